Source: an optimization exercise on an open RTL-to-GDS flow (aim: small area and a short achievable clock period). Production flows keep margins and buffers that such runs may drop. At most, simulation tests tie the RTL to the original design; equivalence was not proved. The runs stand in the order in which they began. Some may have run side by side, so a run need not build on the results above it, and the first need not be the original design. Some runs may be left out. An edit can pass the tests and still lose a function that they never use. Function not checked in runs 2 and 3: the RTL went through the layout flow alone. Power figures rest on the tool's default switching activity, not on a simulated workload.

`flow/run.sh`:
```
#!/bin/bash
# synth_recipe.tcl (not shown) runs the flow's synth.tcl, then flattens the netlist and writes it again
# the make line also repeats each setting of config.mk as NAME=value (left out here)
make -C /OpenROAD-flow-scripts/flow DESIGN_CONFIG=/design/flow/config.mk WORK_HOME=/design/flow/orfs CLKGATE_MAP_FILE= SYNTH_SCRIPT=/design/flow/synth_recipe.tcl finish
```
`flow/design.v`:
```
module dsp_multiplier (
	dataa,
	datab,
	result);
	input	[7:0]  dataa;
	input	[7:0]  datab;
	output	[15:0]  result;
	assign result = $signed(dataa) * $signed(datab);
endmodule
module pe(
    input clk,
    input active,
    input signed [7:0] datain,
    input signed [7:0] win,
    input signed [15:0] sumin,
    input wwrite,
    output reg signed [15:0] maccout,
    output reg signed [7:0] dataout,
    output reg signed [7:0] wout,
    output reg wwriteout,
    output reg activeout
);
    reg signed [15:0] maccout_c;
    reg signed [7:0] dataout_c, wout_c;
    reg signed [7:0] weight, weight_c;
    reg wwriteout_c, activeout_c;
    wire [15:0] mult_result;
    dsp_multiplier mult (
        .dataa (datain),
        .datab (weight),
        .result(mult_result)
    );
    always @(*) begin
        activeout_c = active;
        if (active == 1'b1) begin
            dataout_c = datain;
            maccout_c = sumin + (mult_result);
        end  
        else begin
            dataout_c = dataout;
            maccout_c = maccout;
        end  
    end  
    always @(*) begin
        wwriteout_c = wwrite;
        if ((wwrite == 1'b1) || (wwriteout == 1'b1)) begin
            weight_c    = win;
            wout_c      = weight;
        end  
        else begin
            weight_c = weight;
            wout_c = 8'hAA;
        end  
    end  
    always @(posedge clk) begin
        maccout   <= maccout_c;
        dataout   <= dataout_c;
        weight    <= weight_c;
        wout      <= wout_c;
        wwriteout <= wwriteout_c;
        activeout <= activeout_c;
    end  
endmodule  
module sysArrRow(
    clk,
    active,
    datain,
    win,
    sumin,
    wwrite,
    maccout,
    wout,
    wwriteout,
    activeout,
    dataout
);
    parameter row_width = 2;
    localparam weight_width = 8 * row_width;  
    localparam sum_width = 16 * row_width;  
    input clk;
    input active;
    input signed [7:0] datain;  
    input [weight_width-1:0] win;  
    input [sum_width-1:0] sumin;  
    input [row_width-1:0] wwrite;  
    output wire [sum_width-1:0] maccout;
    output wire [weight_width-1:0] wout;
    output wire [row_width-1:0] wwriteout;
    output wire [row_width-1:0] activeout;
    output signed [7:0] dataout;
    wire [row_width-1:0] activeout_inter;
    wire [(weight_width-8)-1:0] dataout_inter;
    assign activeout = activeout_inter;
    genvar i;
    generate
        for (i = 0; i < row_width; i = i + 1) begin : genblk1
            if (i == 0) begin
                pe first_pe_inst(
                    .clk(clk),
                    .active(active),
                    .datain(datain),
                    .win(win[7:0]),
                    .sumin(sumin[15:0]),
                    .wwrite(wwrite[0]),
                    .maccout(maccout[15:0]),
                    .dataout(dataout_inter[7:0]),
                    .wout(wout[7:0]),
                    .wwriteout(wwriteout[0]),
                    .activeout(activeout_inter[i])
                );
            end  
            else if (i == row_width - 1) begin
                pe last_pe_inst(
                    .clk(clk),
                    .active(activeout_inter[i-1]),
                    .datain(dataout_inter[(i*8)-1:(i-1)*8]),
                    .win(win[((i+1)*8)-1:(i*8)]),
                    .sumin(sumin[((i+1)*16)-1:(i*16)]),
                    .wwrite(wwrite[row_width-1]),
                    .maccout(maccout[((i+1)*16)-1:(i*16)]),
                    .dataout(dataout),
                    .wout(wout[((i+1)*8)-1:(i*8)]),
                    .wwriteout(wwriteout[row_width-1]),
                    .activeout(activeout_inter[i])
                );
            end  
            else begin
                pe pe_inst(
                    .clk(clk),
                    .active(activeout_inter[i-1]),
                    .datain(dataout_inter[(i*8)-1:(i-1)*8]),
                    .win(win[((i+1)*8)-1:(i*8)]),
                    .sumin(sumin[((i+1)*16)-1:(i*16)]),
                    .wwrite(wwrite[i]),
                    .maccout(maccout[((i+1)*16)-1:(i*16)]),
                    .dataout(dataout_inter[((i+1)*8)-1:(i*8)]),
                    .wout(wout[((i+1)*8)-1:(i*8)]),
                    .wwriteout(wwriteout[i]),
                    .activeout(activeout_inter[i])
                );
            end  
        end  
    endgenerate
endmodule  
module sysArr(
    clk,
    active,
    datain,
    win,
    sumin,
    wwrite,
    maccout,
    wout,
    wwriteout,
    activeout,
    dataout
);
    parameter width_height = 2;
    localparam weight_width = 8 * width_height;  
    localparam sum_width = 16 * width_height;  
    localparam data_width = 8 * width_height;  
    input clk;
    input active;
    input [data_width-1:0] datain;  
    input [weight_width-1:0] win;  
    input [sum_width-1:0] sumin;  
    input [width_height-1:0] wwrite;  
    output wire [sum_width-1:0] maccout;  
    output wire [weight_width-1:0] wout;  
    output wire [width_height-1:0] wwriteout;  
    output wire [width_height-1:0] activeout;  
    output [data_width-1:0] dataout;  
    wire [((width_height-1)*width_height*16)-1:0] maccout_inter;
    wire [((width_height-1)*width_height*8)-1:0] wout_inter;
    wire [((width_height-1)*width_height)-1:0] wwriteout_inter;
    wire [((width_height-1)*width_height)-1:0] activeout_inter;
    genvar i;
    generate
        for (i = 0; i < width_height; i = i + 1) begin : genblk1
            if (i == 0) begin
                sysArrRow first_sysArrRow_inst(
                    .clk      (clk),
                    .active   (active),
                    .datain   (datain[((i+1)*8)-1:(i*8)]),
                    .win      (win),
                    .sumin    ({sum_width{1'b0}}),  
                    .wwrite   (wwrite),
                    .maccout  (maccout_inter[((i+1)*width_height*16)-1:(i*width_height*16)]),
                    .wout     (wout_inter[((i+1)*width_height*8)-1:(i*width_height*8)]),
                    .wwriteout(wwriteout_inter[((i+1)*width_height)-1:(i*width_height)]),
                    .activeout(activeout_inter[((i+1)*width_height)-1:(i*width_height)]),
                    .dataout  (dataout[((i+1)*8)-1:(i*8)])
                );
                defparam first_sysArrRow_inst.row_width = width_height;
            end  
            else if (i == width_height-1) begin
                sysArrRow last_sysArrRow_inst(
                    .clk      (clk),
                    .active   (activeout_inter[((i-1)*width_height)]),
                    .datain   (datain[((i+1)*8)-1:(i*8)]),
                    .win      (wout_inter[(i*width_height*8)-1:((i-1)*width_height*8)]),
                    .sumin    (maccout_inter[(i*width_height*16)-1:((i-1)*width_height*16)]),
                    .wwrite   (wwriteout_inter[(i*width_height)-1:((i-1)*width_height)]),
                    .maccout  (maccout),
                    .wout     (wout),
                    .wwriteout(wwriteout),
                    .activeout(activeout),
                    .dataout  (dataout[((i+1)*8)-1:(i*8)])
                );
                defparam last_sysArrRow_inst.row_width = width_height;
            end  
            else begin
                sysArrRow sysArrRow_inst(
                    .clk      (clk),
                    .active   (activeout_inter[((i-1)*width_height)]),
                    .datain   (datain[((i+1)*8)-1:(i*8)]),
                    .win      (wout_inter[(i*width_height*8)-1:((i-1)*width_height*8)]),
                    .sumin    (maccout_inter[(i*width_height*16)-1:((i-1)*width_height*16)]),
                    .wwrite   (wwriteout_inter[(i*width_height)-1:((i-1)*width_height)]),
                    .maccout  (maccout_inter[((i+1)*width_height*16)-1:(i*width_height*16)]),
                    .wout     (wout_inter[((i+1)*width_height*8)-1:(i*width_height*8)]),
                    .wwriteout(wwriteout_inter[((i+1)*width_height)-1:(i*width_height)]),
                    .activeout(activeout_inter[((i+1)*width_height)-1:(i*width_height)]),
                    .dataout  (dataout[((i+1)*8)-1:(i*8)])
                );
                defparam sysArrRow_inst.row_width = width_height;
            end  
        end  
    endgenerate
endmodule  
module mmu_top(
    clk,
    active,
    datain,
    win,
    wwrite,
    maccout,
    wout,
    wwriteout,
    activeout,
    dataout
);
    parameter WIDTH_HEIGHT = 8;
    input clk;
    input active;
    input [8*WIDTH_HEIGHT-1:0] datain;
    input [8*WIDTH_HEIGHT-1:0] win;
    input [WIDTH_HEIGHT-1:0] wwrite;
    output wire [16*WIDTH_HEIGHT-1:0] maccout;
    output wire [8*WIDTH_HEIGHT-1:0] wout;
    output wire [WIDTH_HEIGHT-1:0] wwriteout;
    output wire [WIDTH_HEIGHT-1:0] activeout;
    output wire [8*WIDTH_HEIGHT-1:0] dataout;
    sysArr sysArr(
        .clk      (clk),
        .active   (active),
        .datain   (datain),
        .win      (win),
        .sumin    ({16*WIDTH_HEIGHT{1'b0}}),
        .wwrite   (wwrite),
        .maccout  (maccout),
        .wout     (wout),
        .wwriteout(wwriteout),
        .activeout(activeout),
        .dataout  (dataout)
    );
    defparam sysArr.width_height = WIDTH_HEIGHT;
endmodule  
```
`flow/constraint.sdc`:
```
create_clock -name core_clock -period 5.5 [get_ports {clk}]
set_input_delay 1.1000 -clock core_clock [delete_from_list [all_inputs] [get_ports {clk}]]
set_output_delay 1.1000 -clock core_clock [all_outputs]
set_load 0.01 [all_outputs]
```
`flow/config.mk`:
```
export PLATFORM = sky130hd
export DESIGN_NAME = mmu_top
export DESIGN_NICKNAME = mmu_top
export VERILOG_FILES = /design/flow/design.v
export SDC_FILE = /design/flow/constraint.sdc
export NUM_CORES = 4
export LEC_CHECK = 0
export CAP_MARGIN = 20
export CORE_MARGIN = 2
export CORE_UTILIZATION = 45
export SLEW_MARGIN = 20
```
==> results of run 1 <==
[kinds of logic (layout without fill, tap and decap cells)]
| group | count (synthesis) | count (layout) | share of synthesized area (%) |
|---|---|---|---|
| compound gates | 1236 | 1236 | 3.19 |
| xor+xnor | 1246 | 1246 | 4.27 |
| fa+ha+maj | 6720 | 6720 | 45.9 |
| buf+inv | 4748 | 6063 | 7.01 |
| flops | 2639 | 2639 | 28.7 |
| mux | 4 | 4 | 0.0167 |
| other cells | 0 | 3 | 0 |
| simple gates | 5425 | 5425 | 10.9 |
[routing by layer]
layer	track usage, %	vias to the layer above
met2	30.7	1819
met3	2.39	600
met1	25.9	75500
li1	-	70200
met5	0	-
met4	3.39	16
[through the flow]
step | instance area (um2) | cells
floorplan | 255000 | 22000
global placement | 272000 | 30200
detailed placement | 272000 | 30200
CTS | 283000 | 30800
global route | 283000 | 30800
finish | 283000 | 30800
[how the worst min path moves through the flow]
stage,from,end,slack (ns)
2_1_floorplan,flip-flop,flip-flop,0.35
3_3_place_gp,flip-flop,flip-flop,0.36
3_5_place_dp,flip-flop,flip-flop,0.36
4_1_cts,flip-flop,flip-flop,0.36
5_1_grt,flip-flop,flip-flop,0.37
6_report,flip-flop,flip-flop,0.37
[synth_stat cells, types with 4 or more instances]
cell       number  area (um2)
fa_1         4416       88400
a21oi_1       296        1480
o31a_1         19         166
buf_4          16         120
o22a_1          4        35.0
nand2b_1      144         901
o211ai_1       18         135
xor2_1        207        1810
nor2b_1       338        2110
a31oi_1        50         313
and2_1       2133       13300
nor3_1         65         325
clkinv_1       56         210
a211o_1        10        87.6
a31o_2          9        78.8
a2bb2oi_1      16         140
nand3b_1        4        30.0
o41ai_1        29         254
o21bai_1       72         541
xnor2_1      1039        9100
and3_1          4        25.0
o21a_1        162        1220
edfxtp_1     2048       61500
a21o_1        142        1070
dfxtp_1       591       11800
a211oi_1       92         691
nor2_1        771        2890
clkbuf_1      139         522
or2_2         217        1360
nor4_1          6        37.5
nand2_1      1677        6290
o31ai_1        48         360
o22ai_1        24         150
or4_1          37         278
a311oi_1        8        70.1
nand3_1        14        70.1
nand4_1         6        37.5
inv_1        4535       17000
ha_1         2304       28800
o21ai_0       205        1030
[final cells by class]
class | count | area (um2) | share of cell area, %
flip-flops and latches | 2639 | 73400 | 25.9
clock inverters | 182 | 2070 | 0.733
well taps | 7506 | 9390 | 3.32
multi-input cells | 14600 | 164000 | 58.0
diodes | 3 | 7.51 | 0.00265
inverters | 4591 | 17200 | 6.09
repair buffers | 885 | 7750 | 2.74
clock buffers | 405 | 8900 | 3.15
[repair_timing]
| item | CTS | global route |
|---|---|---|
| resized for setup | 0 | 3 |
| setup endpoints to repair | 0 | 4 |
| setup buffers | 0 | 3 |
| endpoints found under the hold margin | 0 | 0 |
[critical path, cell delays in order, from the launching register on]
cell	delay, ns
edfxtp_1	0.60
and2_1	0.51
fa_1	0.53
fa_1	0.52
fa_1	0.57
fa_1	0.41
ha_1	0.28
ha_1	0.21
or4_1	0.54
a2bb2oi_1	0.17
a31oi_1	0.27
o21ai_0	0.19
xnor2_1	0.15
==> flow_summary.json, run 1 <==
{
  "clockBufferDepth": 4,
  "numCtsBuffers": 318,
  "cts_sinks": 2639,
  "maxCapViolCount": 0,
  "synth.cell_area_um2": 255000,
  "drc": 0,
  "synth_cell_types": 68,
  "timing.slew.headroom_pct": 33.1,
  "clkTransAtPathRegs_ns": 0.06,
  "drive_above_1_share_pct": 5.41,
  "cts_max_level": 5,
  "synthCells": 22000,
  "fin_skew_ns": 0.0630,
  "grt-ovfl-total": 0,
  "wl_met2_mm": 236,
  "insertion_delay_ns": 0.99,
  "fin_crit_ns": 5.21,
  "core_um2": 565000,
  "period_share_pct": 94.7,
  "synth_edf_count": 2048,
  "via_per_inst": 4.81,
  "critPathKind": "flip-flop to flip-flop",
  "dp_slack_ns": -0.589,
  "r2r_slack_ns": 0.29,
  "vias": 148000,
  "synthToLayoutAreaGrowth_pct": 10.8,
  "grt_max_degree": 115,
  "ys_seq_area_share_pct": 28.7,
  "hold_depth": 0,
  "cts_tree": "done",
  "die_y_um": 757,
  "fmax_mhz": 192,
  "path_max_fanout": 9,
  "fp.dieW_um": 757,
  "critPathRequiredTime_ns": 6.21,
  "nets": 29900,
  "fin_util_pct": 50.1,
  "layout_common_cells": "inv_1 (4535), fa_1 (4416), ha_1 (2304)",
  "initial_core_util_pct": 45.2,
  "yosysWarnings": 1,
  "worstPathArrival_ns": 5.92,
  "slew_violations": 0,
  "grt_pass1_wl_mm": 861,
  "grt_util_all_layers_pct": 18.4,
  "rsz0062_at_grt": "no",
  "status": "finished clean",
  "grt_pass1_vias": 165000,
  "reg2regPathDepth": 12,
  "syn_avg_cell_area_um2": 11.6,
  "cp-start-kind": "flip-flop",
  "io_buffers": 409,
  "wl_per_cell_um": 16.3,
  "detail-route-antenna-nets": 0,
  "antenna_found_initial": 16,
  "async_flop_share_pct": 0,
  "die-area_um2": 573000,
  "wirelength_mm": 504,
  "dp_hpwl_mm": 416,
  "setup_viol": 0,
  "min_path_type": "flip-flop to flip-flop",
  "fillers": 50600,
  "ys_ff_latch": 2639,
  "end_kind": "flip-flop",
  "ioPinCount": 410,
  "wl_met1_mm": 239,
  "holdWs_ns": 0.367,
  "layout_commonest_cell": "inv_1",
  "cts_hold_buf": 0,
  "cts_root_buffer": "clkbuf_16",
  "drt_iter0_drc": 6319,
  "rows": 276,
  "setup-tns-final_ns": 0,
  "setup_slack_ns": 0.292,
  "firstDrtPassIters": 5,
  "worst_slew_pin_slew_ns": 1.00,
  "dr.max_layer_used": "met5",
  "met3_length_mm": 18.8,
  "place_congestion": 0.834,
  "ys.flop_type": "edfxtp_1",
  "hold_viol_final": 0
}
Power of run 1 is not shown: default switching activity piles up to over one toggle a cycle in this logic, so the estimate is an artifact.
## Run 2: large edit since run 1, in outline
flow/design.v: 268 -> 17409 lines; modules unchanged: 0
  mmu_top: edited, 38 -> 17366 lines, shown in part
  prefix_add16: new, 39 lines
  fa: new, 4 lines
  removed: dsp_multiplier, pe, sysArrRow, sysArr
==> module mmu_top, changes in run 2, first 57 of 17381 lines <==
@@ -10,29 +10,17357 @@
     activeout,
     dataout
 );
-    parameter WIDTH_HEIGHT = 8;
     input clk;
     input active;
-    input [8*WIDTH_HEIGHT-1:0] datain;
-    input [8*WIDTH_HEIGHT-1:0] win;
-    input [WIDTH_HEIGHT-1:0] wwrite;
-    output wire [16*WIDTH_HEIGHT-1:0] maccout;
-    output wire [8*WIDTH_HEIGHT-1:0] wout;
-    output wire [WIDTH_HEIGHT-1:0] wwriteout;
-    output wire [WIDTH_HEIGHT-1:0] activeout;
-    output wire [8*WIDTH_HEIGHT-1:0] dataout;
-    sysArr sysArr(
-        .clk      (clk),
-        .active   (active),
-        .datain   (datain),
-        .win      (win),
-        .sumin    ({16*WIDTH_HEIGHT{1'b0}}),
-        .wwrite   (wwrite),
-        .maccout  (maccout),
-        .wout     (wout),
-        .wwriteout(wwriteout),
-        .activeout(activeout),
-        .dataout  (dataout)
-    );
-    defparam sysArr.width_height = WIDTH_HEIGHT;
+    input [63:0] datain;
+    input [63:0] win;
+    input [7:0] wwrite;
+    output wire [127:0] maccout;
+    output wire [63:0] wout;
+    output wire [7:0] wwriteout;
+    output wire [7:0] activeout;
+    output wire [63:0] dataout;
+  reg [15:1] act_q;
+  wire [15:0] act = {act_q, active};
+  always @(posedge clk) act_q <= act[14:0];
+  assign activeout = act_q[15:8];
+  reg [7:0] r0c0_d, r0c0_w, r0c0_wo;
+  reg r0c0_ww;
+  wire [7:0] r0c0_di = datain[7:0];
+  wire [7:0] r0c0_wi = win[7:0];
+  wire r0c0_wwi = wwrite[0];
+  wire r0c0_e = r0c0_wwi | r0c0_ww;
+  wire r0c0_a = act[0];
+  wire [7:0] r0c0_dn = r0c0_a ? r0c0_di : r0c0_d;
+  wire [7:0] r0c0_wn = r0c0_e ? r0c0_wi : r0c0_w;
+  always @(posedge clk) begin
+    r0c0_ww <= r0c0_wwi;
+    r0c0_d <= r0c0_dn;
+    r0c0_w <= r0c0_wn;
+    r0c0_wo <= r0c0_w;
+  end
+  wire r0c0_pp0_0 = ~(r0c0_di[0] & r0c0_w[0]);
==> module prefix_add16 as of run 2 <==
module prefix_add16(input [15:0] x, input [15:0] y, output [15:0] s);
  wire [15:0] g0 = x & y;
  wire [15:0] p0 = x ^ y;
  wire [15:0] g1, p1, g2, p2, g3, p3, g4, p4;
  genvar i;
  generate
    for (i = 0; i < 16; i = i + 1) begin : lv
      if (i % 2 == 1) begin : a1
        assign g1[i] = g0[i] | (p0[i] & g0[i - 1]);
        assign p1[i] = p0[i] & p0[i - 1];
      end else begin : b1
        assign g1[i] = g0[i];
        assign p1[i] = p0[i];
      end
      if (i % 4 >= 2) begin : a2
        assign g2[i] = g1[i] | (p1[i] & g1[i - (i % 4) + 1]);
        assign p2[i] = p1[i] & p1[i - (i % 4) + 1];
      end else begin : b2
        assign g2[i] = g1[i];
        assign p2[i] = p1[i];
      end
      if (i % 8 >= 4) begin : a3
        assign g3[i] = g2[i] | (p2[i] & g2[i - (i % 8) + 3]);
        assign p3[i] = p2[i] & p2[i - (i % 8) + 3];
      end else begin : b3
        assign g3[i] = g2[i];
        assign p3[i] = p2[i];
      end
      if (i % 16 >= 8) begin : a4
        assign g4[i] = g3[i] | (p3[i] & g3[7]);
        assign p4[i] = p3[i] & p3[7];
      end else begin : b4
        assign g4[i] = g3[i];
        assign p4[i] = p3[i];
      end
    end
  endgenerate
  assign s = p0 ^ {g4[14:0], 1'b0};
endmodule
==> module fa as of run 2 <==
module fa(input a, input b, input ci, output s, output co);
  assign s = a ^ b ^ ci;
  assign co = (a & b) | (a & ci) | (b & ci);
endmodule
--- a/flow/config.mk
+++ b/flow/config.mk
@@ -8,4 +8,6 @@
 export CAP_MARGIN = 20
 export CORE_MARGIN = 2
 export CORE_UTILIZATION = 45
+export SETUP_SLACK_MARGIN = 2.0
 export SLEW_MARGIN = 20
+export SYNTH_HIERARCHICAL = 1
==> flow_summary.json, run 2 <==
{
  "vias": 102000,
  "layout_common_cells": "fa_1 (3694), nand2_1 (3392), edfxtp_1 (2182)",
  "dp_hpwl_mm": 315,
  "path_buf_inv": 2,
  "synth_common_cells": "fa_1 (3786), nand2_1 (3403), edfxtp_1 (2182)",
  "grt_pass1_wl_mm": 664,
  "dp_slack_ns": 0.678,
  "cts_hold_buf": 0,
  "rows": 244,
  "cp-start-kind": "flip-flop",
  "setup_viol": 0,
  "rsz0062_at_grt": "yes",
  "path_max_fanout": 2,
  "setup_slack_ns": 1.10,
  "worst_slew_pin_slew_ns": 1.00,
  "io_buffers": 409,
  "cts_root_buffer": "clkbuf_16",
  "setup-tns-final_ns": 0,
  "drt_iter0_drc": 6386,
  "die_y_um": 670,
  "pwr-share-seq_pct": 33.7,
  "cp_slowest_cell": "fa_2",
  "netlist.top_cell.by_area": "fa_1",
  "cts_sinks": 3388,
  "status": "finished clean",
  "wl_per_cell_um": 19.8,
  "cts_max_level": 5,
  "min_path_type": "flip-flop to flip-flop",
  "ys_ff_latch": 3388,
  "firstDrtPassIters": 7,
  "antenna_found_initial": 38,
  "grt-ovfl-total": 0,
  "ioPinCount": 410,
  "insertion_delay_ns": 0.96,
  "synth_cell_types": 45,
  "synth_edf_count": 2182,
  "path_cells": "inv_2 -> ha_4 -> fa_2 -> a211oi_2 -> o21ai_1 -> and2_4 -> o21ai_2 -> nand2b_1 -> fa_2 -> xor2_4 -> buf_2",
  "core_um2": 441000,
  "detail-route-antenna-nets": 0,
  "fmax_mhz": 227,
  "peakVddDrop_mv": 0.547,
  "worstPathArrival_ns": 3.30,
  "cp_top_family": "adder cells",
  "syn_avg_cell_area_um2": 13.9,
  "die-area_um2": 449000,
  "fin_util_pct": 50.9,
  "clkTransAtPathRegs_ns": 0.06,
  "period_share_pct": 80.1,
  "p_leak_nw": 85.2,
  "hold_depth": 0,
  "yosysWarnings": 7,
  "via_per_inst": 4.91,
  "fin_skew_ns": 0.0417,
  "place_congestion": 0.855,
  "initial_core_util_pct": 45.2,
  "grt_pass1_vias": 113000,
  "hold_viol_final": 0,
  "synth.cell_area_um2": 199000,
  "reg2regPathDepth": 12,
  "multi_input_area_um2": 103000,
  "yosysTopAreaCellShare_pct": 38.0,
  "synth_area_leaders": "fa_1 (38%), edfxtp_1 (33%), dfxtp_1 (12%)",
  "fp.dieW_um": 670,
  "layout_commonest_cell": "fa_1",
  "critPathKind": "flip-flop to primary output",
  "worst_path_most_repeated_cell": "fa_2",
  "switching_power_mw": 52.7,
  "p_int_mw": 89.9,
  "synthCells": 14300,
  "async_flop_share_pct": 0,
  "worst-path-stages": 11,
  "slew_violations": 0,
  "fin_crit_ns": 4.40,
  "clockBufferDepth": 4,
  "end_kind": "primary output",
  "fillers": 37400,
  "clock_power_share_pct": 17.8,
  "numCtsBuffers": 367,
  "drc": 0,
  "nets": 18800,
  "synth_most_common_cell": "fa_1",
  "ys_seq_area_share_pct": 45.0,
  "maxCapViolCount": 0,
  "ys.flop_type": "edfxtp_1",
  "critPathRequiredTime_ns": 4.40,
  "wirelength_mm": 413,
  "cts_tree": "done",
  "timing.slew.headroom_pct": 33.2,
  "grt_max_degree": 138,
  "grt_util_all_layers_pct": 18.7,
  "register_area_um2": 89800,
  "slowest_delay_ns": 0.40,
  "synthToLayoutAreaGrowth_pct": 12.6,
  "sw_frac_of_total_pct": 37.0,
  "combPwrFrac_pct": 48.5,
  "drive_above_1_share_pct": 9.88,
  "power_density_nw_per_um2": 635
}
## run 2: cell types whose count changed after synthesis, moves of 730 or more
cell     before   now
inv_1      4535  1187
nor2_1      771    41
ha_1       2304   267
and2_1     2133   285
nand2_1    1677  3403
xnor2_1    1039   153
## run 2: timing repair
action                     CTS  global route
setup endpoints to repair   86            69
pin swaps                   82            72
gates cloned                 0             2
buffers inserted           156           146
resized for setup          345           185
## run 2: final cells by class
cell class / instances / share of cell area, %
inverters: 1187 / 1.98
well taps: 5904 / 3.29
clock inverters: 192 / 0.915
flip-flops and latches: 3388 / 40.0
clock buffers: 496 / 4.69
repair buffers: 755 / 3.15
diodes: 15 / 0.0167
multi-input cells: 8918 / 46.0
## run 2: through the flow
step                cell area, um2  instances  hold slack [ns]  total power, mW
floorplan                   200000      14300            0.310             94.4
global placement            208000      19800            0.314              116
detailed placement          208000      19800            0.315              118
CTS                         223000      20700            0.329              145
global route                225000      20800            0.332              158
finish                      225000      20900            0.327              143
## run 2: kinds of logic after synthesis
logic type / after synthesis / synth area share [%]
muxes: 16 / 0.0853
and+or+nand+nor: 3963 / 8.33
xor gates and xnor gates: 177 / 0.777
adders and majority gates: 4053 / 39.7
buffers and inverters: 2016 / 3.93
AOI/OAI and AO/OA: 688 / 2.25
DFF: 3388 / 45.0
other: 1 / 0.00188
## run 2: path summary, 6_finish.rpt
kind                  startpoint  slack [ns]            endpoint
max          r7c0_m0_1$_DFFE_PP_        1.10          maccout[9]
min            r7c6_d[3]$_DFF_P_        0.33   r7c7_d[3]$_DFF_P_
max reg2reg      r6c2_ww$_DFF_P_        1.88  r7c2_qm8_0$_DFF_P_
min reg2reg    r7c6_d[3]$_DFF_P_        0.33   r7c7_d[3]$_DFF_P_
## run 2: per-layer routing
metal	wire (um)	up-vias	GRT usage, %	part of all wire [%]
met2	177000	2667	27.3	43
met4	7880	38	3.88	1.9
met3	22700	579	3.10	5.5
met5	224	-	0	0.054
li1	-	45400	-	-
met1	204000	53600	29.4	50
## run 2: power by group through the flow
| stage | sequential (mW) | clock, mW | combinational, mW |
|---|---|---|---|
| after floorplan | 46.1 | 0 | 48.3 |
| after global placement | 48.8 | 0 | 66.9 |
| after detailed placement | 48.9 | 0 | 69.5 |
| after CTS | 48.3 | 26.1 | 70.2 |
| after global routing | 49.0 | 27.0 | 81.6 |
| final | 48.1 | 25.3 | 69.2 |
## run 2: per-module statistics from Yosys, one instance, submodules excluded
module,cells inside,copies in the design,flip-flops and latches,area (um2)
fa,1,3754,0,20.0
mmu_top,9932,1,3388,119000
prefix_add16,77,8,0,633
==> run 3, diff against run 2 <==
--- a/flow/config.mk
+++ b/flow/config.mk
@@ -8,6 +8,5 @@
 export CAP_MARGIN = 20
 export CORE_MARGIN = 2
 export CORE_UTILIZATION = 45
-export SETUP_SLACK_MARGIN = 2.0
 export SLEW_MARGIN = 20
 export SYNTH_HIERARCHICAL = 1
==> flow_summary.json, run 3 <==
{
  "grt_pass1_vias": 112000,
  "rows": 244,
  "die-area_um2": 449000,
  "ioPinCount": 410,
  "yosysWarnings": 7,
  "final_area_um2": 221000,
  "r2r-end": "r7c2_qm8_0$_DFF_P_",
  "netlist.top_cell.by_area": "fa_1",
  "met3_length_mm": 21.0,
  "drc": 0,
  "synthCells": 14300,
  "critPathKind": "flip-flop to primary output",
  "drt_iter0_drc": 6571,
  "rsz0062_at_grt": "no",
  "end_kind": "primary output",
  "setup-tns-final_ns": 0,
  "async_flop_share_pct": 0,
  "setup_viol": 0,
  "p_leak_nw": 83.0,
  "min_path_type": "flip-flop to flip-flop",
  "r2r_slack_ns": 1.29,
  "grt-ovfl-total": 0,
  "reg2regPathDepth": 9,
  "maxCapViolCount": 0,
  "worstReg2RegStart": "r6c2_ww$_DFF_P_",
  "nets": 18500,
  "layout_common_cells": "fa_1 (3786), nand2_1 (3403), edfxtp_1 (2182)",
  "synth_edf_count": 2182,
  "cp-start-kind": "flip-flop",
  "dr.max_layer_used": "met5",
  "synthToLayoutAreaGrowth_pct": 10.6,
  "grt_util_all_layers_pct": 18.5,
  "hold_depth": 0,
  "die_y_um": 670,
  "fp.dieW_um": 670,
  "fin_skew_ns": 0.0375,
  "syn_avg_cell_area_um2": 13.9,
  "critPathRequiredTime_ns": 4.40,
  "cts_root_buffer": "clkbuf_16",
  "antenna_found_initial": 30,
  "fillers": 37600,
  "finalNonFillerCells": 20600,
  "synth_cell_types": 45,
  "layout_commonest_cell": "fa_1",
  "path_max_fanout": 3,
  "dp.cells": 19800,
  "worst_slew_pin_slew_ns": 1.10,
  "cts_tree": "done",
  "ys_seq_area_share_pct": 45.0,
  "crit_start": "r7c0_m0_1$_DFFE_PP_",
  "fmax_mhz": 193,
  "io_buffers": 409,
  "wl_met2_mm": 175,
  "yosysTopAreaCellShare_pct": 38.0,
  "multi_input_area_um2": 102000,
  "synth.cell_area_um2": 199000,
  "clkTransAtPathRegs_ns": 0.06,
  "clockBufferDepth": 4,
  "status": "finished clean",
  "period_share_pct": 94.4,
  "post_cts_buffers": 0,
  "vias": 101000,
  "drive_above_1_share_pct": 6.09,
  "insertion_delay_ns": 0.96,
  "power_density_nw_per_um2": 643,
  "synth_common_cells": "fa_1 (3786), nand2_1 (3403), edfxtp_1 (2182)",
  "synth_most_common_cell": "fa_1",
  "ys.flop_type": "edfxtp_1",
  "ys_ff_latch": 3388,
  "worstPathArrival_ns": 4.09,
  "wl_met1_mm": 205,
  "grt_pass1_wl_mm": 660,
  "numCtsBuffers": 371,
  "post_dp_cell_area_um2": 208000,
  "slew_violations": 0,
  "grt_max_degree": 138,
  "hold_viol_final": 0,
  "cts_max_level": 5,
  "synth_area_leaders": "fa_1 (38%), edfxtp_1 (33%), dfxtp_1 (12%)",
  "wl_per_cell_um": 19.9,
  "detail-route-antenna-nets": 0,
  "dp_hpwl_mm": 315,
  "via_per_inst": 4.92,
  "firstDrtPassIters": 5,
  "cts_sinks": 3388,
  "initial_core_util_pct": 45.2,
  "core_um2": 441000,
  "holdWs_ns": 0.326,
  "place_congestion": 0.847,
  "timing.slew.headroom_pct": 26.4,
  "peakVddDrop_mv": 0.441,
  "wirelength_mm": 408,
  "setup.worst_path.end": "maccout[9]",
  "fin_crit_ns": 5.19,
  "register_area_um2": 89700
}
==> run 3: cell count changes in the layout (fill, tap and decap cells not counted), sizes merged, moves of 3 or more <==
cell / before / now
buf: 354 / 42
bufinv: 31 / 35
clkbuf: 503 / 494
clkdlybuf4s15: 4 / 0
clkdlybuf4s50: 346 / 409
clkinv: 98 / 101
diode: 15 / 8
dlygate4sd2: 22 / 0
dlymetal6s2s: 22 / 0
==> run 3: cell families after synthesis <==
logic type / after synthesis / share of synthesized area, %
xor+xnor: 177 / 0.777
other cells: 1 / 0.00188
mux: 16 / 0.0853
compound gates: 688 / 2.25
simple gates: 3963 / 8.33
buf+inv: 2016 / 3.93
flops: 3388 / 45.0
fa+ha+maj: 4053 / 39.7
==> run 3: final cells by class <==
type | instances | share of cell area, %
antenna | 8 | 0.00907
clock buffer | 494 | 4.67
clock inverter | 200 | 1.02
inverter | 1187 | 2.02
multi-input combinational | 8918 | 46.3
sequential | 3388 | 40.7
tap | 5904 | 3.35
timing repair buffer | 451 | 2.02
==> run 3: through the flow <==
| step | worst slack, ns | util (%) | total power [mW] |
|---|---|---|---|
| 3_5_place_dp | 0.596 | 47.1 | 118 |
| 2_1_floorplan | 0.330 | - | 94.3 |
| 5_1_grt | 0.00741 | 50.0 | 157 |
| 3_3_place_gp | 0.570 | 47.1 | 116 |
| 6_report | 0.309 | 50.0 | 142 |
| 4_1_cts | 0.169 | 50.0 | 144 |
==> run 3: worst min path at each step <==
stage	startpoint	to	slack, ns
2_1_floorplan	r7c6_d[0]$_DFF_P_	r7c7_d[0]$_DFF_P_	0.31
3_3_place_gp	r7c6_d[7]$_DFF_P_	r7c7_d[7]$_DFF_P_	0.31
3_5_place_dp	r7c6_d[5]$_DFF_P_	r7c7_d[5]$_DFF_P_	0.31
4_1_cts	r7c6_d[1]$_DFF_P_	r7c7_d[1]$_DFF_P_	0.33
5_1_grt	r7c6_d[5]$_DFF_P_	r7c7_d[5]$_DFF_P_	0.33
6_report	r7c6_d[7]$_DFF_P_	r7c7_d[7]$_DFF_P_	0.33
==> run 3: what timing repair did <==
item,4_1_cts,5_1_grt
hold buffers,0,0
resized for setup,0,1
endpoints found under the setup margin,0,1
==> run 3: worst max-delay path: stages (launching register included) <==
cell and delay (ns):
edfxtp_1 0.32, inv_1 0.04, ha_1 0.21, fa_1 0.45, a211oi_1 0.27, o21ai_0 0.14
and2_1 0.20, o21ai_0 0.15, nand2b_1 0.10, fa_1 0.44, xor2_2 0.26, clkdlybuf4s50_1 0.58
==> run 3: per-module statistics from Yosys (local to each module, per instance) <==
module / copies in the design / cells
mmu_top: 1 / 9932
prefix_add16: 8 / 77
fa: 3754 / 1
==> run 3: power breakdown <==
part	switching, mW	internal, mW
clock network	10.3	14.9
logic	36.4	32.0
registers	5.79	42.4
==> run 3: layer usage <==
metal  track usage (%)  up-vias
met5                 0        -
met4              3.47       32
met3              2.87      534
met2              27.2     2469
met1              29.4    53200
li1                  -    44800
==> run 4, diff against run 3 <==
--- a/flow/design.v
+++ b/flow/design.v
@@ -15304,63 +15304,14 @@
   wire fs3501, fc3501;
   fa u_fa3501 (.a(fs3500), .b(fc3497), .ci(fc3498), .s(fs3501), .co(fc3501));
   wire fs3502 = r6c0_m15_0 ^ fc3500 ^ fc3501;
-  reg r7c0_m0_0;
-  always @(posedge clk) if (r7c0_a) r7c0_m0_0 <= r7c0_pp0_0;
-  reg r7c0_m0_1;
-  always @(posedge clk) if (r7c0_a) r7c0_m0_1 <= r6c0_m0_0;
-  reg r7c0_m1_0;
-  always @(posedge clk) if (r7c0_a) r7c0_m1_0 <= fs3440;
-  reg r7c0_m2_0;
-  always @(posedge clk) if (r7c0_a) r7c0_m2_0 <= fs3442;
-  reg r7c0_m3_0;
-  always @(posedge clk) if (r7c0_a) r7c0_m3_0 <= fc3442;
-  reg r7c0_m3_1;
-  always @(posedge clk) if (r7c0_a) r7c0_m3_1 <= fs3445;
-  reg r7c0_m4_0;
-  always @(posedge clk) if (r7c0_a) r7c0_m4_0 <= fs3449;
-  reg r7c0_m5_0;
-  always @(posedge clk) if (r7c0_a) r7c0_m5_0 <= fs3454;
-  reg r7c0_m6_0;
-  always @(posedge clk) if (r7c0_a) r7c0_m6_0 <= fc3454;
-  reg r7c0_m6_1;
-  always @(posedge clk) if (r7c0_a) r7c0_m6_1 <= fs3460;
-  reg r7c0_m7_0;
-  always @(posedge clk) if (r7c0_a) r7c0_m7_0 <= fc3460;
-  reg r7c0_m7_1;
-  always @(posedge clk) if (r7c0_a) r7c0_m7_1 <= fs3467;
-  reg r7c0_m8_0;
-  always @(posedge clk) if (r7c0_a) r7c0_m8_0 <= fc3467;
-  reg r7c0_m8_1;
-  always @(posedge clk) if (r7c0_a) r7c0_m8_1 <= fs3474;
-  reg r7c0_m9_0;
-  always @(posedge clk) if (r7c0_a) r7c0_m9_0 <= fs3480;
-  reg r7c0_m9_1;
-  always @(posedge clk) if (r7c0_a) r7c0_m9_1 <= fs3481;
-  reg r7c0_m10_0;
-  always @(posedge clk) if (r7c0_a) r7c0_m10_0 <= fc3481;
-  reg r7c0_m10_1;
-  always @(posedge clk) if (r7c0_a) r7c0_m10_1 <= fs3487;
-  reg r7c0_m11_0;
-  always @(posedge clk) if (r7c0_a) r7c0_m11_0 <= fc3487;
-  reg r7c0_m11_1;
-  always @(posedge clk) if (r7c0_a) r7c0_m11_1 <= fs3492;
-  reg r7c0_m12_0;
-  always @(posedge clk) if (r7c0_a) r7c0_m12_0 <= fc3492;
-  reg r7c0_m12_1;
-  always @(posedge clk) if (r7c0_a) r7c0_m12_1 <= fs3496;
-  reg r7c0_m13_0;
-  always @(posedge clk) if (r7c0_a) r7c0_m13_0 <= fc3496;
-  reg r7c0_m13_1;
-  always @(posedge clk) if (r7c0_a) r7c0_m13_1 <= fs3499;
-  reg r7c0_m14_0;
-  always @(posedge clk) if (r7c0_a) r7c0_m14_0 <= fc3499;
-  reg r7c0_m14_1;
-  always @(posedge clk) if (r7c0_a) r7c0_m14_1 <= fs3501;
-  reg r7c0_m15_0;
-  always @(posedge clk) if (r7c0_a) r7c0_m15_0 <= fs3502;
-  wire [15:0] r7c0_x = {~r7c0_m15_0, ~r7c0_m14_0, ~r7c0_m13_0, ~r7c0_m12_0, ~r7c0_m11_0, r7c0_m10_0, ~r7c0_m9_0, ~r7c0_m8_0, ~r7c0_m7_0, ~r7c0_m6_0, ~r7c0_m5_0, ~r7c0_m4_0, ~r7c0_m3_0, ~r7c0_m2_0, ~r7c0_m1_0, ~r7c0_m0_0};
-  wire [15:0] r7c0_y = {1'b0, ~r7c0_m14_1, ~r7c0_m13_1, ~r7c0_m12_1, ~r7c0_m11_1, ~r7c0_m10_1, r7c0_m9_1, ~r7c0_m8_1, ~r7c0_m7_1, ~r7c0_m6_1, 1'b0, 1'b0, ~r7c0_m3_1, 1'b0, 1'b0, ~r7c0_m0_1};
-  prefix_add16 r7c0_add (.x(r7c0_x), .y(r7c0_y), .s(maccout[15:0]));
+  wire [15:0] r7c0_x = {~fs3502, ~fc3499, ~fc3496, ~fc3492, ~fc3487, fc3481, ~fs3480, ~fc3467, ~fc3460, ~fc3454, ~fs3454, ~fs3449, ~fc3442, ~fs3442, ~fs3440, ~r7c0_pp0_0};
+  wire [15:0] r7c0_y = {1'b0, ~fs3501, ~fs3499, ~fs3496, ~fs3492, ~fs3487, fs3481, ~fs3474, ~fs3467, ~fs3460, 1'b0, 1'b0, ~fs3445, 1'b0, 1'b0, ~r6c0_m0_0};
+  reg [15:0] r7c0_gq, r7c0_pq;
+  always @(posedge clk) if (r7c0_a) begin
+    r7c0_gq <= r7c0_x & r7c0_y;
+    r7c0_pq <= r7c0_x ^ r7c0_y;
+  end
+  prefix_pg16 r7c0_add (.g0(r7c0_gq), .p0(r7c0_pq), .s(maccout[15:0]));
   assign wout[7:0] = r7c0_wo;
   assign wwriteout[0] = r7c0_ww;
   reg [7:0] r7c1_d, r7c1_w, r7c1_wo;
@@ -17365,8 +17316,9 @@
   assign wwriteout[7] = r7c7_ww;
 endmodule  
 module prefix_add16(input [15:0] x, input [15:0] y, output [15:0] s);
-  wire [15:0] g0 = x & y;
-  wire [15:0] p0 = x ^ y;
+  prefix_pg16 pg (.g0(x & y), .p0(x ^ y), .s(s));
+endmodule
+module prefix_pg16(input [15:0] g0, input [15:0] p0, output [15:0] s);
   wire [15:0] g1, p1, g2, p2, g3, p3, g4, p4;
   genvar i;
   generate
--- a/flow/config.mk
+++ b/flow/config.mk
@@ -8,5 +8,6 @@
 export CAP_MARGIN = 20
 export CORE_MARGIN = 2
 export CORE_UTILIZATION = 45
+export SETUP_SLACK_MARGIN = 2.0
 export SLEW_MARGIN = 20
 export SYNTH_HIERARCHICAL = 1
==> flow_summary.json, run 4 <==
{
  "layout_common_cells": "fa_1 (3664), nand2_1 (3417), edfxtp_1 (2182)",
  "wl_per_cell_um": 19.9,
  "vias": 103000,
  "cp-start-kind": "flip-flop",
  "setup_viol": 0,
  "min_path_type": "flip-flop to flip-flop",
  "drt_iter0_drc": 6759,
  "netlist.top_cell.by_area": "fa_1",
  "nets": 18900,
  "die_y_um": 670,
  "p_leak_nw": 85.3,
  "end_kind": "primary output",
  "fp.dieW_um": 670,
  "worst_slew_pin_slew_ns": 1.00,
  "synth_edf_count": 2182,
  "ioPinCount": 410,
  "cts_root_buffer": "clkbuf_16",
  "ys_ff_latch": 3388,
  "firstDrtPassIters": 7,
  "wirelength_mm": 417,
  "register_area_um2": 89800,
  "maxCapViolCount": 0,
  "critPathKind": "flip-flop to primary output",
  "status": "finished clean",
  "insertion_delay_ns": 0.93,
  "grt_pass1_vias": 113000,
  "setup-tns-final_ns": 0,
  "cts_max_level": 5,
  "path_max_fanout": 3,
  "clkTransAtPathRegs_ns": 0.06,
  "synth_area_leaders": "fa_1 (38%), edfxtp_1 (33%), dfxtp_1 (12%)",
  "grt-ovfl-total": 0,
  "antenna_found_initial": 28,
  "async_flop_share_pct": 0,
  "detail-route-antenna-nets": 0,
  "timing.slew.headroom_pct": 33.2,
  "post_dp_cell_area_um2": 208000,
  "fmax_mhz": 254,
  "final_area_um2": 225000,
  "yosysTopAreaCellShare_pct": 37.7,
  "critPathRequiredTime_ns": 4.40,
  "worstPathArrival_ns": 2.84,
  "grt_pass1_wl_mm": 665,
  "period_share_pct": 71.7,
  "via_per_inst": 4.93,
  "synth_cell_types": 44,
  "drc": 0,
  "cts_sinks": 3388,
  "synth.cell_area_um2": 200000,
  "cts_tree": "done",
  "fin_skew_ns": 0.0305,
  "peakVddDrop_mv": 0.449,
  "dp_hpwl_mm": 316,
  "initial_core_util_pct": 45.2,
  "synthCells": 14300,
  "core_um2": 441000,
  "io_buffers": 409,
  "clockBufferDepth": 4,
  "ys.flop_type": "edfxtp_1",
  "place_congestion": 0.836,
  "synth_common_cells": "fa_1 (3754), nand2_1 (3426), edfxtp_1 (2182)",
  "syn_avg_cell_area_um2": 13.9,
  "numCtsBuffers": 369,
  "synth_most_common_cell": "fa_1",
  "rsz0062_at_grt": "yes",
  "fillers": 37400,
  "hold_viol_final": 0,
  "synthToLayoutAreaGrowth_pct": 12.7,
  "multi_input_area_um2": 103000,
  "ys_seq_area_share_pct": 44.9,
  "rows": 244,
  "slew_violations": 0,
  "die-area_um2": 449000,
  "yosysWarnings": 7,
  "power_density_nw_per_um2": 635,
  "fin_crit_ns": 3.94,
  "layout_commonest_cell": "fa_1",
  "grt_util_all_layers_pct": 18.8,
  "grt_max_degree": 135,
  "drive_above_1_share_pct": 10.2
}
## run 4: changes by cell type in the layout (fill, tap and decap cells not counted), moves of 66 or more
cell | previous run | this run
o21ai_2 | 0 | 74
buf_4 | 37 | 311
clkdlybuf4s50_1 | 409 | 343
o21ai_0 | 371 | 293
fa_2 | 0 | 90
fa_1 | 3786 | 3664
## run 4: path summary, 6_finish.rpt
check	startpoint	slack (ns)	endpoint	depth (start not counted)
min reg2reg	r7c6_d[3]$_DFF_P_	0.33	r7c7_d[3]$_DFF_P_	0
min	r7c6_d[3]$_DFF_P_	0.33	r7c7_d[3]$_DFF_P_	0
max	r7c0_pq[1]$_DFFE_PP_	1.56	maccout[15]	7
max reg2reg	r6c4_ww$_DFF_P_	1.84	r7c4_qm8_0$_DFF_P_	11
## run 4: routing by layer
layer / up-vias / track usage [%] / share of wire, %
li1: 45600 / - / -
met4: 28 / 3.79 / 1.9
met5: - / 0 / 0.041
met3: 535 / 2.86 / 5.4
met1: 54100 / 29.6 / 49
met2: 2791 / 27.7 / 44
## run 4: logic make-up (layout without fill, tap and decap cells)
logic type | Yosys count | after routing | share of synthesized area [%]
xor+xnor | 169 | 169 | 0.742
fa+ha+maj | 4064 | 4064 | 39.6
flops | 3388 | 3388 | 44.9
compound gates | 712 | 712 | 2.36
simple gates | 4019 | 4019 | 8.44
mux | 8 | 8 | 0.0451
buf+inv | 1974 | 2610 | 3.86
other cells | 1 | 30 | 0.00188
## run 4: final cells by class
cell class                      instances  area share [%]
Inverter                             1137            1.90
Antenna cell                            9          0.0100
Tap cell                             5904            3.29
Clock buffer                          499            4.71
Clock inverter                        192           0.903
Timing Repair Buffer                  782            3.31
Sequential cell                      3388            39.9
Multi-Input combinational cell       8993            45.9
## run 4: timing repair
item                       4_1_cts  5_1_grt
cloned                           1        3
setup endpoints to repair      101       67
buffers inserted               186      155
hold buffers                     0        0
gates resized for setup        346      169
pin swaps                       93       68
## run 4: critical path, cell delays in order (launching register included)
cell,delay [ns]
edfxtp_1,0.39
ha_2,0.21
o211a_4,0.25
o211ai_4,0.27
a211oi_4,0.14
or2_4,0.29
o311ai_4,0.20
buf_2,0.17
## run 4: per-module statistics from Yosys (local to each module, per instance)
module        times used  cells
mmu_top                1   9941
prefix_pg16            8     66
prefix_add16           7     16
fa                  3754      1
## run 4: power breakdown
group / internal, mW / switching (mW) / leakage (nW)
Clock: 15.1 / 10.3 / 6.14
Combinational: 32.7 / 36.6 / 47.4
Sequential: 42.4 / 5.80 / 31.7
## run 4: through the flow
stage,setup WS [ns],std cells,utilization [%],power [mW],hold WS (ns)
2_1_floorplan,0.468,14400,-,95.5,0.310
3_3_place_gp,0.542,19900,47.2,117,0.311
3_5_place_dp,0.562,19900,47.2,119,0.315
4_1_cts,1.47,20700,50.5,145,0.328
5_1_grt,1.40,20900,50.9,158,0.333
6_report,1.56,20900,50.9,143,0.326
--- run 5: outline of the changes from run 4 ---
flow/design.v: 17361 -> 17129 lines; modules unchanged: 3
  mmu_top: edited, 17317 -> 17040 lines, shown in part
  prefix_lo16: new, 24 lines
  prefix_hi16: new, 21 lines
==> module mmu_top as of run 5, first 51 of 17040 lines <==
module mmu_top(
    clk,
    active,
    datain,
    win,
    wwrite,
    maccout,
    wout,
    wwriteout,
    activeout,
    dataout
);
    input clk;
    input active;
    input [63:0] datain;
    input [63:0] win;
    input [7:0] wwrite;
    output wire [127:0] maccout;
    output wire [63:0] wout;
    output wire [7:0] wwriteout;
    output wire [7:0] activeout;
    output wire [63:0] dataout;
  reg [15:1] act_q;
  wire [15:0] act = {act_q, active};
  always @(posedge clk) act_q <= act[14:0];
  assign activeout = act_q[15:8];
  reg [7:0] r0c0_d, r0c0_w, r0c0_wo;
  reg r0c0_ww;
  wire [7:0] r0c0_di = datain[7:0];
  wire [7:0] r0c0_wi = win[7:0];
  wire r0c0_wwi = wwrite[0];
  wire r0c0_e = r0c0_wwi | r0c0_ww;
  wire r0c0_a = act[0];
  wire [7:0] r0c0_dn = r0c0_a ? r0c0_di : r0c0_d;
  wire [7:0] r0c0_wn = r0c0_e ? r0c0_wi : r0c0_w;
  always @(posedge clk) begin
    r0c0_ww <= r0c0_wwi;
    r0c0_d <= r0c0_dn;
    r0c0_w <= r0c0_wn;
    r0c0_wo <= r0c0_w;
  end
  wire r0c0_b0one = r0c0_w[0] ^ 1'b0;
  wire r0c0_b0two = (r0c0_w[1] & ~r0c0_w[0] & ~1'b0) | (~r0c0_w[1] & r0c0_w[0] & 1'b0);
  wire r0c0_b0neg = r0c0_w[1];
  wire r0c0_y0_0 = ((r0c0_b0one & r0c0_di[0]) | (r0c0_b0two & 1'b0)) ^ r0c0_b0neg;
  wire r0c0_y0_1 = ((r0c0_b0one & r0c0_di[1]) | (r0c0_b0two & r0c0_di[0])) ^ r0c0_b0neg;
  wire r0c0_y0_2 = ((r0c0_b0one & r0c0_di[2]) | (r0c0_b0two & r0c0_di[1])) ^ r0c0_b0neg;
  wire r0c0_y0_3 = ((r0c0_b0one & r0c0_di[3]) | (r0c0_b0two & r0c0_di[2])) ^ r0c0_b0neg;
  wire r0c0_y0_4 = ((r0c0_b0one & r0c0_di[4]) | (r0c0_b0two & r0c0_di[3])) ^ r0c0_b0neg;
  wire r0c0_y0_5 = ((r0c0_b0one & r0c0_di[5]) | (r0c0_b0two & r0c0_di[4])) ^ r0c0_b0neg;
  wire r0c0_y0_6 = ((r0c0_b0one & r0c0_di[6]) | (r0c0_b0two & r0c0_di[5])) ^ r0c0_b0neg;
==> module prefix_lo16 as of run 5 <==
module prefix_lo16(input [15:0] x, input [15:0] y, output [15:0] g2, output [15:0] p2);
  wire [15:0] g0 = x & y;
  wire [15:0] p0 = x ^ y;
  wire [15:0] g1, p1;
  genvar i;
  generate
    for (i = 0; i < 16; i = i + 1) begin : lv
      if (i % 2 == 1) begin : a1
        assign g1[i] = g0[i] | (p0[i] & g0[i - 1]);
        assign p1[i] = p0[i] & p0[i - 1];
      end else begin : b1
        assign g1[i] = g0[i];
        assign p1[i] = p0[i];
      end
      if (i % 4 >= 2) begin : a2
        assign g2[i] = g1[i] | (p1[i] & g1[i - (i % 4) + 1]);
        assign p2[i] = p1[i] & p1[i - (i % 4) + 1];
      end else begin : b2
        assign g2[i] = g1[i];
        assign p2[i] = p1[i];
      end
    end
  endgenerate
endmodule
==> module prefix_hi16 as of run 5 <==
module prefix_hi16(input [15:0] g2, input [15:0] p2, input [15:0] p0, output [15:0] s);
  wire [15:0] g3, p3, g4;
  genvar i;
  generate
    for (i = 0; i < 16; i = i + 1) begin : lv
      if (i % 8 >= 4) begin : a3
        assign g3[i] = g2[i] | (p2[i] & g2[i - (i % 8) + 3]);
        assign p3[i] = p2[i] & p2[i - (i % 8) + 3];
      end else begin : b3
        assign g3[i] = g2[i];
        assign p3[i] = p2[i];
      end
      if (i % 16 >= 8) begin : a4
        assign g4[i] = g3[i] | (p3[i] & g3[7]);
      end else begin : b4
        assign g4[i] = g3[i];
      end
    end
  endgenerate
  assign s = p0 ^ {g4[14:0], 1'b0};
endmodule
--- a/flow/config.mk
+++ b/flow/config.mk
@@ -7,7 +7,7 @@
 export LEC_CHECK = 0
 export CAP_MARGIN = 20
 export CORE_MARGIN = 2
-export CORE_UTILIZATION = 45
+export CORE_UTILIZATION = 60
 export SETUP_SLACK_MARGIN = 2.0
 export SLEW_MARGIN = 20
 export SYNTH_HIERARCHICAL = 1
==> flow_summary.json, run 5 <==
{
  "path_max_fanout": 5,
  "initial_core_util_pct": 60.4,
  "cts_max_level": 5,
  "fillers": 24400,
  "fin_util_pct": 66.4,
  "fin_skew_ns": 0.0341,
  "insertion_delay_ns": 0.95,
  "status": "finished clean",
  "crit_start": "r7c0_w[3]$_DFFE_PP_",
  "critPathKind": "flip-flop to flip-flop",
  "layout_commonest_cell": "fa_1",
  "firstDrtPassIters": 6,
  "layout_common_cells": "fa_1 (3537), nand2_1 (3334), edfxtp_1 (2169)",
  "synthToLayoutAreaGrowth_pct": 9.91,
  "cp_slowest_cell": "fa_2",
  "io_buffers": 409,
  "syn_avg_cell_area_um2": 13.4,
  "drive_above_1_share_pct": 7.05,
  "setup-tns-final_ns": 0,
  "via_per_inst": 5.52,
  "die-area_um2": 347000,
  "grt_pass1_wl_mm": 696,
  "die_y_um": 589,
  "hold_viol_final": 0,
  "timing.slew.headroom_pct": 30.4,
  "post_dp_cell_area_um2": 212000,
  "cts_hold_buf": 0,
  "fp.dieW_um": 589,
  "end_kind": "flip-flop",
  "vias": 111000,
  "maxCapViolCount": 0,
  "grt_max_degree": 144,
  "worst_slew_pin_slew_ns": 1.04,
  "slowest_delay_ns": 0.60,
  "synthCells": 15300,
  "detail-route-antenna-nets": 0,
  "grt_util_all_layers_pct": 25.5,
  "setup_viol": 0,
  "clkTransAtPathRegs_ns": 0.06,
  "synth.cell_area_um2": 205000,
  "grt-ovfl-total": 0,
  "rows": 214,
  "antenna_found_initial": 11,
  "period_share_pct": 70.2,
  "clockBufferDepth": 4,
  "fin_crit_ns": 3.86,
  "worstPathArrival_ns": 4.53,
  "ioPinCount": 410,
  "drt_iter0_drc": 8822,
  "hp-start": "r7c6_d[0]$_DFF_P_",
  "worstReg2RegStart": "r7c0_w[3]$_DFFE_PP_",
  "core_um2": 340000,
  "nets": 19400,
  "cts_root_buffer": "clkbuf_16",
  "path_cells": "buf_6 -> xor2_1 -> and2_4 -> buf_4 -> buf_6 -> a222oi_1 -> fa_2 -> fa_1 -> fa_2 -> ha_4 -> and3_4 -> and2_1",
  "critPathRequiredTime_ns": 6.17,
  "slew_violations": 0,
  "fmax_mhz": 259,
  "register_area_um2": 91500,
  "dp_hpwl_mm": 329,
  "drc": 0,
  "cts_tree": "done",
  "cts_sinks": 3483,
  "final_area_um2": 226000,
  "yosysWarnings": 7,
  "wirelength_mm": 432,
  "numCtsBuffers": 375,
  "grt_pass1_vias": 121000,
  "wl_per_cell_um": 21.5,
  "rsz0062_at_grt": "yes",
  "min_path_type": "flip-flop to flip-flop",
  "cp-start-kind": "flip-flop",
  "place_congestion": 0.861,
  "multi_input_area_um2": 106000
}
## run 5: what timing repair did
| item | CTS | global route |
|---|---|---|
| pin swaps | 15 | 18 |
| resized for setup | 50 | 30 |
| buffers inserted | 30 | 54 |
| gates cloned | 0 | 0 |
| setup endpoints to repair | 56 | 75 |
## run 5: worst paths after layout
kind / slack (ns) / end / depth (start not counted)
setup / recovery: 1.64 / r7c0_pq[11]$_DFFE_PP_ / 12
hold / removal: 0.33 / r7c7_d[0]$_DFF_P_ / 0
setup reg to reg: 1.64 / r7c0_pq[11]$_DFFE_PP_ / 12
hold reg to reg: 0.33 / r7c7_d[0]$_DFF_P_ / 0
## run 5: per-stage QoR
stage	hold WS [ns]	setup WS (ns)	instances
finish	0.326	1.64	20100
global route	0.333	1.48	20100
CTS	0.326	1.61	20100
detailed placement	0.314	0.660	19400
global placement	0.313	0.610	19400
floorplan	0.310	0.799	15300
## run 5: worst max-delay path: cells and delay by family (launching register included)
family / cells / cell delay [ns]
AND/OR/NAND/NOR: 3 / 0.48
XOR/XNOR: 1 / 0.16
AO/OA/AOI/OAI: 1 / 0.46
adder cells (fa/ha/maj): 4 / 1.61
flip-flops: 1 / 0.49
buffers and inverters: 3 / 0.42
## run 5: area by class of cell
| cell class | instances | area share, % |
|---|---|---|
| Tap cell | 4536 | 2.51 |
| Multi-Input combinational cell | 9751 | 47.0 |
| Timing Repair Buffer | 555 | 2.36 |
| Inverter | 1114 | 1.85 |
| Clock buffer | 471 | 4.56 |
| Sequential cell | 3483 | 40.5 |
| Clock inverter | 234 | 1.19 |
| Antenna cell | 5 | 0.00554 |
## run 5: layer usage
| layer | track usage [%] | part of all wire (%) | vias up |
|---|---|---|---|
| met2 | 37.6 | 44 | 3950 |
| met4 | 5.02 | 1.7 | 0 |
| met5 | 0 | 0 | - |
| li1 | - | - | 48700 |
| met3 | 3.50 | 6.4 | 540 |
| met1 | 41.3 | 48 | 58000 |
Power of run 5 is not shown: the default activity estimate is doubtful for this run.
==> run 6, diff against run 5 <==
--- a/flow/config.mk
+++ b/flow/config.mk
@@ -7,7 +7,7 @@
 export LEC_CHECK = 0
 export CAP_MARGIN = 20
 export CORE_MARGIN = 2
-export CORE_UTILIZATION = 60
+export CORE_UTILIZATION = 45
 export SETUP_SLACK_MARGIN = 2.0
 export SLEW_MARGIN = 20
 export SYNTH_HIERARCHICAL = 1
==> flow_summary.json, run 6 <==
{
  "status": "finished clean",
  "path_buf_inv": 1,
  "maxCapViolCount": 0,
  "dp_hpwl_mm": 327,
  "fin_crit_ns": 3.73,
  "crit_start": "datain[61]",
  "cp_top_family": "adder cells",
  "end_kind": "flip-flop",
  "grt_pass1_vias": 117000,
  "reg2regPathDepth": 10,
  "cts_root_buffer": "clkbuf_16",
  "fin_util_pct": 50.0,
  "path_max_fanout": 3,
  "p_leak_nw": 86.4,
  "path_cells": "clkdlybuf4s50_1 -> a21o_1 -> o211ai_1 -> a222oi_1 -> fa_1 -> fa_1 -> fa_2 -> ha_4 -> a21o_1 -> a21o_2",
  "vias": 108000,
  "yosysWarnings": 7,
  "io_buffers": 409,
  "setup-tns-final_ns": 0,
  "antenna_found_initial": 15,
  "r2r_slack_ns": 1.78,
  "initial_core_util_pct": 45.1,
  "clkTransAtPathRegs_ns": 0.06,
  "drive_above_1_share_pct": 6.98,
  "critPathKind": "primary input to flip-flop",
  "cts_hold_buf": 0,
  "slew_violations": 0,
  "grt-ovfl-total": 0,
  "grt_pass1_wl_mm": 685,
  "min_path_type": "flip-flop to flip-flop",
  "hold_viol_final": 0,
  "rows": 248,
  "grt_max_degree": 124,
  "cp_slowest_cell": "fa_2",
  "cts_max_level": 5,
  "ioPinCount": 410,
  "finalPower_mw": 150,
  "clockBufferDepth": 4,
  "cp-start-kind": "primary input",
  "synth.cell_area_um2": 205000,
  "place_congestion": 0.831,
  "worst-path-stages": 10,
  "setup_viol": 0,
  "fp.dieW_um": 680,
  "worst_slew_pin_slew_ns": 1.05,
  "syn_avg_cell_area_um2": 13.4,
  "worstPathArrival_ns": 4.42,
  "wl_per_cell_um": 19.8,
  "worstReg2RegStart": "r7c0_w[3]$_DFFE_PP_",
  "wirelength_mm": 428,
  "slowest_delay_ns": 0.57,
  "layout_commonest_cell": "fa_1",
  "drc": 0,
  "period_share_pct": 67.7,
  "cts_tree": "done",
  "die-area_um2": 462000,
  "final_area_um2": 228000,
  "r2r-end": "r7c0_gq[10]$_DFFE_PP_",
  "via_per_inst": 5.01,
  "synthToLayoutAreaGrowth_pct": 10.8,
  "cts_sinks": 3483,
  "numCtsBuffers": 376,
  "post_dp_cell_area_um2": 214000,
  "drt_iter0_drc": 7350,
  "hold_end": "r7c7_d[4]$_DFF_P_",
  "grt_util_all_layers_pct": 18.7,
  "timing.slew.headroom_pct": 30.0,
  "rsz0062_at_grt": "yes",
  "holdWs_ns": 0.324,
  "detail-route-antenna-nets": 0,
  "layout_common_cells": "fa_1 (3539), nand2_1 (3333), edfxtp_1 (2169)",
  "power_density_nw_per_um2": 658,
  "core_um2": 456000,
  "die_y_um": 680,
  "fin_skew_ns": 0.0623,
  "hp-start": "r7c6_d[4]$_DFF_P_",
  "firstDrtPassIters": 6,
  "synthCells": 15300,
  "critPathRequiredTime_ns": 6.19,
  "peakVddDrop_mv": 0.525,
  "insertion_delay_ns": 0.98,
  "hold_depth": 0,
  "fmax_mhz": 268,
  "nets": 19400
}
-- run 6: metrics by stage --
| step | instances | worst slack, ns |
|---|---|---|
| after floorplan | 15300 | 0.799 |
| after global placement | 20800 | 0.526 |
| after detailed placement | 20800 | 0.509 |
| after CTS | 21600 | 1.79 |
| after global routing | 21600 | 1.71 |
| final | 21600 | 1.77 |
-- run 6: what timing repair did --
item	in CTS	in global routing
resized for setup	62	34
pin swaps	17	11
hold endpoints to repair	0	0
setup buffers	39	60
endpoints found under the setup margin	58	70
-- run 6: power breakdown --
part	switching, mW	internal, mW	total [mW]
sequential	5.89	43.8	49.7
combinational	38.9	35.3	74.2
clock	10.6	15.3	26.0
-- run 6: worst max-delay path by stage --
stage | to
floorplan | r7c1_qm8_1$_DFF_P_
global placement | r7c0_pq[11]$_DFFE_PP_
detailed placement | r7c0_gq[10]$_DFFE_PP_
CTS | r7c0_gq[10]$_DFFE_PP_
global route | r7c0_gq[10]$_DFFE_PP_
finish | r7c0_gq[10]$_DFFE_PP_
-- run 6: layer usage --
metal	GRT usage [%]	vias to the layer above	wire length, um
li1	-	48800	-
met1	29.7	56200	214000
met2	27.5	2807	185000
met3	2.43	546	20700
met4	3.98	0	8790
met5	0	-	0
-- run 6: worst register-to-register path, cell delays in order, from the launching register on --
cell      delay (ns)
edfxtp_1        0.44
buf_6           0.18
nand2_2         0.13
o211ai_1        0.12
a222oi_1        0.47
fa_1            0.51
fa_1            0.46
fa_2            0.57
ha_4            0.21
a21o_1          0.18
a21o_2          0.20
-- run 6: cell type report --
class / count / area (um2)
Multi-Input combinational cell: 9751 / 106000
Tap cell: 6000 / 7510
Clock buffer: 504 / 10500
Antenna cell: 3 / 7.51
Clock inverter: 201 / 2290
Sequential cell: 3483 / 91500
Fill cell: 38800 / 228000
Inverter: 1114 / 4180
Timing Repair Buffer: 566 / 5420
==> run 7, diff against run 6 <==
--- a/flow/design.v
+++ b/flow/design.v
@@ -39,8 +39,24 @@
     r0c0_w <= r0c0_wn;
     r0c0_wo <= r0c0_w;
   end
-  wire r0c0_b0one = r0c0_w[0] ^ 1'b0;
-  wire r0c0_b0two = (r0c0_w[1] & ~r0c0_w[0] & ~1'b0) | (~r0c0_w[1] & r0c0_w[0] & 1'b0);
+  wire r0c0_ib0one = r0c0_wi[0] ^ 1'b0;
+  wire r0c0_ib0two = (r0c0_wi[1] & ~r0c0_wi[0] & ~1'b0) | (~r0c0_wi[1] & r0c0_wi[0] & 1'b0);
+  wire r0c0_ib1one = r0c0_wi[2] ^ r0c0_wi[1];
+  wire r0c0_ib1two = (r0c0_wi[3] & ~r0c0_wi[2] & ~r0c0_wi[1]) | (~r0c0_wi[3] & r0c0_wi[2] & r0c0_wi[1]);
+  wire r0c0_ib2one = r0c0_wi[4] ^ r0c0_wi[3];
+  wire r0c0_ib2two = (r0c0_wi[5] & ~r0c0_wi[4] & ~r0c0_wi[3]) | (~r0c0_wi[5] & r0c0_wi[4] & r0c0_wi[3]);
+  wire r0c0_ib3one = r0c0_wi[6] ^ r0c0_wi[5];
+  wire r0c0_ib3two = (r0c0_wi[7] & ~r0c0_wi[6] & ~r0c0_wi[5]) | (~r0c0_wi[7] & r0c0_wi[6] & r0c0_wi[5]);
+  reg r0c0_one0, r0c0_two0;
+  always @(posedge clk) if (r0c0_e) begin r0c0_one0 <= r0c0_ib0one; r0c0_two0 <= r0c0_ib0two; end
+  reg r0c0_one1, r0c0_two1;
+  always @(posedge clk) if (r0c0_e) begin r0c0_one1 <= r0c0_ib1one; r0c0_two1 <= r0c0_ib1two; end
+  reg r0c0_one2, r0c0_two2;
+  always @(posedge clk) if (r0c0_e) begin r0c0_one2 <= r0c0_ib2one; r0c0_two2 <= r0c0_ib2two; end
+  reg r0c0_one3, r0c0_two3;
+  always @(posedge clk) if (r0c0_e) begin r0c0_one3 <= r0c0_ib3one; r0c0_two3 <= r0c0_ib3two; end
+  wire r0c0_b0one = r0c0_one0;
+  wire r0c0_b0two = r0c0_two0;
   wire r0c0_b0neg = r0c0_w[1];
   wire r0c0_y0_0 = ((r0c0_b0one & r0c0_di[0]) | (r0c0_b0two & 1'b0)) ^ r0c0_b0neg;
   wire r0c0_y0_1 = ((r0c0_b0one & r0c0_di[1]) | (r0c0_b0two & r0c0_di[0])) ^ r0c0_b0neg;
@@ -51,8 +67,8 @@
   wire r0c0_y0_6 = ((r0c0_b0one & r0c0_di[6]) | (r0c0_b0two & r0c0_di[5])) ^ r0c0_b0neg;
   wire r0c0_y0_7 = ((r0c0_b0one & r0c0_di[7]) | (r0c0_b0two & r0c0_di[6])) ^ r0c0_b0neg;
   wire r0c0_y0_8 = ((r0c0_b0one & r0c0_di[7]) | (r0c0_b0two & r0c0_di[7])) ^ r0c0_b0neg;
-  wire r0c0_b1one = r0c0_w[2] ^ r0c0_w[1];
-  wire r0c0_b1two = (r0c0_w[3] & ~r0c0_w[2] & ~r0c0_w[1]) | (~r0c0_w[3] & r0c0_w[2] & r0c0_w[1]);
+  wire r0c0_b1one = r0c0_one1;
+  wire r0c0_b1two = r0c0_two1;
   wire r0c0_b1neg = r0c0_w[3];
   wire r0c0_y1_0 = ((r0c0_b1one & r0c0_di[0]) | (r0c0_b1two & 1'b0)) ^ r0c0_b1neg;
   wire r0c0_y1_1 = ((r0c0_b1one & r0c0_di[1]) | (r0c0_b1two & r0c0_di[0])) ^ r0c0_b1neg;
@@ -63,8 +79,8 @@
   wire r0c0_y1_6 = ((r0c0_b1one & r0c0_di[6]) | (r0c0_b1two & r0c0_di[5])) ^ r0c0_b1neg;
   wire r0c0_y1_7 = ((r0c0_b1one & r0c0_di[7]) | (r0c0_b1two & r0c0_di[6])) ^ r0c0_b1neg;
   wire r0c0_y1_8 = ((r0c0_b1one & r0c0_di[7]) | (r0c0_b1two & r0c0_di[7])) ^ r0c0_b1neg;
-  wire r0c0_b2one = r0c0_w[4] ^ r0c0_w[3];
-  wire r0c0_b2two = (r0c0_w[5] & ~r0c0_w[4] & ~r0c0_w[3]) | (~r0c0_w[5] & r0c0_w[4] & r0c0_w[3]);
+  wire r0c0_b2one = r0c0_one2;
+  wire r0c0_b2two = r0c0_two2;
   wire r0c0_b2neg = r0c0_w[5];
   wire r0c0_y2_0 = ((r0c0_b2one & r0c0_di[0]) | (r0c0_b2two & 1'b0)) ^ r0c0_b2neg;
   wire r0c0_y2_1 = ((r0c0_b2one & r0c0_di[1]) | (r0c0_b2two & r0c0_di[0])) ^ r0c0_b2neg;
@@ -75,8 +91,8 @@
   wire r0c0_y2_6 = ((r0c0_b2one & r0c0_di[6]) | (r0c0_b2two & r0c0_di[5])) ^ r0c0_b2neg;
   wire r0c0_y2_7 = ((r0c0_b2one & r0c0_di[7]) | (r0c0_b2two & r0c0_di[6])) ^ r0c0_b2neg;
   wire r0c0_y2_8 = ((r0c0_b2one & r0c0_di[7]) | (r0c0_b2two & r0c0_di[7])) ^ r0c0_b2neg;
-  wire r0c0_b3one = r0c0_w[6] ^ r0c0_w[5];
-  wire r0c0_b3two = (r0c0_w[7] & ~r0c0_w[6] & ~r0c0_w[5]) | (~r0c0_w[7] & r0c0_w[6] & r0c0_w[5]);
+  wire r0c0_b3one = r0c0_one3;
+  wire r0c0_b3two = r0c0_two3;
   wire r0c0_b3neg = r0c0_w[7];
   wire r0c0_y3_0 = ((r0c0_b3one & r0c0_di[0]) | (r0c0_b3two & 1'b0)) ^ r0c0_b3neg;
   wire r0c0_y3_1 = ((r0c0_b3one & r0c0_di[1]) | (r0c0_b3two & r0c0_di[0])) ^ r0c0_b3neg;
@@ -1809,8 +1825,24 @@
     r1c0_w <= r1c0_wn;
     r1c0_wo <= r1c0_w;
   end
-  wire r1c0_b0one = r1c0_w[0] ^ 1'b0;
-  wire r1c0_b0two = (r1c0_w[1] & ~r1c0_w[0] & ~1'b0) | (~r1c0_w[1] & r1c0_w[0] & 1'b0);
+  wire r1c0_ib0one = r1c0_wi[0] ^ 1'b0;
+  wire r1c0_ib0two = (r1c0_wi[1] & ~r1c0_wi[0] & ~1'b0) | (~r1c0_wi[1] & r1c0_wi[0] & 1'b0);
+  wire r1c0_ib1one = r1c0_wi[2] ^ r1c0_wi[1];
+  wire r1c0_ib1two = (r1c0_wi[3] & ~r1c0_wi[2] & ~r1c0_wi[1]) | (~r1c0_wi[3] & r1c0_wi[2] & r1c0_wi[1]);
+  wire r1c0_ib2one = r1c0_wi[4] ^ r1c0_wi[3];
+  wire r1c0_ib2two = (r1c0_wi[5] & ~r1c0_wi[4] & ~r1c0_wi[3]) | (~r1c0_wi[5] & r1c0_wi[4] & r1c0_wi[3]);
+  wire r1c0_ib3one = r1c0_wi[6] ^ r1c0_wi[5];
+  wire r1c0_ib3two = (r1c0_wi[7] & ~r1c0_wi[6] & ~r1c0_wi[5]) | (~r1c0_wi[7] & r1c0_wi[6] & r1c0_wi[5]);
+  reg r1c0_one0, r1c0_two0;
+  always @(posedge clk) if (r1c0_e) begin r1c0_one0 <= r1c0_ib0one; r1c0_two0 <= r1c0_ib0two; end
+  reg r1c0_one1, r1c0_two1;
+  always @(posedge clk) if (r1c0_e) begin r1c0_one1 <= r1c0_ib1one; r1c0_two1 <= r1c0_ib1two; end
+  reg r1c0_one2, r1c0_two2;
+  always @(posedge clk) if (r1c0_e) begin r1c0_one2 <= r1c0_ib2one; r1c0_two2 <= r1c0_ib2two; end
+  reg r1c0_one3, r1c0_two3;
+  always @(posedge clk) if (r1c0_e) begin r1c0_one3 <= r1c0_ib3one; r1c0_two3 <= r1c0_ib3two; end
+  wire r1c0_b0one = r1c0_one0;
+  wire r1c0_b0two = r1c0_two0;
   wire r1c0_b0neg = r1c0_w[1];
   wire r1c0_y0_0 = ((r1c0_b0one & r1c0_di[0]) | (r1c0_b0two & 1'b0)) ^ r1c0_b0neg;
   wire r1c0_y0_1 = ((r1c0_b0one & r1c0_di[1]) | (r1c0_b0two & r1c0_di[0])) ^ r1c0_b0neg;
@@ -1821,8 +1853,8 @@
   wire r1c0_y0_6 = ((r1c0_b0one & r1c0_di[6]) | (r1c0_b0two & r1c0_di[5])) ^ r1c0_b0neg;
   wire r1c0_y0_7 = ((r1c0_b0one & r1c0_di[7]) | (r1c0_b0two & r1c0_di[6])) ^ r1c0_b0neg;
   wire r1c0_y0_8 = ((r1c0_b0one & r1c0_di[7]) | (r1c0_b0two & r1c0_di[7])) ^ r1c0_b0neg;
-  wire r1c0_b1one = r1c0_w[2] ^ r1c0_w[1];
-  wire r1c0_b1two = (r1c0_w[3] & ~r1c0_w[2] & ~r1c0_w[1]) | (~r1c0_w[3] & r1c0_w[2] & r1c0_w[1]);
+  wire r1c0_b1one = r1c0_one1;
+  wire r1c0_b1two = r1c0_two1;
   wire r1c0_b1neg = r1c0_w[3];
   wire r1c0_y1_0 = ((r1c0_b1one & r1c0_di[0]) | (r1c0_b1two & 1'b0)) ^ r1c0_b1neg;
   wire r1c0_y1_1 = ((r1c0_b1one & r1c0_di[1]) | (r1c0_b1two & r1c0_di[0])) ^ r1c0_b1neg;
@@ -1833,8 +1865,8 @@
   wire r1c0_y1_6 = ((r1c0_b1one & r1c0_di[6]) | (r1c0_b1two & r1c0_di[5])) ^ r1c0_b1neg;
   wire r1c0_y1_7 = ((r1c0_b1one & r1c0_di[7]) | (r1c0_b1two & r1c0_di[6])) ^ r1c0_b1neg;
   wire r1c0_y1_8 = ((r1c0_b1one & r1c0_di[7]) | (r1c0_b1two & r1c0_di[7])) ^ r1c0_b1neg;
-  wire r1c0_b2one = r1c0_w[4] ^ r1c0_w[3];
-  wire r1c0_b2two = (r1c0_w[5] & ~r1c0_w[4] & ~r1c0_w[3]) | (~r1c0_w[5] & r1c0_w[4] & r1c0_w[3]);
+  wire r1c0_b2one = r1c0_one2;
+  wire r1c0_b2two = r1c0_two2;
   wire r1c0_b2neg = r1c0_w[5];
   wire r1c0_y2_0 = ((r1c0_b2one & r1c0_di[0]) | (r1c0_b2two & 1'b0)) ^ r1c0_b2neg;
   wire r1c0_y2_1 = ((r1c0_b2one & r1c0_di[1]) | (r1c0_b2two & r1c0_di[0])) ^ r1c0_b2neg;
@@ -1845,8 +1877,8 @@
   wire r1c0_y2_6 = ((r1c0_b2one & r1c0_di[6]) | (r1c0_b2two & r1c0_di[5])) ^ r1c0_b2neg;
   wire r1c0_y2_7 = ((r1c0_b2one & r1c0_di[7]) | (r1c0_b2two & r1c0_di[6])) ^ r1c0_b2neg;
   wire r1c0_y2_8 = ((r1c0_b2one & r1c0_di[7]) | (r1c0_b2two & r1c0_di[7])) ^ r1c0_b2neg;
-  wire r1c0_b3one = r1c0_w[6] ^ r1c0_w[5];
-  wire r1c0_b3two = (r1c0_w[7] & ~r1c0_w[6] & ~r1c0_w[5]) | (~r1c0_w[7] & r1c0_w[6] & r1c0_w[5]);
+  wire r1c0_b3one = r1c0_one3;
+  wire r1c0_b3two = r1c0_two3;
   wire r1c0_b3neg = r1c0_w[7];
   wire r1c0_y3_0 = ((r1c0_b3one & r1c0_di[0]) | (r1c0_b3two & 1'b0)) ^ r1c0_b3neg;
   wire r1c0_y3_1 = ((r1c0_b3one & r1c0_di[1]) | (r1c0_b3two & r1c0_di[0])) ^ r1c0_b3neg;
@@ -3945,8 +3977,24 @@
     r2c0_w <= r2c0_wn;
     r2c0_wo <= r2c0_w;
   end
-  wire r2c0_b0one = r2c0_w[0] ^ 1'b0;
-  wire r2c0_b0two = (r2c0_w[1] & ~r2c0_w[0] & ~1'b0) | (~r2c0_w[1] & r2c0_w[0] & 1'b0);
+  wire r2c0_ib0one = r2c0_wi[0] ^ 1'b0;
+  wire r2c0_ib0two = (r2c0_wi[1] & ~r2c0_wi[0] & ~1'b0) | (~r2c0_wi[1] & r2c0_wi[0] & 1'b0);
+  wire r2c0_ib1one = r2c0_wi[2] ^ r2c0_wi[1];
+  wire r2c0_ib1two = (r2c0_wi[3] & ~r2c0_wi[2] & ~r2c0_wi[1]) | (~r2c0_wi[3] & r2c0_wi[2] & r2c0_wi[1]);
+  wire r2c0_ib2one = r2c0_wi[4] ^ r2c0_wi[3];
+  wire r2c0_ib2two = (r2c0_wi[5] & ~r2c0_wi[4] & ~r2c0_wi[3]) | (~r2c0_wi[5] & r2c0_wi[4] & r2c0_wi[3]);
+  wire r2c0_ib3one = r2c0_wi[6] ^ r2c0_wi[5];
+  wire r2c0_ib3two = (r2c0_wi[7] & ~r2c0_wi[6] & ~r2c0_wi[5]) | (~r2c0_wi[7] & r2c0_wi[6] & r2c0_wi[5]);
+  reg r2c0_one0, r2c0_two0;
+  always @(posedge clk) if (r2c0_e) begin r2c0_one0 <= r2c0_ib0one; r2c0_two0 <= r2c0_ib0two; end
+  reg r2c0_one1, r2c0_two1;
+  always @(posedge clk) if (r2c0_e) begin r2c0_one1 <= r2c0_ib1one; r2c0_two1 <= r2c0_ib1two; end
+  reg r2c0_one2, r2c0_two2;
+  always @(posedge clk) if (r2c0_e) begin r2c0_one2 <= r2c0_ib2one; r2c0_two2 <= r2c0_ib2two; end
+  reg r2c0_one3, r2c0_two3;
+  always @(posedge clk) if (r2c0_e) begin r2c0_one3 <= r2c0_ib3one; r2c0_two3 <= r2c0_ib3two; end
+  wire r2c0_b0one = r2c0_one0;
+  wire r2c0_b0two = r2c0_two0;
   wire r2c0_b0neg = r2c0_w[1];
   wire r2c0_y0_0 = ((r2c0_b0one & r2c0_di[0]) | (r2c0_b0two & 1'b0)) ^ r2c0_b0neg;
   wire r2c0_y0_1 = ((r2c0_b0one & r2c0_di[1]) | (r2c0_b0two & r2c0_di[0])) ^ r2c0_b0neg;
@@ -3957,8 +4005,8 @@
   wire r2c0_y0_6 = ((r2c0_b0one & r2c0_di[6]) | (r2c0_b0two & r2c0_di[5])) ^ r2c0_b0neg;
   wire r2c0_y0_7 = ((r2c0_b0one & r2c0_di[7]) | (r2c0_b0two & r2c0_di[6])) ^ r2c0_b0neg;
   wire r2c0_y0_8 = ((r2c0_b0one & r2c0_di[7]) | (r2c0_b0two & r2c0_di[7])) ^ r2c0_b0neg;
-  wire r2c0_b1one = r2c0_w[2] ^ r2c0_w[1];
-  wire r2c0_b1two = (r2c0_w[3] & ~r2c0_w[2] & ~r2c0_w[1]) | (~r2c0_w[3] & r2c0_w[2] & r2c0_w[1]);
+  wire r2c0_b1one = r2c0_one1;
+  wire r2c0_b1two = r2c0_two1;
   wire r2c0_b1neg = r2c0_w[3];
   wire r2c0_y1_0 = ((r2c0_b1one & r2c0_di[0]) | (r2c0_b1two & 1'b0)) ^ r2c0_b1neg;
   wire r2c0_y1_1 = ((r2c0_b1one & r2c0_di[1]) | (r2c0_b1two & r2c0_di[0])) ^ r2c0_b1neg;
@@ -3969,8 +4017,8 @@
   wire r2c0_y1_6 = ((r2c0_b1one & r2c0_di[6]) | (r2c0_b1two & r2c0_di[5])) ^ r2c0_b1neg;
   wire r2c0_y1_7 = ((r2c0_b1one & r2c0_di[7]) | (r2c0_b1two & r2c0_di[6])) ^ r2c0_b1neg;
   wire r2c0_y1_8 = ((r2c0_b1one & r2c0_di[7]) | (r2c0_b1two & r2c0_di[7])) ^ r2c0_b1neg;
-  wire r2c0_b2one = r2c0_w[4] ^ r2c0_w[3];
-  wire r2c0_b2two = (r2c0_w[5] & ~r2c0_w[4] & ~r2c0_w[3]) | (~r2c0_w[5] & r2c0_w[4] & r2c0_w[3]);
+  wire r2c0_b2one = r2c0_one2;
+  wire r2c0_b2two = r2c0_two2;
   wire r2c0_b2neg = r2c0_w[5];
   wire r2c0_y2_0 = ((r2c0_b2one & r2c0_di[0]) | (r2c0_b2two & 1'b0)) ^ r2c0_b2neg;
   wire r2c0_y2_1 = ((r2c0_b2one & r2c0_di[1]) | (r2c0_b2two & r2c0_di[0])) ^ r2c0_b2neg;
@@ -3981,8 +4029,8 @@
   wire r2c0_y2_6 = ((r2c0_b2one & r2c0_di[6]) | (r2c0_b2two & r2c0_di[5])) ^ r2c0_b2neg;
   wire r2c0_y2_7 = ((r2c0_b2one & r2c0_di[7]) | (r2c0_b2two & r2c0_di[6])) ^ r2c0_b2neg;
   wire r2c0_y2_8 = ((r2c0_b2one & r2c0_di[7]) | (r2c0_b2two & r2c0_di[7])) ^ r2c0_b2neg;
-  wire r2c0_b3one = r2c0_w[6] ^ r2c0_w[5];
-  wire r2c0_b3two = (r2c0_w[7] & ~r2c0_w[6] & ~r2c0_w[5]) | (~r2c0_w[7] & r2c0_w[6] & r2c0_w[5]);
+  wire r2c0_b3one = r2c0_one3;
+  wire r2c0_b3two = r2c0_two3;
   wire r2c0_b3neg = r2c0_w[7];
   wire r2c0_y3_0 = ((r2c0_b3one & r2c0_di[0]) | (r2c0_b3two & 1'b0)) ^ r2c0_b3neg;
   wire r2c0_y3_1 = ((r2c0_b3one & r2c0_di[1]) | (r2c0_b3two & r2c0_di[0])) ^ r2c0_b3neg;
@@ -6097,8 +6145,24 @@
     r3c0_w <= r3c0_wn;
     r3c0_wo <= r3c0_w;
   end
-  wire r3c0_b0one = r3c0_w[0] ^ 1'b0;
-  wire r3c0_b0two = (r3c0_w[1] & ~r3c0_w[0] & ~1'b0) | (~r3c0_w[1] & r3c0_w[0] & 1'b0);
+  wire r3c0_ib0one = r3c0_wi[0] ^ 1'b0;
+  wire r3c0_ib0two = (r3c0_wi[1] & ~r3c0_wi[0] & ~1'b0) | (~r3c0_wi[1] & r3c0_wi[0] & 1'b0);
+  wire r3c0_ib1one = r3c0_wi[2] ^ r3c0_wi[1];
+  wire r3c0_ib1two = (r3c0_wi[3] & ~r3c0_wi[2] & ~r3c0_wi[1]) | (~r3c0_wi[3] & r3c0_wi[2] & r3c0_wi[1]);
+  wire r3c0_ib2one = r3c0_wi[4] ^ r3c0_wi[3];
+  wire r3c0_ib2two = (r3c0_wi[5] & ~r3c0_wi[4] & ~r3c0_wi[3]) | (~r3c0_wi[5] & r3c0_wi[4] & r3c0_wi[3]);
+  wire r3c0_ib3one = r3c0_wi[6] ^ r3c0_wi[5];
+  wire r3c0_ib3two = (r3c0_wi[7] & ~r3c0_wi[6] & ~r3c0_wi[5]) | (~r3c0_wi[7] & r3c0_wi[6] & r3c0_wi[5]);
+  reg r3c0_one0, r3c0_two0;
+  always @(posedge clk) if (r3c0_e) begin r3c0_one0 <= r3c0_ib0one; r3c0_two0 <= r3c0_ib0two; end
+  reg r3c0_one1, r3c0_two1;
+  always @(posedge clk) if (r3c0_e) begin r3c0_one1 <= r3c0_ib1one; r3c0_two1 <= r3c0_ib1two; end
+  reg r3c0_one2, r3c0_two2;
+  always @(posedge clk) if (r3c0_e) begin r3c0_one2 <= r3c0_ib2one; r3c0_two2 <= r3c0_ib2two; end
+  reg r3c0_one3, r3c0_two3;
+  always @(posedge clk) if (r3c0_e) begin r3c0_one3 <= r3c0_ib3one; r3c0_two3 <= r3c0_ib3two; end
+  wire r3c0_b0one = r3c0_one0;
+  wire r3c0_b0two = r3c0_two0;
   wire r3c0_b0neg = r3c0_w[1];
   wire r3c0_y0_0 = ((r3c0_b0one & r3c0_di[0]) | (r3c0_b0two & 1'b0)) ^ r3c0_b0neg;
   wire r3c0_y0_1 = ((r3c0_b0one & r3c0_di[1]) | (r3c0_b0two & r3c0_di[0])) ^ r3c0_b0neg;
@@ -6109,8 +6173,8 @@
   wire r3c0_y0_6 = ((r3c0_b0one & r3c0_di[6]) | (r3c0_b0two & r3c0_di[5])) ^ r3c0_b0neg;
   wire r3c0_y0_7 = ((r3c0_b0one & r3c0_di[7]) | (r3c0_b0two & r3c0_di[6])) ^ r3c0_b0neg;
   wire r3c0_y0_8 = ((r3c0_b0one & r3c0_di[7]) | (r3c0_b0two & r3c0_di[7])) ^ r3c0_b0neg;
-  wire r3c0_b1one = r3c0_w[2] ^ r3c0_w[1];
-  wire r3c0_b1two = (r3c0_w[3] & ~r3c0_w[2] & ~r3c0_w[1]) | (~r3c0_w[3] & r3c0_w[2] & r3c0_w[1]);
+  wire r3c0_b1one = r3c0_one1;
+  wire r3c0_b1two = r3c0_two1;
   wire r3c0_b1neg = r3c0_w[3];
   wire r3c0_y1_0 = ((r3c0_b1one & r3c0_di[0]) | (r3c0_b1two & 1'b0)) ^ r3c0_b1neg;
   wire r3c0_y1_1 = ((r3c0_b1one & r3c0_di[1]) | (r3c0_b1two & r3c0_di[0])) ^ r3c0_b1neg;
@@ -6121,8 +6185,8 @@
   wire r3c0_y1_6 = ((r3c0_b1one & r3c0_di[6]) | (r3c0_b1two & r3c0_di[5])) ^ r3c0_b1neg;
   wire r3c0_y1_7 = ((r3c0_b1one & r3c0_di[7]) | (r3c0_b1two & r3c0_di[6])) ^ r3c0_b1neg;
   wire r3c0_y1_8 = ((r3c0_b1one & r3c0_di[7]) | (r3c0_b1two & r3c0_di[7])) ^ r3c0_b1neg;
-  wire r3c0_b2one = r3c0_w[4] ^ r3c0_w[3];
-  wire r3c0_b2two = (r3c0_w[5] & ~r3c0_w[4] & ~r3c0_w[3]) | (~r3c0_w[5] & r3c0_w[4] & r3c0_w[3]);
+  wire r3c0_b2one = r3c0_one2;
+  wire r3c0_b2two = r3c0_two2;
   wire r3c0_b2neg = r3c0_w[5];
   wire r3c0_y2_0 = ((r3c0_b2one & r3c0_di[0]) | (r3c0_b2two & 1'b0)) ^ r3c0_b2neg;
   wire r3c0_y2_1 = ((r3c0_b2one & r3c0_di[1]) | (r3c0_b2two & r3c0_di[0])) ^ r3c0_b2neg;
@@ -6133,8 +6197,8 @@
   wire r3c0_y2_6 = ((r3c0_b2one & r3c0_di[6]) | (r3c0_b2two & r3c0_di[5])) ^ r3c0_b2neg;
   wire r3c0_y2_7 = ((r3c0_b2one & r3c0_di[7]) | (r3c0_b2two & r3c0_di[6])) ^ r3c0_b2neg;
   wire r3c0_y2_8 = ((r3c0_b2one & r3c0_di[7]) | (r3c0_b2two & r3c0_di[7])) ^ r3c0_b2neg;
-  wire r3c0_b3one = r3c0_w[6] ^ r3c0_w[5];
-  wire r3c0_b3two = (r3c0_w[7] & ~r3c0_w[6] & ~r3c0_w[5]) | (~r3c0_w[7] & r3c0_w[6] & r3c0_w[5]);
+  wire r3c0_b3one = r3c0_one3;
+  wire r3c0_b3two = r3c0_two3;
   wire r3c0_b3neg = r3c0_w[7];
   wire r3c0_y3_0 = ((r3c0_b3one & r3c0_di[0]) | (r3c0_b3two & 1'b0)) ^ r3c0_b3neg;
   wire r3c0_y3_1 = ((r3c0_b3one & r3c0_di[1]) | (r3c0_b3two & r3c0_di[0])) ^ r3c0_b3neg;
@@ -8242,8 +8306,24 @@
     r4c0_w <= r4c0_wn;
     r4c0_wo <= r4c0_w;
   end
-  wire r4c0_b0one = r4c0_w[0] ^ 1'b0;
-  wire r4c0_b0two = (r4c0_w[1] & ~r4c0_w[0] & ~1'b0) | (~r4c0_w[1] & r4c0_w[0] & 1'b0);
+  wire r4c0_ib0one = r4c0_wi[0] ^ 1'b0;
+  wire r4c0_ib0two = (r4c0_wi[1] & ~r4c0_wi[0] & ~1'b0) | (~r4c0_wi[1] & r4c0_wi[0] & 1'b0);
+  wire r4c0_ib1one = r4c0_wi[2] ^ r4c0_wi[1];
+  wire r4c0_ib1two = (r4c0_wi[3] & ~r4c0_wi[2] & ~r4c0_wi[1]) | (~r4c0_wi[3] & r4c0_wi[2] & r4c0_wi[1]);
+  wire r4c0_ib2one = r4c0_wi[4] ^ r4c0_wi[3];
+  wire r4c0_ib2two = (r4c0_wi[5] & ~r4c0_wi[4] & ~r4c0_wi[3]) | (~r4c0_wi[5] & r4c0_wi[4] & r4c0_wi[3]);
+  wire r4c0_ib3one = r4c0_wi[6] ^ r4c0_wi[5];
+  wire r4c0_ib3two = (r4c0_wi[7] & ~r4c0_wi[6] & ~r4c0_wi[5]) | (~r4c0_wi[7] & r4c0_wi[6] & r4c0_wi[5]);
+  reg r4c0_one0, r4c0_two0;
+  always @(posedge clk) if (r4c0_e) begin r4c0_one0 <= r4c0_ib0one; r4c0_two0 <= r4c0_ib0two; end
+  reg r4c0_one1, r4c0_two1;
+  always @(posedge clk) if (r4c0_e) begin r4c0_one1 <= r4c0_ib1one; r4c0_two1 <= r4c0_ib1two; end
+  reg r4c0_one2, r4c0_two2;
+  always @(posedge clk) if (r4c0_e) begin r4c0_one2 <= r4c0_ib2one; r4c0_two2 <= r4c0_ib2two; end
+  reg r4c0_one3, r4c0_two3;
+  always @(posedge clk) if (r4c0_e) begin r4c0_one3 <= r4c0_ib3one; r4c0_two3 <= r4c0_ib3two; end
+  wire r4c0_b0one = r4c0_one0;
+  wire r4c0_b0two = r4c0_two0;
   wire r4c0_b0neg = r4c0_w[1];
   wire r4c0_y0_0 = ((r4c0_b0one & r4c0_di[0]) | (r4c0_b0two & 1'b0)) ^ r4c0_b0neg;
   wire r4c0_y0_1 = ((r4c0_b0one & r4c0_di[1]) | (r4c0_b0two & r4c0_di[0])) ^ r4c0_b0neg;
@@ -8254,8 +8334,8 @@
   wire r4c0_y0_6 = ((r4c0_b0one & r4c0_di[6]) | (r4c0_b0two & r4c0_di[5])) ^ r4c0_b0neg;
   wire r4c0_y0_7 = ((r4c0_b0one & r4c0_di[7]) | (r4c0_b0two & r4c0_di[6])) ^ r4c0_b0neg;
   wire r4c0_y0_8 = ((r4c0_b0one & r4c0_di[7]) | (r4c0_b0two & r4c0_di[7])) ^ r4c0_b0neg;
-  wire r4c0_b1one = r4c0_w[2] ^ r4c0_w[1];
-  wire r4c0_b1two = (r4c0_w[3] & ~r4c0_w[2] & ~r4c0_w[1]) | (~r4c0_w[3] & r4c0_w[2] & r4c0_w[1]);
+  wire r4c0_b1one = r4c0_one1;
+  wire r4c0_b1two = r4c0_two1;
   wire r4c0_b1neg = r4c0_w[3];
   wire r4c0_y1_0 = ((r4c0_b1one & r4c0_di[0]) | (r4c0_b1two & 1'b0)) ^ r4c0_b1neg;
   wire r4c0_y1_1 = ((r4c0_b1one & r4c0_di[1]) | (r4c0_b1two & r4c0_di[0])) ^ r4c0_b1neg;
@@ -8266,8 +8346,8 @@
   wire r4c0_y1_6 = ((r4c0_b1one & r4c0_di[6]) | (r4c0_b1two & r4c0_di[5])) ^ r4c0_b1neg;
   wire r4c0_y1_7 = ((r4c0_b1one & r4c0_di[7]) | (r4c0_b1two & r4c0_di[6])) ^ r4c0_b1neg;
   wire r4c0_y1_8 = ((r4c0_b1one & r4c0_di[7]) | (r4c0_b1two & r4c0_di[7])) ^ r4c0_b1neg;
-  wire r4c0_b2one = r4c0_w[4] ^ r4c0_w[3];
-  wire r4c0_b2two = (r4c0_w[5] & ~r4c0_w[4] & ~r4c0_w[3]) | (~r4c0_w[5] & r4c0_w[4] & r4c0_w[3]);
+  wire r4c0_b2one = r4c0_one2;
+  wire r4c0_b2two = r4c0_two2;
   wire r4c0_b2neg = r4c0_w[5];
   wire r4c0_y2_0 = ((r4c0_b2one & r4c0_di[0]) | (r4c0_b2two & 1'b0)) ^ r4c0_b2neg;
   wire r4c0_y2_1 = ((r4c0_b2one & r4c0_di[1]) | (r4c0_b2two & r4c0_di[0])) ^ r4c0_b2neg;
@@ -8278,8 +8358,8 @@
   wire r4c0_y2_6 = ((r4c0_b2one & r4c0_di[6]) | (r4c0_b2two & r4c0_di[5])) ^ r4c0_b2neg;
   wire r4c0_y2_7 = ((r4c0_b2one & r4c0_di[7]) | (r4c0_b2two & r4c0_di[6])) ^ r4c0_b2neg;
   wire r4c0_y2_8 = ((r4c0_b2one & r4c0_di[7]) | (r4c0_b2two & r4c0_di[7])) ^ r4c0_b2neg;
-  wire r4c0_b3one = r4c0_w[6] ^ r4c0_w[5];
-  wire r4c0_b3two = (r4c0_w[7] & ~r4c0_w[6] & ~r4c0_w[5]) | (~r4c0_w[7] & r4c0_w[6] & r4c0_w[5]);
+  wire r4c0_b3one = r4c0_one3;
+  wire r4c0_b3two = r4c0_two3;
   wire r4c0_b3neg = r4c0_w[7];
   wire r4c0_y3_0 = ((r4c0_b3one & r4c0_di[0]) | (r4c0_b3two & 1'b0)) ^ r4c0_b3neg;
   wire r4c0_y3_1 = ((r4c0_b3one & r4c0_di[1]) | (r4c0_b3two & r4c0_di[0])) ^ r4c0_b3neg;
@@ -10415,8 +10495,24 @@
     r5c0_w <= r5c0_wn;
     r5c0_wo <= r5c0_w;
   end
-  wire r5c0_b0one = r5c0_w[0] ^ 1'b0;
-  wire r5c0_b0two = (r5c0_w[1] & ~r5c0_w[0] & ~1'b0) | (~r5c0_w[1] & r5c0_w[0] & 1'b0);
+  wire r5c0_ib0one = r5c0_wi[0] ^ 1'b0;
+  wire r5c0_ib0two = (r5c0_wi[1] & ~r5c0_wi[0] & ~1'b0) | (~r5c0_wi[1] & r5c0_wi[0] & 1'b0);
+  wire r5c0_ib1one = r5c0_wi[2] ^ r5c0_wi[1];
+  wire r5c0_ib1two = (r5c0_wi[3] & ~r5c0_wi[2] & ~r5c0_wi[1]) | (~r5c0_wi[3] & r5c0_wi[2] & r5c0_wi[1]);
+  wire r5c0_ib2one = r5c0_wi[4] ^ r5c0_wi[3];
+  wire r5c0_ib2two = (r5c0_wi[5] & ~r5c0_wi[4] & ~r5c0_wi[3]) | (~r5c0_wi[5] & r5c0_wi[4] & r5c0_wi[3]);
+  wire r5c0_ib3one = r5c0_wi[6] ^ r5c0_wi[5];
+  wire r5c0_ib3two = (r5c0_wi[7] & ~r5c0_wi[6] & ~r5c0_wi[5]) | (~r5c0_wi[7] & r5c0_wi[6] & r5c0_wi[5]);
+  reg r5c0_one0, r5c0_two0;
+  always @(posedge clk) if (r5c0_e) begin r5c0_one0 <= r5c0_ib0one; r5c0_two0 <= r5c0_ib0two; end
+  reg r5c0_one1, r5c0_two1;
+  always @(posedge clk) if (r5c0_e) begin r5c0_one1 <= r5c0_ib1one; r5c0_two1 <= r5c0_ib1two; end
+  reg r5c0_one2, r5c0_two2;
+  always @(posedge clk) if (r5c0_e) begin r5c0_one2 <= r5c0_ib2one; r5c0_two2 <= r5c0_ib2two; end
+  reg r5c0_one3, r5c0_two3;
+  always @(posedge clk) if (r5c0_e) begin r5c0_one3 <= r5c0_ib3one; r5c0_two3 <= r5c0_ib3two; end
+  wire r5c0_b0one = r5c0_one0;
+  wire r5c0_b0two = r5c0_two0;
   wire r5c0_b0neg = r5c0_w[1];
   wire r5c0_y0_0 = ((r5c0_b0one & r5c0_di[0]) | (r5c0_b0two & 1'b0)) ^ r5c0_b0neg;
   wire r5c0_y0_1 = ((r5c0_b0one & r5c0_di[1]) | (r5c0_b0two & r5c0_di[0])) ^ r5c0_b0neg;
@@ -10427,8 +10523,8 @@
   wire r5c0_y0_6 = ((r5c0_b0one & r5c0_di[6]) | (r5c0_b0two & r5c0_di[5])) ^ r5c0_b0neg;
   wire r5c0_y0_7 = ((r5c0_b0one & r5c0_di[7]) | (r5c0_b0two & r5c0_di[6])) ^ r5c0_b0neg;
   wire r5c0_y0_8 = ((r5c0_b0one & r5c0_di[7]) | (r5c0_b0two & r5c0_di[7])) ^ r5c0_b0neg;
-  wire r5c0_b1one = r5c0_w[2] ^ r5c0_w[1];
-  wire r5c0_b1two = (r5c0_w[3] & ~r5c0_w[2] & ~r5c0_w[1]) | (~r5c0_w[3] & r5c0_w[2] & r5c0_w[1]);
+  wire r5c0_b1one = r5c0_one1;
+  wire r5c0_b1two = r5c0_two1;
   wire r5c0_b1neg = r5c0_w[3];
   wire r5c0_y1_0 = ((r5c0_b1one & r5c0_di[0]) | (r5c0_b1two & 1'b0)) ^ r5c0_b1neg;
   wire r5c0_y1_1 = ((r5c0_b1one & r5c0_di[1]) | (r5c0_b1two & r5c0_di[0])) ^ r5c0_b1neg;
@@ -10439,8 +10535,8 @@
   wire r5c0_y1_6 = ((r5c0_b1one & r5c0_di[6]) | (r5c0_b1two & r5c0_di[5])) ^ r5c0_b1neg;
   wire r5c0_y1_7 = ((r5c0_b1one & r5c0_di[7]) | (r5c0_b1two & r5c0_di[6])) ^ r5c0_b1neg;
   wire r5c0_y1_8 = ((r5c0_b1one & r5c0_di[7]) | (r5c0_b1two & r5c0_di[7])) ^ r5c0_b1neg;
-  wire r5c0_b2one = r5c0_w[4] ^ r5c0_w[3];
-  wire r5c0_b2two = (r5c0_w[5] & ~r5c0_w[4] & ~r5c0_w[3]) | (~r5c0_w[5] & r5c0_w[4] & r5c0_w[3]);
+  wire r5c0_b2one = r5c0_one2;
+  wire r5c0_b2two = r5c0_two2;
   wire r5c0_b2neg = r5c0_w[5];
   wire r5c0_y2_0 = ((r5c0_b2one & r5c0_di[0]) | (r5c0_b2two & 1'b0)) ^ r5c0_b2neg;
   wire r5c0_y2_1 = ((r5c0_b2one & r5c0_di[1]) | (r5c0_b2two & r5c0_di[0])) ^ r5c0_b2neg;
@@ -10451,8 +10547,8 @@
   wire r5c0_y2_6 = ((r5c0_b2one & r5c0_di[6]) | (r5c0_b2two & r5c0_di[5])) ^ r5c0_b2neg;
   wire r5c0_y2_7 = ((r5c0_b2one & r5c0_di[7]) | (r5c0_b2two & r5c0_di[6])) ^ r5c0_b2neg;
   wire r5c0_y2_8 = ((r5c0_b2one & r5c0_di[7]) | (r5c0_b2two & r5c0_di[7])) ^ r5c0_b2neg;
-  wire r5c0_b3one = r5c0_w[6] ^ r5c0_w[5];
-  wire r5c0_b3two = (r5c0_w[7] & ~r5c0_w[6] & ~r5c0_w[5]) | (~r5c0_w[7] & r5c0_w[6] & r5c0_w[5]);
+  wire r5c0_b3one = r5c0_one3;
+  wire r5c0_b3two = r5c0_two3;
   wire r5c0_b3neg = r5c0_w[7];
   wire r5c0_y3_0 = ((r5c0_b3one & r5c0_di[0]) | (r5c0_b3two & 1'b0)) ^ r5c0_b3neg;
   wire r5c0_y3_1 = ((r5c0_b3one & r5c0_di[1]) | (r5c0_b3two & r5c0_di[0])) ^ r5c0_b3neg;
@@ -12567,8 +12663,24 @@
     r6c0_w <= r6c0_wn;
     r6c0_wo <= r6c0_w;
   end
-  wire r6c0_b0one = r6c0_w[0] ^ 1'b0;
-  wire r6c0_b0two = (r6c0_w[1] & ~r6c0_w[0] & ~1'b0) | (~r6c0_w[1] & r6c0_w[0] & 1'b0);
+  wire r6c0_ib0one = r6c0_wi[0] ^ 1'b0;
+  wire r6c0_ib0two = (r6c0_wi[1] & ~r6c0_wi[0] & ~1'b0) | (~r6c0_wi[1] & r6c0_wi[0] & 1'b0);
+  wire r6c0_ib1one = r6c0_wi[2] ^ r6c0_wi[1];
+  wire r6c0_ib1two = (r6c0_wi[3] & ~r6c0_wi[2] & ~r6c0_wi[1]) | (~r6c0_wi[3] & r6c0_wi[2] & r6c0_wi[1]);
+  wire r6c0_ib2one = r6c0_wi[4] ^ r6c0_wi[3];
+  wire r6c0_ib2two = (r6c0_wi[5] & ~r6c0_wi[4] & ~r6c0_wi[3]) | (~r6c0_wi[5] & r6c0_wi[4] & r6c0_wi[3]);
+  wire r6c0_ib3one = r6c0_wi[6] ^ r6c0_wi[5];
+  wire r6c0_ib3two = (r6c0_wi[7] & ~r6c0_wi[6] & ~r6c0_wi[5]) | (~r6c0_wi[7] & r6c0_wi[6] & r6c0_wi[5]);
+  reg r6c0_one0, r6c0_two0;
+  always @(posedge clk) if (r6c0_e) begin r6c0_one0 <= r6c0_ib0one; r6c0_two0 <= r6c0_ib0two; end
+  reg r6c0_one1, r6c0_two1;
+  always @(posedge clk) if (r6c0_e) begin r6c0_one1 <= r6c0_ib1one; r6c0_two1 <= r6c0_ib1two; end
+  reg r6c0_one2, r6c0_two2;
+  always @(posedge clk) if (r6c0_e) begin r6c0_one2 <= r6c0_ib2one; r6c0_two2 <= r6c0_ib2two; end
+  reg r6c0_one3, r6c0_two3;
+  always @(posedge clk) if (r6c0_e) begin r6c0_one3 <= r6c0_ib3one; r6c0_two3 <= r6c0_ib3two; end
+  wire r6c0_b0one = r6c0_one0;
+  wire r6c0_b0two = r6c0_two0;
   wire r6c0_b0neg = r6c0_w[1];
   wire r6c0_y0_0 = ((r6c0_b0one & r6c0_di[0]) | (r6c0_b0two & 1'b0)) ^ r6c0_b0neg;
   wire r6c0_y0_1 = ((r6c0_b0one & r6c0_di[1]) | (r6c0_b0two & r6c0_di[0])) ^ r6c0_b0neg;
@@ -12579,8 +12691,8 @@
   wire r6c0_y0_6 = ((r6c0_b0one & r6c0_di[6]) | (r6c0_b0two & r6c0_di[5])) ^ r6c0_b0neg;
   wire r6c0_y0_7 = ((r6c0_b0one & r6c0_di[7]) | (r6c0_b0two & r6c0_di[6])) ^ r6c0_b0neg;
   wire r6c0_y0_8 = ((r6c0_b0one & r6c0_di[7]) | (r6c0_b0two & r6c0_di[7])) ^ r6c0_b0neg;
-  wire r6c0_b1one = r6c0_w[2] ^ r6c0_w[1];
-  wire r6c0_b1two = (r6c0_w[3] & ~r6c0_w[2] & ~r6c0_w[1]) | (~r6c0_w[3] & r6c0_w[2] & r6c0_w[1]);
+  wire r6c0_b1one = r6c0_one1;
+  wire r6c0_b1two = r6c0_two1;
   wire r6c0_b1neg = r6c0_w[3];
   wire r6c0_y1_0 = ((r6c0_b1one & r6c0_di[0]) | (r6c0_b1two & 1'b0)) ^ r6c0_b1neg;
   wire r6c0_y1_1 = ((r6c0_b1one & r6c0_di[1]) | (r6c0_b1two & r6c0_di[0])) ^ r6c0_b1neg;
@@ -12591,8 +12703,8 @@
   wire r6c0_y1_6 = ((r6c0_b1one & r6c0_di[6]) | (r6c0_b1two & r6c0_di[5])) ^ r6c0_b1neg;
   wire r6c0_y1_7 = ((r6c0_b1one & r6c0_di[7]) | (r6c0_b1two & r6c0_di[6])) ^ r6c0_b1neg;
   wire r6c0_y1_8 = ((r6c0_b1one & r6c0_di[7]) | (r6c0_b1two & r6c0_di[7])) ^ r6c0_b1neg;
-  wire r6c0_b2one = r6c0_w[4] ^ r6c0_w[3];
-  wire r6c0_b2two = (r6c0_w[5] & ~r6c0_w[4] & ~r6c0_w[3]) | (~r6c0_w[5] & r6c0_w[4] & r6c0_w[3]);
+  wire r6c0_b2one = r6c0_one2;
+  wire r6c0_b2two = r6c0_two2;
   wire r6c0_b2neg = r6c0_w[5];
   wire r6c0_y2_0 = ((r6c0_b2one & r6c0_di[0]) | (r6c0_b2two & 1'b0)) ^ r6c0_b2neg;
   wire r6c0_y2_1 = ((r6c0_b2one & r6c0_di[1]) | (r6c0_b2two & r6c0_di[0])) ^ r6c0_b2neg;
@@ -12603,8 +12715,8 @@
   wire r6c0_y2_6 = ((r6c0_b2one & r6c0_di[6]) | (r6c0_b2two & r6c0_di[5])) ^ r6c0_b2neg;
   wire r6c0_y2_7 = ((r6c0_b2one & r6c0_di[7]) | (r6c0_b2two & r6c0_di[6])) ^ r6c0_b2neg;
   wire r6c0_y2_8 = ((r6c0_b2one & r6c0_di[7]) | (r6c0_b2two & r6c0_di[7])) ^ r6c0_b2neg;
-  wire r6c0_b3one = r6c0_w[6] ^ r6c0_w[5];
-  wire r6c0_b3two = (r6c0_w[7] & ~r6c0_w[6] & ~r6c0_w[5]) | (~r6c0_w[7] & r6c0_w[6] & r6c0_w[5]);
+  wire r6c0_b3one = r6c0_one3;
+  wire r6c0_b3two = r6c0_two3;
   wire r6c0_b3neg = r6c0_w[7];
   wire r6c0_y3_0 = ((r6c0_b3one & r6c0_di[0]) | (r6c0_b3two & 1'b0)) ^ r6c0_b3neg;
   wire r6c0_y3_1 = ((r6c0_b3one & r6c0_di[1]) | (r6c0_b3two & r6c0_di[0])) ^ r6c0_b3neg;
@@ -14748,8 +14860,24 @@
     r7c0_w <= r7c0_wn;
     r7c0_wo <= r7c0_e ? r7c0_w : 8'hAA;
   end
-  wire r7c0_b0one = r7c0_w[0] ^ 1'b0;
-  wire r7c0_b0two = (r7c0_w[1] & ~r7c0_w[0] & ~1'b0) | (~r7c0_w[1] & r7c0_w[0] & 1'b0);
+  wire r7c0_ib0one = r7c0_wi[0] ^ 1'b0;
+  wire r7c0_ib0two = (r7c0_wi[1] & ~r7c0_wi[0] & ~1'b0) | (~r7c0_wi[1] & r7c0_wi[0] & 1'b0);
+  wire r7c0_ib1one = r7c0_wi[2] ^ r7c0_wi[1];
+  wire r7c0_ib1two = (r7c0_wi[3] & ~r7c0_wi[2] & ~r7c0_wi[1]) | (~r7c0_wi[3] & r7c0_wi[2] & r7c0_wi[1]);
+  wire r7c0_ib2one = r7c0_wi[4] ^ r7c0_wi[3];
+  wire r7c0_ib2two = (r7c0_wi[5] & ~r7c0_wi[4] & ~r7c0_wi[3]) | (~r7c0_wi[5] & r7c0_wi[4] & r7c0_wi[3]);
+  wire r7c0_ib3one = r7c0_wi[6] ^ r7c0_wi[5];
+  wire r7c0_ib3two = (r7c0_wi[7] & ~r7c0_wi[6] & ~r7c0_wi[5]) | (~r7c0_wi[7] & r7c0_wi[6] & r7c0_wi[5]);
+  reg r7c0_one0, r7c0_two0;
+  always @(posedge clk) if (r7c0_e) begin r7c0_one0 <= r7c0_ib0one; r7c0_two0 <= r7c0_ib0two; end
+  reg r7c0_one1, r7c0_two1;
+  always @(posedge clk) if (r7c0_e) begin r7c0_one1 <= r7c0_ib1one; r7c0_two1 <= r7c0_ib1two; end
+  reg r7c0_one2, r7c0_two2;
+  always @(posedge clk) if (r7c0_e) begin r7c0_one2 <= r7c0_ib2one; r7c0_two2 <= r7c0_ib2two; end
+  reg r7c0_one3, r7c0_two3;
+  always @(posedge clk) if (r7c0_e) begin r7c0_one3 <= r7c0_ib3one; r7c0_two3 <= r7c0_ib3two; end
+  wire r7c0_b0one = r7c0_one0;
+  wire r7c0_b0two = r7c0_two0;
   wire r7c0_b0neg = r7c0_w[1];
   wire r7c0_y0_0 = ((r7c0_b0one & r7c0_di[0]) | (r7c0_b0two & 1'b0)) ^ r7c0_b0neg;
   wire r7c0_y0_1 = ((r7c0_b0one & r7c0_di[1]) | (r7c0_b0two & r7c0_di[0])) ^ r7c0_b0neg;
@@ -14760,8 +14888,8 @@
   wire r7c0_y0_6 = ((r7c0_b0one & r7c0_di[6]) | (r7c0_b0two & r7c0_di[5])) ^ r7c0_b0neg;
   wire r7c0_y0_7 = ((r7c0_b0one & r7c0_di[7]) | (r7c0_b0two & r7c0_di[6])) ^ r7c0_b0neg;
   wire r7c0_y0_8 = ((r7c0_b0one & r7c0_di[7]) | (r7c0_b0two & r7c0_di[7])) ^ r7c0_b0neg;
-  wire r7c0_b1one = r7c0_w[2] ^ r7c0_w[1];
-  wire r7c0_b1two = (r7c0_w[3] & ~r7c0_w[2] & ~r7c0_w[1]) | (~r7c0_w[3] & r7c0_w[2] & r7c0_w[1]);
+  wire r7c0_b1one = r7c0_one1;
+  wire r7c0_b1two = r7c0_two1;
   wire r7c0_b1neg = r7c0_w[3];
   wire r7c0_y1_0 = ((r7c0_b1one & r7c0_di[0]) | (r7c0_b1two & 1'b0)) ^ r7c0_b1neg;
   wire r7c0_y1_1 = ((r7c0_b1one & r7c0_di[1]) | (r7c0_b1two & r7c0_di[0])) ^ r7c0_b1neg;
@@ -14772,8 +14900,8 @@
   wire r7c0_y1_6 = ((r7c0_b1one & r7c0_di[6]) | (r7c0_b1two & r7c0_di[5])) ^ r7c0_b1neg;
   wire r7c0_y1_7 = ((r7c0_b1one & r7c0_di[7]) | (r7c0_b1two & r7c0_di[6])) ^ r7c0_b1neg;
   wire r7c0_y1_8 = ((r7c0_b1one & r7c0_di[7]) | (r7c0_b1two & r7c0_di[7])) ^ r7c0_b1neg;
-  wire r7c0_b2one = r7c0_w[4] ^ r7c0_w[3];
-  wire r7c0_b2two = (r7c0_w[5] & ~r7c0_w[4] & ~r7c0_w[3]) | (~r7c0_w[5] & r7c0_w[4] & r7c0_w[3]);
+  wire r7c0_b2one = r7c0_one2;
+  wire r7c0_b2two = r7c0_two2;
   wire r7c0_b2neg = r7c0_w[5];
   wire r7c0_y2_0 = ((r7c0_b2one & r7c0_di[0]) | (r7c0_b2two & 1'b0)) ^ r7c0_b2neg;
   wire r7c0_y2_1 = ((r7c0_b2one & r7c0_di[1]) | (r7c0_b2two & r7c0_di[0])) ^ r7c0_b2neg;
@@ -14784,8 +14912,8 @@
   wire r7c0_y2_6 = ((r7c0_b2one & r7c0_di[6]) | (r7c0_b2two & r7c0_di[5])) ^ r7c0_b2neg;
   wire r7c0_y2_7 = ((r7c0_b2one & r7c0_di[7]) | (r7c0_b2two & r7c0_di[6])) ^ r7c0_b2neg;
   wire r7c0_y2_8 = ((r7c0_b2one & r7c0_di[7]) | (r7c0_b2two & r7c0_di[7])) ^ r7c0_b2neg;
-  wire r7c0_b3one = r7c0_w[6] ^ r7c0_w[5];
-  wire r7c0_b3two = (r7c0_w[7] & ~r7c0_w[6] & ~r7c0_w[5]) | (~r7c0_w[7] & r7c0_w[6] & r7c0_w[5]);
+  wire r7c0_b3one = r7c0_one3;
+  wire r7c0_b3two = r7c0_two3;
   wire r7c0_b3neg = r7c0_w[7];
   wire r7c0_y3_0 = ((r7c0_b3one & r7c0_di[0]) | (r7c0_b3two & 1'b0)) ^ r7c0_b3neg;
   wire r7c0_y3_1 = ((r7c0_b3one & r7c0_di[1]) | (r7c0_b3two & r7c0_di[0])) ^ r7c0_b3neg;
==> flow_summary.json, run 7 <==
{
  "grt_pass1_wl_mm": 656,
  "fin_crit_ns": 3.54,
  "dp_hpwl_mm": 312,
  "antenna_found_initial": 18,
  "min_path_type": "flip-flop to flip-flop",
  "synth.cell_area_um2": 202000,
  "cts_sinks": 3539,
  "wl_per_cell_um": 19.7,
  "cts_root_buffer": "clkbuf_16",
  "period_share_pct": 64.3,
  "timing.slew.headroom_pct": 32.3,
  "clockBufferDepth": 4,
  "worst_slew_pin_slew_ns": 1.02,
  "hold_viol_final": 0,
  "die-area_um2": 455000,
  "vias": 101000,
  "grt_max_degree": 119,
  "die_y_um": 674,
  "end_kind": "primary output",
  "syn_avg_cell_area_um2": 14.0,
  "grt-ovfl-total": 0,
  "path_cells": "a211o_4 -> a31oi_4 -> xnor2_2 -> buf_2",
  "grt_pass1_vias": 111000,
  "fmax_mhz": 283,
  "grt_util_all_layers_pct": 18.2,
  "setup_viol": 0,
  "cp_slowest_cell": "edfxtp_1",
  "holdWs_ns": 0.324,
  "nets": 18600,
  "maxCapViolCount": 0,
  "rsz0062_at_grt": "yes",
  "slowest_delay_ns": 0.47,
  "ioPinCount": 410,
  "critPathRequiredTime_ns": 4.40,
  "numCtsBuffers": 386,
  "worstPathArrival_ns": 2.44,
  "io_buffers": 409,
  "cp-start-kind": "flip-flop",
  "detail-route-antenna-nets": 0,
  "synthToLayoutAreaGrowth_pct": 11.0,
  "critPathKind": "flip-flop to primary output",
  "place_congestion": 0.819,
  "drc": 0,
  "clkTransAtPathRegs_ns": 0.06,
  "cts_max_level": 5,
  "status": "finished clean",
  "core_um2": 448000,
  "layout_common_cells": "fa_1 (3542), nand2_1 (3258), edfxtp_1 (2225)",
  "rows": 246,
  "via_per_inst": 4.88,
  "fillers": 38100,
  "drt_iter0_drc": 6066,
  "slew_violations": 0,
  "cp_top_family": "compound AO/OA/AOI/OAI gates",
  "synthCells": 14500,
  "firstDrtPassIters": 6,
  "setup-tns-final_ns": 0,
  "cts_tree": "done",
  "fp.dieW_um": 674,
  "yosysWarnings": 7,
  "initial_core_util_pct": 45.1,
  "wirelength_mm": 408,
  "drive_above_1_share_pct": 6.45,
  "path_max_fanout": 4,
  "insertion_delay_ns": 0.97,
  "layout_commonest_cell": "fa_1",
  "path_buf_inv": 1,
  "fin_skew_ns": 0.0600
}
-- run 7: cell types whose count changed in the layout (fill, tap and decap cells not counted), moves of 56 or more --
cell	before	now
o211ai_1	65	7
nand2b_1	123	55
xnor2_1	213	414
maj3_1	84	0
a22oi_1	0	219
nand2_1	3333	3258
a21oi_1	221	52
buf_4	128	54
edfxtp_1	2169	2225
a211oi_1	128	0
nor2_1	226	63
nand3_1	84	7
a21o_1	97	35
-- run 7: worst paths after layout --
kind / endpoint / cells past startpoint / from / slack (ns)
setup / recovery: maccout[15] / 4 / r7c0_gq[3]$_DFFE_PP_ / 1.96
hold reg to reg: r7c7_d[1]$_DFF_P_ / 0 / r7c6_d[1]$_DFF_P_ / 0.32
setup reg to reg: r1c1_m9_0$_DFFE_PP_ / 6 / r1c0_d[3]$_DFFE_PP_ / 2.10
hold / removal: r7c7_d[1]$_DFF_P_ / 0 / r7c6_d[1]$_DFF_P_ / 0.32
-- run 7: layout make-up --
cell class | count | area, um2 | area share [%]
clock inverter | 212 | 2360 | 1.05
tap | 5952 | 7450 | 3.32
clock buffer | 514 | 10900 | 4.86
antenna | 2 | 5.00 | 0.00223
multi-input combinational | 9003 | 102000 | 45.4
sequential | 3539 | 93200 | 41.5
inverter | 1058 | 3970 | 1.77
timing repair buffer | 473 | 4660 | 2.07
-- run 7: worst register-to-register path, stage by stage (launching register included) --
cell and delay [ns]:
edfxtp_1 0.63, nand2_1 0.16, fa_1 0.53, fa_1 0.44, fa_1 0.49, fa_1 0.41, fa_1 0.48
-- run 7: stage by stage --
step                instance area [um2]  std cells  util [%]  worst slack, ns
floorplan                        203000      14500         -            0.799
global placement                 211000      20000      47.0            0.819
detailed placement               211000      20000      47.0            0.833
CTS                              224000      20700      50.1             1.83
global route                     225000      20800      50.1             1.87
finish                           225000      20800      50.1             1.96
-- run 7: routing by layer --
| metal | track usage (%) | part of all wire, % |
|---|---|---|
| met5 | 0 | 0 |
| met4 | 3.57 | 1.7 |
| met3 | 2.63 | 4.9 |
| met2 | 26.5 | 42 |
| met1 | 29.2 | 51 |
-- run 7: timing repair --
item	in CTS	in global routing
hold buffers	0	0
setup buffers	9	32
pin swaps	7	3
endpoints found under the hold margin	0	0
gates resized for setup	71	14
setup endpoints to repair	28	19
Power of run 7 is not shown: the default activity estimate is doubtful for this run.
==> run 8, diff against run 7 <==
--- a/flow/config.mk
+++ b/flow/config.mk
@@ -8,6 +8,8 @@
 export CAP_MARGIN = 20
 export CORE_MARGIN = 2
 export CORE_UTILIZATION = 45
+export CTS_CLUSTER_DIAMETER = 120
+export CTS_CLUSTER_SIZE = 24
 export SETUP_SLACK_MARGIN = 2.0
 export SLEW_MARGIN = 20
 export SYNTH_HIERARCHICAL = 1
==> flow_summary.json, run 8 <==
{
  "insertion_delay_ns": 0.94,
  "holdWs_ns": 0.333,
  "grt_max_degree": 119,
  "cts_tree": "done",
  "synthToLayoutAreaGrowth_pct": 7.02,
  "worstPathArrival_ns": 2.41,
  "clkTransAtPathRegs_ns": 0.10,
  "ioPinCount": 410,
  "worst_slew_pin_slew_ns": 1.02,
  "slew_violations": 0,
  "drc": 0,
  "path_cells": "a211o_4 -> a31oi_4 -> xnor2_2 -> buf_2",
  "cts_sinks": 3539,
  "wl_per_cell_um": 19.8,
  "layout_common_cells": "fa_1 (3542), nand2_1 (3258), edfxtp_1 (2225)",
  "end_kind": "primary output",
  "clockBufferDepth": 4,
  "path_max_fanout": 4,
  "vias": 99600,
  "critPathKind": "flip-flop to primary output",
  "rsz0062_at_grt": "yes",
  "numCtsBuffers": 173,
  "fin_crit_ns": 3.51,
  "period_share_pct": 63.7,
  "cts_hold_buf": 0,
  "drive_above_1_share_pct": 3.62,
  "core_um2": 448000,
  "maxCapViolCount": 0,
  "grt-ovfl-total": 0,
  "grt_pass1_wl_mm": 647,
  "setup-tns-final_ns": 0,
  "detail-route-antenna-nets": 0,
  "status": "finished clean",
  "setup_viol": 0,
  "fp.dieW_um": 674,
  "nets": 18400,
  "timing.slew.headroom_pct": 32.2,
  "grt_pass1_vias": 109000,
  "cts_max_level": 4,
  "critPathRequiredTime_ns": 4.40,
  "fin_util_pct": 48.3,
  "initial_core_util_pct": 45.1,
  "wirelength_mm": 403,
  "fin_skew_ns": 0.0534,
  "synth.cell_area_um2": 202000,
  "cts_root_buffer": "clkbuf_16",
  "firstDrtPassIters": 6,
  "cp_slowest_cell": "edfxtp_1",
  "dp_hpwl_mm": 312,
  "hold_viol_final": 0,
  "synthCells": 14500,
  "die-area_um2": 455000,
  "slowest_delay_ns": 0.49,
  "layout_commonest_cell": "fa_1",
  "yosysWarnings": 7,
  "grt_util_all_layers_pct": 18.0,
  "place_congestion": 0.819,
  "rows": 246,
  "drt_iter0_drc": 6146,
  "cp-start-kind": "flip-flop",
  "antenna_found_initial": 20,
  "min_path_type": "flip-flop to flip-flop",
  "syn_avg_cell_area_um2": 14.0,
  "fmax_mhz": 285,
  "io_buffers": 409,
  "via_per_inst": 4.90,
  "die_y_um": 674
}
run 8: final timing paths:
check	startpoint	to	slack, ns	cells past startpoint
setup / recovery	r7c0_gq[3]$_DFFE_PP_	maccout[15]	1.99	4
hold / removal	r7c6_d[6]$_DFF_P_	r7c7_d[6]$_DFF_P_	0.33	0
setup reg to reg	r7c0_one1$_DFFE_PP_	r7c0_gq[10]$_DFFE_PP_	2.07	8
hold reg to reg	r7c6_d[6]$_DFF_P_	r7c7_d[6]$_DFF_P_	0.33	0
run 8: worst max-delay path, delay by kind of cell, from the launching register on:
kind / cells / cell delay (ns)
flops: 1 / 0.49
xor+xnor: 1 / 0.18
buf+inv: 1 / 0.18
compound gates: 2 / 0.65
run 8: area by class of cell:
| type | instances | area (um2) |
|---|---|---|
| Clock inverter | 17 | 265 |
| Clock buffer | 295 | 4880 |
| Inverter | 1058 | 3970 |
| Antenna cell | 4 | 10.0 |
| Sequential cell | 3539 | 93200 |
| Fill cell | 38800 | 232000 |
| Timing Repair Buffer | 471 | 4650 |
| Multi-Input combinational cell | 9003 | 102000 |
| Tap cell | 5952 | 7450 |
run 8: stage by stage:
stage	setup WS (ns)	cells	instance area, um2
finish	1.99	20300	216000
global placement	0.819	20000	211000
global route	1.89	20300	216000
detailed placement	0.833	20000	211000
floorplan	0.799	14500	203000
CTS	1.92	20300	216000
run 8: metal layers:
layer  part of all wire, %  GRT usage [%]
met1                    52           29.4
met2                    42           26.3
met3                   4.3           2.02
met4                   1.5           2.91
met5                     0              0
run 8: what timing repair did:
| item | CTS | global route |
|---|---|---|
| resized for setup | 74 | 4 |
| setup buffers | 9 | 30 |
| pin swaps | 12 | 0 |
| setup endpoints to repair | 30 | 20 |
| cloned | 0 | 0 |
Power of run 8 is not shown: the default activity estimate is doubtful for this run.
==> run 9, diff against run 8 <==
--- a/flow/config.mk
+++ b/flow/config.mk
@@ -8,8 +8,8 @@
 export CAP_MARGIN = 20
 export CORE_MARGIN = 2
 export CORE_UTILIZATION = 45
-export CTS_CLUSTER_DIAMETER = 120
-export CTS_CLUSTER_SIZE = 24
+export CTS_CLUSTER_DIAMETER = 150
+export CTS_CLUSTER_SIZE = 30
 export SETUP_SLACK_MARGIN = 2.0
 export SLEW_MARGIN = 20
 export SYNTH_HIERARCHICAL = 1
==> flow_summary.json, run 9 <==
{
  "timing.slew.headroom_pct": 32.7,
  "grt_util_all_layers_pct": 18.0,
  "use_met1_pct": 29.4,
  "path_cells": "a211o_4 -> a31oi_4 -> xnor2_2 -> buf_2",
  "clkTransAtPathRegs_ns": 0.12,
  "grt_pass1_vias": 108000,
  "die_y_um": 674,
  "place_congestion": 0.819,
  "end_kind": "primary output",
  "drc": 0,
  "status": "finished clean",
  "dp_hpwl_mm": 312,
  "layout_commonest_cell": "fa_1",
  "r2r-end": "r7c0_gq[10]$_DFFE_PP_",
  "numCtsBuffers": 142,
  "slowest_delay_ns": 0.48,
  "path_max_fanout": 4,
  "cts_hold_buf": 0,
  "cts_max_level": 4,
  "grt-ovfl-total": 0,
  "busiest_layer": "met1",
  "antenna_found_initial": 21,
  "synth.cell_area_um2": 202000,
  "initial_core_util_pct": 45.1,
  "core_um2": 448000,
  "hold_depth": 0,
  "via_per_inst": 4.90,
  "drive_above_1_share_pct": 3.50,
  "reg2regPathDepth": 8,
  "critPathKind": "flip-flop to primary output",
  "setup_viol": 0,
  "min_path_type": "flip-flop to flip-flop",
  "hold_end": "r7c7_d[5]$_DFF_P_",
  "rsz0062_at_grt": "yes",
  "grt_max_degree": 119,
  "syn_avg_cell_area_um2": 14.0,
  "wl_per_cell_um": 19.8,
  "drt_iter0_drc": 6354,
  "maxCapViolCount": 0,
  "cp-start-kind": "flip-flop",
  "vias": 99400,
  "rows": 246,
  "fp.dieW_um": 674,
  "cp_top_family": "compound AO/OA/AOI/OAI gates",
  "critPathRequiredTime_ns": 4.40,
  "io_buffers": 409,
  "layout_common_cells": "fa_1 (3542), nand2_1 (3258), edfxtp_1 (2225)",
  "worst_slew_pin_slew_ns": 1.01,
  "gr-usage-met2_pct": 26.2,
  "synthCells": 14500,
  "synthToLayoutAreaGrowth_pct": 6.61,
  "setup-tns-final_ns": 0,
  "grt_util_met3_pct": 1.87,
  "fin_skew_ns": 0.0584,
  "grt_pass1_wl_mm": 646,
  "insertion_delay_ns": 0.92,
  "ioPinCount": 410,
  "slew_violations": 0,
  "nets": 18300,
  "cts_root_buffer": "clkbuf_16",
  "cp_slowest_cell": "edfxtp_1",
  "yosysWarnings": 7,
  "path_buf_inv": 1,
  "clockBufferDepth": 4,
  "worstPathArrival_ns": 2.42,
  "firstDrtPassIters": 5,
  "hold_viol_final": 0,
  "fmax_mhz": 284,
  "detail-route-antenna-nets": 0,
  "period_share_pct": 63.9,
  "wirelength_mm": 402,
  "cts_tree": "done",
  "hp-start": "r7c6_d[5]$_DFF_P_",
  "cts_sinks": 3539,
  "die-area_um2": 455000,
  "fin_crit_ns": 3.52,
  "r2r_slack_ns": 2.10,
  "worstReg2RegStart": "r7c0_two3$_DFFE_PP_"
}
==> run 9: area by class of cell <==
| cell class | count | area (um2) |
|---|---|---|
| Fill cell | 38900 | 232000 |
| Sequential cell | 3539 | 93200 |
| Multi-Input combinational cell | 9003 | 102000 |
| Timing Repair Buffer | 477 | 4740 |
| Tap cell | 5952 | 7450 |
| Clock inverter | 14 | 186 |
| Antenna cell | 3 | 7.51 |
| Clock buffer | 241 | 4040 |
| Inverter | 1058 | 3970 |
==> run 9: repair_timing <==
| item | 4_1_cts | 5_1_grt |
|---|---|---|
| pin swaps | 6 | 4 |
| gates resized for setup | 77 | 12 |
| buffers inserted | 10 | 35 |
| setup endpoints to repair | 29 | 22 |
==> run 9: worst max path at each step <==
stage                          from  depth (start not counted)  slack (ns)               endpoint
2_1_floorplan      act_q[7]$_DFF_P_                          7        0.80     r7c1_qm8_1$_DFF_P_
3_3_place_gp             datain[59]                          9        0.82  r7c0_gq[10]$_DFFE_PP_
3_5_place_dp             datain[59]                          9        0.83  r7c0_gq[10]$_DFFE_PP_
4_1_cts        r7c0_gq[3]$_DFFE_PP_                          4        1.85            maccout[15]
5_1_grt        r7c0_gq[3]$_DFFE_PP_                          4        1.90            maccout[15]
6_report       r7c0_gq[3]$_DFFE_PP_                          4        1.98            maccout[15]
==> run 9: stage by stage <==
step	hold WS, ns	util, %	setup slack (ns)	cell area (um2)	std cells
floorplan	0.310	-	0.799	203000	14500
global placement	0.312	47.0	0.819	211000	20000
detailed placement	0.313	47.0	0.833	211000	20000
CTS	0.329	48.0	1.85	215000	20200
global route	0.339	48.1	1.90	216000	20300
finish	0.328	48.1	1.98	216000	20300
==> run 9: worst reg2reg max path, delay by kind of cell (launching register included) <==
family                   cells  cell delay (ns)
adder cells (fa/ha/maj)      4             1.80
flip-flops                   1             0.64
AO/OA/AOI/OAI                3             0.49
XOR/XNOR                     1             0.25
==> run 9: layer usage <==
| metal | share of wire [%] | wire length (um) |
|---|---|---|
| met3 | 4.1 | 16500 |
| met1 | 52 | 209000 |
| met2 | 43 | 171000 |
| met5 | 0 | 0 |
| met4 | 1.5 | 5860 |
Power of run 9 is not shown: the default activity estimate is doubtful for this run.
--- run 10: outline of the changes from run 9 ---
flow/design.v: 17257 -> 17264 lines; modules unchanged: 5
  mmu_top: edited, 17168 -> 17175 lines, shown in part
==> module mmu_top, changes in run 10, first 43 of 16857 lines <==
@@ -348,43 +348,45 @@
   wire iv3 = ~fs49;
   wire fs50, fc50;
   fa u_fa50 (.a(r0c1_pp7_1), .b(fc42), .ci(iv3), .s(fs50), .co(fc50));
-  wire fs51 = ~(~fc44 ^ ~fc45);
-  wire fc51 = ~(~fc44 & ~fc45);
+  wire iv4 = ~fs50;
+  wire fs51, fc51;
+  fa u_fa51 (.a(fc44), .b(fc45), .ci(iv4), .s(fs51), .co(fc51));
   wire fs52, fc52;
   fa u_fa52 (.a(r0c1_pp3_6), .b(r0c1_pp4_5), .ci(r0c1_pp5_4), .s(fs52), .co(fc52));
-  wire iv4 = ~r0c1_pp6_3;
+  wire iv5 = ~r0c1_pp6_3;
   wire fs53, fc53;
-  fa u_fa53 (.a(r0c1_pp2_7), .b(iv4), .ci(r0c1_pp7_2), .s(fs53), .co(fc53));
+  fa u_fa53 (.a(r0c1_pp2_7), .b(iv5), .ci(r0c1_pp7_2), .s(fs53), .co(fc53));
   wire fs54, fc54;
   fa u_fa54 (.a(fc46), .b(fs52), .ci(fc47), .s(fs54), .co(fc54));
-  wire iv5 = ~fs53;
+  wire iv6 = ~fs53;
   wire fs55, fc55;
-  fa u_fa55 (.a(iv5), .b(fc48), .ci(fs54), .s(fs55), .co(fc55));
+  fa u_fa55 (.a(iv6), .b(fc48), .ci(fs54), .s(fs55), .co(fc55));
+  wire iv7 = ~fc50;
   wire fs56, fc56;
-  fa u_fa56 (.a(fc49), .b(fs55), .ci(fc51), .s(fs56), .co(fc56));
+  fa u_fa56 (.a(fc49), .b(fs55), .ci(iv7), .s(fs56), .co(fc56));
   wire fs57, fc57;
   fa u_fa57 (.a(r0c1_pp4_6), .b(r0c1_pp5_5), .ci(r0c1_pp6_4), .s(fs57), .co(fc57));
   wire fs58, fc58;
   fa u_fa58 (.a(r0c1_pp3_7), .b(r0c1_pp7_3), .ci(fc53), .s(fs58), .co(fc58));
   wire fs59, fc59;
   fa u_fa59 (.a(fc52), .b(fs57), .ci(fc54), .s(fs59), .co(fc59));
-  wire iv6 = ~fs58;
+  wire iv8 = ~fs58;
   wire fs60, fc60;
-  fa u_fa60 (.a(iv6), .b(fs59), .ci(fc55), .s(fs60), .co(fc60));
+  fa u_fa60 (.a(iv8), .b(fs59), .ci(fc55), .s(fs60), .co(fc60));
   wire fs61 = ~(r0c1_pp4_7 ^ ~r0c1_pp5_6);
   wire fc61 = r0c1_pp4_7 | ~r0c1_pp5_6;
-  wire iv7 = ~r0c1_pp6_5;
+  wire iv9 = ~r0c1_pp6_5;
   wire fs62, fc62;
--- a/flow/config.mk
+++ b/flow/config.mk
@@ -8,8 +8,8 @@
 export CAP_MARGIN = 20
 export CORE_MARGIN = 2
 export CORE_UTILIZATION = 45
-export CTS_CLUSTER_DIAMETER = 150
-export CTS_CLUSTER_SIZE = 30
+export CTS_CLUSTER_DIAMETER = 120
+export CTS_CLUSTER_SIZE = 24
 export SETUP_SLACK_MARGIN = 2.0
 export SLEW_MARGIN = 20
 export SYNTH_HIERARCHICAL = 1
==> flow_summary.json, run 10 <==
{
  "drive_above_1_share_pct": 7.46,
  "fp.dieW_um": 673,
  "rsz0062_at_grt": "yes",
  "synthCells": 14600,
  "cts_tree": "done",
  "vias": 102000,
  "clkTransAtPathRegs_ns": 0.10,
  "hold_viol_final": 0,
  "cts_root_buffer": "clkbuf_16",
  "cp-start-kind": "flip-flop",
  "r2r_slack_ns": 2.08,
  "via_per_inst": 4.86,
  "firstDrtPassIters": 7,
  "numCtsBuffers": 171,
  "setup-tns-final_ns": 0,
  "cts_max_level": 4,
  "drc": 0,
  "die_y_um": 673,
  "grt-ovfl-total": 0,
  "wirelength_mm": 402,
  "detail-route-antenna-nets": 0,
  "final_area_um2": 219000,
  "path_cells": "a211o_4 -> a31oi_4 -> xnor2_2 -> buf_2",
  "antenna_found_initial": 11,
  "grt_max_degree": 145,
  "fin_util_pct": 49.2,
  "maxCapViolCount": 0,
  "critPathKind": "flip-flop to primary output",
  "worst_slew_pin_slew_ns": 1.13,
  "syn_avg_cell_area_um2": 13.8,
  "worstPathArrival_ns": 2.44,
  "slowest_delay_ns": 0.50,
  "period_share_pct": 64.4,
  "cts_hold_buf": 0,
  "timing.slew.headroom_pct": 24.7,
  "grt_pass1_vias": 109000,
  "cp_top_family": "compound AO/OA/AOI/OAI gates",
  "synth.cell_area_um2": 202000,
  "slew_violations": 0,
  "path_buf_inv": 1,
  "min_path_type": "flip-flop to flip-flop",
  "fmax_mhz": 282,
  "layout_commonest_cell": "fa_1",
  "status": "finished clean",
  "dp_slack_ns": 0.759,
  "layout_common_cells": "fa_1 (3541), nand2_1 (3274), edfxtp_1 (2183)",
  "cp_slowest_cell": "edfxtp_1",
  "rows": 245,
  "critPathRequiredTime_ns": 4.40,
  "insertion_delay_ns": 0.95,
  "post_dp_cell_area_um2": 210000,
  "nets": 18900,
  "yosysWarnings": 7,
  "setup_slack_ns": 1.96,
  "fin_skew_ns": 0.0579,
  "fin_crit_ns": 3.54,
  "synthToLayoutAreaGrowth_pct": 8.73,
  "setup_viol": 0,
  "core_um2": 446000,
  "end_kind": "primary output",
  "path_max_fanout": 6,
  "drt_iter0_drc": 6331,
  "ioPinCount": 410,
  "grt_pass1_wl_mm": 645,
  "wl_per_cell_um": 19.2,
  "dp_hpwl_mm": 310,
  "place_congestion": 0.829,
  "grt_util_all_layers_pct": 17.9,
  "clockBufferDepth": 4,
  "die-area_um2": 454000,
  "initial_core_util_pct": 45.2,
  "io_buffers": 409,
  "cts_sinks": 3497
}
run 10: what timing repair did:
item,4_1_cts,5_1_grt
endpoints found under the hold margin,0,0
setup endpoints to repair,29,163
buffers inserted,13,486
gates resized for setup,47,160
pin swaps,1,9
run 10: cell type report:
type / instances / area (um2)
inverters: 1212 / 4550
multi-input cells: 9010 / 102000
repair buffers: 931 / 8060
clock inverters: 15 / 198
flip-flops and latches: 3497 / 92100
fillers: 38500 / 226000
clock buffers: 300 / 4870
diodes: 4 / 10.0
well taps: 5928 / 7420
run 10: final timing paths:
path	depth (start not counted)	end	startpoint
worst min register to register	0	r7c7_d[7]$_DFF_P_	r7c6_d[7]$_DFF_P_
worst min-delay path	0	r7c7_d[7]$_DFF_P_	r7c6_d[7]$_DFF_P_
worst max-delay path	4	maccout[14]	r7c0_gq[3]$_DFFE_PP_
worst max register to register	6	r5c1_m8_0$_DFFE_PP_	r5c0_d[0]$_DFFE_PP_
run 10: worst register-to-register path, delay by kind of cell (launching register included):
kind | cells | cell delay, ns
AND/OR/NAND/NOR | 1 | 0.28
flip-flops | 1 | 0.60
adder cells (fa/ha/maj) | 5 | 2.28
run 10: routing by layer:
metal  vias up  GRT usage (%)  wire length, um
li1      45900              -                -
met4         0           3.22             7020
met1     53000           29.0           206000
met3       401           2.04            17500
met2      2252           26.4           172000
met5         -              0                0
run 10: stage by stage:
stage	hold WS, ns	instances
global route	0.345	20900
detailed placement	0.314	20100
global placement	0.313	20100
finish	0.334	20900
floorplan	0.310	14600
CTS	0.337	20400
Power of run 10 is not shown: the default activity estimate is doubtful for this run.
==> run 11, diff against run 10 <==
==> flow/design.v: back to that of run 7 <==
--- a/flow/config.mk
+++ b/flow/config.mk
@@ -7,7 +7,7 @@
 export LEC_CHECK = 0
 export CAP_MARGIN = 20
 export CORE_MARGIN = 2
-export CORE_UTILIZATION = 45
+export CORE_UTILIZATION = 55
 export CTS_CLUSTER_DIAMETER = 120
 export CTS_CLUSTER_SIZE = 24
 export SETUP_SLACK_MARGIN = 2.0
==> flow_summary.json, run 11 <==
{
  "status": "finished clean",
  "rows": 222,
  "maxCapViolCount": 0,
  "wirelength_mm": 417,
  "detail-route-antenna-nets": 0,
  "synthToLayoutAreaGrowth_pct": 6.29,
  "grt_pass1_vias": 113000,
  "critPathRequiredTime_ns": 4.40,
  "clkTransAtPathRegs_ns": 0.10,
  "nets": 18400,
  "worst_slew_pin_slew_ns": 1.02,
  "rsz0062_at_grt": "yes",
  "dp_hpwl_mm": 325,
  "min_path_type": "flip-flop to flip-flop",
  "via_per_inst": 5.31,
  "cts_sinks": 3539,
  "die-area_um2": 373000,
  "place_congestion": 0.846,
  "initial_core_util_pct": 55.3,
  "cp-start-kind": "flip-flop",
  "hold_viol_final": 0,
  "cts_tree": "done",
  "critPathKind": "flip-flop to primary output",
  "grt_util_all_layers_pct": 23.0,
  "fin_crit_ns": 3.54,
  "wl_per_cell_um": 21.7,
  "die_y_um": 610,
  "setup-tns-final_ns": 0,
  "fin_skew_ns": 0.0465,
  "layout_common_cells": "fa_1 (3541), nand2_1 (3258), edfxtp_1 (2225)",
  "r2r_slack_ns": 2.11,
  "period_share_pct": 64.5,
  "worstPathArrival_ns": 2.44,
  "fmax_mhz": 282,
  "path_max_fanout": 4,
  "cts_root_buffer": "clkbuf_16",
  "synth.cell_area_um2": 202000,
  "timing.slew.headroom_pct": 32.1,
  "layout_commonest_cell": "fa_1",
  "grt-ovfl-total": 0,
  "fp.dieW_um": 610,
  "cts_max_level": 4,
  "grt_pass1_wl_mm": 672,
  "insertion_delay_ns": 0.92,
  "io_buffers": 409,
  "vias": 102000,
  "drive_above_1_share_pct": 3.74,
  "grt_max_degree": 119,
  "setup_viol": 0,
  "end_kind": "primary output",
  "numCtsBuffers": 170,
  "slew_violations": 0,
  "drt_iter0_drc": 7602,
  "yosysWarnings": 7,
  "clockBufferDepth": 4,
  "firstDrtPassIters": 6,
  "antenna_found_initial": 7,
  "core_um2": 366000,
  "ioPinCount": 410,
  "drc": 0,
  "synthCells": 14500,
  "syn_avg_cell_area_um2": 14.0
}
## run 11: cell type report
type / instances / area, um2
repair buffers: 495 / 4860
multi-input cells: 9003 / 102000
flip-flops and latches: 3539 / 93200
fillers: 28500 / 151000
diodes: 1 / 2.50
clock inverters: 8 / 67.6
clock buffers: 297 / 4880
inverters: 1058 / 3970
well taps: 4816 / 6030
## run 11: what timing repair did
item                                    CTS  global route
buffers inserted                         11            59
pin swaps                                 1             9
hold buffers                              0             0
resized for setup                        48            24
endpoints found under the setup margin   26            32
## run 11: metal layers
| layer | wire length, um | vias up | part of all wire (%) | GRT usage (%) |
|---|---|---|---|---|
| met3 | 23000 | 356 | 5.5 | 2.80 |
| li1 | - | 44900 | - | - |
| met4 | 5930 | 0 | 1.4 | 3.60 |
| met1 | 209000 | 53800 | 50 | 37.9 |
| met2 | 180000 | 2990 | 43 | 33.6 |
| met5 | 0 | - | 0 | 0 |
## run 11: worst paths after layout
check | from | to | depth (start not counted)
worst min register to register | r7c6_d[5]$_DFF_P_ | r7c7_d[5]$_DFF_P_ | 0
worst min-delay path | r7c6_d[5]$_DFF_P_ | r7c7_d[5]$_DFF_P_ | 0
worst max-delay path | r7c0_gq[3]$_DFFE_PP_ | maccout[13] | 5
worst max register to register | r1c3_d[3]$_DFF_P_ | r1c4_m10_1$_DFFE_PP_ | 6
## run 11: critical path, stage by stage, from the launching register on
cell	delay [ns]
edfxtp_1	0.47
a211o_4	0.43
buf_6	0.14
a31oi_4	0.15
xnor2_2	0.17
buf_2	0.18
## run 11: through the flow
step	setup slack [ns]	util (%)	cell area, um2	instances	hold WS, ns
2_1_floorplan	0.799	-	203000	14500	0.310
3_5_place_dp	0.795	57.2	209000	18800	0.315
4_1_cts	1.82	58.6	215000	19200	0.338
3_3_place_gp	0.758	57.2	209000	18800	0.315
5_1_grt	1.85	58.8	215000	19200	0.351
6_report	1.96	58.8	215000	19200	0.336
Power of run 11 is not shown: the default activity estimate is doubtful for this run.

## separate check: timing with driven ports
Ports are ideal in the flow. The routed layouts listed here were re-timed in OpenROAD.
Step 1 sets driving cells, clkbuf_16 on the clock port and buf_2 on the other inputs (assumed; they add their load-dependent delay and slew).
Step 2 times the ports against the registers' clock, not the clock port: input delays grow and output delays shrink by t, the midpoint of the rising clock arrivals with the driver on.
Slacks: ideal / step 1 / step 2; pairs: ideal / step 1.
run | shift t [ns] | setup WS [ns] | worst setup path after step 2
run 1 | 1.075 | 0.292 / 0.292 / -0.602 | input to register
run 2 | 1.046 | 1.097 / 0.987 / 1.007 | input to register
run 3 | 1.047 | 0.309 / 0.199 / 0.534 | input to register
run 4 | 1.034 | 1.559 / 1.452 / 1.003 | input to register
run 5 | 1.037 | 1.639 / 1.639 / 0.778 | input to register
run 6 | 1.060 | 1.774 / 1.781 / 0.797 | input to register
run 7 | 1.050 | 1.962 / 1.857 / 1.069 | input to register
run 8 | 1.017 | 1.995 / 1.888 / 1.080 | input to register
run 9 | 1.007 | 1.983 / 1.871 / 1.112 | input to register
run 10 | 1.027 | 1.958 / 1.852 / 0.970 | input to register
run 11 | 1.009 | 1.955 / 1.853 / 1.061 | input to register
With both steps, setup timing fails in run 1, where it was met with ideal ports. The setup slack of run 10, which loses most, moves by -0.106 ns with the drivers and by -0.988 ns with both steps.
